This design comes from an exercise in tuning for small area, a short achievable clock period and few clock cycles on the open sky130 flow, not from production work. Function was checked by simulation only, so behaviour that the tests miss may differ from the original. The runs stand in the order in which they began. Some may have run side by side, so a run need not build on the results above it, and the first need not be the original design. The series may have gaps, and a smaller design here may also do less where the tests do not look. Power figures rest on the tool's default switching activity, not on a simulated workload.

[design.v]
module RegisterFile (
    input  logic        clk,
    input  logic        rst_n,
    input  logic        we,
    input  logic [4:0]  waddr,
    input  logic [31:0] wdata,
    input  logic [4:0]  raddr1,
    input  logic [4:0]  raddr2,
    output logic [31:0] rdata1,
    output logic [31:0] rdata2
);
    logic [31:0] rf [1:31];
    logic [31:1] valid;
    always_ff @(posedge clk or negedge rst_n) begin
        if (!rst_n)
            valid <= '0;
        else if (we)
            valid[waddr] <= 1'b1;
    end
    always_ff @(posedge clk) begin
        if (we)
            rf[waddr] <= wdata;
    end
    always_comb begin
        rdata1 = '0;
        rdata2 = '0;
        if (raddr1 != 5'd0 && valid[raddr1]) rdata1 = rf[raddr1];
        if (raddr2 != 5'd0 && valid[raddr2]) rdata2 = rf[raddr2];
    end
endmodule
`timescale 1ns / 1ps
module rv32i_core (
    input  logic        clk,
    input  logic        rst_n,
    output logic [31:0] imem_addr,
    input  logic [31:0] imem_rdata,
    output logic [31:0] dmem_addr,
    output logic [3:0]  dmem_we,
    output logic [31:0] dmem_wdata,
    input  logic [31:0] dmem_rdata,
    output logic        halt
);
    localparam logic [4:0] LUI    = 5'b01101;
    localparam logic [4:0] AUIPC  = 5'b00101;
    localparam logic [4:0] JAL    = 5'b11011;
    localparam logic [4:0] JALR   = 5'b11001;
    localparam logic [4:0] BRANCH = 5'b11000;
    localparam logic [4:0] LOAD   = 5'b00000;
    localparam logic [4:0] STORE  = 5'b01000;
    localparam logic [4:0] OP_IMM = 5'b00100;
    localparam logic [4:0] OP     = 5'b01100;
    localparam logic [4:0] SYSTEM = 5'b11100;
    logic [31:2] pc_f;       
    logic [31:2] pc_e;       
    logic        e_valid;
    logic [31:0] ir;         
    logic [31:0] a_reg, b_reg;
    logic        halt_r;
    logic [4:0] op;
    logic [2:0] f3;
    logic [4:0] rd;
    assign op = ir[6:2];
    assign f3 = ir[14:12];
    assign rd = ir[11:7];
    logic exec;
    assign exec = e_valid & ~halt_r;
    logic is_lui, is_auipc, is_jal, is_jalr, is_br, is_load, is_store, is_opimm, is_op;
    assign is_lui   = (op == LUI);
    assign is_auipc = (op == AUIPC);
    assign is_jal   = (op == JAL);
    assign is_jalr  = (op == JALR);
    assign is_br    = (op == BRANCH);
    assign is_load  = (op == LOAD);
    assign is_store = (op == STORE);
    assign is_opimm = (op == OP_IMM);
    assign is_op    = (op == OP);
    logic [31:0] imm_i, imm_s, imm_b, imm_u, imm_j;
    assign imm_i = {{21{ir[31]}}, ir[30:20]};
    assign imm_s = {{21{ir[31]}}, ir[30:25], ir[11:7]};
    assign imm_b = {{20{ir[31]}}, ir[7], ir[30:25], ir[11:8], 1'b0};
    assign imm_u = {ir[31:12], 12'b0};
    assign imm_j = {{12{ir[31]}}, ir[19:12], ir[20], ir[30:21], 1'b0};
    logic [31:0] op2;
    assign op2 = (is_op | is_br) ? b_reg : (is_store ? imm_s : imm_i);
    logic sub;
    assign sub = is_br | (is_op & ir[30] & (f3 == 3'b000)) | ((is_op | is_opimm) & (f3[2:1] == 2'b01));
    logic [32:0] sum33;
    assign sum33 = {1'b0, a_reg} + {1'b0, op2 ^ {32{sub}}} + {32'd0, sub};
    logic [31:0] sum;
    assign sum = sum33[31:0];
    logic ltu, lt;
    assign ltu = ~sum33[32];
    assign lt  = (a_reg[31] ^ op2[31]) ? a_reg[31] : ltu;
    logic eq;
    assign eq = (a_reg == b_reg);
    logic cond;
    always_comb begin
        case (f3)
            3'b000:  cond = eq;
            3'b001:  cond = ~eq;
            3'b100:  cond = lt;
            3'b101:  cond = ~lt;
            3'b110:  cond = ltu;
            3'b111:  cond = ~ltu;
            default: cond = 1'b0;
        endcase
    end
    logic [31:0] timm;
    assign timm = is_jal ? imm_j : (is_br ? imm_b : imm_u);
    logic [31:0] tsum;
    assign tsum = {pc_e, 2'b00} + timm;
    logic redirect;
    assign redirect = exec & (is_jal | is_jalr | (is_br & cond));
    logic [31:2] fetch_pc;
    assign fetch_pc = !redirect ? pc_f : (is_jalr ? sum[31:2] : tsum[31:2]);
    assign imem_addr = {fetch_pc, 2'b00};
    logic [4:0] shamt;
    assign shamt = is_op ? b_reg[4:0] : ir[24:20];
    logic [31:0] sh_in, sh_rev, sh_out, sh_res;
    logic        sh_left, sh_fill;
    assign sh_left = (f3 == 3'b001);
    assign sh_fill = ir[30] & a_reg[31] & ~sh_left;
    always_comb begin
        for (int i = 0; i < 32; i++) sh_rev[i] = a_reg[31 - i];
    end
    assign sh_in  = sh_left ? sh_rev : a_reg;
    assign sh_out = $signed({sh_fill, sh_in}) >>> shamt;
    always_comb begin
        for (int i = 0; i < 32; i++) sh_res[i] = sh_left ? sh_out[31 - i] : sh_out[i];
    end
    logic [31:0] alu_res;
    always_comb begin
        case (f3)
            3'b000:  alu_res = sum;
            3'b001:  alu_res = sh_res;
            3'b010:  alu_res = {31'd0, lt};
            3'b011:  alu_res = {31'd0, ltu};
            3'b100:  alu_res = a_reg ^ op2;
            3'b101:  alu_res = sh_res;
            3'b110:  alu_res = a_reg | op2;
            default: alu_res = a_reg & op2;
        endcase
    end
    logic [31:0] ld_data;
    logic [15:0] ld_h;
    logic [7:0]  ld_b;
    assign ld_h = sum[1] ? dmem_rdata[31:16] : dmem_rdata[15:0];
    assign ld_b = sum[0] ? ld_h[15:8] : ld_h[7:0];
    always_comb begin
        case (f3[1:0])
            2'b00:   ld_data = {{24{ld_b[7] & ~f3[2]}}, ld_b};
            2'b01:   ld_data = {{16{ld_h[15] & ~f3[2]}}, ld_h};
            default: ld_data = dmem_rdata;
        endcase
    end
    logic [31:0] wb_data;
    always_comb begin
        if (is_load)                 wb_data = ld_data;
        else if (is_jal | is_jalr)   wb_data = {pc_f, 2'b00};
        else if (is_lui)             wb_data = imm_u;
        else if (is_auipc)           wb_data = tsum;
        else                         wb_data = alu_res;
    end
    logic wb_en;
    assign wb_en = exec & (rd != 5'd0) &
                   (is_lui | is_auipc | is_jal | is_jalr | is_load | is_opimm | is_op);
    assign dmem_addr = sum;
    always_comb begin
        case (f3[1:0])
            2'b00: begin
                dmem_wdata = {4{b_reg[7:0]}};
                dmem_we    = 4'b0001 << sum[1:0];
            end
            2'b01: begin
                dmem_wdata = {2{b_reg[15:0]}};
                dmem_we    = sum[1] ? 4'b1100 : 4'b0011;
            end
            default: begin
                dmem_wdata = b_reg;
                dmem_we    = 4'b1111;
            end
        endcase
        if (!(exec & is_store))
            dmem_we = 4'b0000;
    end
    logic [4:0] rs1_f, rs2_f;
    assign rs1_f = imem_rdata[19:15];
    assign rs2_f = imem_rdata[24:20];
    logic [31:0] rf_rs1, rf_rs2;
    RegisterFile register_file (
        .clk(clk),
        .rst_n(rst_n),
        .we(wb_en),
        .waddr(rd),
        .wdata(wb_data),
        .raddr1(rs1_f),
        .raddr2(rs2_f),
        .rdata1(rf_rs1),
        .rdata2(rf_rs2)
    );
    logic byp1, byp2;
    assign byp1 = wb_en & (rd == rs1_f);
    assign byp2 = wb_en & (rd == rs2_f);
    always_ff @(posedge clk or negedge rst_n) begin
        if (!rst_n) begin
            pc_f    <= 30'h0040_0000;
            e_valid <= 1'b0;
            halt_r  <= 1'b0;
        end else if (!halt_r) begin
            pc_f    <= fetch_pc + 30'd1;
            e_valid <= 1'b1;
            halt_r  <= (imem_rdata[6:2] == SYSTEM);
        end
    end
    always_ff @(posedge clk) begin
        if (!halt_r) begin
            pc_e  <= fetch_pc;
            ir    <= imem_rdata;
            a_reg <= byp1 ? wb_data : rf_rs1;
            b_reg <= byp2 ? wb_data : rf_rs2;
        end
    end
    assign halt = halt_r;
endmodule
[run.sh]
#!/bin/bash
# synth_recipe.tcl (not shown) runs the flow's synth.tcl, then flattens the netlist and writes it again
# the make line also repeats each setting of config.mk as NAME=value (left out here)
make -C /OpenROAD-flow-scripts/flow DESIGN_CONFIG=/design/flow/config.mk WORK_HOME=/design/flow/orfs CLKGATE_MAP_FILE= SYNTH_SCRIPT=/design/flow/synth_recipe.tcl finish
[config.mk]
export PLATFORM = sky130hd
export DESIGN_NAME = rv32i_core
export DESIGN_NICKNAME = rv32i_core
export VERILOG_FILES = /design/flow/design.v
export SDC_FILE = /design/flow/constraint.sdc
export NUM_CORES = 4
export LEC_CHECK = 0
export CAP_MARGIN = 20
export CORE_MARGIN = 2
export CORE_UTILIZATION = 30
export PLACE_DENSITY = 0.5
export SLEW_MARGIN = 20
[constraint.sdc]
create_clock -name core_clock -period 11.0 [get_ports {clk}]
set_input_delay 2.2000 -clock core_clock [delete_from_list [all_inputs] [get_ports {clk}]]
set_output_delay 2.2000 -clock core_clock [all_outputs]
set_load 0.01 [all_outputs]
==> results of run 1 <==
[power groups by stage]
stage / clock (W) / combinational, W / sequential, W
2_1_floorplan: 0 / 0.00219 / 0.00566
3_3_place_gp: 0 / 0.00394 / 0.00576
3_5_place_dp: 0 / 0.00396 / 0.00576
4_1_cts: 0.00461 / 0.00397 / 0.00567
5_1_grt: 0.00479 / 0.00424 / 0.00569
6_report: 0.00452 / 0.00403 / 0.00568
[cell usage in the layout, fill, tap and decap left out, types with 20 or more instances in the layout]
master / n
o211ai_1: 27
ha_1: 139
nor3_1: 41
a21o_1: 75
o22ai_1: 41
xnor2_1: 104
a221oi_1: 29
clkinv_2: 25
mux2_2: 37
clkbuf_1: 24
edfxtp_1: 1116
o21ai_0: 200
dfrtp_1: 61
clkdlybuf4s50_1: 151
nand2_1: 243
buf_4: 179
xor2_1: 47
a21oi_1: 262
mux2i_1: 234
nor2_4: 34
mux4_2: 627
a31oi_1: 26
nand3_1: 55
nand4_1: 32
nor2_1: 245
and3_1: 20
clkbuf_16: 138
clkinv_1: 28
inv_1: 132
a211oi_1: 40
[per-layer routing]
metal | track usage | part of all wire
met2 | 0.359 | 0.46
met5 | 0 | 0.00011
met4 | 0.0890 | 0.042
met3 | 0.0381 | 0.076
met1 | 0.308 | 0.42
[cells in the mapped netlist (20+ instances only)]
master | instances | area, um2
edfxtp_1 | 1116 | 33500
mux4_2 | 627 | 14100
nor2_1 | 281 | 1050
a21oi_1 | 264 | 1320
nand2_1 | 243 | 912
mux2i_1 | 238 | 2380
clkbuf_1 | 231 | 867
o21ai_0 | 200 | 1000
ha_1 | 139 | 1740
inv_1 | 133 | 499
xnor2_1 | 104 | 911
buf_1 | 85 | 319
a21o_1 | 75 | 563
dfrtp_1 | 62 | 1550
nand3_1 | 55 | 275
xor2_1 | 47 | 412
a211oi_1 | 42 | 315
nor3_1 | 42 | 210
o22ai_1 | 42 | 263
mux2_2 | 37 | 417
nand4_1 | 32 | 200
a221oi_1 | 31 | 272
a31oi_1 | 28 | 175
o211ai_1 | 27 | 203
and3_1 | 20 | 125
nor2b_1 | 20 | 125
o2bb2ai_1 | 20 | 175
[cells by family after synthesis]
family | count (synthesis) | synth area share
AO/OA/AOI/OAI | 907 | 0.0881
XOR/XNOR | 152 | 0.0202
adder cells (fa/ha/maj) | 141 | 0.0267
buffers and inverters | 479 | 0.0281
flip-flops | 1179 | 0.527
multiplexers | 905 | 0.255
other | 1 | 0.0000563
AND/OR/NAND/NOR | 797 | 0.0552
[worst reg2reg max path: cells and delay by family, from the launching register on]
kind	cells	cell delay (ns)
fa+ha+maj	2	0.83
flops	1	0.54
simple gates	10	3.81
xor+xnor	2	0.41
buf+inv	2	0.85
compound gates	6	1.73
mux	1	0.29
[how the worst min path moves through the flow]
stage / slack (ns) / cells past startpoint / end / startpoint
finish: 0.47 / 1 / register_file.valid[2]$_DFFE_PN0P_ / register_file.valid[2]$_DFFE_PN0P_
global placement: 0.45 / 1 / register_file.valid[21]$_DFFE_PN0P_ / register_file.valid[21]$_DFFE_PN0P_
global route: 0.49 / 1 / register_file.valid[13]$_DFFE_PN0P_ / register_file.valid[13]$_DFFE_PN0P_
detailed placement: 0.46 / 1 / register_file.valid[31]$_DFFE_PN0P_ / register_file.valid[31]$_DFFE_PN0P_
floorplan: 0.44 / 1 / register_file.valid[30]$_DFFE_PN0P_ / register_file.valid[30]$_DFFE_PN0P_
CTS: 0.48 / 1 / register_file.valid[31]$_DFFE_PN0P_ / register_file.valid[31]$_DFFE_PN0P_
[through the flow]
step,instances,instance area [um2],power [W]
3_5_place_dp,7520,72400,0.00972
5_1_grt,7768,76900,0.0147
2_1_floorplan,4562,66600,0.00786
6_report,7772,76900,0.0142
4_1_cts,7766,76900,0.0143
3_3_place_gp,7520,72400,0.00970
[final cells by class]
cell class	count	area (um2)	share of cell area
repair buffers	344	3070	0.0399
inverters	136	515	0.00670
multi-input cells	2904	30100	0.391
diodes	5	12.5	0.000163
clock buffers	166	3600	0.0468
clock inverters	80	847	0.0110
flip-flops and latches	1179	35100	0.456
well taps	2958	3700	0.0481
==> flow_summary.yaml, run 1 <==
setup_path:
  crit_start: "ir[12]$_DFFE_PN_"
  crit_chain: "inv_1 -> a31oi_1 -> o31a_1 -> xnor2_1 -> ha_1 -> a21o_1 -> a31oi_1 -> nor3_1 -> or4_1 -> o22ai_1 -> xor2_1 -> inv_1 -> a21oi_1 -> o21ai_0 -> clkdlybuf4s50_1"
  worstReg2RegStart: "ir[4]$_DFFE_PN_"
  rrSetupSlack_ns: 2.43
  endpoint: "imem_addr[21]"
  slowest_stage: "a31oi_1"
  crit_path_max_incr_delay_ns: 0.84
  critical_path_depth: 15
  cp-end-kind: "output pin"
  crit_buf_inv: 3
  setup.worst_path.start_class: "flop"
  crit_family: "compound AO/OA/AOI/OAI gates"
  worstPathMaxFanout: 11
  path_class: "reg -> out"
  worstPathRequired_ns: 8.80
  worstRegToRegCells: 23
  r2r_end: "pc_f[18]$_DFFE_PN0N_"
  arrival_ns: 7.83
timing:
  hold_viol: 0
  fin_crit_sh: 0.911
  fin_ws_ns: 0.974
  relSlewSlack: 0.160
  finalCriticalPeriod_ns: 10.03
  rsz0062_at_grt: "no"
  worst_slew_pin_slew_ns: 1.23
  fin_tns_setup_ns: 0
  hold_ws_ns: 0.471
  fmax_mhz: 99.7
  slew_viol_final: 0
  skew_ns: 0.0775
  finalSetupViolCount: 0
die:
  die_h_um: 475
  start_util: 0.303
  fp-row-count: 172
  ios: 167
  core_area_mm2: 0.220
  die_w_um: 475
  dieArea_mm2: 0.226
global_route:
  grt_pass1_vias: 45039
  grt_use_total: 0.226
  grt_max_degree: 96
  antenna_found_initial: 12
  globalRouteOverflowTotal: 0
  grt_pass1_wl_mm: 359
detailed_routing:
  drc_errors: 0
  vias: 45532
  dr.first_iter.drc_count: 5752
  ant_nets: 0
  wl_mm: 259
  viasPerCell: 5.86
  drtPass1Iterations: 6
  routedWlPerCell_um: 33.4
synthesis:
  synth_flop_cell: "edfxtp_1"
  synth_cell_types: 97
  yosysWarningCount: 2
  avgSynthCellArea_um2: 14.6
  synth_edf_count: 1116
  synth_cells: 4561
  synth_area_mm2: 0.0666
  synthArstFlopShare: 0.0534
  ys_seq_area_frac: 0.527
  synth-seq-cells: 1179
power:
  power_density_mw_per_mm2: 185
  cellInternalPower_w: 0.00938
  p_sw_w: 0.00484
  p_seq_frac: 0.399
  clkPwrFrac: 0.318
  vdd_drop_max_mv: 0.169
  p_sw_frac: 0.340
  p_comb_frac: 0.283
  p_leak_nw: 26.1
place:
  gp_congestion: 0.996
  port-buffer-count: 162
  hpwl_mm: 168
  pre_cts_ws_ns: 1.97
clock_tree:
  cts_repair_resize_count: 0
  cts_root_buf: "clkbuf_16"
  clock_path_buffers: 3
  cts_setup_buffers: 0
  tritoncts: "built"
  cts_sinks: 1179
  cts-buffers-inserted: 138
  clk_latency_ns: 0.84
  clk_pin_slew_ns: 0.06
  holdBufCountCts: 0
  cts-htree-levels: 4
finish:
  area_delta_synth_final_pct: 15.5
  largest_reg_flops: 992
  fin_util: 0.349
  drive_above_1_share: 0.240
  fin_nets: 4910
  fillers: 20949
min_path:
  holdCritPathClass: "reg -> reg"
job:
  drv_cap: 0
run_status:
  status: "timing/DRC/antenna clean"
Testbench counts, summed over its fixed seeds: cycles 37,878.
==> run 2, diff against run 1 <==
--- a/design.v
+++ b/design.v
@@ -20,4 +20,5 @@
     always_ff @(posedge clk) begin
-        if (we)
-            rf[waddr] <= wdata;
+        for (int i = 1; i < 32; i++)
+            if (we && waddr == 5'(i))
+                rf[i] <= wdata;
     end
@@ -26,4 +27,6 @@
         rdata2 = '0;
-        if (raddr1 != 5'd0 && valid[raddr1]) rdata1 = rf[raddr1];
-        if (raddr2 != 5'd0 && valid[raddr2]) rdata2 = rf[raddr2];
+        for (int i = 1; i < 32; i++) begin
+            rdata1 = rdata1 | (rf[i] & {32{valid[i] && raddr1 == 5'(i)}});
+            rdata2 = rdata2 | (rf[i] & {32{valid[i] && raddr2 == 5'(i)}});
+        end
     end
@@ -52,38 +55,36 @@
     localparam logic [4:0] SYSTEM = 5'b11100;
+    logic [31:0] fi;
+    assign fi = imem_rdata;
+    logic [4:0] f_op;
+    logic [2:0] f_f3;
+    assign f_op = fi[6:2];
+    assign f_f3 = fi[14:12];
+    logic f_lui, f_auipc, f_jal, f_jalr, f_br, f_load, f_store, f_opimm, f_op_r, f_sys;
+    assign f_lui   = (f_op == LUI);
+    assign f_auipc = (f_op == AUIPC);
+    assign f_jal   = (f_op == JAL);
+    assign f_jalr  = (f_op == JALR);
+    assign f_br    = (f_op == BRANCH);
+    assign f_load  = (f_op == LOAD);
+    assign f_store = (f_op == STORE);
+    assign f_opimm = (f_op == OP_IMM);
+    assign f_op_r  = (f_op == OP);
+    assign f_sys   = (f_op == SYSTEM);
+    logic [31:0] f_imm;
+    always_comb begin
+        if (f_lui | f_auipc)  f_imm = {fi[31:12], 12'b0};
+        else if (f_jal)       f_imm = {{12{fi[31]}}, fi[19:12], fi[20], fi[30:21], 1'b0};
+        else if (f_br)        f_imm = {{20{fi[31]}}, fi[7], fi[30:25], fi[11:8], 1'b0};
+        else if (f_store)     f_imm = {{21{fi[31]}}, fi[30:25], fi[11:7]};
+        else                  f_imm = {{21{fi[31]}}, fi[30:20]};
+    end
     logic [31:2] pc_f;       
     logic [31:2] pc_e;       
-    logic        e_valid;
-    logic [31:0] ir;         
-    logic [31:0] a_reg, b_reg;
     logic        halt_r;
-    logic [4:0] op;
-    logic [2:0] f3;
-    logic [4:0] rd;
-    assign op = ir[6:2];
-    assign f3 = ir[14:12];
-    assign rd = ir[11:7];
-    logic exec;
-    assign exec = e_valid & ~halt_r;
-    logic is_lui, is_auipc, is_jal, is_jalr, is_br, is_load, is_store, is_opimm, is_op;
-    assign is_lui   = (op == LUI);
-    assign is_auipc = (op == AUIPC);
-    assign is_jal   = (op == JAL);
-    assign is_jalr  = (op == JALR);
-    assign is_br    = (op == BRANCH);
-    assign is_load  = (op == LOAD);
-    assign is_store = (op == STORE);
-    assign is_opimm = (op == OP_IMM);
-    assign is_op    = (op == OP);
-    logic [31:0] imm_i, imm_s, imm_b, imm_u, imm_j;
-    assign imm_i = {{21{ir[31]}}, ir[30:20]};
-    assign imm_s = {{21{ir[31]}}, ir[30:25], ir[11:7]};
-    assign imm_b = {{20{ir[31]}}, ir[7], ir[30:25], ir[11:8], 1'b0};
-    assign imm_u = {ir[31:12], 12'b0};
-    assign imm_j = {{12{ir[31]}}, ir[19:12], ir[20], ir[30:21], 1'b0};
-    logic [31:0] op2;
-    assign op2 = (is_op | is_br) ? b_reg : (is_store ? imm_s : imm_i);
-    logic sub;
-    assign sub = is_br | (is_op & ir[30] & (f3 == 3'b000)) | ((is_op | is_opimm) & (f3[2:1] == 2'b01));
+    logic [31:0] a_reg, b_reg, imm_reg, op2x;
+    logic [2:0]  f3;
+    logic [4:0]  rd;
+    logic        e_lui, e_auipc, e_jal, e_jalr, e_br, e_load, e_store, e_alu, e_sub, e_sra, e_wb;
     logic [32:0] sum33;
-    assign sum33 = {1'b0, a_reg} + {1'b0, op2 ^ {32{sub}}} + {32'd0, sub};
+    assign sum33 = {1'b0, a_reg} + {1'b0, op2x} + {32'd0, e_sub};
     logic [31:0] sum;
@@ -92,5 +93,7 @@
     assign ltu = ~sum33[32];
-    assign lt  = (a_reg[31] ^ op2[31]) ? a_reg[31] : ltu;
+    assign lt  = (a_reg[31] ^ ~op2x[31]) ? a_reg[31] : ltu;
     logic eq;
-    assign eq = (a_reg == b_reg);
+    assign eq = &(a_reg ^ op2x);
+    logic [31:0] op2;
+    assign op2 = op2x;    
     logic cond;
@@ -107,17 +110,16 @@
     end
-    logic [31:0] timm;
-    assign timm = is_jal ? imm_j : (is_br ? imm_b : imm_u);
+    assign pc_f = pc_e + 30'd1;
     logic [31:0] tsum;
-    assign tsum = {pc_e, 2'b00} + timm;
+    assign tsum = {pc_e, 2'b00} + imm_reg;
     logic redirect;
-    assign redirect = exec & (is_jal | is_jalr | (is_br & cond));
+    assign redirect = e_jal | e_jalr | (e_br & cond);
     logic [31:2] fetch_pc;
-    assign fetch_pc = !redirect ? pc_f : (is_jalr ? sum[31:2] : tsum[31:2]);
+    assign fetch_pc = !redirect ? pc_f : (e_jalr ? sum[31:2] : tsum[31:2]);
     assign imem_addr = {fetch_pc, 2'b00};
     logic [4:0] shamt;
-    assign shamt = is_op ? b_reg[4:0] : ir[24:20];
-    logic [31:0] sh_in, sh_rev, sh_out, sh_res;
+    assign shamt = op2[4:0];
+    logic [31:0] sh_rev, sh_in, sh_out, sh_res;
     logic        sh_left, sh_fill;
-    assign sh_left = (f3 == 3'b001);
-    assign sh_fill = ir[30] & a_reg[31] & ~sh_left;
+    assign sh_left = ~f3[2];
+    assign sh_fill = e_sra & a_reg[31];
     always_comb begin
@@ -157,11 +159,8 @@
     always_comb begin
-        if (is_load)                 wb_data = ld_data;
-        else if (is_jal | is_jalr)   wb_data = {pc_f, 2'b00};
-        else if (is_lui)             wb_data = imm_u;
-        else if (is_auipc)           wb_data = tsum;
+        if (e_load)                  wb_data = ld_data;
+        else if (e_jal | e_jalr)     wb_data = {pc_f, 2'b00};
+        else if (e_lui)              wb_data = imm_reg;
+        else if (e_auipc)            wb_data = tsum;
         else                         wb_data = alu_res;
     end
-    logic wb_en;
-    assign wb_en = exec & (rd != 5'd0) &
-                   (is_lui | is_auipc | is_jal | is_jalr | is_load | is_opimm | is_op);
     assign dmem_addr = sum;
@@ -182,3 +181,3 @@
         endcase
-        if (!(exec & is_store))
+        if (!e_store)
             dmem_we = 4'b0000;
@@ -186,4 +185,4 @@
     logic [4:0] rs1_f, rs2_f;
-    assign rs1_f = imem_rdata[19:15];
-    assign rs2_f = imem_rdata[24:20];
+    assign rs1_f = fi[19:15];
+    assign rs2_f = fi[24:20];
     logic [31:0] rf_rs1, rf_rs2;
@@ -192,3 +191,3 @@
         .rst_n(rst_n),
-        .we(wb_en),
+        .we(e_wb),
         .waddr(rd),
@@ -201,13 +200,29 @@
     logic byp1, byp2;
-    assign byp1 = wb_en & (rd == rs1_f);
-    assign byp2 = wb_en & (rd == rs2_f);
+    assign byp1 = e_wb & (rd == rs1_f);
+    assign byp2 = e_wb & (rd == rs2_f);
+    logic [31:0] f_rs2;
+    assign f_rs2 = byp2 ? wb_data : rf_rs2;
+    logic f_sub;
+    assign f_sub = f_br | (f_op_r & fi[30] & (f_f3 == 3'b000)) |
+                   ((f_op_r | f_opimm) & (f_f3[2:1] == 2'b01));
+    logic go;
+    assign go = ~halt_r;
     always_ff @(posedge clk or negedge rst_n) begin
         if (!rst_n) begin
-            pc_f    <= 30'h0040_0000;
-            e_valid <= 1'b0;
+            pc_e    <= 30'h003F_FFFF;    
             halt_r  <= 1'b0;
-        end else if (!halt_r) begin
-            pc_f    <= fetch_pc + 30'd1;
-            e_valid <= 1'b1;
-            halt_r  <= (imem_rdata[6:2] == SYSTEM);
+            e_jal   <= 1'b0;
+            e_jalr  <= 1'b0;
+            e_br    <= 1'b0;
+            e_store <= 1'b0;
+            e_wb    <= 1'b0;
+        end else begin
+            pc_e    <= fetch_pc;
+            halt_r  <= halt_r | f_sys;
+            e_jal   <= go & f_jal;
+            e_jalr  <= go & f_jalr;
+            e_br    <= go & f_br;
+            e_store <= go & f_store;
+            e_wb    <= go & (fi[11:7] != 5'd0) &
+                       (f_lui | f_auipc | f_jal | f_jalr | f_load | f_opimm | f_op_r);
         end
@@ -215,8 +230,13 @@
     always_ff @(posedge clk) begin
-        if (!halt_r) begin
-            pc_e  <= fetch_pc;
-            ir    <= imem_rdata;
-            a_reg <= byp1 ? wb_data : rf_rs1;
-            b_reg <= byp2 ? wb_data : rf_rs2;
-        end
+         f3      <= f_f3;
+        rd      <= fi[11:7];
+        imm_reg <= f_imm;
+        e_lui   <= f_lui;
+        e_auipc <= f_auipc;
+        e_load  <= f_load;
+        e_sub   <= f_sub;
+        e_sra   <= fi[30];
+        a_reg   <= byp1 ? wb_data : rf_rs1;
+        b_reg   <= f_rs2;
+        op2x    <= ((f_op_r | f_br) ? f_rs2 : f_imm) ^ {32{f_sub}};
     end
--- a/config.mk
+++ b/config.mk
@@ -9,4 +9,5 @@
 export CORE_MARGIN = 2
-export CORE_UTILIZATION = 30
-export PLACE_DENSITY = 0.5
+export CORE_UTILIZATION = 55
+export PLACE_DENSITY = 0.65
+export SETUP_SLACK_MARGIN = 5
 export SLEW_MARGIN = 20
==> flow_summary.yaml, run 2 <==
finish:
  fin_nets: 5449
  area_delta_synth_final_pct: 16.2
  largest_reg_flops: 992
  layout_commonest_cell: "edfxtp_1"
  mostFrequentLayoutCells: "edfxtp_1, a22oi_1, nand2_1"
  drive_above_1_share: 0.172
  top_register: "register_file.rf"
  finalNonFillerCells: 6879
  fin_util: 0.642
die:
  die_h_um: 337
  start_util: 0.552
  fp-row-count: 122
  ios: 167
  dieArea_mm2: 0.113
  core_area_mm2: 0.110
  die_w_um: 337
power:
  total_power_w: 0.0128
  power_density_mw_per_mm2: 180
  p_leak_nw: 24.5
  vdd_drop_max_mv: 0.156
setup_path:
  r2r_end: "op2x[5]$_DFF_P_"
  worstPathMaxFanout: 8
  critical_path_depth: 15
  endpoint: "imem_addr[16]"
  crit_chain: "inv_1 -> ha_4 -> nor2b_4 -> o21a_1 -> o21ai_2 -> a311oi_2 -> o21ai_1 -> a31oi_2 -> xnor2_2 -> buf_6 -> a31oi_4 -> buf_4 -> buf_4 -> a21oi_2 -> buf_2"
  cp-end-kind: "output pin"
  crit_start: "a_reg[2]$_DFF_P_"
  crit_buf_inv: 5
  worstPathRequired_ns: 8.80
  worstReg2RegStart: "f3[2]$_DFF_P_"
  path_class: "reg -> out"
  crit_family: "compound AO/OA/AOI/OAI gates"
  arrival_ns: 4.27
  worstRegToRegCells: 12
  slowest_stage: "dfxtp_1"
  rrSetupSlack_ns: 5.02
  crit_path_max_incr_delay_ns: 0.60
  setup.worst_path.start_class: "flop"
  cpMostUsedCell: "buf_4"
global_route:
  grt_pass1_wl_mm: 430
  globalRouteOverflowTotal: 0
  grt_max_degree: 68
  grt_use_total: 0.555
  grt_pass1_vias: 52869
  antenna_found_initial: 26
synthesis:
  netlist_top_cells_area: "edfxtp_1, a22oi_1, dfxtp_1, a221oi_1, a22o_1"
  synth_area_leader_cell: "edfxtp_1"
  synth_most_common_cell: "edfxtp_1"
  synth_flop_cell: "edfxtp_1"
  synth-seq-cells: 1200
  ys_seq_area_frac: 0.564
  synth_top_area_share: 0.489
  synth_area_mm2: 0.0609
  synthTopCellsByCount: "edfxtp_1, a22oi_1, clkbuf_1"
  synth_cells: 5170
  synth_edf_count: 992
  avgSynthCellArea_um2: 11.8
  yosysWarningCount: 3
  synth_cell_types: 104
  synthArstFlopShare: 0.0558
place:
  port-buffer-count: 162
  dpl.cell_count: 6543
  gp_congestion: 1.06
  hpwl_mm: 193
job:
  drv_cap: 0
clock_tree:
  clock_path_buffers: 3
  cts-buffers-inserted: 118
  cts-htree-levels: 3
  clk_pin_slew_ns: 0.06
  clk_latency_ns: 0.78
  holdBufCountCts: 0
  tritoncts: "built"
  cts_root_buf: "clkbuf_16"
  cts_sinks: 1200
detailed_routing:
  drtPass1Iterations: 16
  ant_nets: 0
  routedWlPerCell_um: 46.8
  vias: 57586
  wl_mm: 322
  drc_errors: 0
  viasPerCell: 8.37
  dr.first_iter.drc_count: 13706
timing:
  fmax_mhz: 155
  fin_crit_sh: 0.588
  skew_ns: 0.118
  hold_ws_ns: 0.498
  finalSetupViolCount: 0
  worst_slew_pin_slew_ns: 1.44
  finalCriticalPeriod_ns: 6.47
  hold_viol: 0
  relSlewSlack: 0.0395
  fin_tns_setup_ns: 0
  slew_viol_final: 0
  rsz0062_at_grt: "yes"
run_status:
  status: "timing/DRC/antenna clean"
min_path:
  min_path_cells: 1
  holdCritPathClass: "reg -> reg"
run 2: changes by cell type after synthesis, sizes merged, moves of 124 or more:
cell    change
mux2i     -174
clkbuf    +133
a22oi     +405
dfxtp     +141
edfxtp    -124
mux4      -583
a221oi    +234
a22o      +238
run 2: what timing repair did:
item                                    4_1_cts  5_1_grt
endpoints found under the setup margin       59       84
gates resized for setup                     422       60
buffers inserted                             72       16
cloned                                       11        0
pin swaps                                    54       20
run 2: worst register-to-register path, cell delays in order (launching register included):
cell	delay (ns)
dfxtp_4	0.83
buf_6	0.55
mux4_1	0.55
mux2_2	0.35
mux2i_1	0.51
o211ai_1	0.20
a221oi_2	0.49
a2111oi_1	0.35
a311o_1	0.35
buf_4	0.26
a2bb2oi_2	0.34
mux2_2	0.35
xnor2_1	0.70
run 2: kinds of logic after synthesis:
logic type	after synthesis	synth area share
and+or+nand+nor	1236	0.102
muxes	151	0.0350
xor gates and xnor gates	125	0.0181
adders and majority gates	109	0.0228
buffers and inverters	557	0.0361
DFF	1200	0.564
AOI/OAI and AO/OA	1791	0.222
other	1	0.0000616
run 2: layer usage:
layer | wire length, um | track usage
met1 | 98000 | 0.630
met4 | 40200 | 0.505
met5 | 385 | 0.0217
met2 | 127000 | 0.770
met3 | 56200 | 0.264
run 2: cell type report:
class | instances | area (um2)
fillers | 8533 | 39500
diodes | 18 | 45.0
clock buffers | 155 | 3270
clock inverters | 64 | 619
repair buffers | 433 | 4050
flip-flops and latches | 1200 | 34400
inverters | 106 | 409
multi-input cells | 3415 | 26100
well taps | 1488 | 1860
run 2: how the worst min path moves through the flow:
stage	start	to	slack, ns
floorplan	register_file.valid[1]$_DFFE_PN0P_	register_file.valid[1]$_DFFE_PN0P_	0.43
global placement	register_file.valid[6]$_DFFE_PN0P_	register_file.valid[6]$_DFFE_PN0P_	0.46
detailed placement	register_file.valid[6]$_DFFE_PN0P_	register_file.valid[6]$_DFFE_PN0P_	0.47
CTS	register_file.valid[5]$_DFFE_PN0P_	register_file.valid[5]$_DFFE_PN0P_	0.49
global route	register_file.valid[6]$_DFFE_PN0P_	register_file.valid[6]$_DFFE_PN0P_	0.51
finish	register_file.valid[28]$_DFFE_PN0P_	register_file.valid[28]$_DFFE_PN0P_	0.50
run 2: power breakdown:
group / switching, W / internal [W]
Clock: 0.00186 / 0.00224
Sequential: 0.000214 / 0.00526
Combinational: 0.00208 / 0.00110
run 2: stage by stage:
step | instance area [um2] | worst slack [ns]
final | 70700 | 4.53
after CTS | 70200 | 4.62
after floorplan | 60900 | 5.15
after global placement | 64300 | 3.09
after detailed placement | 64300 | 3.07
after global routing | 70700 | 4.48
Testbench counts for the RTL of run 2, summed over its fixed seeds: cycles 37,878.
==> run 3, diff against run 2 <==
==> design.v (replaced) <==
module rf_aoi3 (
    input  logic [2:0] s,
    input  logic [2:0] d,
    output logic       y
);
    assign y = ~|(s & d);
endmodule
`timescale 1ns / 1ps
module rv32i_core (
    input  logic        clk,
    input  logic        rst_n,
    output logic [31:0] imem_addr,
    input  logic [31:0] imem_rdata,
    output logic [31:0] dmem_addr,
    output logic [3:0]  dmem_we,
    output logic [31:0] dmem_wdata,
    input  logic [31:0] dmem_rdata,
    output logic        halt
);
    localparam logic [4:0] LUI    = 5'b01101;
    localparam logic [4:0] AUIPC  = 5'b00101;
    localparam logic [4:0] JAL    = 5'b11011;
    localparam logic [4:0] JALR   = 5'b11001;
    localparam logic [4:0] BRANCH = 5'b11000;
    localparam logic [4:0] LOAD   = 5'b00000;
    localparam logic [4:0] STORE  = 5'b01000;
    localparam logic [4:0] OP_IMM = 5'b00100;
    localparam logic [4:0] OP     = 5'b01100;
    localparam logic [4:0] SYSTEM = 5'b11100;
    logic [31:0] fi;
    assign fi = imem_rdata;
    logic [4:0] f_op;
    logic [2:0] f_f3;
    logic [4:0] f_rd;
    assign f_op = fi[6:2];
    assign f_f3 = fi[14:12];
    assign f_rd = fi[11:7];
    logic f_lui, f_auipc, f_jal, f_jalr, f_br, f_load, f_store, f_opimm, f_op_r, f_sys, f_alu;
    assign f_lui   = (f_op == LUI);
    assign f_auipc = (f_op == AUIPC);
    assign f_jal   = (f_op == JAL);
    assign f_jalr  = (f_op == JALR);
    assign f_br    = (f_op == BRANCH);
    assign f_load  = (f_op == LOAD);
    assign f_store = (f_op == STORE);
    assign f_opimm = (f_op == OP_IMM);
    assign f_op_r  = (f_op == OP);
    assign f_sys   = (f_op == SYSTEM);
    assign f_alu   = f_opimm | f_op_r;
    logic [31:0] f_imm;
    always_comb begin
        if (f_lui | f_auipc)  f_imm = {fi[31:12], 12'b0};
        else if (f_jal)       f_imm = {{12{fi[31]}}, fi[19:12], fi[20], fi[30:21], 1'b0};
        else if (f_br)        f_imm = {{20{fi[31]}}, fi[7], fi[30:25], fi[11:8], 1'b0};
        else if (f_store)     f_imm = {{21{fi[31]}}, fi[30:25], fi[11:7]};
        else                  f_imm = {{21{fi[31]}}, fi[30:20]};
    end
    logic f_sub;
    assign f_sub = f_br | (f_op_r & fi[30] & (f_f3 == 3'b000)) | (f_alu & (f_f3[2:1] == 2'b01));
    logic [31:2] pc_e;       
    logic        halt_r;
    logic [31:0] a_reg, c_reg, op2x;    
    logic [4:0]  rd;
    logic        e_jal, e_jalr, e_store, e_wb, e_sub;
    logic        e_beq, e_blt, e_bltu, e_binv;
    logic        e_r_add, e_r_sl, e_r_sr, e_r_slt, e_r_sltu, e_r_xor, e_r_or, e_r_and;
    logic        e_r_imm, e_r_tsum, e_r_link, e_r_lb, e_r_lh, e_r_lw;
    logic        e_ld_s;     
    logic        e_sra;
    logic        e_sb, e_sh;
    logic [32:0] sum33;
    assign sum33 = {1'b0, a_reg} + {1'b0, op2x} + {32'd0, e_sub};
    logic [31:0] sum;
    assign sum = sum33[31:0];
    logic ltu, lt;
    assign ltu = ~sum33[32];
    assign lt  = (a_reg[31] ^ ~op2x[31]) ? a_reg[31] : ltu;
    logic eq;
    assign eq = &(a_reg ^ op2x);
    logic taken;
    assign taken = (e_beq & (eq ^ e_binv)) | (e_blt & (lt ^ e_binv)) | (e_bltu & (ltu ^ e_binv));
    logic [31:2] pc_f;       
    assign pc_f = pc_e + 30'd1;
    logic [31:0] tsum;
    assign tsum = {pc_e, 2'b00} + c_reg;
    logic [31:2] fetch_pc;
    always_comb begin
        if (e_jalr)              fetch_pc = sum[31:2];
        else if (e_jal | taken)  fetch_pc = tsum[31:2];
        else                     fetch_pc = pc_f;
    end
    assign imem_addr = {fetch_pc, 2'b00};
    logic [4:0] shamt;
    assign shamt = op2x[4:0];
    logic [31:0] sh_rev, sh_in, sh_out, sh_l;
    logic        sh_fill;
    assign sh_fill = e_sra & a_reg[31];
    always_comb begin
        for (int i = 0; i < 32; i++) sh_rev[i] = a_reg[31 - i];
    end
    assign sh_in  = e_r_sl ? sh_rev : a_reg;
    assign sh_out = $signed({sh_fill, sh_in}) >>> shamt;
    always_comb begin
        for (int i = 0; i < 32; i++) sh_l[i] = sh_out[31 - i];
    end
    logic [15:0] ld_h;
    logic [7:0]  ld_b;
    assign ld_h = sum[1] ? dmem_rdata[31:16] : dmem_rdata[15:0];
    assign ld_b = sum[0] ? ld_h[15:8] : ld_h[7:0];
    logic [31:0] wb_data;
    always_comb begin
        wb_data = ({32{e_r_add}}  & sum)
                | ({32{e_r_sl}}   & sh_l)
                | ({32{e_r_sr}}   & sh_out)
                | ({32{e_r_xor}}  & (a_reg ^ op2x))
                | ({32{e_r_or}}   & (a_reg | op2x))
                | ({32{e_r_and}}  & (a_reg & op2x))
                | ({32{e_r_imm}}  & c_reg)
                | ({32{e_r_tsum}} & tsum)
                | ({32{e_r_link}} & {pc_f, 2'b00})
                | ({32{e_r_lw}}   & dmem_rdata);
        wb_data[0]     = wb_data[0] | (e_r_slt & lt) | (e_r_sltu & ltu) | (e_r_lb & ld_b[0]) | (e_r_lh & ld_h[0]);
        wb_data[7:1]   = wb_data[7:1] | ({7{e_r_lb}} & ld_b[7:1]) | ({7{e_r_lh}} & ld_h[7:1]);
        wb_data[15:8]  = wb_data[15:8] | ({8{e_r_lb & e_ld_s & ld_b[7]}}) | ({8{e_r_lh}} & ld_h[15:8]);
        wb_data[31:16] = wb_data[31:16] | ({16{e_r_lb & e_ld_s & ld_b[7]}}) | ({16{e_r_lh & e_ld_s & ld_h[15]}});
    end
    assign dmem_addr = sum;
    always_comb begin
        if (e_sb) begin
            dmem_wdata = {4{c_reg[7:0]}};
            dmem_we    = {sum[1] & sum[0], sum[1] & ~sum[0], ~sum[1] & sum[0], ~sum[1] & ~sum[0]};
        end else if (e_sh) begin
            dmem_wdata = {2{c_reg[15:0]}};
            dmem_we    = {sum[1], sum[1], ~sum[1], ~sum[1]};
        end else begin
            dmem_wdata = c_reg;
            dmem_we    = 4'b1111;
        end
        if (!e_store)
            dmem_we = 4'b0000;
    end
    logic [4:0] rs1_f, rs2_f;
    assign rs1_f = fi[19:15];
    assign rs2_f = fi[24:20];
    logic [31:0] rf_rs1, rf_rs2;
    logic [31:0] rf [1:31];
    logic [31:1] rf_valid;
    always_ff @(posedge clk or negedge rst_n) begin
        if (!rst_n)
            rf_valid <= '0;
        else if (e_wb)
            rf_valid[rd] <= 1'b1;
    end
    always_ff @(posedge clk) begin
        for (int i = 1; i < 32; i++)
            if (e_wb && rd == 5'(i))
                rf[i] <= wb_data;
    end
    logic [31:1] sel1, sel2;
    always_comb begin
        for (int i = 1; i < 32; i++) begin
            sel1[i] = rf_valid[i] && rs1_f == 5'(i);
            sel2[i] = rf_valid[i] && rs2_f == 5'(i);
        end
    end
    logic [10:0] t1 [0:31];
    logic [10:0] t2 [0:31];
    genvar gb, gg;
    generate
        for (gb = 0; gb < 32; gb++) begin : rd_bit
            for (gg = 0; gg < 10; gg++) begin : rd_grp
                rf_aoi3 u1 (
                    .s(sel1[3*gg+3:3*gg+1]),
                    .d({rf[3*gg+3][gb], rf[3*gg+2][gb], rf[3*gg+1][gb]}),
                    .y(t1[gb][gg])
                );
                rf_aoi3 u2 (
                    .s(sel2[3*gg+3:3*gg+1]),
                    .d({rf[3*gg+3][gb], rf[3*gg+2][gb], rf[3*gg+1][gb]}),
                    .y(t2[gb][gg])
                );
            end
            assign t1[gb][10] = ~(sel1[31] & rf[31][gb]);
            assign t2[gb][10] = ~(sel2[31] & rf[31][gb]);
            assign rf_rs1[gb] = ~&t1[gb];
            assign rf_rs2[gb] = ~&t2[gb];
        end
    endgenerate
    logic byp1, byp2;
    assign byp1 = e_wb & (rd == rs1_f);
    assign byp2 = e_wb & (rd == rs2_f);
    logic [31:0] f_rs1, f_rs2;
    assign f_rs1 = byp1 ? wb_data : rf_rs1;
    assign f_rs2 = byp2 ? wb_data : rf_rs2;
    logic go;
    assign go = ~halt_r;
    always_ff @(posedge clk or negedge rst_n) begin
        if (!rst_n) begin
            pc_e    <= 30'h003F_FFFF;    
            halt_r  <= 1'b0;
            e_jal   <= 1'b0;
            e_jalr  <= 1'b0;
            e_beq   <= 1'b0;
            e_blt   <= 1'b0;
            e_bltu  <= 1'b0;
            e_store <= 1'b0;
            e_wb    <= 1'b0;
        end else begin
            pc_e    <= fetch_pc;
            halt_r  <= halt_r | f_sys;
            e_jal   <= go & f_jal;
            e_jalr  <= go & f_jalr;
            e_beq   <= go & f_br & (f_f3[2:1] == 2'b00);
            e_blt   <= go & f_br & (f_f3[2:1] == 2'b10);
            e_bltu  <= go & f_br & (f_f3[2:1] == 2'b11);
            e_store <= go & f_store;
            e_wb    <= go & (f_rd != 5'd0) &
                       (f_lui | f_auipc | f_jal | f_jalr | f_load | f_alu);
        end
    end
    always_ff @(posedge clk) begin
        rd       <= f_rd;
        e_sub    <= f_sub;
        e_binv   <= f_f3[0];
        e_sra    <= fi[30];
        e_r_add  <= f_alu & (f_f3 == 3'b000);
        e_r_sl   <= f_alu & (f_f3 == 3'b001);
        e_r_slt  <= f_alu & (f_f3 == 3'b010);
        e_r_sltu <= f_alu & (f_f3 == 3'b011);
        e_r_xor  <= f_alu & (f_f3 == 3'b100);
        e_r_sr   <= f_alu & (f_f3 == 3'b101);
        e_r_or   <= f_alu & (f_f3 == 3'b110);
        e_r_and  <= f_alu & (f_f3 == 3'b111);
        e_r_imm  <= f_lui;
        e_r_tsum <= f_auipc;
        e_r_link <= f_jal | f_jalr;
        e_r_lb   <= f_load & (f_f3[1:0] == 2'b00);
        e_r_lh   <= f_load & (f_f3[1:0] == 2'b01);
        e_r_lw   <= f_load & f_f3[1];
        e_ld_s   <= ~f_f3[2];
        e_sb     <= f_f3[1:0] == 2'b00;
        e_sh     <= f_f3[1:0] == 2'b01;
        a_reg    <= f_rs1;
        c_reg    <= f_store ? f_rs2 : f_imm;
        op2x     <= ((f_op_r | f_br) ? f_rs2 : f_imm) ^ {32{f_sub}};
    end
    assign halt = halt_r;
endmodule
==> flow/run.sh (new file) <==
#!/bin/bash
# Layout flow: the standard ORFS flow (standard.sh, unchanged synthesis and
# steps), except that the port buffers are sky130_fd_sc_hd__buf_4 cells rather
# than the delay cells buffer_ports picks by default. The make output goes to
# orfs_flow.log here; ORFS keeps each tool's log under orfs/logs/.
set -uo pipefail
if ! bash standard.sh "BUFFER_PORTS_ARGS=-buffer_cell sky130_fd_sc_hd__buf_4" finish > orfs_flow.log 2>&1; then
    tail -40 orfs_flow.log
    exit 1
fi
==> standard.sh (new file) <==
#!/bin/bash
# synth_recipe.tcl (not shown) runs the flow's synth.tcl, then flattens the netlist and writes it again
# the make line also repeats each setting of config.mk as NAME=value (left out here)
make -C /OpenROAD-flow-scripts/flow DESIGN_CONFIG=/design/flow/config.mk WORK_HOME=/design/flow/orfs CLKGATE_MAP_FILE= SYNTH_SCRIPT=/design/flow/synth_recipe.tcl "${@:-finish}"
--- a/config.mk
+++ b/config.mk
@@ -9,5 +9,6 @@
 export CORE_MARGIN = 2
-export CORE_UTILIZATION = 55
-export PLACE_DENSITY = 0.65
+export CORE_UTILIZATION = 30
+export PLACE_DENSITY = 0.5
 export SETUP_SLACK_MARGIN = 5
 export SLEW_MARGIN = 20
+export SYNTH_HIERARCHICAL = 1
removed: run.sh
==> flow_summary.yaml, run 3 <==
setup_path:
  arrival_ns: 4.48
  crit_chain: "buf_12 -> fa_2 -> inv_2 -> fa_2 -> nor2b_2 -> o31a_1 -> o221ai_4 -> nand2_4 -> a211oi_4 -> mux2i_2 -> nor3_4 -> buf_12 -> buf_12 -> mux2_4 -> mux2_4 -> buf_6"
  rrSetupSlack_ns: 5.11
  r2r_end: "rf[21][10]$_DFFE_PP_"
  path_class: "reg -> out"
  worstReg2RegStart: "e_r_sl$_DFF_P_"
  worstPathRequired_ns: 8.80
  cpMostUsedCell: "buf_12"
  cp-end-kind: "output pin"
  crit_path_max_incr_delay_ns: 0.38
  setup.worst_path.start_class: "flop"
  worstPathMaxFanout: 5
  worstRegToRegCells: 9
  slowest_stage: "fa_2"
die:
  fp-row-count: 160
  core_area_mm2: 0.190
  dieArea_mm2: 0.194
  die_w_um: 440
  die_h_um: 440
  ios: 167
  start_util: 0.301
power:
  p_leak_nw: 24.1
  total_power_w: 0.0120
  p_seq_frac: 0.439
  p_sw_w: 0.00371
  p_sw_frac: 0.308
  p_comb_frac: 0.215
  cellInternalPower_w: 0.00834
  clkPwrFrac: 0.347
  power_density_mw_per_mm2: 177
  vdd_drop_max_mv: 0.165
finish:
  mostFrequentLayoutCells: "edfxtp_1, a222oi_1, buf_4"
  fin_util: 0.359
  top_register: "rf"
  fin_area_mm2: 0.0680
  drive_above_1_share: 0.205
  fillers: 18333
  area_delta_synth_final_pct: 19.3
  layout_commonest_cell: "edfxtp_1"
  largest_reg_flops: 992
  fin_nets: 4858
timing:
  worst_slew_pin_slew_ns: 1.30
  skew_ns: 0.0595
  finalSetupViolCount: 0
  fin_crit_sh: 0.607
  rsz0062_at_grt: "yes"
  slew_viol_final: 0
  hold_ws_ns: 0.468
  fin_tns_setup_ns: 0
  fmax_mhz: 150
  relSlewSlack: 0.122
  finalCriticalPeriod_ns: 6.68
  hold_viol: 0
run_status:
  status: "timing/DRC/antenna clean"
global_route:
  grt_max_degree: 55
  grt_pass1_vias: 45082
  use_met3: 0.0697
  antenna_found_initial: 14
  grt_use_total: 0.276
  grtUsageMet2: 0.424
  top_usage_layer: "met2"
  use_met1: 0.343
  grt_pass1_wl_mm: 373
  globalRouteOverflowTotal: 0
detailed_routing:
  dr.first_iter.drc_count: 9346
  viasPerCell: 6.52
  drtPass1Iterations: 15
  routedWlPerCell_um: 38.0
  vias: 47606
  wl_mm: 277
  ant_nets: 0
  drc_errors: 0
job:
  drv_cap: 0
synthesis:
  synth_area_leader_cell: "edfxtp_1"
  synth_edf_count: 992
  synth-seq-cells: 1182
  synth_cell_types: 99
  avgSynthCellArea_um2: 13.2
  synth_top_area_share: 0.522
  synthTopCellsByCount: "edfxtp_1, a222oi_1, nand2_1"
  synth_area_mm2: 0.0570
  netlist_top_cells_area: "edfxtp_1, a222oi_1, dfxtp_1, ha_1, dfrtp_1"
  synth_flop_cell: "edfxtp_1"
  synthArstFlopShare: 0.0584
  yosysWarningCount: 13
  ys_seq_area_frac: 0.596
  synth_most_common_cell: "edfxtp_1"
  synth_cells: 4305
place:
  hpwl_mm: 180
  place_area_mm2: 0.0624
  gp_congestion: 1.00
  port-buffer-count: 162
clock_tree:
  tritoncts: "built"
  clk_latency_ns: 0.80
  clk_pin_slew_ns: 0.06
  cts-htree-levels: 3
  cts-buffers-inserted: 121
  cts_sinks: 1182
  cts_root_buf: "clkbuf_16"
  clock_path_buffers: 3
  holdBufCountCts: 0
min_path:
  holdCritPathClass: "reg -> reg"
  min_path_cells: 1
  min-delay-start: "rf_valid[10]$_DFFE_PN0P_"
  worstHoldEndpoint: "rf_valid[10]$_DFFE_PN0P_"
-- run 3: changes by cell type in the layout (fill, tap and decap cells not counted), sizes merged, moves of 29 or more --
cell,previous run,this run
a2111oi,6,69
a21o,31,67
a21oi,219,183
a221oi,265,15
a222oi,65,660
a22o,248,2
a22oi,414,24
buf,294,426
clkdlybuf4s50,119,0
mux2i,65,100
nand3,158,78
nor2,248,190
nor3,114,42
o21bai,40,11
-- run 3: kinds of logic (layout without fill, tap and decap cells) --
family,after synthesis,after routing,share of synthesized area
other,1,9,0.0000658
XOR/XNOR,127,127,0.0195
AO/OA/AOI/OAI,1409,1409,0.207
multiplexers,186,186,0.0441
buffers and inverters,305,785,0.0220
adder cells (fa/ha/maj),109,109,0.0243
flip-flops,1182,1182,0.596
AND/OR/NAND/NOR,986,986,0.0873
-- run 3: final cells by class --
class | count | area [um2] | share of cell area
Sequential cell | 1182 | 34000 | 0.500
Inverter | 126 | 492 | 0.00723
Tap cell | 2511 | 3140 | 0.0462
Clock buffer | 137 | 3160 | 0.0464
Antenna cell | 7 | 17.5 | 0.000257
Multi-Input combinational cell | 2819 | 22800 | 0.335
Timing Repair inverter | 1 | 5.00 | 0.0000736
Clock inverter | 89 | 823 | 0.0121
Timing Repair Buffer | 432 | 3560 | 0.0524
-- run 3: worst max-delay path, delay by kind of cell (launching register included) --
| family | cells | cell delay (ns) |
|---|---|---|
| AOI/OAI and AO/OA | 3 | 0.97 |
| adders and majority gates | 2 | 0.58 |
| buffers and inverters | 5 | 0.63 |
| DFF | 1 | 0.35 |
| muxes | 3 | 0.91 |
| and+or+nand+nor | 3 | 0.25 |
-- run 3: Yosys stat by module (local to each module, per instance) --
module      flops+latches  copies in the design  cells  area (um2)
rf_aoi3                 0                   640      1        10.0
rv32i_core           1182                     1   3665       50600
-- run 3: how the worst max path moves through the flow --
stage	from	end	slack (ns)	depth (start not counted)
4_1_cts	op2x[0]$_DFF_P_	imem_addr[14]	4.30	16
5_1_grt	op2x[0]$_DFF_P_	imem_addr[14]	4.28	16
3_5_place_dp	op2x[1]$_DFF_P_	imem_addr[14]	3.55	13
6_report	op2x[0]$_DFF_P_	imem_addr[14]	4.32	16
2_1_floorplan	op2x[2]$_DFF_P_	imem_addr[6]	5.01	15
3_3_place_gp	op2x[1]$_DFF_P_	imem_addr[14]	3.56	13
-- run 3: power by group through the flow --
stage | Sequential [W] | Combinational, W | Clock, W
after floorplan | 0.00527 | 0.00131 | 0
after detailed placement | 0.00536 | 0.00229 | 0
after CTS | 0.00527 | 0.00246 | 0.00422
final | 0.00528 | 0.00259 | 0.00418
after global placement | 0.00536 | 0.00228 | 0
after global routing | 0.00529 | 0.00272 | 0.00440
-- run 3: what timing repair did --
| action | CTS | global route |
|---|---|---|
| cloned | 5 | 4 |
| endpoints found under the setup margin | 177 | 47 |
| pin swaps | 26 | 27 |
| resized for setup | 159 | 56 |
| endpoints found under the hold margin | 0 | 0 |
| buffers inserted | 53 | 30 |
-- run 3: through the flow --
stage,worst slack [ns],cells
2_1_floorplan,5.01,4306
3_3_place_gp,3.56,6978
3_5_place_dp,3.55,6978
4_1_cts,4.30,7262
5_1_grt,4.28,7302
6_report,4.32,7304
-- run 3: routing by layer --
metal	vias to the layer above	routed length, um	part of all wire
met5	-	46	0.00017
met4	6	21700	0.078
met3	634	30600	0.11
met2	3331	123000	0.44
met1	24156	102000	0.37
li1	19479	-	-
Testbench counts for the RTL of run 3, summed over its fixed seeds: cycles 37,878.
==> run 4, diff against run 3 <==
==> design.v (replaced) <==
module rf_aoi3 (
    input  logic [2:0] s,
    input  logic [2:0] d,
    output logic       y
);
    assign y = ~|(s & d);
endmodule
`timescale 1ns / 1ps
module rv32i_core (
    input  logic        clk,
    input  logic        rst_n,
    output logic [31:0] imem_addr,
    input  logic [31:0] imem_rdata,
    output logic [31:0] dmem_addr,
    output logic [3:0]  dmem_we,
    output logic [31:0] dmem_wdata,
    input  logic [31:0] dmem_rdata,
    output logic        halt
);
    localparam logic [4:0] LUI    = 5'b01101;
    localparam logic [4:0] AUIPC  = 5'b00101;
    localparam logic [4:0] JAL    = 5'b11011;
    localparam logic [4:0] JALR   = 5'b11001;
    localparam logic [4:0] BRANCH = 5'b11000;
    localparam logic [4:0] LOAD   = 5'b00000;
    localparam logic [4:0] STORE  = 5'b01000;
    localparam logic [4:0] OP_IMM = 5'b00100;
    localparam logic [4:0] OP     = 5'b01100;
    localparam logic [4:0] SYSTEM = 5'b11100;
    logic [31:2] pc_f;       
    logic        halt_r;
    logic [31:0] a_reg, op2x;
    logic [31:0] x_reg;      
    logic [4:0]  e_rd;
    logic        e_jalr, e_store, e_load, e_wb, e_sys, e_sub, e_pred;
    logic        e_beq, e_blt, e_bltu, e_binv;
    logic        e_r_add, e_r_sl, e_r_sr, e_r_slt, e_r_sltu, e_r_xor, e_r_or, e_r_and, e_r_x;
    logic        e_sra, e_sb, e_sh;
    logic        e_lb, e_lh, e_lw, e_ld_s;
    logic        e_fa, e_fo, e_fx;    
    logic [31:0] m_res;      
    logic [31:0] m_wdata;
    logic [3:0]  m_we;
    logic [4:0]  m_rd;
    logic        m_wb, m_lb, m_lh, m_lw, m_ld_s;
    logic [31:0] fi;
    assign fi = imem_rdata;
    logic [4:0] f_op;
    logic [2:0] f_f3;
    logic [4:0] f_rd, rs1_f, rs2_f;
    assign f_op  = fi[6:2];
    assign f_f3  = fi[14:12];
    assign f_rd  = fi[11:7];
    assign rs1_f = fi[19:15];
    assign rs2_f = fi[24:20];
    logic f_lui, f_auipc, f_jal, f_jalr, f_br, f_load, f_store, f_opimm, f_op_r, f_sys, f_alu;
    assign f_lui   = (f_op == LUI);
    assign f_auipc = (f_op == AUIPC);
    assign f_jal   = (f_op == JAL);
    assign f_jalr  = (f_op == JALR);
    assign f_br    = (f_op == BRANCH);
    assign f_load  = (f_op == LOAD);
    assign f_store = (f_op == STORE);
    assign f_opimm = (f_op == OP_IMM);
    assign f_op_r  = (f_op == OP);
    assign f_sys   = (f_op == SYSTEM);
    assign f_alu   = f_opimm | f_op_r;
    logic f_use1, f_use2;    
    assign f_use1 = ~(f_lui | f_auipc | f_jal);
    assign f_use2 = f_op_r | f_br | f_store;
    logic [31:0] f_imm;      
    assign f_imm = f_store ? {{21{fi[31]}}, fi[30:25], fi[11:7]} : {{21{fi[31]}}, fi[30:20]};
    logic f_sub;
    assign f_sub = f_br | (f_op_r & fi[30] & (f_f3 == 3'b000)) | (f_alu & (f_f3[2:1] == 2'b01));
    logic [31:0] ea, eo, ex;
    assign ea = e_fa ? m_res : a_reg;
    assign eo = e_fo ? (m_res ^ {32{e_sub}}) : op2x;
    assign ex = e_fx ? m_res : x_reg;
    logic [32:0] sum33;
    assign sum33 = {1'b0, ea} + {1'b0, eo} + {32'd0, e_sub};
    logic [31:0] sum;
    assign sum = sum33[31:0];
    logic ltu, lt;
    assign ltu = ~sum33[32];
    assign lt  = (ea[31] ^ ~eo[31]) ? ea[31] : ltu;
    logic eq;
    assign eq = &(ea ^ eo);
    logic taken;
    assign taken = (e_beq & (eq ^ e_binv)) | (e_blt & (lt ^ e_binv)) | (e_bltu & (ltu ^ e_binv));
    logic e_redir;
    assign e_redir = e_jalr | ((e_beq | e_blt | e_bltu) & (taken ^ e_pred));
    logic [31:2] e_target;
    assign e_target = e_jalr ? sum[31:2] : x_reg[31:2];
    logic [4:0] shamt;
    assign shamt = eo[4:0];
    logic [31:0] sh_rev, sh_in, sh_out, sh_l;
    logic        sh_fill;
    assign sh_fill = e_sra & ea[31];
    always_comb begin
        for (int i = 0; i < 32; i++) sh_rev[i] = ea[31 - i];
    end
    assign sh_in  = e_r_sl ? sh_rev : ea;
    assign sh_out = $signed({sh_fill, sh_in}) >>> shamt;
    always_comb begin
        for (int i = 0; i < 32; i++) sh_l[i] = sh_out[31 - i];
    end
    logic [31:0] e_res;
    always_comb begin
        e_res = ({32{e_r_add}}  & sum)
              | ({32{e_r_sl}}   & sh_l)
              | ({32{e_r_sr}}   & sh_out)
              | ({32{e_r_xor}}  & (ea ^ eo))
              | ({32{e_r_or}}   & (ea | eo))
              | ({32{e_r_and}}  & (ea & eo))
              | ({32{e_r_x}}    & x_reg);
        e_res[0] = e_res[0] | (e_r_slt & lt) | (e_r_sltu & ltu);
    end
    logic [3:0]  e_we;
    logic [31:0] e_wdata;
    always_comb begin
        if (e_sb) begin
            e_wdata = {4{ex[7:0]}};
            e_we    = {sum[1] & sum[0], sum[1] & ~sum[0], ~sum[1] & sum[0], ~sum[1] & ~sum[0]};
        end else if (e_sh) begin
            e_wdata = {2{ex[15:0]}};
            e_we    = {sum[1], sum[1], ~sum[1], ~sum[1]};
        end else begin
            e_wdata = ex;
            e_we    = 4'b1111;
        end
        if (!e_store)
            e_we = 4'b0000;
    end
    assign dmem_addr  = m_res;
    assign dmem_we    = m_we;
    assign dmem_wdata = m_wdata;
    logic [15:0] ld_h;
    logic [7:0]  ld_b;
    assign ld_h = m_res[1] ? dmem_rdata[31:16] : dmem_rdata[15:0];
    assign ld_b = m_res[0] ? ld_h[15:8] : ld_h[7:0];
    logic [31:0] wb_data;
    always_comb begin
        if (m_lw)       wb_data = dmem_rdata;
        else if (m_lh)  wb_data = {{16{m_ld_s & ld_h[15]}}, ld_h};
        else if (m_lb)  wb_data = {{24{m_ld_s & ld_b[7]}}, ld_b};
        else            wb_data = m_res;
    end
    logic [31:0] rf_rs1, rf_rs2;
    logic [31:0] rf [1:31];
    logic [31:1] rf_valid;
    always_ff @(posedge clk or negedge rst_n) begin
        if (!rst_n)
            rf_valid <= '0;
        else if (m_wb)
            rf_valid[m_rd] <= 1'b1;
    end
    always_ff @(posedge clk) begin
        for (int i = 1; i < 32; i++)
            if (m_wb && m_rd == 5'(i))
                rf[i] <= wb_data;
    end
    logic [31:1] sel1, sel2;
    always_comb begin
        for (int i = 1; i < 32; i++) begin
            sel1[i] = rf_valid[i] && rs1_f == 5'(i);
            sel2[i] = rf_valid[i] && rs2_f == 5'(i);
        end
    end
    logic [10:0] t1 [0:31];
    logic [10:0] t2 [0:31];
    genvar gb, gg;
    generate
        for (gb = 0; gb < 32; gb++) begin : rd_bit
            for (gg = 0; gg < 10; gg++) begin : rd_grp
                rf_aoi3 u1 (
                    .s(sel1[3*gg+3:3*gg+1]),
                    .d({rf[3*gg+3][gb], rf[3*gg+2][gb], rf[3*gg+1][gb]}),
                    .y(t1[gb][gg])
                );
                rf_aoi3 u2 (
                    .s(sel2[3*gg+3:3*gg+1]),
                    .d({rf[3*gg+3][gb], rf[3*gg+2][gb], rf[3*gg+1][gb]}),
                    .y(t2[gb][gg])
                );
            end
            assign t1[gb][10] = ~(sel1[31] & rf[31][gb]);
            assign t2[gb][10] = ~(sel2[31] & rf[31][gb]);
            assign rf_rs1[gb] = ~&t1[gb];
            assign rf_rs2[gb] = ~&t2[gb];
        end
    endgenerate
    logic [31:0] f_rs1, f_rs2;
    assign f_rs1 = (m_wb & (m_rd == rs1_f)) ? wb_data : rf_rs1;
    assign f_rs2 = (m_wb & (m_rd == rs2_f)) ? wb_data : rf_rs2;
    assign imem_addr = {pc_f, 2'b00};
    logic [31:2] f_pc4;
    assign f_pc4 = pc_f + 30'd1;
    logic [31:0] f_imm_b, f_imm_j;
    assign f_imm_b = {{20{fi[31]}}, fi[7], fi[30:25], fi[11:8], 1'b0};
    assign f_imm_j = {{12{fi[31]}}, fi[19:12], fi[20], fi[30:21], 1'b0};
    logic [31:0] f_tgt_b, f_tgt_j, f_tgt_u;
    assign f_tgt_b = {pc_f, 2'b00} + f_imm_b;
    assign f_tgt_j = {pc_f, 2'b00} + f_imm_j;
    assign f_tgt_u = {pc_f[31:12] + fi[31:12], pc_f[11:2], 2'b00};
    logic f_pred;
    assign f_pred = f_jal | (f_br & fi[31]);
    logic stall;
    assign stall = e_load & e_wb & ((f_use1 & (rs1_f == e_rd)) | (f_use2 & (rs2_f == e_rd)));
    logic [31:2] pc_next;
    always_comb begin
        if (e_redir)      pc_next = e_target;
        else if (stall)   pc_next = pc_f;
        else if (f_jal)   pc_next = f_tgt_j[31:2];
        else if (f_pred)  pc_next = f_tgt_b[31:2];
        else              pc_next = f_pc4;
    end
    logic [31:0] f_x;
    always_comb begin
        if (f_store)              f_x = f_rs2;
        else if (f_lui)           f_x = {fi[31:12], 12'b0};
        else if (f_auipc)         f_x = f_tgt_u;
        else if (f_br & ~fi[31])  f_x = f_tgt_b;            
        else                      f_x = {f_pc4, 2'b00};     
    end
    logic f_fa, f_fb;
    assign f_fa = e_wb & (e_rd == rs1_f);
    assign f_fb = e_wb & (e_rd == rs2_f);
    logic go, halting;
    assign halting = halt_r | e_sys;
    assign go = ~halting & ~e_redir & ~stall;
    always_ff @(posedge clk or negedge rst_n) begin
        if (!rst_n) begin
            pc_f    <= 30'h0040_0000;    
            halt_r  <= 1'b0;
            e_jalr  <= 1'b0;
            e_beq   <= 1'b0;
            e_blt   <= 1'b0;
            e_bltu  <= 1'b0;
            e_store <= 1'b0;
            e_load  <= 1'b0;
            e_wb    <= 1'b0;
            e_sys   <= 1'b0;
            m_we    <= 4'b0000;
            m_wb    <= 1'b0;
        end else begin
            if (!halting)
                pc_f <= pc_next;
            halt_r  <= halting;
            e_jalr  <= go & f_jalr;
            e_beq   <= go & f_br & (f_f3[2:1] == 2'b00);
            e_blt   <= go & f_br & (f_f3[2:1] == 2'b10);
            e_bltu  <= go & f_br & (f_f3[2:1] == 2'b11);
            e_store <= go & f_store;
            e_load  <= go & f_load;
            e_wb    <= go & (f_rd != 5'd0) &
                       (f_lui | f_auipc | f_jal | f_jalr | f_load | f_alu);
            e_sys   <= go & f_sys;
            m_we    <= e_we;
            m_wb    <= e_wb;
        end
    end
    always_ff @(posedge clk) begin
        e_rd     <= f_rd;
        e_sub    <= f_sub;
        e_pred   <= fi[31];
        e_binv   <= f_f3[0];
        e_sra    <= fi[30];
        e_r_add  <= (f_alu & (f_f3 == 3'b000)) | f_load | f_store;
        e_r_sl   <= f_alu & (f_f3 == 3'b001);
        e_r_slt  <= f_alu & (f_f3 == 3'b010);
        e_r_sltu <= f_alu & (f_f3 == 3'b011);
        e_r_xor  <= f_alu & (f_f3 == 3'b100);
        e_r_sr   <= f_alu & (f_f3 == 3'b101);
        e_r_or   <= f_alu & (f_f3 == 3'b110);
        e_r_and  <= f_alu & (f_f3 == 3'b111);
        e_r_x    <= f_lui | f_auipc | f_jal | f_jalr;
        e_lb     <= f_load & (f_f3[1:0] == 2'b00);
        e_lh     <= f_load & (f_f3[1:0] == 2'b01);
        e_lw     <= f_load & f_f3[1];
        e_ld_s   <= ~f_f3[2];
        e_sb     <= f_f3[1:0] == 2'b00;
        e_sh     <= f_f3[1:0] == 2'b01;
        e_fa     <= f_fa;
        e_fo     <= f_fb & (f_op_r | f_br);
        e_fx     <= f_fb;
        a_reg    <= f_rs1;
        x_reg    <= f_x;
        op2x     <= ((f_op_r | f_br) ? f_rs2 : f_imm) ^ {32{f_sub}};
        m_res    <= e_res;
        m_wdata  <= e_wdata;
        m_rd     <= e_rd;
        m_lb     <= e_lb;
        m_lh     <= e_lh;
        m_lw     <= e_lw;
        m_ld_s   <= e_ld_s;
    end
    assign halt = halt_r;
endmodule
==> flow/run.sh (replaced) <==
#!/bin/bash
# Layout flow: the standard ORFS flow (standard.sh, unchanged synthesis and
# steps) with these changes:
#  - the port buffers are sky130_fd_sc_hd__buf_4 cells rather than the delay
#    cells buffer_ports picks by default;
set -uo pipefail
if ! bash standard.sh "BUFFER_PORTS_ARGS=-buffer_cell sky130_fd_sc_hd__buf_4" \
        "SETUP_SLACK_MARGIN=6.5" finish > orfs_flow.log 2>&1; then
    tail -40 orfs_flow.log
    exit 1
fi
--- a/config.mk
+++ b/config.mk
@@ -11,3 +11,2 @@
 export PLACE_DENSITY = 0.5
-export SETUP_SLACK_MARGIN = 5
 export SLEW_MARGIN = 20
==> flow_summary.yaml, run 4 <==
detailed_routing:
  viasPerCell: 6.45
  met1Wirelength_mm: 112
  routedWlPerCell_um: 35.6
  ant_nets: 0
  dr.first_iter.drc_count: 10716
  drc_errors: 0
  drtPass1Iterations: 13
  top_layer: "met5"
  wl_mm: 293
  wl_met2_mm: 127
  wl_met3_mm: 33.7
  vias: 53128
die:
  core_area_mm2: 0.207
  die_h_um: 460
  die_w_um: 460
  ios: 167
  dieArea_mm2: 0.211
  start_util: 0.301
  fp-row-count: 167
timing:
  rsz0062_at_grt: "yes"
  finalSetupViolCount: 0
  fin_crit_sh: 0.423
  relSlewSlack: 0.165
  fmax_mhz: 215
  skew_ns: 0.0451
  hold_ws_ns: 0.332
  fin_ws_ns: 6.35
  hold_viol: 0
  fin_tns_setup_ns: 0
  slew_viol_final: 0
  worst_slew_pin_slew_ns: 1.24
  finalCriticalPeriod_ns: 4.65
setup_path:
  cpMostUsedCell: "buf_4"
  slowest_stage: "a2111oi_4"
  crit_path_max_incr_delay_ns: 0.54
  worstPathRequired_ns: 11.70
  rrSetupSlack_ns: 6.57
  setup.worst_path.start_class: "primary input"
  worstReg2RegStart: "e_sub$_DFF_P_"
  path_class: "in -> reg"
  worstPathMaxFanout: 11
  crit_chain: "buf_6 -> nor2b_4 -> buf_4 -> and3_4 -> buf_4 -> a222oi_1 -> nand4_1 -> a2111oi_4 -> mux2i_4 -> mux2_4 -> xnor2_2"
  arrival_ns: 5.35
  r2r_end: "pc_f[17]$_DFFE_PN0P_"
  worstRegToRegCells: 16
  cp-end-kind: "flop"
synthesis:
  synth_cell_types: 104
  synth_area_leader_cell: "edfxtp_1"
  synthTopCellsByCount: "edfxtp_1, a222oi_1, nor2_1"
  synth_edf_count: 992
  synth_most_common_cell: "edfxtp_1"
  synth_cells: 5031
  netlist_top_cells_area: "edfxtp_1, a222oi_1, dfxtp_1, dfrtp_1, ha_1"
  synth_top_area_share: 0.478
  synth_flop_cell: "edfxtp_1"
  synth-seq-cells: 1263
  ys_seq_area_frac: 0.571
  avgSynthCellArea_um2: 12.4
  synthArstFlopShare: 0.0594
  synth_area_mm2: 0.0623
  yosysWarningCount: 13
place:
  gp_congestion: 0.956
  port-buffer-count: 162
  hpwl_mm: 179
  pre_cts_ws_ns: 4.73
clock_tree:
  cts_root_buf: "clkbuf_16"
  tritoncts: "built"
  cts-htree-levels: 4
  cts-buffers-inserted: 140
  cts_sinks: 1263
  clk_pin_slew_ns: 0.06
  clk_latency_ns: 0.83
  clock_path_buffers: 3
finish:
  final-seq-area_mm2: 0.0356
  fin_nets: 5609
  area_delta_synth_final_pct: 22.3
  mostFrequentLayoutCells: "edfxtp_1, a222oi_1, buf_4"
  largest_reg_flops: 992
  multi_input_area_mm2: 0.0276
  fillers: 20024
  layout_commonest_cell: "edfxtp_1"
  fin_util: 0.368
  drive_above_1_share: 0.212
  top_register: "rf"
global_route:
  grt_pass1_vias: 49699
  grt_use_total: 0.263
  globalRouteOverflowTotal: 0
  antenna_found_initial: 15
  grt_pass1_wl_mm: 395
  grt_max_degree: 57
run_status:
  status: "timing/DRC/antenna clean"
power:
  vdd_drop_max_mv: 0.115
  power_density_mw_per_mm2: 189
  p_leak_nw: 26.7
min_path:
  min_path_cells: 0
  holdCritPathClass: "reg -> reg"
  min-delay-start: "e_lw$_DFF_P_"
  worstHoldEndpoint: "m_lw$_DFF_P_"
job:
  drv_cap: 0
run 4: routing by layer:
metal,GRT usage,up-vias
li1,-,21941
met1,0.344,26716
met2,0.398,3761
met3,0.0582,700
met4,0.159,10
met5,0,-
run 4: timing repair:
item / in CTS / in global routing
buffers inserted: 61 / 62
gates resized for setup: 311 / 224
cloned: 24 / 8
pin swaps: 86 / 110
hold buffers: 0 / 0
setup endpoints to repair: 231 / 252
run 4: how the worst max path moves through the flow:
| stage | startpoint | end | cells after the start |
|---|---|---|---|
| after floorplan | imem_rdata[9] | pc_f[22]$_DFFE_PN0P_ | 13 |
| after global placement | imem_rdata[21] | op2x[24]$_DFF_P_ | 11 |
| after detailed placement | imem_rdata[20] | op2x[5]$_DFF_P_ | 11 |
| after CTS | imem_rdata[9] | x_reg[18]$_DFF_P_ | 14 |
| after global routing | imem_rdata[20] | op2x[18]$_DFF_P_ | 13 |
| final | imem_rdata[23] | op2x[16]$_DFF_P_ | 11 |
run 4: per-stage QoR:
stage          power (W)  instances  instance area (um2)
3_3_place_gp     0.00927       7815                67600
2_1_floorplan    0.00785       5032                62500
6_report          0.0144       8236                76200
5_1_grt           0.0149       8232                76200
3_5_place_dp     0.00929       7815                67600
4_1_cts           0.0142       8159                74500
run 4: layout make-up:
class                      instances  area share
sequential                      1263       0.467
multi-input combinational       3386       0.362
timing repair buffer             460      0.0574
clock buffer                     173      0.0494
tap                             2704      0.0444
clock inverter                    86      0.0106
inverter                         153     0.00793
timing repair inverter             5    0.000460
antenna                            6    0.000197
run 4: logic make-up after synthesis:
family | synth area share
muxes | 0.0463
other | 0.0000602
AOI/OAI and AO/OA | 0.211
DFF | 0.571
buffers and inverters | 0.0260
xor gates and xnor gates | 0.0288
and+or+nand+nor | 0.0896
adders and majority gates | 0.0275
run 4: power breakdown:
group          internal [W]  switching [W]  leakage (nW)
Sequential          0.00550       0.000456          11.7
Clock               0.00265        0.00210          2.23
Combinational       0.00142        0.00230          12.7
Total               0.00957        0.00486          26.7
run 4: critical path: cells and delay by family:
kind / cells / cell delay (ns)
xor+xnor: 1 / 0.13
buf+inv: 3 / 0.57
compound gates: 2 / 0.93
simple gates: 3 / 0.83
mux: 2 / 0.64
run 4: Yosys stat by module (local to each module, per instance):
| module | area (um2) | times used | flip-flops and latches |
|---|---|---|---|
| rv32i_core | 55900 | 1 | 1263 |
| rf_aoi3 | 10.0 | 640 | 0 |
Testbench counts for the RTL of run 4, summed over its fixed seeds: cycles 39,800.
==> run 5, diff against run 4 <==
--- a/flow/run.sh
+++ b/flow/run.sh
@@ -5,4 +5,9 @@
 #    cells buffer_ports picks by default;
+#  - clock tree synthesis uses sky130_fd_sc_hd__clkbuf_16 only, clusters of up
+#    to 20 sinks within 100 um, and adds no dummy loads (fewer clock buffers;
+#    flip-flop clock slew stays near 100 ps);
 set -uo pipefail
-if ! bash standard.sh "BUFFER_PORTS_ARGS=-buffer_cell sky130_fd_sc_hd__buf_4" \
+CTS="-sink_clustering_enable -repair_clock_nets -dont_use_dummy_load"
+CTS="$CTS -buf_list sky130_fd_sc_hd__clkbuf_16 -sink_clustering_size 20 -sink_clustering_max_diameter 100"
+if ! bash standard.sh "BUFFER_PORTS_ARGS=-buffer_cell sky130_fd_sc_hd__buf_4" "CTS_ARGS=$CTS" \
         "SETUP_SLACK_MARGIN=6.5" finish > orfs_flow.log 2>&1; then
==> flow_summary.yaml, run 5 <==
clock_tree:
  cts_sinks: 1263
  cts_root_buf: "clkbuf_16"
  holdBufCountCts: 0
  cts-buffers-inserted: 77
  cts-htree-levels: 3
  clk_pin_slew_ns: 0.08
  clock_path_buffers: 3
  clk_latency_ns: 0.77
  tritoncts: "built"
finish:
  fin_nets: 5528
  top_register: "rf"
  drive_above_1_share: 0.195
  fillers: 20186
  layout_commonest_cell: "edfxtp_1"
  area_delta_synth_final_pct: 18.1
  finalNonFillerCells: 8033
  mostFrequentLayoutCells: "edfxtp_1, a222oi_1, buf_4"
  largest_reg_flops: 992
  fin_area_mm2: 0.0736
global_route:
  grt_use_total: 0.263
  grt_pass1_wl_mm: 393
  globalRouteOverflowTotal: 0
  antenna_found_initial: 15
  grt_pass1_vias: 48889
  grt_max_degree: 57
timing:
  slew_viol_final: 0
  hold_viol: 0
  rsz0062_at_grt: "yes"
  fin_ws_ns: 6.19
  fmax_mhz: 208
  fin_tns_setup_ns: 0
  skew_ns: 0.0888
  relSlewSlack: 0.0988
  finalCriticalPeriod_ns: 4.81
  fin_crit_sh: 0.437
  finalSetupViolCount: 0
  worst_slew_pin_slew_ns: 1.33
setup_path:
  worstPathMaxFanout: 5
  slowest_stage: "a2111o_1"
  crit_path_max_incr_delay_ns: 0.56
  crit_chain: "buf_16 -> nor2b_4 -> nor2b_4 -> buf_12 -> and3_4 -> buf_12 -> buf_12 -> buf_8 -> a222oi_1 -> nand4_1 -> a2111o_1 -> o21ai_4 -> o21ai_2 -> xnor2_2"
  crit_family: "compound AO/OA/AOI/OAI gates"
  arrival_ns: 5.35
  worstPathRequired_ns: 11.54
  cp-end-kind: "flop"
  crit_buf_inv: 5
  path_class: "in -> reg"
  cpMostUsedCell: "buf_12"
  setup.worst_path.start_class: "primary input"
run_status:
  status: "timing/DRC/antenna clean"
synthesis:
  avgSynthCellArea_um2: 12.4
  synth_top_area_share: 0.478
  synth_flop_cell: "edfxtp_1"
  synth_cells: 5031
  synth-seq-cells: 1263
  synth_most_common_cell: "edfxtp_1"
  synthArstFlopShare: 0.0594
  netlist_top_cells_area: "edfxtp_1, a222oi_1, dfxtp_1, dfrtp_1, ha_1"
  synthTopCellsByCount: "edfxtp_1, a222oi_1, nor2_1"
  yosysWarningCount: 13
  synth_edf_count: 992
  synth_area_mm2: 0.0623
  ys_seq_area_frac: 0.571
  synth_area_leader_cell: "edfxtp_1"
  synth_cell_types: 104
place:
  port-buffer-count: 162
  place_area_mm2: 0.0676
  dpl.cell_count: 7815
  pre_cts_ws_ns: 4.73
  gp_congestion: 0.956
  hpwl_mm: 179
die:
  dieArea_mm2: 0.211
  core_area_mm2: 0.207
  fp-row-count: 167
  die_w_um: 460
  ios: 167
  die_h_um: 460
  start_util: 0.301
detailed_routing:
  vias: 52272
  viasPerCell: 6.51
  drtPass1Iterations: 12
  ant_nets: 0
  dr.first_iter.drc_count: 10521
  drc_errors: 0
  wl_mm: 292
  routedWlPerCell_um: 36.3
power:
  p_seq_frac: 0.472
  vdd_drop_max_mv: 0.0991
  p_leak_nw: 25.3
  p_sw_frac: 0.350
  total_power_w: 0.0126
  p_comb_frac: 0.300
  cellInternalPower_w: 0.00818
  p_sw_w: 0.00441
  clkPwrFrac: 0.228
  power_density_mw_per_mm2: 171
min_path:
  holdCritPathClass: "reg -> reg"
job:
  drv_cap: 0
==> run 5: cell counts after synthesis <==
No cell type changed its count.
==> run 5: power groups by stage <==
stage	Sequential, W	Clock, W	Combinational [W]
final	0.00595	0.00287	0.00377
after global routing	0.00595	0.00305	0.00398
after CTS	0.00592	0.00289	0.00353
after detailed placement	0.00601	0	0.00328
after global placement	0.00601	0	0.00326
after floorplan	0.00584	0	0.00201
==> run 5: metrics by stage <==
stage                util  hold WS, ns
floorplan               -        0.310
global placement    0.327        0.319
detailed placement  0.327        0.316
CTS                 0.349        0.345
global route        0.356        0.348
finish              0.356        0.340
==> run 5: layout make-up <==
| cell class | instances | area [um2] | share of cell area |
|---|---|---|---|
| Sequential cell | 1263 | 35600 | 0.484 |
| Multi-Input combinational cell | 3385 | 27700 | 0.377 |
| Timing Repair Buffer | 441 | 4280 | 0.0582 |
| Tap cell | 2704 | 3380 | 0.0460 |
| Clock buffer | 77 | 1930 | 0.0262 |
| Inverter | 153 | 604 | 0.00821 |
| Timing Repair inverter | 7 | 47.5 | 0.000646 |
| Antenna cell | 3 | 7.51 | 0.000102 |
==> run 5: cells by family after synthesis <==
logic type               after synthesis  share of synthesized area
multiplexers                         243                     0.0463
XOR/XNOR                             205                     0.0288
buffers and inverters                394                     0.0260
other                                  1                  0.0000602
AO/OA/AOI/OAI                       1663                      0.211
AND/OR/NAND/NOR                     1128                     0.0896
flip-flops                          1263                      0.571
adder cells (fa/ha/maj)              134                     0.0275
==> run 5: timing repair <==
action | CTS | global route
gates resized for setup | 392 | 184
endpoints found under the setup margin | 241 | 261
buffers inserted | 65 | 39
gates cloned | 22 | 12
pin swaps | 129 | 136
==> run 5: per-module statistics from Yosys (local to each module, per instance) <==
module | flops+latches | cell area, um2 | times used
rv32i_core | 1263 | 55900 | 1
rf_aoi3 | 0 | 10.0 | 640
==> run 5: path summary, 6_finish.rpt <==
check	from	end	slack, ns	depth (start not counted)
setup / recovery	imem_rdata[20]	op2x[25]$_DFF_P_	6.19	14
hold / removal	e_lh$_DFF_P_	m_lh$_DFF_P_	0.34	0
setup reg to reg	m_res[11]$_DFF_P_	pc_f[20]$_DFFE_PN0P_	6.57	13
hold reg to reg	e_lh$_DFF_P_	m_lh$_DFF_P_	0.34	0
max in group asynchronous	rst_n	pc_f[3]$_DFFE_PN0P_	8.45	2
min in group asynchronous	rst_n	m_we[1]$_DFF_PN0_	1.38	1
==> run 5: layer usage <==
metal  vias up  wire length [um]  part of all wire  GRT usage
met1     26514            111000              0.38      0.342
met3       652             32700              0.11     0.0584
li1      21626                 -                 -          -
met2      3472            128000              0.44      0.399
met4         8             20600             0.071      0.157
met5         -                60           0.00021          0
==> run 6, diff against run 5 <==
--- a/config.mk
+++ b/config.mk
@@ -13 +13,2 @@
 export SYNTH_HIERARCHICAL = 1
+export TNS_END_PERCENT = 10
==> flow_summary.yaml, run 6 <==
run_status:
  status: "timing/DRC/antenna clean"
setup_path:
  arrival_ns: 5.17
  worstPathMaxFanout: 31
  slowest_stage: "a22oi_1"
  crit_chain: "buf_4 -> mux4_2 -> a21boi_1 -> buf_4 -> o21bai_1 -> a22oi_1 -> inv_1"
  worstRegToRegCells: 11
  rrSetupSlack_ns: 6.37
  cpMostUsedCell: "buf_4"
  worstPathRequired_ns: 11.25
  path_class: "in -> reg"
  crit_path_max_incr_delay_ns: 0.82
  r2r_end: "pc_f[22]$_DFFE_PN0P_"
  cp-end-kind: "flop"
  worstReg2RegStart: "m_res[13]$_DFF_P_"
  setup.worst_path.start_class: "primary input"
timing:
  worst_slew_pin_slew_ns: 1.22
  finalSetupViolCount: 0
  finalCriticalPeriod_ns: 4.92
  hold_viol: 0
  skew_ns: 0.0704
  relSlewSlack: 0.187
  slew_viol_final: 0
  fmax_mhz: 203
  fin_tns_setup_ns: 0
  rsz0062_at_grt: "yes"
  fin_crit_sh: 0.448
synthesis:
  synth_cell_types: 104
  synth-compound-area-share: 0.211
  synth_top_family_by_area: "compound AO/OA/AOI/OAI gates"
  synth_edf_count: 992
  synth-seq-cells: 1263
  synthMuxAreaShare: 0.0463
  ys_seq_area_frac: 0.571
  synthArstFlopShare: 0.0594
  synth_cells: 5031
  avgSynthCellArea_um2: 12.4
  synthTopCellsByCount: "edfxtp_1, a222oi_1, nor2_1"
  synth_flop_cell: "edfxtp_1"
  yosysWarningCount: 13
  synthSimpleGateAreaFrac: 0.0896
  synthAdderAreaFrac: 0.0275
  synth_area_leader_cell: "edfxtp_1"
  synth_most_common_cell: "edfxtp_1"
  synth-xor-area-share: 0.0288
  synth_top_area_share: 0.478
  netlist_top_cells_area: "edfxtp_1, a222oi_1, dfxtp_1, dfrtp_1, ha_1"
  synth_area_mm2: 0.0623
finish:
  drive_above_1_share: 0.163
  largest_reg_flops: 992
  area_delta_synth_final_pct: 15.4
  fillers: 20268
  finalNonFillerCells: 7970
  layout_commonest_cell: "edfxtp_1"
  top_register: "rf"
  fin_nets: 5463
  mostFrequentLayoutCells: "edfxtp_1, a222oi_1, buf_4"
  fin_util: 0.348
clock_tree:
  cts_sinks: 1263
  clk_pin_slew_ns: 0.09
  cts-buffers-inserted: 77
  cts-htree-levels: 3
  tritoncts: "built"
  clk_latency_ns: 0.75
  clock_path_buffers: 3
  cts_root_buf: "clkbuf_16"
die:
  ios: 167
  fp-row-count: 167
  die_w_um: 460
  core_area_mm2: 0.207
  start_util: 0.301
  dieArea_mm2: 0.211
  die_h_um: 460
min_path:
  holdCritPathClass: "reg -> reg"
  min-delay-start: "e_ld_s$_DFF_P_"
  worstHoldEndpoint: "m_ld_s$_DFF_P_"
  min_path_cells: 0
detailed_routing:
  drtPass1Iterations: 13
  drc_errors: 0
  viasPerCell: 6.53
  dr.first_iter.drc_count: 10930
  wl_mm: 290
  ant_nets: 0
  vias: 52048
  routedWlPerCell_um: 36.4
global_route:
  grt_pass1_wl_mm: 395
  grt_use_total: 0.263
  grt_max_degree: 59
  antenna_found_initial: 10
  globalRouteOverflowTotal: 0
  grt_pass1_vias: 49104
place:
  gp_congestion: 0.955
  dpl.cell_count: 7822
  port-buffer-count: 162
  hpwl_mm: 180
power:
  p_leak_nw: 24.8
  power_density_mw_per_mm2: 172
  vdd_drop_max_mv: 0.103
  total_power_w: 0.0124
job:
  drv_cap: 0
## run 6: cell counts after synthesis
Identical to the previous run, type by type.
## run 6: critical path, delay by kind of cell
kind	cells	cell delay (ns)
buf+inv	3	1.23
compound gates	3	1.20
mux	1	0.49
## run 6: kinds of logic (layout without fill, tap and decap cells)
| kind of cell | Yosys count | in the layout |
|---|---|---|
| flip-flops | 1263 | 1263 |
| multiplexers | 243 | 243 |
| other | 1 | 7 |
| AO/OA/AOI/OAI | 1663 | 1663 |
| adder cells (fa/ha/maj) | 134 | 134 |
| buffers and inverters | 394 | 613 |
| AND/OR/NAND/NOR | 1128 | 1138 |
| XOR/XNOR | 205 | 205 |
## run 6: metal layers
| metal | wire length [um] | track usage |
|---|---|---|
| met1 | 111000 | 0.344 |
| met2 | 127000 | 0.400 |
| met3 | 33200 | 0.0613 |
| met4 | 18800 | 0.147 |
| met5 | 20 | 0 |
## run 6: per-stage QoR
step	setup WS (ns)	cell area, um2	hold slack (ns)
6_report	6.08	71900	0.364
4_1_cts	6.25	71500	0.366
5_1_grt	6.04	71900	0.374
2_1_floorplan	6.25	62500	0.310
3_5_place_dp	4.52	67600	0.328
3_3_place_gp	4.48	67600	0.319
## run 6: cell type report
type / count / area (um2) / share of cell area
Antenna cell: 5 / 12.5 / 0.000174
Timing Repair Buffer: 380 / 3610 / 0.0502
Sequential cell: 1263 / 35600 / 0.495
Multi-Input combinational cell: 3385 / 26800 / 0.372
Tap cell: 2704 / 3380 / 0.0470
Clock buffer: 77 / 1930 / 0.0268
Inverter: 153 / 586 / 0.00814
Timing Repair inverter: 3 / 22.5 / 0.000313
## run 6: Yosys stat by module (local to each module, per instance)
module	flip-flops and latches	cells	area, um2	times used
rf_aoi3	0	1	10.0	640
rv32i_core	1263	4391	55900	1
## run 6: worst max-delay path by stage
stage / start / end / slack (ns)
final: dmem_rdata[31] / rf[15][24]$_DFFE_PP_ / 6.08
after global routing: dmem_rdata[31] / rf[14][24]$_DFFE_PP_ / 6.04
after CTS: imem_rdata[16] / a_reg[0]$_DFF_P_ / 6.25
after detailed placement: imem_rdata[24] / op2x[16]$_DFF_P_ / 4.52
after global placement: imem_rdata[23] / op2x[16]$_DFF_P_ / 4.48
after floorplan: imem_rdata[9] / pc_f[22]$_DFFE_PN0P_ / 6.25
## run 6: report_power, final
group          internal [W]  total (W)  switching [W]
Combinational       0.00129    0.00353        0.00224
Clock               0.00125    0.00287        0.00163
Sequential          0.00549    0.00595       0.000460
Total               0.00802     0.0124        0.00433
## run 6: timing repair
item                       CTS  global route
cloned                      23             3
hold buffers                 0             0
pin swaps                   79            20
resized for setup          279            69
setup buffers               33             7
setup endpoints to repair  301           337
==> run 7, diff against run 6 <==
--- a/config.mk
+++ b/config.mk
@@ -9,6 +9,5 @@
 export CORE_MARGIN = 2
-export CORE_UTILIZATION = 30
-export PLACE_DENSITY = 0.5
+export CORE_UTILIZATION = 35
+export PLACE_DENSITY = 0.55
 export SLEW_MARGIN = 20
 export SYNTH_HIERARCHICAL = 1
-export TNS_END_PERCENT = 10
==> flow_summary.yaml, run 7 <==
run_status:
  status: "timing/DRC/antenna clean"
die:
  fp-row-count: 154
  ios: 167
  start_util: 0.353
  die_h_um: 426
  die_w_um: 426
  dieArea_mm2: 0.181
  core_area_mm2: 0.176
setup_path:
  cpMostUsedCell: "buf_16"
  worstReg2RegStart: "e_fa$_DFF_P_"
  crit_path_max_incr_delay_ns: 0.59
  crit_chain: "buf_16 -> nor2b_4 -> and2_4 -> and3_4 -> buf_4 -> buf_16 -> a222oi_1 -> nand4_1 -> a2111o_1 -> o21ai_4 -> o21ai_2 -> xnor2_2"
  rrSetupSlack_ns: 6.53
  worstRegToRegCells: 15
  r2r_end: "pc_f[17]$_DFFE_PN0P_"
  setup.worst_path.start_class: "primary input"
  arrival_ns: 5.26
  worstPathRequired_ns: 11.55
  cp-end-kind: "flop"
  slowest_stage: "a2111o_1"
  worstPathMaxFanout: 8
  path_class: "in -> reg"
min_path:
  min-delay-start: "e_lb$_DFF_P_"
  min_path_cells: 0
  worstHoldEndpoint: "m_lb$_DFF_P_"
  holdCritPathClass: "reg -> reg"
clock_tree:
  holdBufCountCts: 0
  cts_sinks: 1263
  cts-htree-levels: 3
  clock_path_buffers: 3
  cts_root_buf: "clkbuf_16"
  clk_pin_slew_ns: 0.08
  cts-buffers-inserted: 77
  tritoncts: "built"
  clk_latency_ns: 0.74
timing:
  fin_tns_setup_ns: 0
  fmax_mhz: 212
  skew_ns: 0.0824
  slew_viol_final: 0
  fin_crit_sh: 0.429
  finalCriticalPeriod_ns: 4.72
  rsz0062_at_grt: "yes"
  hold_viol: 0
  worst_slew_pin_slew_ns: 1.26
  relSlewSlack: 0.150
  finalSetupViolCount: 0
synthesis:
  synthTopCellsByCount: "edfxtp_1, a222oi_1, nor2_1"
  synth_area_leader_cell: "edfxtp_1"
  synth_cell_types: 104
  synth_area_mm2: 0.0623
  synthArstFlopShare: 0.0594
  avgSynthCellArea_um2: 12.4
  yosysWarningCount: 13
  synth_cells: 5031
  synth_most_common_cell: "edfxtp_1"
  netlist_top_cells_area: "edfxtp_1, a222oi_1, dfxtp_1, dfrtp_1, ha_1"
  synth_top_area_share: 0.478
  synth-seq-cells: 1263
  synth_edf_count: 992
  ys_seq_area_frac: 0.571
  synth_flop_cell: "edfxtp_1"
detailed_routing:
  viasPerCell: 6.89
  dr.first_iter.drc_count: 10899
  drc_errors: 0
  wl_mm: 285
  routedWlPerCell_um: 37.1
  ant_nets: 0
  vias: 52920
  drtPass1Iterations: 15
finish:
  drive_above_1_share: 0.193
  finalNonFillerCells: 7679
  largest_reg_flops: 992
  area_delta_synth_final_pct: 17.4
  fin_nets: 5532
  top_register: "rf"
  layout_commonest_cell: "edfxtp_1"
  mostFrequentLayoutCells: "edfxtp_1, a222oi_1, buf_4"
global_route:
  grt_pass1_vias: 48748
  globalRouteOverflowTotal: 0
  antenna_found_initial: 11
  grt_use_total: 0.297
  grt_pass1_wl_mm: 383
  grt_max_degree: 71
place:
  gp_congestion: 0.971
  dpl.cell_count: 7447
  port-buffer-count: 162
  hpwl_mm: 173
power:
  vdd_drop_max_mv: 0.117
  p_leak_nw: 25.4
  power_density_mw_per_mm2: 171
job:
  drv_cap: 0
[run 7: modules after synthesis, one instance, submodules excluded]
| module | cells | copies in the design | area, um2 | flip-flops and latches |
|---|---|---|---|---|
| rf_aoi3 | 1 | 640 | 10.0 | 0 |
| rv32i_core | 4391 | 1 | 55900 | 1263 |
[run 7: how the worst max path moves through the flow]
stage                   start                   end  cells past startpoint
2_1_floorplan   imem_rdata[9]  pc_f[22]$_DFFE_PN0P_                     13
3_3_place_gp   imem_rdata[24]      op2x[23]$_DFF_P_                     11
3_5_place_dp   imem_rdata[24]      op2x[23]$_DFF_P_                     11
4_1_cts        dmem_rdata[31]  rf[13][29]$_DFFE_PP_                      7
5_1_grt        dmem_rdata[31]  rf[14][15]$_DFFE_PP_                      8
6_report       imem_rdata[24]      op2x[25]$_DFF_P_                     12
[run 7: cell families after synthesis]
family,count (synthesis),synth area share
DFF,1263,0.571
xor gates and xnor gates,205,0.0288
other,1,0.0000602
buffers and inverters,394,0.0260
and+or+nand+nor,1128,0.0896
muxes,243,0.0463
AOI/OAI and AO/OA,1663,0.211
adders and majority gates,134,0.0275
[run 7: stage by stage]
step           worst slack, ns  area, um2  hold WS [ns]  utilization  power, W
6_report                  6.28      73200         0.352        0.415    0.0125
5_1_grt                   6.36      73100         0.354        0.414    0.0129
4_1_cts                   6.31      71500         0.349        0.405    0.0123
3_5_place_dp              4.66      67100         0.312        0.380   0.00925
3_3_place_gp              4.66      67100         0.318        0.380   0.00923
2_1_floorplan             6.25      62500         0.310            -   0.00785
[run 7: layout make-up]
type | instances | area (um2)
Antenna cell | 9 | 22.5
Clock buffer | 77 | 1930
Fill cell | 16612 | 103000
Inverter | 153 | 596
Multi-Input combinational cell | 3391 | 27700
Sequential cell | 1263 | 35600
Tap cell | 2340 | 2930
Timing Repair Buffer | 441 | 4300
Timing Repair inverter | 5 | 35.0
[run 7: critical path, delay by kind of cell]
family,cells,cell delay (ns)
simple gates,4,1.07
compound gates,4,1.30
buf+inv,3,0.44
xor+xnor,1,0.21
[run 7: repair_timing]
item,CTS,global route
buffers inserted,48,55
gates cloned,26,13
pin swaps,110,126
setup endpoints to repair,300,334
resized for setup,364,208
hold endpoints to repair,0,0
[run 7: report_power, final]
group          internal, W  total (W)  switching, W
Combinational      0.00144    0.00375       0.00231
Sequential         0.00549    0.00595      0.000462
Clock              0.00125    0.00285       0.00160
[run 7: metal layers]
layer | vias up | GRT usage | part of all wire
li1 | 21636 | - | -
met1 | 26593 | 0.381 | 0.37
met2 | 3897 | 0.448 | 0.43
met3 | 782 | 0.0828 | 0.13
met4 | 12 | 0.177 | 0.072
met5 | - | 0 | 0.00072
==> run 8, diff against run 7 <==
--- a/design.v
+++ b/design.v
@@ -34,3 +34,3 @@
     logic [4:0]  e_rd;
-    logic        e_jalr, e_store, e_load, e_wb, e_sys, e_sub, e_pred;
+    logic        e_jalr, e_store, e_load, e_wb, e_sys, e_sub;
     logic        e_beq, e_blt, e_bltu, e_binv;
@@ -90,3 +90,3 @@
     logic e_redir;
-    assign e_redir = e_jalr | ((e_beq | e_blt | e_bltu) & (taken ^ e_pred));
+    assign e_redir = e_jalr | ((e_beq | e_blt | e_bltu) & ~taken);
     logic [31:2] e_target;
@@ -205,3 +205,3 @@
     logic f_pred;
-    assign f_pred = f_jal | (f_br & fi[31]);
+    assign f_pred = f_jal | f_br;
     logic stall;
@@ -221,3 +221,2 @@
         else if (f_auipc)         f_x = f_tgt_u;
-        else if (f_br & ~fi[31])  f_x = f_tgt_b;            
         else                      f_x = {f_pc4, 2'b00};     
@@ -264,3 +263,2 @@
         e_sub    <= f_sub;
-        e_pred   <= fi[31];
         e_binv   <= f_f3[0];
--- a/flow/run.sh
+++ b/flow/run.sh
@@ -3,3 +3,3 @@
 # steps) with these changes:
-#  - the port buffers are sky130_fd_sc_hd__buf_4 cells rather than the delay
+#  - the port buffers are sky130_fd_sc_hd__buf_2 cells rather than the delay
 #    cells buffer_ports picks by default;
@@ -11,3 +11,3 @@
 CTS="$CTS -buf_list sky130_fd_sc_hd__clkbuf_16 -sink_clustering_size 20 -sink_clustering_max_diameter 100"
-if ! bash standard.sh "BUFFER_PORTS_ARGS=-buffer_cell sky130_fd_sc_hd__buf_4" "CTS_ARGS=$CTS" \
+if ! bash standard.sh "BUFFER_PORTS_ARGS=-buffer_cell sky130_fd_sc_hd__buf_2" "CTS_ARGS=$CTS" \
         "SETUP_SLACK_MARGIN=6.5" finish > orfs_flow.log 2>&1; then
--- a/config.mk
+++ b/config.mk
@@ -9,4 +9,4 @@
 export CORE_MARGIN = 2
-export CORE_UTILIZATION = 35
-export PLACE_DENSITY = 0.55
+export CORE_UTILIZATION = 30
+export PLACE_DENSITY = 0.5
 export SLEW_MARGIN = 20
==> flow_summary.yaml, run 8 <==
clock_tree:
  tritoncts: "built"
  cts_root_buf: "clkbuf_16"
  cts-buffers-inserted: 75
  clk_latency_ns: 0.75
  clk_pin_slew_ns: 0.09
  clock_path_buffers: 3
  cts_sinks: 1262
  holdBufCountCts: 0
  cts-htree-levels: 3
global_route:
  grt_max_degree: 65
  grt_pass1_wl_mm: 392
  globalRouteOverflowTotal: 0
  antenna_found_initial: 22
  grt_pass1_vias: 48626
  grt_use_total: 0.264
power:
  power_density_mw_per_mm2: 166
  clkPwrFrac: 0.233
  p_leak_nw: 24.8
  p_seq_frac: 0.493
  cellInternalPower_w: 0.00789
  p_comb_frac: 0.274
  p_sw_frac: 0.344
  p_sw_w: 0.00413
  vdd_drop_max_mv: 0.119
timing:
  slew_viol_final: 0
  finalSetupViolCount: 0
  skew_ns: 0.107
  fmax_mhz: 216
  hold_viol: 0
  fin_crit_sh: 0.421
  rsz0062_at_grt: "yes"
  finalCriticalPeriod_ns: 4.63
  fin_tns_setup_ns: 0
  worst_slew_pin_slew_ns: 1.15
  relSlewSlack: 0.233
job:
  drv_cap: 0
min_path:
  holdCritPathClass: "reg -> reg"
  min-delay-start: "e_lb$_DFF_P_"
  min_path_cells: 0
  worstHoldEndpoint: "m_lb$_DFF_P_"
die:
  dieArea_mm2: 0.209
  die_w_um: 457
  die_h_um: 457
  start_util: 0.302
  fp-row-count: 166
  ios: 167
  core_area_mm2: 0.204
synthesis:
  synth_edf_count: 992
  synthTopCellsByCount: "edfxtp_1, a222oi_1, nand2_1"
  yosysWarningCount: 13
  synth_top_area_share: 0.483
  synth_cells: 4952
  ys_seq_area_frac: 0.577
  synthArstFlopShare: 0.0594
  netlist_top_cells_area: "edfxtp_1, a222oi_1, dfxtp_1, dfrtp_1, ha_1"
  avgSynthCellArea_um2: 12.4
  synth-seq-cells: 1262
  synth_flop_cell: "edfxtp_1"
  synth_area_leader_cell: "edfxtp_1"
  synth_cell_types: 102
  synth_most_common_cell: "edfxtp_1"
  synth_area_mm2: 0.0616
setup_path:
  worstReg2RegStart: "e_fa$_DFF_P_"
  rrSetupSlack_ns: 6.52
  setup.worst_path.start_class: "primary input"
  cpMostUsedCell: "buf_6"
  worstPathMaxFanout: 10
  arrival_ns: 5.17
  path_class: "in -> reg"
  worstPathRequired_ns: 11.54
  worstRegToRegCells: 16
  slowest_stage: "a2111o_1"
  cp-end-kind: "flop"
  crit_path_max_incr_delay_ns: 0.56
  r2r_end: "pc_f[30]$_DFFE_PN0P_"
  crit_chain: "buf_6 -> and2_4 -> nor2b_4 -> and3_4 -> buf_6 -> a222oi_1 -> nand4_1 -> a2111o_1 -> o21ai_4 -> buf_4 -> o21ai_0"
finish:
  mostFrequentLayoutCells: "edfxtp_1, a222oi_1, nand2_1"
  area_delta_synth_final_pct: 17.6
  layout_commonest_cell: "edfxtp_1"
  fin_area_mm2: 0.0725
  top_register: "rf"
  fin_nets: 5460
  largest_reg_flops: 992
  drive_above_1_share: 0.197
detailed_routing:
  vias: 52129
  drc_errors: 0
  ant_nets: 0
  routedWlPerCell_um: 36.6
  dr.first_iter.drc_count: 11332
  wl_mm: 291
  drtPass1Iterations: 13
  viasPerCell: 6.55
place:
  gp_congestion: 0.951
  hpwl_mm: 179
  place_area_mm2: 0.0667
  port-buffer-count: 162
run_status:
  status: "timing/DRC/antenna clean"
## run 8: Yosys stat by module, one instance, submodules excluded
module	copies in the design	flip-flops and latches	cell area (um2)	cells
rv32i_core	1	1262	55200	4312
rf_aoi3	640	0	10.0	1
## run 8: kinds of logic (layout without fill, tap and decap cells)
family,after synthesis,count (layout),share of synthesized area
simple gates,1145,1154,0.0927
mux,190,190,0.0381
flops,1262,1262,0.577
fa+ha+maj,134,134,0.0278
compound gates,1648,1649,0.213
other cells,1,11,0.0000608
xor+xnor,191,191,0.0271
buf+inv,381,676,0.0247
## run 8: worst max-delay path by stage
stage | startpoint | to | cells after the start
floorplan | imem_rdata[16] | pc_f[30]$_DFFE_PN0P_ | 11
global placement | imem_rdata[23] | op2x[14]$_DFF_P_ | 13
detailed placement | imem_rdata[20] | op2x[3]$_DFF_P_ | 11
CTS | imem_rdata[21] | op2x[23]$_DFF_P_ | 11
global route | imem_rdata[16] | pc_f[30]$_DFFE_PN0P_ | 12
finish | imem_rdata[21] | x_reg[23]$_DFF_P_ | 11
## run 8: area by class of cell
type / count / area [um2]
diodes: 9 / 22.5
inverters: 155 / 604
well taps: 2688 / 3360
clock buffers: 75 / 1880
multi-input cells: 3320 / 27200
fillers: 20033 / 132000
repair inverters: 5 / 35.0
flip-flops and latches: 1262 / 35600
repair buffers: 441 / 3820
## run 8: critical path, delay by kind of cell
kind	cells	cell delay (ns)
buffers and inverters	3	0.53
and+or+nand+nor	4	1.12
AOI/OAI and AO/OA	4	1.29
## run 8: per-stage QoR
stage | utilization | power, W | hold WS (ns) | instances | setup slack (ns)
after floorplan | - | 0.00763 | 0.310 | 4953 | 6.46
after global placement | 0.326 | 0.00890 | 0.320 | 7735 | 4.41
after detailed placement | 0.326 | 0.00893 | 0.319 | 7737 | 4.40
after CTS | 0.348 | 0.0118 | 0.330 | 7899 | 6.46
after global routing | 0.355 | 0.0124 | 0.330 | 7949 | 6.42
final | 0.355 | 0.0120 | 0.317 | 7955 | 6.37
## run 8: metal layers
layer  routed length, um  share of wire  GRT usage  vias to the layer above
li1                    -              -          -                    21411
met1              109000           0.38      0.345                    26416
met2              131000           0.45      0.414                     3680
met3               34200           0.12     0.0564                      610
met4               16500          0.057      0.131                       12
met5                 157        0.00054          0                        -
## run 8: power groups by stage
stage / sequential [W] / combinational (W) / clock [W]
2_1_floorplan: 0.00580 / 0.00183 / 0
3_3_place_gp: 0.00599 / 0.00291 / 0
3_5_place_dp: 0.00600 / 0.00293 / 0
4_1_cts: 0.00590 / 0.00310 / 0.00283
5_1_grt: 0.00593 / 0.00348 / 0.00299
6_report: 0.00593 / 0.00329 / 0.00281
## run 8: what timing repair did
item / in CTS / in global routing
pin swaps: 78 / 107
setup endpoints to repair: 301 / 200
gates resized for setup: 386 / 188
buffers inserted: 64 / 37
cloned: 23 / 6
Testbench counts for the RTL of run 8, summed over its fixed seeds: cycles 39,729.
==> run 9, diff against run 8 <==
--- a/design.v
+++ b/design.v
@@ -40,2 +40,3 @@
     logic        e_fa, e_fo, e_fx;    
+    logic        e_wa, e_wo, e_wx;    
     logic [31:0] m_res;      
@@ -45,2 +46,3 @@
     logic        m_wb, m_lb, m_lh, m_lw, m_ld_s;
+    logic [31:0] w_res;
     logic [31:0] fi;
@@ -75,5 +77,13 @@
     logic [31:0] ea, eo, ex;
-    assign ea = e_fa ? m_res : a_reg;
-    assign eo = e_fo ? (m_res ^ {32{e_sub}}) : op2x;
-    assign ex = e_fx ? m_res : x_reg;
+    always_comb begin
+        if (e_fa)       ea = m_res;
+        else if (e_wa)  ea = w_res;
+        else            ea = a_reg;
+        if (e_fo)       eo = m_res ^ {32{e_sub}};
+        else if (e_wo)  eo = w_res ^ {32{e_sub}};
+        else            eo = op2x;
+        if (e_fx)       ex = m_res;
+        else if (e_wx)  ex = w_res;
+        else            ex = x_reg;
+    end
     logic [32:0] sum33;
@@ -192,4 +202,4 @@
     logic [31:0] f_rs1, f_rs2;
-    assign f_rs1 = (m_wb & (m_rd == rs1_f)) ? wb_data : rf_rs1;
-    assign f_rs2 = (m_wb & (m_rd == rs2_f)) ? wb_data : rf_rs2;
+    assign f_rs1 = rf_rs1;
+    assign f_rs2 = rf_rs2;
     assign imem_addr = {pc_f, 2'b00};
@@ -223,5 +233,7 @@
     end
-    logic f_fa, f_fb;
+    logic f_fa, f_fb, f_wa, f_wb;
     assign f_fa = e_wb & (e_rd == rs1_f);
     assign f_fb = e_wb & (e_rd == rs2_f);
+    assign f_wa = m_wb & (m_rd == rs1_f);
+    assign f_wb = m_wb & (m_rd == rs2_f);
     logic go, halting;
@@ -283,2 +295,5 @@
         e_fx     <= f_fb;
+        e_wa     <= f_wa;
+        e_wo     <= f_wb & (f_op_r | f_br);
+        e_wx     <= f_wb;
         a_reg    <= f_rs1;
@@ -293,2 +308,3 @@
         m_ld_s   <= e_ld_s;
+        w_res    <= wb_data;
     end
--- a/config.mk
+++ b/config.mk
@@ -9,4 +9,4 @@
 export CORE_MARGIN = 2
-export CORE_UTILIZATION = 30
-export PLACE_DENSITY = 0.5
+export CORE_UTILIZATION = 35
+export PLACE_DENSITY = 0.55
 export SLEW_MARGIN = 20
==> flow_summary.yaml, run 9 <==
synthesis:
  synth_cells: 5208
  synth_top_area_share: 0.473
  synth_flop_cell: "edfxtp_1"
  synth_edf_count: 992
  avgSynthCellArea_um2: 12.1
  ys_seq_area_frac: 0.576
  synth-seq-cells: 1297
  synthArstFlopShare: 0.0578
  synth_area_mm2: 0.0630
  synth_most_common_cell: "edfxtp_1"
  synthTopCellsByCount: "edfxtp_1, a222oi_1, nand2_1"
  netlist_top_cells_area: "edfxtp_1, a222oi_1, dfxtp_1, dfrtp_1, nand2_1"
  synth_area_leader_cell: "edfxtp_1"
  synth_cell_types: 94
  yosysWarningCount: 13
die:
  die_w_um: 428
  start_util: 0.353
  core_area_mm2: 0.179
  ios: 167
  fp-row-count: 155
  dieArea_mm2: 0.183
  die_h_um: 428
timing:
  hold_viol: 0
  relSlewSlack: 0.156
  finalCriticalPeriod_ns: 4.58
  slew_viol_final: 0
  hold_ws_ns: 0.334
  skew_ns: 0.111
  fmax_mhz: 218
  rsz0062_at_grt: "yes"
  worst_slew_pin_slew_ns: 1.25
  finalSetupViolCount: 0
  fin_tns_setup_ns: 0
  fin_crit_sh: 0.416
power:
  p_seq_frac: 0.491
  power_density_mw_per_mm2: 173
  clkPwrFrac: 0.231
  p_comb_frac: 0.278
  p_sw_frac: 0.350
  p_leak_nw: 25.6
  vdd_drop_max_mv: 0.106
  p_sw_w: 0.00438
  total_power_w: 0.0125
  cellInternalPower_w: 0.00814
clock_tree:
  cts_root_buf: "clkbuf_16"
  clk_latency_ns: 0.72
  cts-htree-levels: 3
  cts_sinks: 1297
  clock_path_buffers: 3
  clk_pin_slew_ns: 0.08
  cts-buffers-inserted: 79
  tritoncts: "built"
finish:
  layout_commonest_cell: "edfxtp_1"
  drive_above_1_share: 0.160
  final-seq-area_mm2: 0.0363
  mostFrequentLayoutCells: "edfxtp_1, a222oi_1, nand2_1"
  multi_input_area_mm2: 0.0271
  largest_reg_flops: 992
  fillers: 16862
  fin_area_mm2: 0.0725
  fin_nets: 5656
  area_delta_synth_final_pct: 15.2
  top_register: "rf"
min_path:
  min-delay-start: "e_lh$_DFF_P_"
  min_path_cells: 0
  holdCritPathClass: "reg -> reg"
  worstHoldEndpoint: "m_lh$_DFF_P_"
detailed_routing:
  dr.first_iter.drc_count: 11677
  wl_mm: 294
  drtPass1Iterations: 13
  viasPerCell: 6.97
  ant_nets: 0
  routedWlPerCell_um: 37.6
  drc_errors: 0
  vias: 54468
global_route:
  grt_use_total: 0.299
  grt_max_degree: 70
  globalRouteOverflowTotal: 0
  antenna_found_initial: 14
  grt_pass1_wl_mm: 390
  grt_pass1_vias: 49504
place:
  place_area_mm2: 0.0675
  gp_congestion: 0.973
  port-buffer-count: 162
  hpwl_mm: 184
setup_path:
  r2r_end: "pc_f[6]$_DFFE_PN0P_"
  worstRegToRegCells: 15
  rrSetupSlack_ns: 6.51
  worstPathRequired_ns: 11.63
  setup.worst_path.start_class: "primary input"
  path_class: "in -> reg"
  worstPathMaxFanout: 32
  worstReg2RegStart: "e_wa$_DFF_P_"
  arrival_ns: 5.21
  cp-end-kind: "flop"
job:
  drv_cap: 0
run_status:
  status: "timing/DRC/antenna clean"
## run 9: cell count changes in the layout (fill, tap and decap cells not counted), moves of 31 or more
cell / before / now
a21o_1: 61 / 105
nor2_1: 258 / 211
nor3_1: 29 / 61
o21a_1: 10 / 41
o21ai_0: 196 / 242
nand4_1: 108 / 156
dfxtp_1: 174 / 221
nand2_1: 302 / 434
nand3_1: 92 / 57
## run 9: worst max-delay path: stages
cell      delay (ns)
clkbuf_4        0.22
nor2b_1         0.34
nor2b_1         0.41
and3_2          1.08
a222oi_1        0.27
nand4_1         0.39
a2111o_1        0.22
## run 9: per-module statistics from Yosys (local to each module, per instance)
| module | flip-flops and latches | cells |
|---|---|---|
| rv32i_core | 1297 | 4568 |
| rf_aoi3 | 0 | 1 |
## run 9: cells by family (layout without fill, tap and decap cells)
| group | after synthesis | count (layout) | share of synthesized area |
|---|---|---|---|
| XOR/XNOR | 158 | 158 | 0.0220 |
| AO/OA/AOI/OAI | 1855 | 1855 | 0.231 |
| flip-flops | 1297 | 1297 | 0.576 |
| AND/OR/NAND/NOR | 1230 | 1232 | 0.0937 |
| buffers and inverters | 379 | 622 | 0.0238 |
| multiplexers | 154 | 154 | 0.0258 |
| adder cells (fa/ha/maj) | 134 | 134 | 0.0272 |
| other | 1 | 6 | 0.0000596 |
## run 9: final cells by class
type | instances | area share
sequential | 1297 | 0.500
multi-input combinational | 3535 | 0.374
timing repair buffer | 422 | 0.0503
tap | 2355 | 0.0406
clock buffer | 79 | 0.0273
inverter | 120 | 0.00682
timing repair inverter | 1 | 0.000155
antenna | 4 | 0.000138
## run 9: how the worst max path moves through the flow
stage | start | to | slack [ns]
global route | imem_rdata[10] | pc_f[28]$_DFFE_PN0P_ | 6.42
floorplan | imem_rdata[25] | pc_f[26]$_DFFE_PN0P_ | 6.44
finish | imem_rdata[17] | a_reg[15]$_DFF_P_ | 6.42
CTS | imem_rdata[22] | pc_f[28]$_DFFE_PN0P_ | 6.39
global placement | m_res[0]$_DFF_P_ | pc_f[28]$_DFFE_PN0P_ | 4.19
detailed placement | m_res[0]$_DFF_P_ | pc_f[28]$_DFFE_PN0P_ | 4.14
## run 9: power groups by stage
stage          Combinational [W]  Sequential [W]  Clock (W)
6_report                 0.00348         0.00615    0.00289
5_1_grt                  0.00366         0.00613    0.00308
4_1_cts                  0.00313         0.00610    0.00291
3_5_place_dp             0.00300         0.00621          0
3_3_place_gp             0.00299         0.00621          0
2_1_floorplan            0.00186         0.00595          0
## run 9: per-layer routing
metal  up-vias  part of all wire  GRT usage
met4        10             0.063      0.144
met1     27236              0.36      0.385
li1      22292                 -          -
met2      4129              0.44      0.463
met3       801              0.13     0.0831
met5         -           0.00098          0
## run 9: timing repair
action,4_1_cts,5_1_grt
endpoints found under the setup margin,134,96
pin swaps,41,90
gates resized for setup,194,205
buffers inserted,24,47
hold buffers,0,0
gates cloned,8,19
## run 9: metrics by stage
step,util,std cells,worst slack [ns]
floorplan,-,5209,6.44
detailed placement,0.378,7632,4.14
CTS,0.396,7743,6.39
global route,0.406,7809,6.42
global placement,0.378,7631,4.19
finish,0.406,7813,6.42
Testbench counts for the RTL of run 9, summed over its fixed seeds: cycles 39,729.
==> run 10, diff against run 9 <==
--- a/design.v
+++ b/design.v
@@ -40,3 +40,2 @@
     logic        e_fa, e_fo, e_fx;    
-    logic        e_wa, e_wo, e_wx;    
     logic [31:0] m_res;      
@@ -46,3 +45,2 @@
     logic        m_wb, m_lb, m_lh, m_lw, m_ld_s;
-    logic [31:0] w_res;
     logic [31:0] fi;
@@ -77,13 +75,5 @@
     logic [31:0] ea, eo, ex;
-    always_comb begin
-        if (e_fa)       ea = m_res;
-        else if (e_wa)  ea = w_res;
-        else            ea = a_reg;
-        if (e_fo)       eo = m_res ^ {32{e_sub}};
-        else if (e_wo)  eo = w_res ^ {32{e_sub}};
-        else            eo = op2x;
-        if (e_fx)       ex = m_res;
-        else if (e_wx)  ex = w_res;
-        else            ex = x_reg;
-    end
+    assign ea = e_fa ? m_res : a_reg;
+    assign eo = e_fo ? (m_res ^ {32{e_sub}}) : op2x;
+    assign ex = e_fx ? m_res : x_reg;
     logic [32:0] sum33;
@@ -202,4 +192,4 @@
     logic [31:0] f_rs1, f_rs2;
-    assign f_rs1 = rf_rs1;
-    assign f_rs2 = rf_rs2;
+    assign f_rs1 = (m_wb & (m_rd == rs1_f)) ? wb_data : rf_rs1;
+    assign f_rs2 = (m_wb & (m_rd == rs2_f)) ? wb_data : rf_rs2;
     assign imem_addr = {pc_f, 2'b00};
@@ -233,7 +223,5 @@
     end
-    logic f_fa, f_fb, f_wa, f_wb;
+    logic f_fa, f_fb;
     assign f_fa = e_wb & (e_rd == rs1_f);
     assign f_fb = e_wb & (e_rd == rs2_f);
-    assign f_wa = m_wb & (m_rd == rs1_f);
-    assign f_wb = m_wb & (m_rd == rs2_f);
     logic go, halting;
@@ -295,5 +283,2 @@
         e_fx     <= f_fb;
-        e_wa     <= f_wa;
-        e_wo     <= f_wb & (f_op_r | f_br);
-        e_wx     <= f_wb;
         a_reg    <= f_rs1;
@@ -308,3 +293,2 @@
         m_ld_s   <= e_ld_s;
-        w_res    <= wb_data;
     end
==> flow_summary.yaml, run 10 <==
finish:
  largest_reg_flops: 992
  layout_commonest_cell: "edfxtp_1"
  area_delta_synth_final_pct: 17.0
  mostFrequentLayoutCells: "edfxtp_1, a222oi_1, nand2_1"
  drive_above_1_share: 0.197
  fin_nets: 5463
  top_register: "rf"
place:
  pre_cts_ws_ns: 4.49
  hpwl_mm: 175
  gp_congestion: 0.974
  port-buffer-count: 162
timing:
  fin_tns_setup_ns: 0
  hold_viol: 0
  worst_slew_pin_slew_ns: 1.29
  fin_ws_ns: 6.23
  slew_viol_final: 0
  skew_ns: 0.0964
  fin_crit_sh: 0.433
  hold_ws_ns: 0.336
  rsz0062_at_grt: "yes"
  finalCriticalPeriod_ns: 4.77
  finalSetupViolCount: 0
  relSlewSlack: 0.136
  fmax_mhz: 210
clock_tree:
  cts_sinks: 1262
  clk_latency_ns: 0.75
  tritoncts: "built"
  cts_root_buf: "clkbuf_16"
  cts-htree-levels: 3
  clk_pin_slew_ns: 0.08
  holdBufCountCts: 0
  cts-buffers-inserted: 75
  clock_path_buffers: 3
power:
  power_density_mw_per_mm2: 167
  p_leak_nw: 24.8
  total_power_w: 0.0120
  vdd_drop_max_mv: 0.113
global_route:
  grt_pass1_wl_mm: 380
  grt_use_total: 0.298
  globalRouteOverflowTotal: 0
  antenna_found_initial: 26
  grt_pass1_vias: 48278
  grt_max_degree: 65
synthesis:
  synth_flop_cell: "edfxtp_1"
  synth_cell_types: 102
  synth-compound-area-share: 0.213
  netlist_top_cells_area: "edfxtp_1, a222oi_1, dfxtp_1, dfrtp_1, ha_1"
  synth-seq-cells: 1262
  synthArstFlopShare: 0.0594
  ys_seq_area_frac: 0.577
  synthTopCellsByCount: "edfxtp_1, a222oi_1, nand2_1"
  synthSimpleGateAreaFrac: 0.0927
  synth_edf_count: 992
  synth_area_mm2: 0.0616
  synth-xor-area-share: 0.0271
  synthMuxAreaShare: 0.0381
  synth_area_leader_cell: "edfxtp_1"
  synthAdderAreaFrac: 0.0278
  avgSynthCellArea_um2: 12.4
  synth_top_family_by_area: "compound AO/OA/AOI/OAI gates"
  yosysWarningCount: 13
  synth_most_common_cell: "edfxtp_1"
  synth_top_area_share: 0.483
  synth_cells: 4952
setup_path:
  worstReg2RegStart: "e_fa$_DFF_P_"
  setup.worst_path.start_class: "primary input"
  worstPathRequired_ns: 11.23
  arrival_ns: 5.00
  endpoint: "rf[22][13]$_DFFE_PP_"
  path_class: "in -> reg"
  rrSetupSlack_ns: 6.50
  cp-end-kind: "flop"
  r2r_end: "pc_f[31]$_DFFE_PN0P_"
  crit_start: "dmem_rdata[31]"
  worstRegToRegCells: 17
  worstPathMaxFanout: 31
detailed_routing:
  routedWlPerCell_um: 37.4
  drtPass1Iterations: 13
  drc_errors: 0
  ant_nets: 0
  wl_mm: 284
  viasPerCell: 6.89
  dr.first_iter.drc_count: 11203
  vias: 52422
die:
  start_util: 0.351
  die_h_um: 424
  ios: 167
  dieArea_mm2: 0.180
  core_area_mm2: 0.176
  die_w_um: 424
  fp-row-count: 154
job:
  drv_cap: 0
run_status:
  status: "timing/DRC/antenna clean"
min_path:
  holdCritPathClass: "reg -> reg"
[run 10: cell types whose count changed after synthesis, moves of 33 or more]
cell	change
dfxtp_1	-35
a21o_1	-46
nand3_1	+50
nor2_1	+49
o21ai_0	-42
inv_1	+40
nand2_1	-135
nand4_1	-48
o21a_1	-38
and4_1	+47
a2111oi_0	+33
[run 10: cell families after synthesis]
group,count (synthesis)
simple gates,1145
mux,190
compound gates,1648
flops,1262
xor+xnor,191
buf+inv,381
other cells,1
fa+ha+maj,134
[run 10: per-module statistics from Yosys (local to each module, per instance)]
module,flip-flops and latches,copies in the design
rv32i_core,1262,1
rf_aoi3,0,640
[run 10: critical path, stage by stage]
cell      delay, ns
buf_2          0.12
mux4_2         0.47
a21boi_1       0.15
buf_4          0.28
o311ai_0       0.17
o21ai_1        0.72
inv_1          0.85
[run 10: layer usage]
| layer | GRT usage | wire, um | up-vias |
|---|---|---|---|
| met2 | 0.460 | 126000 | 3935 |
| met1 | 0.387 | 104000 | 26293 |
| met3 | 0.0688 | 35500 | 768 |
| met5 | 0 | 108 | - |
| met4 | 0.162 | 18400 | 16 |
| li1 | - | - | 21410 |
[run 10: area by class of cell]
class	count	area [um2]
Fill cell	16588	103000
Sequential cell	1262	35600
Multi-Input combinational cell	3319	27300
Timing Repair Buffer	441	3760
Tap cell	2340	2930
Clock buffer	75	1880
Inverter	155	623
Timing Repair inverter	9	56.3
Antenna cell	11	27.5
[run 10: how the worst min path moves through the flow]
stage          slack [ns]  cells past startpoint    startpoint      endpoint
2_1_floorplan        0.31                      0  e_lb$_DFF_P_  m_lb$_DFF_P_
3_3_place_gp         0.32                      0  e_lb$_DFF_P_  m_lb$_DFF_P_
3_5_place_dp         0.31                      0  e_lb$_DFF_P_  m_lb$_DFF_P_
4_1_cts              0.34                      0  e_lb$_DFF_P_  m_lb$_DFF_P_
5_1_grt              0.34                      0  e_lb$_DFF_P_  m_lb$_DFF_P_
6_report             0.34                      0  e_lb$_DFF_P_  m_lb$_DFF_P_
[run 10: stage by stage]
step	utilization	cell area (um2)	cells
global route	0.411	72100	7605
CTS	0.401	70300	7523
finish	0.411	72100	7612
global placement	0.377	66200	7391
floorplan	-	62000	4953
detailed placement	0.377	66200	7391
[run 10: power breakdown]
part | switching, W | internal [W] | total [W] | leakage [nW]
Clock | 0.00157 | 0.00121 | 0.00279 | 0.924
Combinational | 0.00212 | 0.00124 | 0.00336 | 12.1
Sequential | 0.000438 | 0.00547 | 0.00591 | 11.7
[run 10: repair_timing]
action	CTS	global route
endpoints found under the setup margin	267	370
gates cloned	16	14
setup buffers	41	64
pin swaps	89	104
gates resized for setup	374	221
Testbench counts for the RTL of run 10, summed over its fixed seeds: cycles 39,729.
==> run 11, diff against run 10 <==
--- a/design.v
+++ b/design.v
@@ -40,2 +40,3 @@
     logic        e_fa, e_fo, e_fx;    
+    logic        e_wa, e_wo, e_wx;    
     logic [31:0] m_res;      
@@ -45,2 +46,3 @@
     logic        m_wb, m_lb, m_lh, m_lw, m_ld_s;
+    logic [31:0] w_res;
     logic [31:0] fi;
@@ -75,5 +77,13 @@
     logic [31:0] ea, eo, ex;
-    assign ea = e_fa ? m_res : a_reg;
-    assign eo = e_fo ? (m_res ^ {32{e_sub}}) : op2x;
-    assign ex = e_fx ? m_res : x_reg;
+    always_comb begin
+        if (e_fa)       ea = m_res;
+        else if (e_wa)  ea = w_res;
+        else            ea = a_reg;
+        if (e_fo)       eo = m_res ^ {32{e_sub}};
+        else if (e_wo)  eo = w_res ^ {32{e_sub}};
+        else            eo = op2x;
+        if (e_fx)       ex = m_res;
+        else if (e_wx)  ex = w_res;
+        else            ex = x_reg;
+    end
     logic [32:0] sum33;
@@ -192,4 +202,4 @@
     logic [31:0] f_rs1, f_rs2;
-    assign f_rs1 = (m_wb & (m_rd == rs1_f)) ? wb_data : rf_rs1;
-    assign f_rs2 = (m_wb & (m_rd == rs2_f)) ? wb_data : rf_rs2;
+    assign f_rs1 = rf_rs1;
+    assign f_rs2 = rf_rs2;
     assign imem_addr = {pc_f, 2'b00};
@@ -223,5 +233,7 @@
     end
-    logic f_fa, f_fb;
+    logic f_fa, f_fb, f_wa, f_wb;
     assign f_fa = e_wb & (e_rd == rs1_f);
     assign f_fb = e_wb & (e_rd == rs2_f);
+    assign f_wa = m_wb & (m_rd == rs1_f);
+    assign f_wb = m_wb & (m_rd == rs2_f);
     logic go, halting;
@@ -283,2 +295,5 @@
         e_fx     <= f_fb;
+        e_wa     <= f_wa;
+        e_wo     <= f_wb & (f_op_r | f_br);
+        e_wx     <= f_wb;
         a_reg    <= f_rs1;
@@ -293,2 +308,3 @@
         m_ld_s   <= e_ld_s;
+        w_res    <= wb_data;
     end
--- a/config.mk
+++ b/config.mk
@@ -9,4 +9,4 @@
 export CORE_MARGIN = 2
-export CORE_UTILIZATION = 35
-export PLACE_DENSITY = 0.55
+export CORE_UTILIZATION = 40
+export PLACE_DENSITY = 0.6
 export SLEW_MARGIN = 20
==> flow_summary.yaml, run 11 <==
finish:
  layout_commonest_cell: "edfxtp_1"
  area_delta_synth_final_pct: 13.3
  drive_above_1_share: 0.149
  fillers: 14284
  mostFrequentLayoutCells: "edfxtp_1, a222oi_1, nand2_1"
  fin_area_mm2: 0.0714
  largest_reg_flops: 992
  finalNonFillerCells: 7504
  fin_nets: 5639
  top_register: "rf"
clock_tree:
  cts_sinks: 1297
  clk_latency_ns: 0.74
  clk_pin_slew_ns: 0.10
  tritoncts: "built"
  clock_path_buffers: 3
  cts-buffers-inserted: 78
  cts_root_buf: "clkbuf_16"
  holdBufCountCts: 0
  cts-htree-levels: 3
synthesis:
  netlist_top_cells_area: "edfxtp_1, a222oi_1, dfxtp_1, dfrtp_1, nand2_1"
  synth_top_area_share: 0.473
  synth_area_mm2: 0.0630
  synthTopCellsByCount: "edfxtp_1, a222oi_1, nand2_1"
  avgSynthCellArea_um2: 12.1
  synth_cells: 5208
  synth_cell_types: 94
  ys_seq_area_frac: 0.576
  synth_area_leader_cell: "edfxtp_1"
  yosysWarningCount: 13
  synth_flop_cell: "edfxtp_1"
  synthArstFlopShare: 0.0578
  synth-seq-cells: 1297
  synth_most_common_cell: "edfxtp_1"
  synth_edf_count: 992
power:
  p_leak_nw: 25.4
  power_density_mw_per_mm2: 174
  total_power_w: 0.0124
  vdd_drop_max_mv: 0.126
global_route:
  antenna_found_initial: 22
  grt_max_degree: 70
  grt_pass1_vias: 50639
  grt_pass1_wl_mm: 390
  globalRouteOverflowTotal: 0
  grt_use_total: 0.341
timing:
  hold_viol: 0
  rsz0062_at_grt: "yes"
  relSlewSlack: 0.257
  finalSetupViolCount: 0
  fin_crit_sh: 0.420
  worst_slew_pin_slew_ns: 1.11
  fmax_mhz: 216
  slew_viol_final: 0
  finalCriticalPeriod_ns: 4.62
  skew_ns: 0.0961
  fin_tns_setup_ns: 0
die:
  start_util: 0.403
  dieArea_mm2: 0.161
  ios: 167
  core_area_mm2: 0.156
  die_w_um: 401
  die_h_um: 401
  fp-row-count: 145
detailed_routing:
  drtPass1Iterations: 14
  viasPerCell: 7.28
  dr.first_iter.drc_count: 12070
  routedWlPerCell_um: 38.5
  wl_mm: 289
  drc_errors: 0
  vias: 54649
  ant_nets: 0
setup_path:
  r2r_end: "m_res[20]$_DFF_P_"
  setup.worst_path.start_class: "primary input"
  worstRegToRegCells: 21
  rrSetupSlack_ns: 6.56
  path_class: "in -> reg"
  cp-end-kind: "flop"
  endpoint: "x_reg[25]$_DFF_P_"
  worstPathMaxFanout: 16
  arrival_ns: 5.16
  worstPathRequired_ns: 11.53
  crit_start: "imem_rdata[21]"
  worstReg2RegStart: "e_fo$_DFF_P_"
place:
  dpl.cell_count: 7341
  place_area_mm2: 0.0672
  hpwl_mm: 178
  port-buffer-count: 162
  gp_congestion: 1.02
min_path:
  holdCritPathClass: "reg -> reg"
job:
  drv_cap: 0
run_status:
  status: "timing/DRC/antenna clean"
==> run 11: cell count changes in the layout (fill, tap and decap cells not counted), sizes merged, moves of 44 or more <==
cell	change
nand2	+134
a21o	+53
nand3	-50
nand4	+48
nor2	-48
and4	-47
buf	-44
==> run 11: final cells by class <==
cell class / instances / area, um2 / share of cell area
Inverter: 120 / 467 / 0.00654
Multi-Input combinational cell: 3545 / 26900 / 0.377
Tap cell: 2058 / 2570 / 0.0361
Timing Repair Buffer: 397 / 3150 / 0.0442
Sequential cell: 1297 / 36300 / 0.509
Clock buffer: 78 / 1950 / 0.0274
Antenna cell: 9 / 22.5 / 0.000316
==> run 11: critical path: stages <==
cell and delay (ns):
buf_4 0.18, and2_4 0.19, nor2b_4 0.17, and3_2 0.41, a222oi_1 0.42, nand4_1 0.53
a2111o_1 0.70, buf_6 0.19, nand2_1 0.07, o21ai_0 0.08
==> run 11: per-layer routing <==
metal / global-route usage / share of wire
met5: 0.00119 / 0.00016
met4: 0.218 / 0.079
met3: 0.0986 / 0.14
met2: 0.520 / 0.43
met1: 0.425 / 0.35
==> run 11: worst min path at each step <==
stage | cells after the start | from | endpoint | slack [ns]
2_1_floorplan | 0 | e_lb$_DFF_P_ | m_lb$_DFF_P_ | 0.31
3_3_place_gp | 0 | e_lw$_DFF_P_ | m_lw$_DFF_P_ | 0.32
3_5_place_dp | 0 | e_lw$_DFF_P_ | m_lw$_DFF_P_ | 0.32
4_1_cts | 0 | e_lw$_DFF_P_ | m_lw$_DFF_P_ | 0.34
5_1_grt | 0 | e_lw$_DFF_P_ | m_lw$_DFF_P_ | 0.34
6_report | 0 | e_lw$_DFF_P_ | m_lw$_DFF_P_ | 0.34
==> run 11: timing repair <==
action / in CTS / in global routing
setup buffers: 27 / 26
pin swaps: 29 / 49
endpoints found under the setup margin: 134 / 70
endpoints found under the hold margin: 0 / 0
resized for setup: 179 / 147
cloned: 17 / 6
==> run 11: stage by stage <==
step / setup slack (ns) / hold slack (ns) / util
4_1_cts: 6.50 / 0.340 / 0.451
6_report: 6.38 / 0.338 / 0.457
3_3_place_gp: 3.93 / 0.319 / 0.430
2_1_floorplan: 6.44 / 0.310 / -
5_1_grt: 6.43 / 0.343 / 0.457
3_5_place_dp: 3.90 / 0.320 / 0.430
==> run 11: Yosys stat by module (local to each module, per instance) <==
module      times used  flip-flops and latches
rf_aoi3            640                       0
rv32i_core           1                    1297
==> run 11: logic make-up (layout without fill, tap and decap cells) <==
kind of cell	after synthesis	after routing	share of synthesized area
XOR/XNOR	158	158	0.0220
AND/OR/NAND/NOR	1230	1235	0.0937
flip-flops	1297	1297	0.576
buffers and inverters	379	595	0.0238
other	1	11	0.0000596
adder cells (fa/ha/maj)	134	134	0.0272
AO/OA/AOI/OAI	1855	1862	0.231
multiplexers	154	154	0.0258
==> run 11: report_power, final <==
group,switching (W),internal [W],leakage [nW]
registers,0.000534,0.00560,12.0
clock network,0.00161,0.00126,0.961
logic,0.00220,0.00120,12.4
Testbench counts for the RTL of run 11, summed over its fixed seeds: cycles 39,729.
==> run 12, diff against run 11 <==
--- a/config.mk
+++ b/config.mk
@@ -9,4 +9,4 @@
 export CORE_MARGIN = 2
-export CORE_UTILIZATION = 40
-export PLACE_DENSITY = 0.6
+export CORE_UTILIZATION = 30
+export PLACE_DENSITY = 0.5
 export SLEW_MARGIN = 20
==> flow_summary.yaml, run 12 <==
job:
  drv_cap: 0
global_route:
  grt_use_total: 0.271
  globalRouteOverflowTotal: 0
  grt_pass1_vias: 50251
  antenna_found_initial: 32
  grt_pass1_wl_mm: 407
  grt_max_degree: 65
synthesis:
  avgSynthCellArea_um2: 12.1
  synthArstFlopShare: 0.0578
  synth_cell_types: 94
  synthTopCellsByCount: "edfxtp_1, a222oi_1, nand2_1"
  synth_flop_cell: "edfxtp_1"
  synth_edf_count: 992
  synth_most_common_cell: "edfxtp_1"
  synth-seq-cells: 1297
  netlist_top_cells_area: "edfxtp_1, a222oi_1, dfxtp_1, dfrtp_1, nand2_1"
  synth_cells: 5208
  yosysWarningCount: 13
  synth_area_leader_cell: "edfxtp_1"
  ys_seq_area_frac: 0.576
  synth_top_area_share: 0.473
  synth_area_mm2: 0.0630
timing:
  rsz0062_at_grt: "yes"
  worst_slew_pin_slew_ns: 1.22
  fmax_mhz: 218
  skew_ns: 0.122
  fin_crit_sh: 0.417
  finalSetupViolCount: 0
  fin_tns_setup_ns: 0
  relSlewSlack: 0.190
  fin_ws_ns: 6.42
  hold_ws_ns: 0.333
  finalCriticalPeriod_ns: 4.58
  hold_viol: 0
  slew_viol_final: 0
run_status:
  status: "timing/DRC/antenna clean"
clock_tree:
  cts-htree-levels: 3
  tritoncts: "built"
  cts_sinks: 1297
  cts_root_buf: "clkbuf_16"
  clk_pin_slew_ns: 0.09
  cts-buffers-inserted: 79
  clk_latency_ns: 0.74
  clock_path_buffers: 3
  holdBufCountCts: 0
power:
  p_comb_frac: 0.281
  cellInternalPower_w: 0.00818
  p_sw_frac: 0.349
  power_density_mw_per_mm2: 171
  clkPwrFrac: 0.231
  p_leak_nw: 25.9
  p_seq_frac: 0.488
  p_sw_w: 0.00439
  vdd_drop_max_mv: 0.128
detailed_routing:
  ant_nets: 0
  drtPass1Iterations: 13
  dr.first_iter.drc_count: 10723
  drc_errors: 0
  wl_met2_mm: 133
  met1Wirelength_mm: 115
  viasPerCell: 6.51
  vias: 54138
  wl_met3_mm: 36.6
  top_layer: "met5"
  routedWlPerCell_um: 36.5
  wl_mm: 303
setup_path:
  setup.worst_path.start_class: "primary input"
  crit_chain: "buf_4 -> nor2b_1 -> nor2b_1 -> and3_2 -> a222oi_1 -> nand4_1 -> a2111o_1"
  arrival_ns: 5.20
  slowest_stage: "and3_2"
  cpMostUsedCell: "nor2b_1"
  worstPathRequired_ns: 11.62
  crit_path_max_incr_delay_ns: 1.05
  worstRegToRegCells: 17
  path_class: "in -> reg"
  cp-end-kind: "flop"
  worstPathMaxFanout: 32
die:
  die_h_um: 462
  fp-row-count: 168
  die_w_um: 462
  ios: 167
  core_area_mm2: 0.209
  start_util: 0.301
  dieArea_mm2: 0.214
finish:
  final-seq-area_mm2: 0.0363
  top_register: "rf"
  largest_reg_flops: 992
  layout_commonest_cell: "edfxtp_1"
  fin_nets: 5693
  multi_input_area_mm2: 0.0272
  fillers: 20722
  area_delta_synth_final_pct: 17.0
  fin_area_mm2: 0.0736
  mostFrequentLayoutCells: "edfxtp_1, a222oi_1, nand2_1"
  drive_above_1_share: 0.172
place:
  gp_congestion: 1.00
  port-buffer-count: 162
  pre_cts_ws_ns: 4.22
  hpwl_mm: 194
  place_area_mm2: 0.0682
min_path:
  min_path_cells: 0
  holdCritPathClass: "reg -> reg"
==> run 12: cell counts after synthesis <==
Identical to the previous run, type by type.
==> run 12: critical path: cells and delay by family <==
kind            cells  cell delay [ns]
compound gates      2             0.53
simple gates        4             2.18
buf+inv             1             0.23
==> run 12: routing by layer <==
metal  GRT usage  vias up
li1            -    22400
met3      0.0645      646
met5           0        -
met2       0.417     3691
met4       0.139       16
met1       0.354    27385
==> run 12: metrics by stage <==
step | power (W) | util | std cells
global placement | 0.00923 | 0.326 | 8092
floorplan | 0.00781 | - | 5209
global route | 0.0130 | 0.352 | 8298
finish | 0.0126 | 0.352 | 8310
CTS | 0.0123 | 0.345 | 8250
detailed placement | 0.00924 | 0.326 | 8092
==> run 12: final cells by class <==
| type | instances | area share |
|---|---|---|
| clock buffer | 79 | 0.0268 |
| antenna | 14 | 0.000476 |
| timing repair buffer | 461 | 0.0569 |
| multi-input combinational | 3534 | 0.369 |
| tap | 2805 | 0.0477 |
| sequential | 1297 | 0.493 |
| inverter | 120 | 0.00647 |
==> run 12: worst paths after layout <==
check                               start                    to  slack, ns
setup / recovery           imem_rdata[16]     a_reg[20]$_DFF_P_       6.42
hold / removal               e_lb$_DFF_P_          m_lb$_DFF_P_       0.33
setup reg to reg             e_fo$_DFF_P_  pc_f[19]$_DFFE_PN0P_       6.43
hold reg to reg              e_lb$_DFF_P_          m_lb$_DFF_P_       0.33
max in group asynchronous           rst_n     m_we[3]$_DFF_PN0_       8.33
min in group asynchronous           rst_n  pc_f[20]$_DFFE_PN0P_       1.46
==> run 12: cells by family (layout without fill, tap and decap cells) <==
group | Yosys count | in the layout | share of synthesized area
other cells | 1 | 16 | 0.0000596
flops | 1297 | 1297 | 0.576
buf+inv | 379 | 660 | 0.0238
simple gates | 1230 | 1230 | 0.0937
xor+xnor | 158 | 158 | 0.0220
mux | 154 | 154 | 0.0258
fa+ha+maj | 134 | 134 | 0.0272
compound gates | 1855 | 1856 | 0.231
==> run 12: modules after synthesis, one instance, submodules excluded <==
module / cells inside / area, um2 / flops+latches
rv32i_core: 4568 / 56600 / 1297
rf_aoi3: 1 / 10.0 / 0
==> run 12: what timing repair did <==
item	CTS	global route
buffers inserted	64	29
endpoints found under the hold margin	0	0
endpoints found under the setup margin	155	92
pin swaps	71	80
cloned	15	14
gates resized for setup	266	191
==> run 12: power groups by stage <==
stage / logic (W) / clock network (W) / registers (W)
6_report: 0.00353 / 0.00291 / 0.00613
5_1_grt: 0.00374 / 0.00311 / 0.00612
4_1_cts: 0.00325 / 0.00295 / 0.00608
3_5_place_dp: 0.00305 / 0 / 0.00619
3_3_place_gp: 0.00304 / 0 / 0.00618
2_1_floorplan: 0.00186 / 0 / 0.00595
==> run 13, diff against run 12 <==
--- a/design.v
+++ b/design.v
@@ -40,3 +40,2 @@
     logic        e_fa, e_fo, e_fx;    
-    logic        e_wa, e_wo, e_wx;    
     logic [31:0] m_res;      
@@ -46,3 +45,2 @@
     logic        m_wb, m_lb, m_lh, m_lw, m_ld_s;
-    logic [31:0] w_res;
     logic [31:0] fi;
@@ -77,13 +75,5 @@
     logic [31:0] ea, eo, ex;
-    always_comb begin
-        if (e_fa)       ea = m_res;
-        else if (e_wa)  ea = w_res;
-        else            ea = a_reg;
-        if (e_fo)       eo = m_res ^ {32{e_sub}};
-        else if (e_wo)  eo = w_res ^ {32{e_sub}};
-        else            eo = op2x;
-        if (e_fx)       ex = m_res;
-        else if (e_wx)  ex = w_res;
-        else            ex = x_reg;
-    end
+    assign ea = e_fa ? m_res : a_reg;
+    assign eo = e_fo ? (m_res ^ {32{e_sub}}) : op2x;
+    assign ex = e_fx ? m_res : x_reg;
     logic [32:0] sum33;
@@ -202,4 +192,4 @@
     logic [31:0] f_rs1, f_rs2;
-    assign f_rs1 = rf_rs1;
-    assign f_rs2 = rf_rs2;
+    assign f_rs1 = (m_wb & (m_rd == rs1_f)) ? wb_data : rf_rs1;
+    assign f_rs2 = (m_wb & (m_rd == rs2_f)) ? wb_data : rf_rs2;
     assign imem_addr = {pc_f, 2'b00};
@@ -233,7 +223,5 @@
     end
-    logic f_fa, f_fb, f_wa, f_wb;
+    logic f_fa, f_fb;
     assign f_fa = e_wb & (e_rd == rs1_f);
     assign f_fb = e_wb & (e_rd == rs2_f);
-    assign f_wa = m_wb & (m_rd == rs1_f);
-    assign f_wb = m_wb & (m_rd == rs2_f);
     logic go, halting;
@@ -295,5 +283,2 @@
         e_fx     <= f_fb;
-        e_wa     <= f_wa;
-        e_wo     <= f_wb & (f_op_r | f_br);
-        e_wx     <= f_wb;
         a_reg    <= f_rs1;
@@ -308,3 +293,2 @@
         m_ld_s   <= e_ld_s;
-        w_res    <= wb_data;
     end
--- a/config.mk
+++ b/config.mk
@@ -9,4 +9,4 @@
 export CORE_MARGIN = 2
-export CORE_UTILIZATION = 30
-export PLACE_DENSITY = 0.5
+export CORE_UTILIZATION = 40
+export PLACE_DENSITY = 0.6
 export SLEW_MARGIN = 20
==> flow_summary.yaml, run 13 <==
run_status:
  status: "timing/DRC/antenna clean"
die:
  start_util: 0.402
  core_area_mm2: 0.154
  fp-row-count: 144
  dieArea_mm2: 0.157
  die_w_um: 397
  ios: 167
  die_h_um: 397
power:
  power_density_mw_per_mm2: 168
  p_leak_nw: 24.4
  vdd_drop_max_mv: 0.137
finish:
  mostFrequentLayoutCells: "edfxtp_1, a222oi_1, nand2_1"
  area_delta_synth_final_pct: 14.6
  fin_util: 0.460
  drive_above_1_share: 0.178
  layout_commonest_cell: "edfxtp_1"
  fillers: 13962
  largest_reg_flops: 992
  top_register: "rf"
  fin_nets: 5420
min_path:
  holdCritPathClass: "reg -> reg"
clock_tree:
  cts-htree-levels: 3
  clock_path_buffers: 3
  tritoncts: "built"
  cts-buffers-inserted: 75
  clk_pin_slew_ns: 0.08
  holdBufCountCts: 0
  clk_latency_ns: 0.74
  cts_root_buf: "clkbuf_16"
  cts_sinks: 1262
setup_path:
  arrival_ns: 5.30
  crit_family: "compound AO/OA/AOI/OAI gates"
  crit_chain: "buf_12 -> and3_4 -> and3_1 -> buf_6 -> a222oi_1 -> nand4_1 -> a2111o_1 -> o21ai_4 -> o21ai_2 -> xnor2_1"
  worstPathMaxFanout: 32
  slowest_stage: "nand4_1"
  worstPathRequired_ns: 11.58
  setup.worst_path.start_class: "primary input"
  cp-end-kind: "flop"
  crit_path_max_incr_delay_ns: 0.67
  path_class: "in -> reg"
  crit_buf_inv: 2
synthesis:
  synth_area_leader_cell: "edfxtp_1"
  synth_edf_count: 992
  synthArstFlopShare: 0.0594
  synth_flop_cell: "edfxtp_1"
  ys_seq_area_frac: 0.577
  synth-seq-cells: 1262
  netlist_top_cells_area: "edfxtp_1, a222oi_1, dfxtp_1, dfrtp_1, ha_1"
  yosysWarningCount: 13
  synth_area_mm2: 0.0616
  synth_top_area_share: 0.483
  avgSynthCellArea_um2: 12.4
  synth_cell_types: 102
  synthTopCellsByCount: "edfxtp_1, a222oi_1, nand2_1"
  synth_cells: 4952
  synth_most_common_cell: "edfxtp_1"
detailed_routing:
  drc_errors: 0
  viasPerCell: 7.25
  drtPass1Iterations: 11
  ant_nets: 0
  dr.first_iter.drc_count: 12199
  wl_mm: 275
  vias: 52714
  routedWlPerCell_um: 37.9
place:
  pre_cts_ws_ns: 4.63
  gp_congestion: 1.02
  port-buffer-count: 162
  hpwl_mm: 169
global_route:
  globalRouteOverflowTotal: 0
  grt_pass1_vias: 47909
  grt_max_degree: 65
  grt_use_total: 0.330
  antenna_found_initial: 22
  grt_pass1_wl_mm: 369
timing:
  skew_ns: 0.117
  rsz0062_at_grt: "yes"
  hold_viol: 0
  fmax_mhz: 212
  finalSetupViolCount: 0
  hold_ws_ns: 0.320
  fin_ws_ns: 6.28
  worst_slew_pin_slew_ns: 1.16
  finalCriticalPeriod_ns: 4.72
  relSlewSlack: 0.227
  fin_crit_sh: 0.429
  fin_tns_setup_ns: 0
  slew_viol_final: 0
job:
  drv_cap: 0
-- run 13: cell count changes after synthesis, moves of 35 or more --
cell and delta:
dfxtp_1 -35, nor2_1 +49, o21ai_0 -42, nand3_1 +50, nand2_1 -135, o21a_1 -38, nand4_1 -48, inv_1 +40
a21o_1 -46, and4_1 +47
-- run 13: through the flow --
stage          instance area, um2  power, W  instances
2_1_floorplan               62000   0.00763       4953
3_3_place_gp                65700   0.00881       7072
3_5_place_dp                65800   0.00883       7075
4_1_cts                     69200    0.0116       7198
5_1_grt                     70600    0.0122       7263
6_report                    70600    0.0119       7273
-- run 13: worst register-to-register path, cell delays in order (launching register included) --
cell      delay, ns
dfxtp_4        0.43
buf_12         0.21
mux2i_1        0.51
inv_1          0.09
ha_1           0.42
nand4_1        0.17
or4_4          0.60
nor3_2         0.22
xor2_1         0.20
a221o_1        0.23
buf_4          0.15
a211oi_4       0.04
buf_12         0.20
a211oi_1       0.52
o31ai_1        0.12
mux2_2         0.28
-- run 13: logic make-up after synthesis --
kind of cell / synth area share
mux: 0.0381
buf+inv: 0.0247
other cells: 0.0000608
xor+xnor: 0.0271
compound gates: 0.213
simple gates: 0.0927
fa+ha+maj: 0.0278
flops: 0.577
-- run 13: per-module statistics from Yosys (local to each module, per instance) --
module / copies in the design / cells inside / flops+latches / cell area, um2
rv32i_core: 1 / 4312 / 1262 / 55200
rf_aoi3: 640 / 1 / 0 / 10.0
-- run 13: final timing paths --
path                       slack (ns)  cells past startpoint                       to           start
max                              6.28                     10         op2x[20]$_DFF_P_  imem_rdata[22]
max in group asynchronous        8.49                      2  rf_valid[6]$_DFFE_PN0P_           rst_n
min reg2reg                      0.32                      0             m_lb$_DFF_P_    e_lb$_DFF_P_
min                              0.32                      0             m_lb$_DFF_P_    e_lb$_DFF_P_
min in group asynchronous        1.38                      1     pc_f[27]$_DFFE_PN0P_           rst_n
max reg2reg                      6.53                     15     pc_f[12]$_DFFE_PN0P_    e_fa$_DFF_P_
-- run 13: layout make-up --
type | count | area (um2) | share of cell area
inverters | 155 | 598 | 0.00847
repair inverters | 2 | 13.8 | 0.000195
clock buffers | 75 | 1880 | 0.0266
well taps | 2044 | 2560 | 0.0362
multi-input cells | 3326 | 26700 | 0.378
repair buffers | 398 | 3290 | 0.0466
flip-flops and latches | 1262 | 35600 | 0.504
diodes | 11 | 27.5 | 0.000390
-- run 13: where the power goes --
group / total [W] / internal, W / switching (W)
combinational: 0.00320 / 0.00116 / 0.00204
clock: 0.00275 / 0.00121 / 0.00154
sequential: 0.00592 / 0.00547 / 0.000448
total: 0.0119 / 0.00784 / 0.00403
-- run 13: per-layer routing --
| layer | part of all wire | up-vias | GRT usage |
|---|---|---|---|
| li1 | - | 21322 | - |
| met1 | 0.36 | 26024 | 0.432 |
| met2 | 0.42 | 4506 | 0.486 |
| met3 | 0.15 | 840 | 0.0988 |
| met4 | 0.073 | 22 | 0.186 |
| met5 | 0.0013 | - | 0.00708 |
-- run 13: repair_timing --
action                                 in CTS  in global routing
setup buffers                              31                 51
endpoints found under the hold margin       0                  0
resized for setup                         286                168
gates cloned                               17                 12
pin swaps                                  48                 67
setup endpoints to repair                 148                143
Testbench counts for the RTL of run 13, summed over its fixed seeds: cycles 39,729.

re-timing with driven ports:
In the flow no input, the clock included, has a driving cell. The finished layouts below were timed again as built, in two steps.
Step 1 sets driving cells, clkbuf_16 on the clock port and buf_2 on the other inputs (assumed; they add their load-dependent delay and slew).
Step 2 also shifts input and output timing later by t, the mid clock arrival at the registers, as if the neighbouring blocks saw the same clock.
a / b / c = ideal / step 1 / step 2; a / b = the first two.
run	shift t [ns]	setup slack, ns	latest minus earliest clock arrival (ns)	pins driven straight from the clock port
run 1	0.893	0.974 / 0.885 / 1.778	0.078 / 0.078	1
run 2	0.804	4.528 / 4.448 / 4.039	0.118 / 0.118	1
run 3	0.858	4.325 / 4.239 / 4.500	0.062 / 0.062	1
run 4	0.895	6.349 / 6.376 / 5.481	0.046 / 0.046	1
run 5	0.819	6.191 / 6.222 / 5.404	0.089 / 0.089	1
run 6	0.802	6.077 / 6.122 / 5.320	0.073 / 0.072	1
run 7	0.784	6.282 / 6.219 / 5.435	0.084 / 0.084	1
run 8	0.782	6.374 / 6.302 / 5.519	0.123 / 0.123	1
run 9	0.765	6.422 / 6.438 / 5.672	0.141 / 0.141	1
run 10	0.781	6.233 / 6.301 / 5.520	0.113 / 0.113	1
run 11	0.771	6.377 / 6.391 / 5.620	0.101 / 0.100	1
run 12	0.776	6.415 / 6.387 / 5.611	0.131 / 0.131	1
run 13	0.770	6.278 / 6.231 / 5.460	0.117 / 0.117	1
After both steps setup and hold are still met in every run listed. For run 4, which loses most, drivers alone change the setup slack by +0.027 ns; drivers and shift together by -0.868 ns.
